This design comes from an exercise in tuning for small area on the open sky130 flow, not from production work. At most, simulation tests tie the RTL to the original design; equivalence was not proved. Order is by start time. A run may have started before the one above it ended, and the first run may already hold edits. Some runs may be left out. An edit can pass the tests and still lose a function that they never use. Only the layout flow was run in runs 3 to 5, 9 to 15 and 17 to 21; the RTL was not checked for function there. The clock cells of runs 8 to 27 come from the design's own scripts or RTL, not from TritonCTS. No driver is modelled on the clock port, so clock power and skew are understated where the tree is cut down; a real chip needs a root buffer or a tree.

$ cat design.v
`timescale 1ns / 1ps
module Zad_1_1(
        input logic[11:0] input0,
        input logic[11:0] input1,
        output logic[23:0] output0
    );
always_comb begin
    output0 = input0*input1;
end
endmodule
`timescale 1ns / 1ps
module Zad_6_2(
    input logic clk,
    input logic rst,
    input logic start,
    output logic ready,
    input logic [23:0] input0,
    input logic [23:0] input1,
    output logic [47:0] output0
    );
    logic [11:0] mtp_input0, mtp_input1;
    logic [23:0] mtp_output0;
    Zad_1_1 Zad_1_1(.input0(mtp_input0),
                       .input1(mtp_input1),
                       .output0(mtp_output0));
    logic[11:0] a0, a1, b0, b1;
    assign a0 = input0[11:0];
    assign a1 = input0[23:12];
    assign b0 = input1[11:0];
    assign b1 = input1[23:12];
    logic [23:0] tmp;
    logic [47:0] result;
    assign output0 = result;
    localparam logic [2:0] IDLE = 3'd0, P0 = 3'd1, P1 = 3'd2, P2 = 3'd3, DONE = 3'd4;
    logic [2:0] state;
    always_ff @ (posedge clk) begin: fsm
        if(rst) begin
            state <= IDLE;
            ready <= 1'b0;
        end
        else begin
        case(state)
            IDLE: begin
                ready <=1'b0;
                if(start==1'b0) begin
                    state<=IDLE;
                 end
                 else begin
                    result<=48'h0;
                    tmp<=mtp_output0;
                    state<=P0;
                end
            end
            P0: begin
                result[23:0]<=tmp;
                tmp <= mtp_output0;
                state <=P1;
            end
            P1: begin
                result[35:12]<=result[35:12]+tmp;
                tmp<=mtp_output0;
                state<=P2;
            end
            P2: begin
                result[36:12] <= result[35:12] + tmp;
                tmp <= mtp_output0;
                state<=DONE;
            end
            DONE: begin
                result[47:24]<=result[47:24] + tmp;
                ready<=1'b1;
                state<=IDLE;
            end
            default: begin
                state<=IDLE;
            end
       endcase
       end
   end: fsm
   always_comb begin
   case(state)
        IDLE:begin
            mtp_input0 =a0;
            mtp_input1 =b0;
        end
        P0:begin
            mtp_input0 =a1;
            mtp_input1 =b0;
        end
        P1:begin
            mtp_input0 =a0;
            mtp_input1 =b1;
        end
        P2:begin
            mtp_input0 =a1;
            mtp_input1 =b1;
        end
        default:begin
            mtp_input0 =12'h0;
            mtp_input1 =12'h0;
        end
   endcase
   end
endmodule
`timescale 1ns / 1ps
module Zad_8_1(
       input logic [15:0] input0,
       output logic [23:0] output0,
       input logic clk,
       input logic rst,
       input logic start,
       output logic ready
    );
localparam logic [23:0] A = 24'h0F0F0D;  
localparam logic [23:0] B = 24'h169696;  
localparam logic [23:0] HALF = 24'h040000;  
localparam logic [23:0] TWO = 24'h100000;  
logic [4:0] scaling;  
logic [47:0] mtpResult;  
logic [23:0] scaledVal;
logic [23:0] approxedVal;
logic [23:0] newVal;
logic mtp_start;
logic mtp_ready;
logic[23:0] mtp_input0;
logic[23:0] mtp_input1;
logic[47:0] mtp_output0;
Zad_6_2 mtp_inst(
        .clk(clk),
        .rst(rst),
        .start(mtp_start),
        .ready(mtp_ready),
        .input0(mtp_input0),
        .input1(mtp_input1),
        .output0(mtp_output0));
localparam logic [3:0] IDLE = 4'd0, COMP_AND_SCALE = 4'd1, MUL_A = 4'd2, SUB_B = 4'd3,
                       MUL_SCALED = 4'd4, SUB_2 = 4'd5, MUL_NEW = 4'd6, CHECK_EQ = 4'd7,
                       ASSIGN_NEW = 4'd8, MUL_SCALING = 4'd9, DONE = 4'd10;
logic [3:0] state;
    always_ff@(posedge clk) begin: fsm
        if(rst) begin
            state<=IDLE;
            ready<=1'b0;
        end
        else begin
        case(state)
        IDLE: begin
            ready<=1'b0;
            if(start==1'b0) begin
                state<=IDLE;
            end
            else begin
                scaledVal<=input0;
                scaling <= 5'd19;
                state<=COMP_AND_SCALE;
                end
         end
         COMP_AND_SCALE: begin
                if(scaledVal == 24'h0) begin
                    approxedVal<=24'hFFFFFF;
                    scaling<=5'd0;
                    state<=DONE;
                end
                else if(scaledVal<HALF) begin
                    scaledVal<=scaledVal << 1;
                    scaling <= scaling - 5'd1;
                    state<=COMP_AND_SCALE;
                end
                else begin
                    state<=MUL_A;
                end
         end
         MUL_A: begin
                if(mtp_ready==1'b1) begin
                    mtpResult<=mtp_output0;
                    state<=SUB_B;
                 end
                 else begin
                    state<=MUL_A;
                 end
         end
         SUB_B: begin
                approxedVal <= B - mtpResult[42:19];
                state<=MUL_SCALED;
         end
         MUL_SCALED: begin
                if(mtp_ready ==1'b1) begin
                    mtpResult<=mtp_output0;
                    state<=SUB_2;
                 end
                 else begin
                    state<=MUL_SCALED;
                 end
         end
         SUB_2: begin
            newVal <= TWO-mtpResult[42:19];
            state <= MUL_NEW;
         end
         MUL_NEW: begin
                if(mtp_ready == 1'b1) begin
                    mtpResult <= mtp_output0;
                    state<=CHECK_EQ;
                 end
                 else begin
                    state <= MUL_NEW;
                 end
          end
          CHECK_EQ: begin
                if(approxedVal == mtpResult[42:19]) begin
                    state <= DONE;
                end
                else begin
                    state<=ASSIGN_NEW;
                    newVal<=mtpResult[42:19];
                end    
          end
          ASSIGN_NEW: begin
                approxedVal<=newVal;
                state<=MUL_SCALED;
          end
          DONE: begin
                output0<=(approxedVal >>scaling);
                ready<=1'b1;
                state<=IDLE;
          end
          default: begin
                state<=IDLE;
          end
         endcase
         end
    end: fsm
    always_comb begin
        case(state)
            MUL_A: begin
                mtp_start = ~mtp_ready;
                mtp_input0 = A;
                mtp_input1 = scaledVal;
            end
            MUL_SCALING: begin
                mtp_start = ~mtp_ready;
                mtp_input0 = {19'h0, scaling};
                mtp_input1 = approxedVal;   
            end    
            MUL_SCALED: begin
                mtp_start = ~mtp_ready;
                mtp_input0 = approxedVal;
                mtp_input1 = scaledVal;
            end
            MUL_NEW: begin
                mtp_start = ~mtp_ready;
                mtp_input0 = approxedVal;
                mtp_input1 = newVal; 
             end
            default: begin
                mtp_start = 1'b0;
                mtp_input0 = 24'h0;
                mtp_input1 = 24'h0;
            end                       
        endcase
   end             
endmodule
$ cat run.sh
#!/bin/bash
# synth_recipe.tcl (not shown) runs the flow's synth.tcl, then flattens the netlist and writes it again
# the make line also repeats each setting of config.mk as NAME=value (left out here)
make -C /OpenROAD-flow-scripts/flow DESIGN_CONFIG=/design/flow/config.mk WORK_HOME=/design/flow/orfs CLKGATE_MAP_FILE= SYNTH_SCRIPT=/design/flow/synth_recipe.tcl finish
$ cat config.mk
export PLATFORM = sky130hd
export DESIGN_NAME = Zad_8_1
export DESIGN_NICKNAME = Zad_8_1
export VERILOG_FILES = /design/flow/design.v
export SDC_FILE = /design/flow/constraint.sdc
export NUM_CORES = 4
export LEC_CHECK = 0
export CAP_MARGIN = 20
export CORE_MARGIN = 2
export CORE_UTILIZATION = 40
export SLEW_MARGIN = 20
$ cat constraint.sdc
create_clock -name core_clock -period 7.0 [get_ports {clk}]
set_input_delay 1.4000 -clock core_clock [delete_from_list [all_inputs] [get_ports {clk}]]
set_output_delay 1.4000 -clock core_clock [all_outputs]
set_load 0.01 [all_outputs]
==> results of run 1 <==
-- layer usage --
layer  global-route usage [%]  up-vias  wire [um]
li1                         -     6364          -
met1                     30.7     6632      21700
met2                     37.5      496      23200
met3                     3.50       98       2900
met4                     10.1        0       2120
met5                        0        -          0
-- worst reg2reg max path: stages (launching register included) --
cell,delay (ps)
dfxtp_4,400
buf_4,190
inv_1,90
nand2_1,110
a21oi_4,100
buf_6,160
a22oi_1,310
a21oi_2,110
nor2_2,180
buf_4,200
nor2_1,80
fa_1,510
fa_1,560
fa_1,550
fa_1,560
inv_1,60
fa_1,550
inv_1,50
ha_1,380
o211ai_1,140
a211oi_2,290
a21oi_1,150
o31ai_1,350
a21oi_2,120
o21ai_1,160
xnor2_1,80
-- Yosys cell counts (18+ instances only) --
| cell | instances | area, um^2 |
|---|---|---|
| edfxtp_1 | 180 | 5410 |
| nand2_1 | 175 | 657 |
| inv_1 | 151 | 567 |
| nor2_1 | 137 | 514 |
| a21oi_1 | 131 | 656 |
| ha_1 | 107 | 1340 |
| fa_1 | 102 | 2040 |
| o21ai_0 | 98 | 490 |
| clkbuf_1 | 64 | 240 |
| xor2_1 | 61 | 534 |
| xnor2_1 | 52 | 455 |
| nor2b_1 | 33 | 206 |
| a21o_1 | 30 | 225 |
| and2_1 | 28 | 175 |
| nor3_1 | 28 | 140 |
| a211oi_1 | 27 | 203 |
| nand2b_1 | 24 | 150 |
| o22ai_1 | 24 | 150 |
| mux2_2 | 23 | 259 |
| mux2i_1 | 23 | 230 |
| nand3_1 | 21 | 105 |
| buf_2 | 18 | 90.1 |
-- per-stage QoR --
stage | hold slack (ps) | setup TNS (ps)
after CTS | 483 | 0
after global routing | 492 | -15.1
after global placement | 459 | 0
after floorplan | 431 | 0
final | 479 | 0
after detailed placement | 469 | 0
-- logic make-up (layout without fill, tap and decap cells) --
logic type                 Yosys count  after routing  synth area share (%)
AOI/OAI and AO/OA                  449            449                  16.7
xor gates and xnor gates           113            113                  5.84
adders and majority gates          209            209                  19.9
buffers and inverters              246            296                  5.76
DFF                                189            189                  32.9
muxes                               57             57                  4.35
and+or+nand+nor                    517            517                  14.4
-- worst paths after layout --
kind / from / end / slack (ps) / cells past startpoint
worst min-delay path: mtp_inst.result[36]$_SDFFCE_PN0P_ / mtpResult[36]$_DFFE_PP_ / 480 / 0
worst max register to register: state[1]$_SDFF_PP0_ / mtp_inst.tmp[23]$_DFFE_PP_ / 330 / 25
worst max-delay path: state[1]$_SDFF_PP0_ / mtp_inst.tmp[23]$_DFFE_PP_ / 330 / 25
worst min register to register: mtp_inst.result[36]$_SDFFCE_PN0P_ / mtpResult[36]$_DFFE_PP_ / 480 / 0
-- layout make-up --
type                       count  share of cell area (%)
tap                          539                    3.56
timing repair buffer         113                    5.35
clock buffer                  20                    2.31
inverter                     151                    2.99
clock inverter                12                   0.806
multi-input combinational   1345                    55.4
sequential                   189                    29.5
-- flip-flops by register name, summed over array words and instances, names as in the netlist --
signal / count
approxedVal: 24
mtpResult: 24
mtp_inst.ready: 1
mtp_inst.result: 31
mtp_inst.state: 3
mtp_inst.tmp: 24
newVal: 24
output0: 24
ready: 1
scaledVal: 24
scaling: 5
state: 4
-- timing repair --
item,CTS,global route
setup buffers,0,4
hold endpoints to repair,0,0
setup endpoints to repair,0,7
hold buffers,0,0
resized for setup,0,28
==> run notes, run 1 <==
Async S/R FF share, synth 0%; total core area 41900 um^2; CTS root buffer clkbuf_16; critical path peak fanout 11; Finished Layout Cells 2369; register area 5590 um^2; hpwl dp 39.5 mm; Synth cell types 77; register area share after synthesis 32.9%; fin crit period 6670 ps; Max-Cap Viols 0; Mapped Cells 1780; GPL Wtd Cong 0.960; total routed wirelength 49.9 mm; most frequent cells in the layout 180 x edfxtp_1, 173 x nand2_1, 150 x inv_1; CTS buffer count 17; initial antenna violation count 0; Slew Limit Fails 0; Fin. Hold Viols 0; initial core utilization 40.5%; grt ovf 0; Rows 75; Worst path slowest cell fa_1; CTS tree yes; CTS H-Tree Depth 4; mean post-synth cell area 9.52 um^2; Critical path buffers and inverters 6; Largest delay share family, worst path adder cells; Die H 210 um; synthesized area 17000 um^2; die area 44000 um^2; ANT nets after route 0; Tcrit/Tclk final 95.3%; Critical Path AT 6880 ps; clock tree buffer depth 2; Synth warnings 3; crit path capture type flop; cell mode on critical path fa_1; number of port buffers 43; DR WL/cell 21.0 um; area of placed instances 18200 um^2; die width 210 um; Layout Nets 2045; Main synth FF type edfxtp_1; via count 13.6k; Initial DRC Count 1078; Worst-Skew Late Latency 470 ps; Ports 44; number of synthesized flops with an enable pin 180; Post-Layout Inst Area 18900 um^2; Placed Instances 2332; endpoints failing setup 0; final core occ 45.2%; Fillers 3932; crit start category flop; slew of the pin with the lowest slew margin 1030 ps; Slew HR 31.1%; Setup WS pre-CTS 151 ps; multi-input logic area 10500 um^2; most common cell after layout, fill and taps aside edfxtp_1; Seq cells post-synth 189; Vias/cell 5.74; first-pass GRT wire length 77.8 mm; CP Class reg2reg; data required time at the worst endpoint 7210 ps; DRT Pass-1 Iters 7; outcome complete, no violations; clk sinks 189; Worst Hold Class reg2reg; number of global-route vias before repair 13.3k; synth-to-layout area growth 11.7%; slowest stage delay, CP 560 ps; clk_skew 17.2 ps; drt drc 0; ANT cells 0; FMAX 0.150 GHz; post-route setup slack 328 ps; largest net degree at the start of global routing 36; layout cells sized above 1 9.34%; clock-pin slew on the worst setup and hold paths 80 ps; GR Util All Layers 23.1%
Power of run 1 is not shown: the default activity estimate is doubtful for this run.
==> run 2: changes to the inputs <==
==> design.v (replaced) <==
`timescale 1ns / 1ps
module Zad_8_1(
       input logic [15:0] input0,
       output logic [23:0] output0,
       input logic clk,
       input logic rst,
       input logic start,
       output logic ready
    );
logic [15:0] d;     
logic [16:0] r;     
logic [19:0] q;     
logic [4:0] cnt;    
logic first, s, z;
assign z = (d == 16'd0);
logic [16:0] t, op, sum;
logic [17:0] c;
assign first = (cnt == 5'd0);
assign s = r[16] & ~first;                   
assign t = {r[15:0] & {16{~first}}, first};   
assign op = s ? {1'b0, d} : {1'b1, ~d};
assign c[0] = ~s;
genvar i;
generate for (i = 0; i < 17; i++) begin : g_add
    assign sum[i] = t[i] ^ op[i] ^ c[i];
    assign c[i+1] = (t[i] & op[i]) | (t[i] & c[i]) | (op[i] & c[i]);
end endgenerate
always_ff @(posedge clk) begin
    if (start) d <= input0;
    r <= sum;
    q <= {q[18:0], ~sum[16] | z};
    if (rst)                cnt <= 5'd21;
    else if (start)         cnt <= 5'd0;
    else if (cnt != 5'd21)  cnt <= cnt + 5'd1;
end
assign ready = (cnt == 5'd20);
assign output0 = {{4{z}}, q};
endmodule
==> run notes, run 2 <==
outcome complete, no violations; number of global-route vias before repair 1403 (-89%); Slew Limit Fails 0 (unchanged); Worst Hold Class reg2reg; met3 WL 157 um (-95%); unrepaired setup endpoints after global routing yes; data required time at the worst endpoint 7220 ps (about the same); critical path peak fanout 4 (-7); CP Class reg2reg; Placed Instances 279 (-88%); Crit Reg-Reg Startpoint cnt[1]$_SDFFE_PP0N_; first-pass GRT wire length 6.46 mm (-92%); total core area 5440 um^2 (-87%); most frequent cells in the layout 43 x clkdlybuf4s50_1, 42 x dfxtp_1, 17 x xnor2_1; register area share after synthesis 59.7% (+27 points); setup TNS 0 ps (unchanged); Rows 27 (-64%); Synth area leaders dfxtp_1 38%, edfxtp_1 22%, fa_1 14%; Worst-Skew Late Latency 330 ps (-140 ps); Vias/cell 4.44 (-23%); Main synth FF type dfxtp_1; Ports 44 (unchanged); initial core utilization 40.7% (+0.19 points); clock-pin slew on the worst setup and hold paths 70 ps (about the same); M1 WL 1.58 mm (-93%); crit path capture type flop; register area 1320 um^2 (-76%); leading area contributor after synthesis dfxtp_1; Max-Cap Viols 0 (unchanged); Seq cells post-synth 58 (-69%); synthesized area 2210 um^2 (-87%); Fillers 448 (-89%); Synth cell types 30 (-61%); clock tree buffer depth 2 (unchanged); Commonest cells post-synth 42 x dfxtp_1, 17 x xnor2_1, 16 x edfxtp_1, 16 x inv_1, 15 x fa_1; die width 78.4 um (-63%); Tcrit/Tclk final 97.1% (+1.8 points); total routed wirelength 3.87 mm (-92%); Synth warnings 1 (-2); fin crit period 6800 ps (+123 ps); CTS Hold Buffers Added 0 (unchanged); mean post-synth cell area 13.7 um^2 (+44%); DR WL/cell 13.1 um (-38%); clk sinks 58 (-69%); post-synth top area share 38.0% (+6.1 points); Layout Nets 256 (-87%); initial antenna violation count 0 (unchanged); FMAX 0.147 GHz (-1.8%); most common cell after layout, fill and taps aside clkdlybuf4s50_1; Top Registers q (20), r (17), d (16); Fin. Hold Viols 0 (unchanged); hpwl dp 2.86 mm (-93%); Critical Path AT 7010 ps (+130 ps); crit start category flop; Async S/R FF share, synth 0% (unchanged); CTS root buffer clkbuf_8; multi-input logic area 827 um^2 (-92%); DRT Pass-1 Iters 4 (-3); GPL Wtd Cong 0.737 (-23%); CTS H-Tree Depth 3 (-1); most common cell in the netlist dfxtp_1; number of synthesized flops with an enable pin 16 (-91%); worst setup path startpoint cnt[1]$_SDFFE_PP0N_; endpoints failing setup 0 (unchanged); Largest register FFs 20 (-35%); Slew HR 37.2% (+6.1 points); clk_skew 9.46 ps (-7.73 ps); Worst path slowest cell or4b_4; Min Hold Slack 349 ps (-130 ps); hold_sp q[14]$_DFF_P_; cell mode on critical path fa_2; number of port buffers 43 (unchanged); synth-to-layout area growth 34.7%; met2 WL 2.07 mm (-91%); CTS buffer count 9 (-8); die area 6140 um^2 (-86%); Largest Register q; Top Metal Used met4; Critical Path, Cell by Cell inv_2 > ha_2 > or4b_4 > nand2_8 > xor2_4 > fa_2 > fa_1 > inv_1 > fa_2 > fa_2 > fa_2 > fa_2 > fa_2 > fa_2 > fa_2 > fa_2 > fa_2 > fa_2 > fa_2 > fa_2 > fa_2 > o21a_1 > or2_2; via count 1313 (-90%); Initial DRC Count 30 (-97%); GR Util All Layers 14.5% (-8.6 points); CTS tree yes; Die H 78.4 um (-63%); Mapped Cells 161 (-91%); drt drc 0 (unchanged); slew of the pin with the lowest slew margin 940 ps (-88.5 ps); grt ovf 0 (unchanged); slowest stage delay, CP 530 ps (-30 ps); Finished Layout Cells 296 (-88%); layout cells sized above 1 20.5% (+11 points); largest net degree at the start of global routing 22 (-39%); ANT cells 0 (unchanged); ANT nets after route 0 (unchanged)
run 2: area by class of cell:
class / count / share of cell area [%]
Inverter: 16 / 2.01
Tap cell: 72 / 3.02
Sequential cell: 58 / 44.3
Clock inverter: 5 / 0.965
Clock buffer: 11 / 4.74
Multi-Input combinational cell: 80 / 27.7
Timing Repair Buffer: 54 / 17.2
run 2: logic make-up after synthesis:
kind of cell    after synthesis  synth area share (%)
fa+ha+maj                    18                  15.3
flops                        58                  59.7
simple gates                 35                  9.10
buf+inv                      23                  5.65
xor+xnor                     20                  7.91
mux                           1                 0.452
compound gates                6                  1.92
run 2: worst paths after layout:
kind / slack [ps] / cells after the start / end
worst max-delay path: 200 / 23 / r[16]$_DFF_P_
worst min-delay path: 350 / 0 / q[15]$_DFF_P_
worst max register to register: 200 / 23 / r[16]$_DFF_P_
worst min register to register: 350 / 0 / q[15]$_DFF_P_
run 2: what timing repair did:
action	4_1_cts	5_1_grt
endpoints found under the hold margin	0	0
resized for setup	5	5
pin swaps	2	3
buffers inserted	0	1
endpoints found under the setup margin	3	2
run 2: stage by stage:
step / instance area (um^2) / util (%) / worst slack, ps
finish: 2980 / 54.8 / 205
global placement: 2770 / 51.0 / -52.3
detailed placement: 2770 / 51.0 / -220
CTS: 2960 / 54.3 / 12.9
global route: 2980 / 54.8 / -12.7
floorplan: 2240 / - / 38.1
run 2: layer usage:
layer	vias to the layer above	GRT usage [%]
met5	-	0
met4	0	8.07
met1	648	15.7
met2	25	24.2
li1	632	-
met3	8	5.52
run 2: worst max-delay path: cells and delay by family (launching register included):
kind | cells | cell delay [ps]
adder cells (fa/ha/maj) | 16 | 5050
AO/OA/AOI/OAI | 1 | 120
XOR/XNOR | 1 | 160
flip-flops | 1 | 320
AND/OR/NAND/NOR | 3 | 930
buffers and inverters | 2 | 110
Power of run 2 is not shown: the default activity estimate is doubtful for this run.
==> run 3: changes to the inputs <==
==> design.v (replaced) <==
`timescale 1ns / 1ps
module Zad_8_1(
       input logic [15:0] input0,
       output logic [23:0] output0,
       input logic clk,
       input logic rst,
       input logic start,
       output logic ready
    );
logic [15:0] dn;    
logic [15:0] r;     
logic [19:0] q;     
logic [4:0] cnt;    
logic first, clr, qb;
logic [16:0] t, op, sum;
logic [17:0] c;
assign first = (cnt == 5'd0);
assign clr = (cnt >= 5'd20);             
assign t = {r, first};                   
assign op = {1'b1, dn};
assign c[0] = 1'b1;
genvar i;
generate for (i = 0; i < 17; i++) begin : g_sub
    assign sum[i] = t[i] ^ op[i] ^ c[i];
    assign c[i+1] = (t[i] & op[i]) | (t[i] & c[i]) | (op[i] & c[i]);
end endgenerate
assign qb = c[17];    
always_ff @(posedge clk) begin
    if (start) dn <= ~input0;
    if (clr)     r <= 16'd0;
    else if (qb) r <= sum[15:0];
    else         r <= t[15:0];
    q <= {q[18:0], qb};
    if (rst)                cnt <= 5'd21;
    else if (start)         cnt <= 5'd0;
    else if (cnt != 5'd21)  cnt <= cnt + 5'd1;
end
assign ready = (cnt == 5'd20);
assign output0 = {{4{dn == 16'hFFFF}}, q};
endmodule
==> flow/run.sh (new file) <==
#!/bin/bash
cp standard.sh standard_sh_copy.txt
cp config.mk config_mk_copy.txt
export BUFFER_PORTS_ARGS="-buffer_cell sky130_fd_sc_hd__buf_1"
export CTS_ARGS="-sink_clustering_enable -repair_clock_nets -dont_use_dummy_load"
bash standard.sh > standard.log 2>&1
==> standard.sh (new file) <==
#!/bin/bash
# synth_recipe.tcl (not shown) runs the flow's synth.tcl, then flattens the netlist and writes it again
# the make line also repeats each setting of config.mk as NAME=value (left out here)
make -C /OpenROAD-flow-scripts/flow DESIGN_CONFIG=/design/flow/config.mk WORK_HOME=/design/flow/orfs CLKGATE_MAP_FILE= SYNTH_SCRIPT=/design/flow/synth_recipe.tcl "${@:-finish}"
removed: run.sh
==> run notes, run 3 <==
outcome complete, no violations; Seq cells post-synth 57 (-1.7%); die area 6100 um^2 (-0.75%); Worst-Skew Late Latency 330 ps (about the same); crit path capture type flop; Synth cell types 31 (+3.3%); slowest stage delay, CP 380 ps (-150 ps); FF-to-FF path depth 27 (+17%); Crit Reg-Reg Startpoint cnt[1]$_SDFFE_PP0N_; CTS H-Tree Depth 3 (unchanged); Synth area leaders dfxtp_1 37%, edfxtp_1 22%, fa_1 14%; Async S/R FF share, synth 0% (unchanged); R2R Setup Slk 290 ps (+80 ps); Largest Register q; R2R Path End r[7]$_SDFF_PP0_; GPL Wtd Cong 0.733 (-0.54%); number of port buffers 43 (unchanged); Largest register FFs 20 (unchanged); endpoints failing setup 0 (unchanged); cell mode on critical path fa_2; Critical Path AT 6890 ps (-120 ps); CP Class reg2reg; ANT cells 0 (unchanged); Mapped Cells 180 (+12%); Layout Nets 273 (+6.6%); mean post-synth cell area 12.2 um^2 (-11%); total routed wirelength 3.50 mm (-9.6%); CTS buffer count 9 (unchanged); unrepaired setup endpoints after global routing no; initial antenna violation count 0 (unchanged); Hold Path Stages 0 (unchanged); hold_sp q[5]$_DFF_P_; layout cells sized above 1 17.2% (-3.4 points); clk sinks 57 (-1.7%); Vias/cell 4.51 (+1.6%); CTS root buffer clkbuf_8; Worst path slowest cell fa_1; Setup WS pre-CTS -220 ps (-0.827 ps); grt ovf 0 (unchanged); Slew HR 53.2% (+16 points); first-pass GRT wire length 6.25 mm (-3.2%); crit start category flop; Max-Cap Viols 0 (unchanged); total core area 5200 um^2 (-4.3%); critical path depth in cells 27 (+17%); ANT nets after route 0 (unchanged); clock-pin slew on the worst setup and hold paths 50 ps (-20 ps); Commonest cells post-synth 41 x dfxtp_1, 29 x nand2_1, 23 x inv_1, 16 x edfxtp_1; via count 1366 (+4.0%); number of synthesized flops with an enable pin 16 (unchanged); Main synth FF type dfxtp_1; Post-CTS Setup Bufs 0 (unchanged); most common cell after layout, fill and taps aside buf_1; number of global-route vias before repair 1377 (-1.9%); Initial DRC Count 74 (+150%); critical path peak fanout 15 (+11); slew of the pin with the lowest slew margin 696 ps (-244 ps); Largest delay share family, worst path adder cells; synthesized area 2200 um^2 (-0.79%); Post-Layout Inst Area 2630 um^2 (-12%); DR WL/cell 11.6 um (-12%); Die H 78.1 um (-0.38%); post-route setup slack 287 ps (+82.1 ps); area of placed instances 2470 um^2 (-11%); initial core utilization 42.2% (+1.5 points); post-synth top area share 37.4% (-0.61 points); Top Registers q (20), dn (16), r (16); synth-to-layout area growth 19.7%; data required time at the worst endpoint 7170 ps (-50 ps); most frequent cells in the layout 42 x buf_1, 40 x dfxtp_1, 29 x nand2_1; largest net degree at the start of global routing 22 (unchanged); most common cell in the netlist dfxtp_1; Synth warnings 1 (unchanged); Fin. Hold Viols 0 (unchanged); CTS Hold Buffers Added 0 (unchanged); CTS tree yes; final core occ 50.5% (-4.3 points); die width 78.1 um (-0.38%); Ports 44 (unchanged); DRT Pass-1 Iters 6 (+2); FMAX 0.149 GHz (+1.2%); clk_skew 10.1 ps (+0.587 ps); GR Util All Layers 13.8% (-0.64 points); setup TNS 0 ps (unchanged); Worst Hold Class reg2reg; fin crit period 6710 ps (-82.0 ps); Hold Path End q[6]$_DFF_P_; leading area contributor after synthesis dfxtp_1; Rows 26 (-3.7%); Slew Limit Fails 0 (unchanged); clock tree buffer depth 2 (unchanged); register area share after synthesis 59.3% (-0.44 points); hpwl dp 2.52 mm (-12%); Tcrit/Tclk final 95.9% (-1.2 points); Critical path buffers and inverters 5 (+3); drt drc 0 (unchanged)
[run 3: how the worst max path moves through the flow]
stage	startpoint	end	slack, ps
CTS	cnt[1]$_SDFFE_PP0N_	r[7]$_SDFF_PP0_	30
finish	cnt[1]$_SDFFE_PP0N_	r[7]$_SDFF_PP0_	290
global placement	cnt[0]$_SDFFE_PP1P_	r[12]$_SDFF_PP0_	-140
global route	cnt[1]$_SDFFE_PP0N_	r[5]$_SDFF_PP0_	20
detailed placement	cnt[1]$_SDFFE_PP0N_	r[10]$_SDFF_PP0_	-220
floorplan	cnt[1]$_SDFFE_PP0N_	r[15]$_SDFF_PP0_	0.8
[run 3: cells by family after synthesis]
logic type      after synthesis  share of synthesized area, %
xor+xnor                      4                          1.60
mux                           1                         0.456
fa+ha+maj                    19                          16.0
flops                        57                          59.3
simple gates                 47                          10.3
buf+inv                      32                          7.12
compound gates               20                          5.36
[run 3: metrics by stage]
| step | hold slack [ps] | cells |
|---|---|---|
| detailed placement | 334 | 294 |
| floorplan | 382 | 180 |
| global route | 354 | 303 |
| CTS | 346 | 303 |
| finish | 343 | 303 |
| global placement | 331 | 294 |
[run 3: metal layers]
layer	vias to the layer above	wire (um)	global-route usage (%)
met5	-	0	0
met2	37	1660	20.9
li1	682	-	-
met4	0	70	7.54
met1	640	1550	15.8
met3	7	222	7.24
[run 3: final cells by class]
class | count | area, um^2
Fill cell | 488 | 2580
Sequential cell | 57 | 1300
Multi-Input combinational cell | 91 | 778
Timing Repair Buffer | 52 | 246
Clock buffer | 9 | 124
Inverter | 24 | 90.1
Tap cell | 70 | 87.6
[run 3: repair_timing]
item                       in CTS  in global routing
gates resized for setup         7                  6
setup endpoints to repair      17                 17
cloned                          0                  0
Power of run 3 is not shown: the default activity estimate is doubtful for this run.
==> run 4: changes to the inputs <==
==> flow/run.sh (replaced) <==
#!/bin/bash
export BUFFER_PORTS_ARGS="-buffer_cell sky130_fd_sc_hd__buf_1"
export CTS_ARGS="-sink_clustering_enable -repair_clock_nets -dont_use_dummy_load -sink_clustering_size 64 -sink_clustering_max_diameter 300 -buf_list sky130_fd_sc_hd__clkbuf_16"
bash standard.sh > standard.log 2>&1
==> run notes, run 4 <==
Fin. Hold Viols 0 (unchanged); unrepaired setup endpoints after global routing no; fin crit period 6740 ps (+24.3 ps); Largest delay share family, worst path adder cells; slew of the pin with the lowest slew margin 698 ps (+2.48 ps); Adder-Cell Fraction of Synth Area 16.0% (unchanged); Async S/R FF share, synth 0% (unchanged); DRT Pass-1 Iters 4 (-2); outcome complete, no violations; hpwl dp 2.52 mm (unchanged); clk_skew 6.84 ps (-3.21 ps); cell mode on critical path fa_2; Compound-Gate Fraction of Synth Area 5.36% (unchanged); CTS root buffer clkbuf_16; CP Class reg2reg; clk sinks 57 (unchanged); post-synthesis xor/xnor area fraction 1.60% (unchanged); number of synthesized flops with an enable pin 16 (unchanged); Die H 78.1 um (unchanged); CTS buffer count 9 (unchanged); Tcrit/Tclk final 96.2% (+0.35 points); Synth warnings 1 (unchanged); Slew Limit Fails 0 (unchanged); Critical Path AT 6900 ps (about the same); die width 78.1 um (unchanged); ANT cells 0 (unchanged); layout cells sized above 1 17.6% (+0.43 points); first-pass GRT wire length 6.32 mm (+1.1%); Largest Register q; post-synthesis simple-gate area fraction 10.3% (unchanged); Mapped Cells 180 (unchanged); initial core utilization 42.2% (unchanged); multiplexer share of the synthesized area 0.456% (unchanged); synth-to-layout area growth 24.4%; most common cell after layout, fill and taps aside buf_1; via count 1346 (-1.5%); Top Registers q (20), dn (16), r (16); FMAX 0.148 GHz (-0.36%); clock tree buffer depth 2 (unchanged); Worst path slowest cell fa_1; leading area contributor after synthesis dfxtp_1; Synth cell types 31 (unchanged); critical path peak fanout 15 (unchanged); total core area 5200 um^2 (unchanged); Critical path buffers and inverters 5 (unchanged); endpoints failing setup 0 (unchanged); crit path capture type flop; Synth area leaders dfxtp_1 37%, edfxtp_1 22%, fa_1 14%; GR Util All Layers 13.9% (+0.071 points); crit start category flop; number of global-route vias before repair 1398 (+1.5%); Main synth FF type dfxtp_1; Rows 26 (unchanged); largest net degree at the start of global routing 22 (unchanged); largest family of logic cells by synthesized area adder cells; most common cell in the netlist dfxtp_1; CTS tree yes; Min Hold Slack 343 ps (-0.108 ps); total routed wirelength 3.54 mm (+0.97%); drt drc 0 (unchanged); die area 6100 um^2 (unchanged); post-synth top area share 37.4% (unchanged); data required time at the worst endpoint 7160 ps (about the same); register area share after synthesis 59.3% (unchanged); Vias/cell 4.44 (-1.5%); Seq cells post-synth 57 (unchanged); initial antenna violation count 0 (unchanged); CTS H-Tree Depth 3 (unchanged); Ports 44 (unchanged); grt ovf 0 (unchanged); GPL Wtd Cong 0.733 (unchanged); Slew HR 53.0% (-0.17 points); slowest stage delay, CP 380 ps (about the same); Fillers 477 (-2.3%); ANT nets after route 0 (unchanged); Max-Cap Viols 0 (unchanged); Worst Hold Class reg2reg; Commonest cells post-synth 41 x dfxtp_1, 29 x nand2_1, 23 x inv_1, 16 x edfxtp_1; clock-pin slew on the worst setup and hold paths 40 ps (about the same); most frequent cells in the layout 42 x buf_1, 40 x dfxtp_1, 29 x nand2_1; mean post-synth cell area 12.2 um^2 (unchanged); synthesized area 2200 um^2 (unchanged); Largest register FFs 20 (unchanged); Initial DRC Count 69 (-6.8%); Layout Nets 273 (unchanged); number of port buffers 43 (unchanged); DR WL/cell 11.7 um (+0.97%); Worst-Skew Late Latency 310 ps (-20 ps)
-- run 4: cell counts after synthesis --
No cell type changed its count.
-- run 4: worst paths after layout --
kind	from	end	slack, ps	depth (start not counted)
setup / recovery	cnt[1]$_SDFFE_PP0N_	r[7]$_SDFF_PP0_	260	27
hold / removal	q[4]$_DFF_P_	q[5]$_DFF_P_	340	0
setup reg to reg	cnt[1]$_SDFFE_PP0N_	r[7]$_SDFF_PP0_	260	27
hold reg to reg	q[4]$_DFF_P_	q[5]$_DFF_P_	340	0
-- run 4: stage by stage --
step	setup slack, ps	instance area, um^2	cells	setup TNS (ps)	utilization (%)
2_1_floorplan	0.782	2210	180	0	-
3_3_place_gp	-142	2470	294	-1780	47.5
3_5_place_dp	-220	2470	294	-3140	47.5
4_1_cts	29.6	2720	303	0	52.2
5_1_grt	15.4	2730	303	0	52.5
6_report	263	2730	303	0	52.5
-- run 4: worst register-to-register path, cell delays in order, from the launching register on --
cell and delay [ps]:
dfxtp_1 320, inv_1 50, ha_1 200, nand2b_4 70, or3_4 110, ha_1 130, inv_1 50, fa_2 340
fa_2 350, fa_2 350, fa_2 340, fa_2 340, fa_2 340, fa_2 350, fa_2 360, fa_2 350
fa_2 340, fa_1 380, fa_2 360, fa_2 360, fa_2 340, inv_2 70, fa_2 170, nor2b_4 160
inv_2 70, buf_12 150, nand2_1 70, a21oi_1 60
-- run 4: cell families (layout without fill, tap and decap cells) --
kind of cell | Yosys count | in the layout
flip-flops | 57 | 57
AO/OA/AOI/OAI | 20 | 20
AND/OR/NAND/NOR | 47 | 47
XOR/XNOR | 4 | 4
multiplexers | 1 | 1
adder cells (fa/ha/maj) | 19 | 19
buffers and inverters | 32 | 85
-- run 4: repair_timing --
action	4_1_cts	5_1_grt
endpoints found under the setup margin	17	17
hold buffers	0	0
pin swaps	0	0
gates resized for setup	7	7
buffers inserted	0	0
-- run 4: final cells by class --
class	count	area, um^2	area share (%)
repair buffers	52	246	9.02
flip-flops and latches	57	1300	47.7
inverters	24	90.1	3.30
well taps	70	87.6	3.21
multi-input cells	91	781	28.6
clock buffers	9	225	8.24
-- run 4: per-layer routing --
| layer | vias up | share of wire (%) | GRT usage (%) |
|---|---|---|---|
| met1 | 635 | 44 | 15.8 |
| met4 | 0 | 0.37 | 7.02 |
| li1 | 676 | - | - |
| met2 | 33 | 50 | 21.4 |
| met5 | - | 0 | 0 |
| met3 | 2 | 5.7 | 7.24 |
Power of run 4 is not shown: the default activity estimate is doubtful for this run.
==> run 5: changes to the inputs <==
==> flow/run.sh (replaced) <==
#!/bin/bash
export BUFFER_PORTS_ARGS="-buffer_cell sky130_fd_sc_hd__buf_1"
export CTS_ARGS="-sink_clustering_enable -repair_clock_nets -dont_use_dummy_load -buf_list sky130_fd_sc_hd__clkbuf_4"
bash standard.sh > standard.log 2>&1
==> run notes, run 5 <==
Max-Cap Viols 0 (unchanged); leading area contributor after synthesis dfxtp_1; Async S/R FF share, synth 0% (unchanged); via count 1369 (+1.7%); Worst Hold Class reg2reg; post-route setup slack 290 ps (+26.9 ps); Slew HR 53.2% (+0.19 points); Worst path slowest cell fa_1; Main synth FF type dfxtp_1; synth-to-layout area growth 17.2%; Synth cell types 31 (unchanged); Worst-Skew Late Latency 380 ps (+70 ps); Fin. Hold Viols 0 (unchanged); number of port buffers 43 (unchanged); initial antenna violation count 0 (unchanged); crit path capture type flop; Synth warnings 1 (unchanged); Top Registers q (20), dn (16), r (16); Rows 26 (unchanged); DR WL/cell 11.5 um (-1.9%); most frequent cells in the layout 42 x buf_1, 39 x dfxtp_1, 29 x nand2_1; Critical path buffers and inverters 5 (unchanged); synthesized area 2200 um^2 (unchanged); Synth area leaders dfxtp_1 37%, edfxtp_1 22%, fa_1 14%; largest net degree at the start of global routing 22 (unchanged); register area share after synthesis 59.3% (unchanged); first-pass GRT wire length 6.22 mm (-1.5%); hpwl dp 2.52 mm (unchanged); Seq cells post-synth 57 (unchanged); initial core utilization 42.2% (unchanged); setup TNS 0 ps (unchanged); most common cell after layout, fill and taps aside buf_1; Vias/cell 4.52 (+1.7%); post-synth top area share 37.4% (unchanged); grt ovf 0 (unchanged); CTS buffer count 9 (unchanged); cell mode on critical path fa_2; most common cell in the netlist dfxtp_1; Ports 44 (unchanged); total routed wirelength 3.47 mm (-1.9%); CP Class reg2reg; ANT nets after route 0 (unchanged); outcome complete, no violations; slowest stage delay, CP 380 ps (about the same); data required time at the worst endpoint 7220 ps (+60 ps); clk sinks 57 (unchanged); CTS root buffer clkbuf_4; DRT Pass-1 Iters 4 (unchanged); CTS H-Tree Depth 3 (unchanged); Commonest cells post-synth 41 x dfxtp_1, 29 x nand2_1, 23 x inv_1, 16 x edfxtp_1; mean post-synth cell area 12.2 um^2 (unchanged); total core area 5200 um^2 (unchanged); Largest delay share family, worst path adder cells; Fillers 498 (+4.4%); fin crit period 6710 ps (-26.9 ps); final core occ 49.4% (-3.1 points); clock-pin slew on the worst setup and hold paths 80 ps (+40 ps); CTS tree yes; FMAX 0.149 GHz (+0.40%); Mapped Cells 180 (unchanged); Die H 78.1 um (unchanged); GR Util All Layers 13.7% (-0.20 points); number of global-route vias before repair 1367 (-2.2%); crit start category flop; Critical Path AT 6930 ps (+30 ps); clock tree buffer depth 2 (unchanged); GPL Wtd Cong 0.733 (unchanged); endpoints failing setup 0 (unchanged); drt drc 0 (unchanged); ANT cells 0 (unchanged); layout cells sized above 1 17.6% (unchanged); Largest Register q; Tcrit/Tclk final 95.9% (-0.38 points); die width 78.1 um (unchanged); critical path peak fanout 15 (unchanged); Slew Limit Fails 0 (unchanged); Initial DRC Count 58 (-16%); die area 6100 um^2 (unchanged); number of synthesized flops with an enable pin 16 (unchanged); Largest register FFs 20 (unchanged); slew of the pin with the lowest slew margin 695 ps (-2.86 ps); Layout Nets 273 (unchanged); Setup WS pre-CTS -220 ps (unchanged); clk_skew 14.6 ps (+7.80 ps); unrepaired setup endpoints after global routing no
-- run 5: changes by cell type in the layout (fill, tap and decap cells not counted) --
cell       delta
dfxtp_1       -1
fa_2          -1
clkbuf_4      +9
fa_1          +1
dfxtp_2       +1
clkbuf_16     -9
-- run 5: path summary, 6_finish.rpt --
| path | from | endpoint | slack, ps | cells after the start |
|---|---|---|---|---|
| max | cnt[0]$_SDFFE_PP1P_ | r[5]$_SDFF_PP0_ | 290 | 27 |
| min reg2reg | q[5]$_DFF_P_ | q[6]$_DFF_P_ | 350 | 0 |
| min | q[5]$_DFF_P_ | q[6]$_DFF_P_ | 350 | 0 |
| max reg2reg | cnt[0]$_SDFFE_PP1P_ | r[5]$_SDFF_PP0_ | 290 | 27 |
-- run 5: routing by layer --
metal / GRT usage [%] / routed length (um)
met3: 5.86 / 204
met1: 15.6 / 1520
met5: 0 / 0
met4: 9.12 / 105
met2: 20.9 / 1640
-- run 5: timing repair --
action                                  in CTS  in global routing
endpoints found under the hold margin        0                  0
resized for setup                            7                  7
buffers inserted                             0                  0
hold buffers                                 0                  0
endpoints found under the setup margin      17                 17
-- run 5: metrics by stage --
stage | instance area [um^2] | std cells | hold slack (ps)
5_1_grt | 2570 | 303 | 354
3_5_place_dp | 2470 | 294 | 334
2_1_floorplan | 2210 | 180 | 382
3_3_place_gp | 2470 | 294 | 331
6_report | 2570 | 303 | 351
4_1_cts | 2560 | 303 | 348
-- run 5: kinds of logic (layout without fill, tap and decap cells) --
family / Yosys count / in the layout / share of synthesized area [%]
DFF: 57 / 57 / 59.3
buffers and inverters: 32 / 85 / 7.12
adders and majority gates: 19 / 19 / 16.0
AOI/OAI and AO/OA: 20 / 20 / 5.36
xor gates and xnor gates: 4 / 4 / 1.60
muxes: 1 / 1 / 0.456
and+or+nand+nor: 47 / 47 / 10.3
-- run 5: layout make-up --
type / instances / area [um^2] / area share, %
Multi-Input combinational cell: 91 / 778 / 30.2
Inverter: 24 / 90.1 / 3.50
Tap cell: 70 / 87.6 / 3.40
Clock buffer: 9 / 67.6 / 2.63
Timing Repair Buffer: 52 / 246 / 9.58
Sequential cell: 57 / 1300 / 50.7
Power of run 5 is not shown: the default activity estimate is doubtful for this run.
==> run 6: changes to the inputs <==
==> design.v (replaced) <==
`timescale 1ns / 1ps
module Zad_8_1(
       input logic [15:0] input0,
       output logic [23:0] output0,
       input logic clk,
       input logic rst,
       input logic start,
       output logic ready
    );
logic [15:0] d;     
logic [15:0] rn;    
logic [18:0] q;     
logic [4:0] cnt;    
logic done, clr, qb, hi;
logic [16:0] tn, dx, sn;    
logic [17:0] k;             
assign done = (cnt == 5'b00110);         
assign clr = done | (cnt == 5'b00000);   
assign tn = {rn, 1'b1};
assign dx = {1'b0, d};
assign k[0] = 1'b0;
genvar i;
generate for (i = 0; i < 17; i++) begin : g_sub
    assign sn[i] = tn[i] ^ dx[i] ^ k[i];
    assign k[i+1] = (tn[i] & dx[i]) | (tn[i] & k[i]) | (dx[i] & k[i]);
end endgenerate
assign qb = ~k[17];    
always_ff @(posedge clk) begin
    if (start) d <= input0;
    if (clr)     rn <= {15'h7FFF, input0 == 16'd1};
    else if (qb) rn <= sn[15:0];
    else         rn <= tn[15:0];
    q <= {q[17:0], qb};
    if (rst)                cnt <= 5'b00000;
    else if (start)         cnt <= 5'b00001;
    else if (done)          cnt <= 5'b00000;
    else                    cnt <= {cnt[3:0], cnt[4] ^ cnt[2]};
end
assign hi = (d[15:1] == 15'd0);          
assign ready = done;
assign output0 = {{4{hi & ~d[0]}}, hi, q};
endmodule
==> flow/run.sh (replaced) <==
#!/bin/bash
# The standard layout (standard.sh), with buf_1 cells as the port buffers
# and the clock tree built from the buffers listed below, without dummy loads.
export BUFFER_PORTS_ARGS="-buffer_cell sky130_fd_sc_hd__buf_1"
export CTS_ARGS="-repair_clock_nets -dont_use_dummy_load -buf_list sky130_fd_sc_hd__clkbuf_1 sky130_fd_sc_hd__clkbuf_2"
bash standard.sh > standard.log 2>&1
==> run notes, run 6 <==
Mapped Cells 156 (-13%); Commonest cells post-synth 40 x dfxtp_1, 28 x nand2_1, 16 x edfxtp_1, 15 x fa_1, 15 x nand3_1; mean post-synth cell area 13.1 um^2 (+7.2%); initial core utilization 42.3% (+0.15 points); Synth warnings 1 (unchanged); register area share after synthesis 62.8% (+3.6 points); Die H 75.4 um (-3.4%); most common cell in the netlist dfxtp_1; Main synth FF type dfxtp_1; Seq cells post-synth 56 (-1.8%); GPL Wtd Cong 0.820 (+12%); Synth area leaders dfxtp_1 39%, edfxtp_1 24%, fa_1 15%; outcome stopped before the end; Tool Error [ERROR STA-0564] clock_tree_synthesis positional arguments not supported.; synthesized area 2040 um^2 (-7.1%); die width 75.4 um (-3.4%); Async S/R FF share, synth 0% (unchanged); Rows 25 (-3.8%); post-synth top area share 39.3% (+1.9 points); hpwl dp 2.41 mm (-4.4%); leading area contributor after synthesis dfxtp_1; Stop stage 4_1_cts; Synth cell types 26 (-16%); number of port buffers 43 (unchanged); Ports 44 (unchanged); area of placed instances 2260 um^2 (-8.6%); number of synthesized flops with an enable pin 16 (unchanged)
-- run 6: cell count changes after synthesis, moves of 2 or more --
cell      before  now
a21oi_1       15    0
a31oi_1        0    2
o21bai_1       2    0
nand3_1        2   15
inv_1         23    5
nand4_1        4    1
nor4_1         1    6
ha_1           4    0
and2_1         1    5
-- run 6: how the worst min path moves through the flow --
stage / from / endpoint / depth (start not counted)
floorplan: q[9]$_DFF_P_ / q[10]$_DFF_P_ / 0
global placement: q[9]$_DFF_P_ / q[10]$_DFF_P_ / 0
detailed placement: q[14]$_DFF_P_ / q[15]$_DFF_P_ / 0
-- run 6: kinds of logic after synthesis --
kind of cell               after synthesis  synth area share, %
and+or+nand+nor                         64                 15.7
DFF                                     56                 62.8
adders and majority gates               15                 14.7
buffers and inverters                   14                 4.17
AOI/OAI and AO/OA                        5                 1.72
xor gates and xnor gates                 2                0.859
-- run 6: through the flow --
stage / util, % / worst slack (ps) / std cells
floorplan: - / 397 / 156
global placement: 46.9 / 185 / 261
detailed placement: 46.9 / 133 / 261
==> run 7: changes to the inputs <==
==> flow/run.sh (replaced) <==
#!/bin/bash
# The standard layout (standard.sh), with buf_1 cells as the port buffers
# and the clock tree built from the buffers listed below, without dummy loads.
export BUFFER_PORTS_ARGS="-buffer_cell sky130_fd_sc_hd__buf_1"
export CTS_ARGS="-sink_clustering_enable -repair_clock_nets -dont_use_dummy_load -sink_clustering_size 30 -sink_clustering_max_diameter 200 -buf_list sky130_fd_sc_hd__clkbuf_8"
bash standard.sh > standard.log 2>&1
==> run notes, run 7 <==
largest net degree at the start of global routing 19; drt drc 0; ANT nets after route 0; Crit Reg-Reg Startpoint d[0]$_DFFE_PP_; CTS Hold Buffers Added 0; Fin. Hold Viols 0; register area share after synthesis 62.8% (unchanged); synthesized area 2040 um^2 (unchanged); Critical Path AT 6870 ps; Ports 44 (unchanged); Commonest cells post-synth 40 x dfxtp_1, 28 x nand2_1, 16 x edfxtp_1, 15 x fa_1, 15 x nand3_1; leading area contributor after synthesis dfxtp_1; synth-to-layout area growth 14.4%; Die H 75.4 um (unchanged); number of port buffers 43 (unchanged); FF-to-FF path depth 22; Slew HR 42.8%; hold_sp q[9]$_DFF_P_; Worst path slowest cell fa_1; setup TNS 0 ps; Synth warnings 1 (unchanged); CTS root buffer clkbuf_8; GPL Wtd Cong 0.820 (unchanged); Synth area leaders dfxtp_1 39%, edfxtp_1 24%, fa_1 15%; Rows 25 (unchanged); crit path capture type flop; FMAX 0.150 GHz; CTS H-Tree Depth 2; unrepaired setup endpoints after global routing no; worst setup path startpoint d[0]$_DFFE_PP_; total core area 4820 um^2; Largest delay share family, worst path adder cells; fin crit period 6650 ps; Top Registers q (19), d (16), rn (16); Worst-Skew Late Latency 310 ps; DRT Pass-1 Iters 4; Max-Cap Viols 0; data required time at the worst endpoint 7230 ps; Critical path buffers and inverters 4; Worst Hold Class reg2reg; Seq cells post-synth 56 (unchanged); Finished Layout Cells 266; Initial DRC Count 43; mean post-synth cell area 13.1 um^2 (unchanged); ANT cells 0; grt ovf 0; slew of the pin with the lowest slew margin 858 ps; clk_skew 23.7 ps; clock-pin slew on the worst setup and hold paths 100 ps; Placed Instances 261 (unchanged); Layout Nets 235; hpwl dp 2.41 mm (unchanged); CP Class reg2reg; clk sinks 56; initial core utilization 42.3% (unchanged); critical path depth in cells 22; Hold Path Stages 0; via count 1203; initial antenna violation count 0; endpoints failing setup 0; slowest stage delay, CP 400 ps; Fillers 435; Main synth FF type dfxtp_1; Slew Limit Fails 0; total routed wirelength 3.13 mm; die width 75.4 um (unchanged); CTS buffer count 5; number of synthesized flops with an enable pin 16 (unchanged); number of global-route vias before repair 1153; GR Util All Layers 13.4%; Vias/cell 4.52; CTS tree yes; Tcrit/Tclk final 94.9%; clock tree buffer depth 2; post-synth top area share 39.3% (unchanged); die area 5690 um^2; DR WL/cell 11.8 um; most common cell in the netlist dfxtp_1; Mapped Cells 156 (unchanged); Largest Register q; cell mode on critical path fa_1; most common cell after layout, fill and taps aside buf_1; critical path peak fanout 14; Synth cell types 26 (unchanged); layout cells sized above 1 8.04%; Async S/R FF share, synth 0% (unchanged); Largest register FFs 19; first-pass GRT wire length 5.53 mm; outcome complete, no violations; Critical Path, Cell by Cell inv_2 > fa_1 > inv_1 > fa_1 > fa_1 > fa_1 > fa_1 > fa_1 > fa_2 > fa_2 > fa_1 > fa_1 > fa_1 > fa_1 > fa_1 > fa_1 > fa_1 > and2_4 > inv_2 > buf_12 > nand2_1 > nand3_1; most frequent cells in the layout 43 x buf_1, 40 x dfxtp_1, 28 x nand2_1; crit start category flop
-- run 7: cell counts after synthesis --
No cell type changed its count.
-- run 7: through the flow --
stage / worst slack (ps) / hold WS (ps) / area, um^2 / utilization, %
after floorplan: 397 / 382 / 2040 / -
after global placement: 185 / 334 / 2260 / 46.9
after detailed placement: 133 / 335 / 2260 / 46.9
after CTS: 92.8 / 336 / 2330 / 48.3
after global routing: 35.1 / 347 / 2330 / 48.4
final: 355 / 331 / 2330 / 48.4
-- run 7: worst paths after layout --
path,endpoint,slack (ps)
worst min-delay path,q[10]$_DFF_P_,330
worst min register to register,q[10]$_DFF_P_,330
worst max register to register,rn[6]$_SDFF_PN1_,350
worst max-delay path,rn[6]$_SDFF_PN1_,350
-- run 7: cell families after synthesis --
logic type                 count (synthesis)  share of synthesized area [%]
AOI/OAI and AO/OA                          5                           1.72
xor gates and xnor gates                   2                          0.859
adders and majority gates                 15                           14.7
buffers and inverters                     14                           4.17
DFF                                       56                           62.8
and+or+nand+nor                           64                           15.7
-- run 7: final cells by class --
type | instances | area [um^2] | area share, %
clock buffers | 5 | 68.8 | 2.95
flip-flops and latches | 56 | 1280 | 54.9
well taps | 67 | 83.8 | 3.59
repair buffers | 46 | 196 | 8.42
multi-input cells | 86 | 681 | 29.2
inverters | 6 | 22.5 | 0.965
-- run 7: routing by layer --
layer	vias up	wire, um	global-route usage [%]
li1	605	-	-
met1	562	1520	19.9
met2	31	1410	18.3
met3	5	136	4.37
met4	0	53	5.26
met5	-	0	0
-- run 7: repair_timing --
| item | in CTS | in global routing |
|---|---|---|
| resized for setup | 0 | 5 |
| setup buffers | 0 | 0 |
| setup endpoints to repair | 0 | 17 |
Power of run 7 is not shown: the default activity estimate is doubtful for this run.
==> run 8: changes to the inputs <==
==> flow/run.sh (replaced) <==
#!/bin/bash
# The standard layout (standard.sh), with buf_1 cells as the port buffers and
# a one-level clock distribution (flow/clkn.tcl) in place of TritonCTS.
export OWN_FLOW_DIR=$(pwd)/flow
export BUFFER_PORTS_ARGS="-buffer_cell sky130_fd_sc_hd__buf_1"
export PRE_CTS_TCL=$OWN_FLOW_DIR/cts_pre.tcl
export CLK_NBUF=2
export CLK_BUF=sky130_fd_sc_hd__clkbuf_16
bash standard.sh > standard.log 2>&1
==> flow/clkn.tcl (new file) <==
# Clock distribution without CTS: the clock port drives CLK_NBUF buffers of type
# CLK_BUF directly, each driving one cluster of registers (k-means on the register
# locations), placed at its cluster's centroid.
set nbuf $::env(CLK_NBUF)
set bcell $::env(CLK_BUF)
set block [ord::get_db_block]
set dbu [$block getDbUnitsPerMicron]
set pts {}
foreach it [[$block findNet clk] getITerms] {
  set b [[$it getInst] getBBox]
  lappend pts [list [expr {([$b xMin] + [$b xMax]) / 2.0 / $dbu}] [expr {([$b yMin] + [$b yMax]) / 2.0 / $dbu}] [$it getInst]]
}
set pts [lsort -real -index 0 $pts]
set n [llength $pts]
# initial centres: spread along x
set cen {}
for {set k 0} {$k < $nbuf} {incr k} {
  set p [lindex $pts [expr {int(($k + 0.5) * $n / $nbuf)}]]
  lappend cen [list [lindex $p 0] [lindex $p 1]]
}
for {set iter 0} {$iter < 50} {incr iter} {
  set asg {}
  foreach p $pts {
    set best 0; set bd 1e18
    for {set k 0} {$k < $nbuf} {incr k} {
      set c [lindex $cen $k]
      set dd [expr {abs([lindex $p 0] - [lindex $c 0]) + abs([lindex $p 1] - [lindex $c 1])}]
      if {$dd < $bd} { set bd $dd; set best $k }
    }
    lappend asg $best
  }
  set new {}
  for {set k 0} {$k < $nbuf} {incr k} {
    set sx 0; set sy 0; set m 0
    foreach p $pts a $asg { if {$a == $k} { set sx [expr {$sx + [lindex $p 0]}]; set sy [expr {$sy + [lindex $p 1]}]; incr m } }
    if {$m > 0} { lappend new [list [expr {$sx / $m}] [expr {$sy / $m}]] } else { lappend new [lindex $cen $k] }
  }
  set cen $new
}
for {set k 0} {$k < $nbuf} {incr k} {
  set pins {}
  foreach p $pts a $asg { if {$a == $k} { lappend pins [get_pins -of_objects [get_cells [[lindex $p 2] getName]] -filter "direction == input && is_clock"] } }
  set c [lindex $cen $k]
  puts "clock buffer $k: [llength $pins] registers at $c"
  insert_buffer -buffer_cell $bcell -net clk -load_pins $pins -location $c -buffer_name clkbuf_$k -net_name clknet_$k
}
==> flow/cts_pre.tcl (new file) <==
# Sourced by ORFS's cts.tcl before clock_tree_synthesis (PRE_CTS_TCL): build the
# clock distribution with clkn.tcl and turn the following clock_tree_synthesis
# call into a no-op.
source $::env(OWN_FLOW_DIR)/clkn.tcl
rename clock_tree_synthesis {}
proc clock_tree_synthesis {args} { puts "clock_tree_synthesis skipped: clock buffers placed by clkn.tcl" }
==> run notes, run 8 <==
outcome complete, no violations; via count 1173 (-2.5%); Main synth FF type dfxtp_1; Seq cells post-synth 56 (unchanged); synth-to-layout area growth 13.5%; die width 75.4 um (unchanged); Synth warnings 1 (unchanged); Slew Limit Fails 0 (unchanged); crit start category flop; DRT Pass-1 Iters 4 (unchanged); Rows 25 (unchanged); Critical Path AT 6760 ps (-110 ps); total routed wirelength 3.07 mm (-2.0%); synthesized area 2040 um^2 (unchanged); initial antenna violation count 0 (unchanged); Commonest cells post-synth 40 x dfxtp_1, 28 x nand2_1, 16 x edfxtp_1, 15 x fa_1, 15 x nand3_1; Tcrit/Tclk final 95.1% (+0.13 points); Largest Register q; drt drc 0 (unchanged); post-synth top area share 39.3% (unchanged); GR Util All Layers 11.9% (-1.5 points); number of port buffers 43 (unchanged); R2R Setup Slk 350 ps (about the same); final core occ 48.1% (-0.39 points); Largest register FFs 19 (unchanged); total core area 4820 um^2 (unchanged); FMAX 0.150 GHz (-0.14%); CTS Hold Buffers Added 0 (unchanged); Vias/cell 4.46 (-1.4%); Min Hold Slack 355 ps (+23.4 ps); grt ovf 0 (unchanged); most common cell in the netlist dfxtp_1; Slew HR 42.5% (-0.31 points); number of global-route vias before repair 1127 (-2.3%); Top Registers q (19), d (16), rn (16); Initial DRC Count 38 (-12%); ANT nets after route 0 (unchanged); Worst Hold Class reg2reg; Synth area leaders dfxtp_1 39%, edfxtp_1 24%, fa_1 15%; ANT cells 0 (unchanged); Mapped Cells 156 (unchanged); data required time at the worst endpoint 7110 ps (-120 ps); Ports 44 (unchanged); hpwl dp 2.41 mm (unchanged); Fin. Hold Viols 0 (unchanged); register area share after synthesis 62.8% (unchanged); fin crit period 6650 ps (+9.12 ps); number of synthesized flops with an enable pin 16 (unchanged); largest net degree at the start of global routing 30 (+11); mean post-synth cell area 13.1 um^2 (unchanged); crit path capture type flop; Async S/R FF share, synth 0% (unchanged); slew of the pin with the lowest slew margin 862 ps (+4.70 ps); Fillers 442 (+1.6%); endpoints failing setup 0 (unchanged); CP Class reg2reg; Worst-Skew Late Latency 160 ps (-150 ps); most common cell after layout, fill and taps aside buf_1; layout cells sized above 1 6.63% (-1.4 points); first-pass GRT wire length 5.37 mm (-2.9%); Max-Cap Viols 0 (unchanged); critical path peak fanout 14 (unchanged); most frequent cells in the layout 43 x buf_1, 40 x dfxtp_1, 28 x nand2_1; clk_skew 7.75 ps (-15.9 ps); Synth cell types 26 (unchanged); setup TNS 0 ps (unchanged); die area 5690 um^2 (unchanged); GPL Wtd Cong 0.820 (unchanged); leading area contributor after synthesis dfxtp_1; Layout Nets 232 (-1.3%); DR WL/cell 11.7 um (-0.83%); initial core utilization 42.3% (unchanged); clock-pin slew on the worst setup and hold paths 100 ps (about the same); unrepaired setup endpoints after global routing no; Die H 75.4 um (unchanged)
run 8: cell counts after synthesis:
Identical to the previous run, type by type.
run 8: final timing paths:
check	to	cells past startpoint	startpoint
max	rn[12]$_SDFF_PN1_	22	d[0]$_DFFE_PP_
min	q[15]$_DFF_P_	0	q[14]$_DFF_P_
max reg2reg	rn[12]$_SDFF_PN1_	22	d[0]$_DFFE_PP_
min reg2reg	q[15]$_DFF_P_	0	q[14]$_DFF_P_
run 8: critical path, stage by stage, from the launching register on:
cell	delay (ps)
edfxtp_1	390
inv_2	90
fa_1	180
inv_1	50
fa_1	370
fa_1	390
fa_1	380
fa_1	380
fa_1	400
fa_2	350
fa_2	340
fa_1	380
fa_1	390
fa_1	400
fa_1	390
fa_1	390
fa_1	390
fa_1	370
and2_4	180
inv_2	100
buf_12	140
nand2_1	50
nand3_1	70
run 8: final cells by class, clock buffers not listed:
type	count	area, um^2	area share (%)
Timing Repair Buffer	46	196	8.49
Sequential cell	56	1280	55.4
Tap cell	67	83.8	3.62
Multi-Input combinational cell	86	681	29.4
Inverter	6	22.5	0.973
run 8: timing repair:
item                                    in CTS  in global routing
setup buffers                                0                  0
endpoints found under the setup margin       0                 17
resized for setup                            0                  5
hold endpoints to repair                     0                  0
run 8: kinds of logic after synthesis:
family                   Yosys count  synth area share [%]
AND/OR/NAND/NOR                   64                  15.7
adder cells (fa/ha/maj)           15                  14.7
buffers and inverters             14                  4.17
flip-flops                        56                  62.8
AO/OA/AOI/OAI                      5                  1.72
XOR/XNOR                           2                 0.859
run 8: routing by layer:
layer / track usage (%) / vias up / wire length (um)
li1: - / 598 / -
met1: 19.8 / 554 / 1560
met2: 18.2 / 19 / 1400
met3: 0.529 / 2 / 84
met4: 0.780 / 0 / 27
met5: 0 / - / 0
run 8: stage by stage:
stage | std cells | area [um^2] | setup slack (ps)
after global placement | 261 | 2260 | 185
final | 263 | 2310 | 345
after global routing | 263 | 2310 | 25.9
after detailed placement | 261 | 2260 | 133
after CTS | 263 | 2310 | 118
after floorplan | 156 | 2040 | 397
Power of run 8 is not shown: the default activity estimate is doubtful for this run.
==> run 9: changes to the inputs <==
--- a/design.v
+++ b/design.v
@@ -9,12 +9,13 @@
     );
 logic [15:0] d;     
 logic [15:0] rn;    
-logic [18:0] q;     
+logic [17:0] q;     
 logic [4:0] cnt;    
 logic done, clr, qb, hi;
+logic [15:0] r0n;           
 logic [16:0] tn, dx, sn;    
 logic [17:0] k;             
-assign done = (cnt == 5'b00110);         
+assign done = (cnt == 5'b00011);         
 assign clr = done | (cnt == 5'b00000);   
 assign tn = {rn, 1'b1};
 assign dx = {1'b0, d};
@@ -27,16 +28,17 @@
 assign qb = ~k[17];    
 always_ff @(posedge clk) begin
     if (start) d <= input0;
-    if (clr)     rn <= {15'h7FFF, input0 == 16'd1};
+    if (clr)     rn <= r0n;
     else if (qb) rn <= sn[15:0];
     else         rn <= tn[15:0];
-    q <= {q[17:0], qb};
+    q <= {q[16:0], qb};
     if (rst)                cnt <= 5'b00000;
     else if (start)         cnt <= 5'b00001;
     else if (done)          cnt <= 5'b00000;
     else                    cnt <= {cnt[3:0], cnt[4] ^ cnt[2]};
 end
-assign hi = (d[15:1] == 15'd0);          
+assign r0n = {14'h3FFF, (input0[15:2] == 14'd0) & (input0[1] ^ input0[0]), 1'b1};
+assign hi = (d[15:2] == 14'd0);          
 assign ready = done;
-assign output0 = {{4{hi & ~d[0]}}, hi, q};
+assign output0 = {{4{hi & ~d[1] & ~d[0]}}, hi & ~d[1], hi & ~d[0], q};
 endmodule
==> run notes, run 9 <==
outcome complete, no violations; Critical path buffers and inverters 2 (-2); layout cells sized above 1 7.54% (+0.91 points); Critical Path AT 6810 ps (+50 ps); GPL Wtd Cong 0.777 (-5.2%); cell mode on critical path fa_1; Mapped Cells 157 (+0.64%); Vias/cell 4.63 (+3.8%); number of port buffers 43 (unchanged); data required time at the worst endpoint 7090 ps (-20 ps); grt ovf 0 (unchanged); synth-to-layout area growth 14.0%; fin crit period 6720 ps (+64.2 ps); largest net degree at the start of global routing 33 (+10%); Ports 44 (unchanged); critical path peak fanout 7 (-7); Layout Nets 235 (+1.3%); Slew HR 34.4% (-8.1 points); DR WL/cell 12.7 um (+9.2%); most common cell in the netlist dfxtp_1; register area share after synthesis 61.9% (-0.91 points); Slew Limit Fails 0 (unchanged); leading area contributor after synthesis dfxtp_1; Synth cell types 24 (-7.7%); Worst path slowest cell edfxtp_1; DRT Pass-1 Iters 4 (unchanged); initial antenna violation count 0 (unchanged); Initial DRC Count 72 (+89%); endpoints failing setup 0 (unchanged); unrepaired setup endpoints after global routing no; Main synth FF type dfxtp_1; number of synthesized flops with an enable pin 16 (unchanged); Critical Path, Cell by Cell inv_1 > fa_1 > inv_1 > fa_2 > fa_2 > fa_1 > fa_1 > fa_1 > fa_1 > fa_1 > fa_1 > fa_1 > fa_1 > fa_1 > fa_1 > fa_1 > fa_2 > and2_4 > a221oi_2 > o21bai_1; M1 WL 1.47 mm (-5.8%); Top Metal Used met4; most frequent cells in the layout 43 x buf_1, 39 x dfxtp_1, 28 x nand2_1; FMAX 0.149 GHz (-0.95%); CP Class reg2reg; Largest Register q; setup TNS 0 ps (unchanged); ANT nets after route 0 (unchanged); drt drc 0 (unchanged); hpwl dp 2.60 mm (+7.7%); Largest register FFs 18 (-1); die width 75.4 um (about the same); Worst Hold Class reg2reg; die area 5680 um^2 (-0.12%); clock-pin slew on the worst setup and hold paths 110 ps (about the same); post-synth top area share 38.3% (-0.93 points); total routed wirelength 3.39 mm (+10%); crit start category flop; Die H 75.4 um (about the same); Largest delay share family, worst path adder cells; Synth warnings 1 (unchanged); first-pass GRT wire length 5.60 mm (+4.2%); crit path capture type flop; slew of the pin with the lowest slew margin 983 ps (+121 ps); clk_skew 18.8 ps (+11.0 ps); Commonest cells post-synth 39 x dfxtp_1, 28 x nand2_1, 17 x nand3_1, 16 x edfxtp_1, 15 x fa_1; GR Util All Layers 12.6% (+0.66 points); Worst-Skew Late Latency 170 ps (about the same); ANT cells 0 (unchanged); number of global-route vias before repair 1199 (+6.4%); met2 WL 1.71 mm (+23%); via count 1232 (+5.0%); met3 WL 147 um (+75%); Rows 25 (unchanged); Tcrit/Tclk final 96.0% (+0.92 points); Async S/R FF share, synth 0% (unchanged); total core area 4820 um^2 (unchanged); Max-Cap Viols 0 (unchanged); Fin. Hold Viols 0 (unchanged); Synth area leaders dfxtp_1 38%, edfxtp_1 24%, fa_1 15%; mean post-synth cell area 13.0 um^2 (-0.76%); most common cell after layout, fill and taps aside buf_1; slowest stage delay, CP 420 ps (+20 ps); initial core utilization 42.3% (-0.052 points); synthesized area 2040 um^2 (-0.12%); Seq cells post-synth 55 (-1.8%); Top Registers q (18), d (16), rn (16)
-- run 9: changes by cell type after synthesis, moves of 2 or more --
cell and change:
nor2_1 +5, and2_1 -3, a31oi_1 -2, nand3_1 +2
xnor2_1 -2, xor2_1 +2
-- run 9: through the flow --
step	std cells	worst slack [ps]	utilization [%]	cell area (um^2)	hold WS, ps
finish	266	281	48.2	2320	357
global route	266	41.2	48.2	2320	366
CTS	262	42.3	47.1	2270	338
detailed placement	260	68.9	46.1	2220	337
global placement	260	163	46.1	2220	332
floorplan	157	308	-	2040	382
-- run 9: worst register-to-register path, stage by stage (launching register included) --
cell	delay [ps]
edfxtp_1	420
inv_1	90
fa_1	170
inv_1	50
fa_2	350
fa_2	360
fa_1	390
fa_1	400
fa_1	400
fa_1	390
fa_1	400
fa_1	390
fa_1	380
fa_1	390
fa_1	380
fa_1	390
fa_1	390
fa_2	340
and2_4	180
a221oi_2	250
o21bai_1	130
-- run 9: layout make-up, clock buffers not listed --
| type | instances | area, um^2 |
|---|---|---|
| tap | 67 | 83.8 |
| sequential | 55 | 1260 |
| multi-input combinational | 89 | 699 |
| inverter | 6 | 23.8 |
| fill | 468 | 2490 |
| timing repair buffer | 47 | 204 |
-- run 9: timing repair --
action	CTS	global route
hold buffers	0	0
resized for setup	0	4
setup endpoints to repair	0	17
buffers inserted	0	4
-- run 9: path summary, 6_finish.rpt --
path	startpoint	end	slack, ps	cells after the start
min reg2reg	q[4]$_DFF_P_	q[5]$_DFF_P_	360	0
min	q[4]$_DFF_P_	q[5]$_DFF_P_	360	0
max	d[1]$_DFFE_PP_	rn[1]$_DFF_P_	280	20
max reg2reg	d[1]$_DFFE_PP_	rn[1]$_DFF_P_	280	20
-- run 9: per-layer routing --
| layer | vias up | track usage [%] |
|---|---|---|
| met4 | 0 | 1.95 |
| met3 | 5 | 0.529 |
| li1 | 608 | - |
| met1 | 589 | 18.3 |
| met2 | 30 | 21.5 |
| met5 | - | 0 |
-- run 9: kinds of logic (layout without fill, tap and decap cells) --
group / after synthesis / count (layout) / share of synthesized area (%)
buf+inv: 13 / 55 / 4.11
fa+ha+maj: 15 / 15 / 14.7
simple gates: 68 / 68 / 16.1
compound gates: 3 / 3 / 1.47
xor+xnor: 3 / 3 / 1.66
flops: 55 / 55 / 61.9
Power of run 9 is not shown: the default activity estimate is doubtful for this run.
==> run 10: changes to the inputs <==
==> design.v (replaced) <==
`timescale 1ns / 1ps
module Zad_8_1(
       input logic [15:0] input0,
       output logic [23:0] output0,
       input logic clk,
       input logic rst,
       input logic start,
       output logic ready
    );
logic [35:0] w;      
logic [17:0] dr;     
logic [2:0] ph;      
logic busy;          
logic init;          
logic sg;            
logic sh;            
logic c;             
logic p0, p3, p5, rph, sub, shin, hi, ge3, cin;
logic [5:0] din, op, sum;
logic [6:0] k;
assign p0  = ~ph[2] & ~ph[0];
assign p3  = ph[2] & ph[0];
assign p5  = ph[2] & ~ph[1];
assign rph = ph[2];                      
assign hi  = (dr[15:2] == 14'd0);        
assign ge3 = ~hi | (dr[1] & dr[0]);      
assign sub  = ~sg;                       
assign shin = p0 ? ~sg : sh;             
assign din = init ? {3'b000, p3 & ge3, 1'b0, p0} : {w[4:0], shin};
assign op  = rph ? (dr[5:0] ^ {6{sub}}) : 6'd0;
assign cin = rph & (p3 ? sub : c);
assign k[0] = cin;
genvar i;
generate for (i = 0; i < 6; i++) begin : g_add
    assign sum[i] = din[i] ^ op[i] ^ k[i];
    assign k[i+1] = (din[i] & op[i]) | (din[i] & k[i]) | (op[i] & k[i]);
end endgenerate
assign ready = busy & ~init & p0 & w[17];
always_ff @(posedge clk) begin
    w  <= {sum, w[35:6]};
    dr <= start ? {2'b00, input0} : {dr[5:0], dr[17:6]};
    sh <= w[5];
    c  <= k[6];
    if (start)   ph <= 3'b000;
    else         ph <= {ph[1:0], ~ph[2]};
    if (start)   init <= 1'b1;
    else if (p5) init <= 1'b0;
    if (start)   sg <= 1'b0;
    else if (p5) sg <= sum[5];
    if (rst)        busy <= 1'b0;
    else if (start) busy <= 1'b1;
    else if (ready) busy <= 1'b0;
end
assign output0 = {{4{hi & ~dr[1] & ~dr[0]}}, hi & ~dr[1], hi & ~dr[0], w[16:0], ~sg};
endmodule
==> run notes, run 10 <==
Ports 44 (unchanged); ANT nets after route 0 (unchanged); hpwl dp 2.27 mm (-13%); FMAX 0.312 GHz (+110%); Mapped Cells 166 (+5.7%); Layout Nets 214 (-8.9%); register area 1240 um^2 (-1.6%); DRT Pass-1 Iters 4 (unchanged); Die H 75.8 um (+0.52%); most common cell after layout, fill and taps aside dfxtp_1; Synth area leaders dfxtp_1 60%, buf_4 7.7%, mux2_1 7.1%; largest net degree at the start of global routing 33 (unchanged); Placed Instances 255 (-1.9%); Min Hold Slack 337 ps (-20.2 ps); mean post-synth cell area 12.4 um^2 (-4.4%); Slew HR 67.1% (+33 points); initial antenna violation count 0 (unchanged); Commonest cells post-synth 62 x dfxtp_1, 21 x buf_4, 13 x mux2_1, 13 x nand2_1, 9 x inv_1; synthesized area 2060 um^2 (+1.1%); Vias/cell 4.18 (-9.7%); critical path peak fanout 12 (+5); Main synth FF type dfxtp_1; layout cells sized above 1 6.42% (-1.1 points); ANT cells 0 (unchanged); number of port buffers 43 (unchanged); leading area contributor after synthesis dfxtp_1; most frequent cells in the layout 62 x dfxtp_1, 43 x buf_1, 13 x nand2_1, 13 x mux2_1, 9 x inv_1; data required time at the worst endpoint 7090 ps (about the same); unrepaired setup endpoints after global routing no; Async S/R FF share, synth 0% (unchanged); fin crit period 3200 ps (-3510 ps); CTS Hold Buffers Added 0 (unchanged); setup TNS 0 ps (unchanged); via count 1075 (-13%); synth-to-layout area growth 6.50%; Finished Layout Cells 257 (-3.4%); Worst-Skew Late Latency 170 ps (about the same); register area share after synthesis 60.3% (-1.6 points); crit start category flop; Synth warnings 1 (unchanged); Fin. Hold Viols 0 (unchanged); CTS resizes 0 (unchanged); Critical Path AT 3300 ps (-3510 ps); Setup WS pre-CTS 3770 ps (+3700 ps); Initial DRC Count 10 (-86%); number of synthesized flops with an enable pin 0 (-16); total routed wirelength 2.91 mm (-14%); outcome complete, no violations; drt drc 0 (unchanged); Max-Cap Viols 0 (unchanged); Post-CTS Setup Bufs 0 (unchanged); Fillers 481 (+2.8%); GR Util All Layers 10.7% (-1.9 points); number of global-route vias before repair 991 (-17%); post-synth top area share 60.3% (+22 points); endpoints failing setup 0 (unchanged); Seq cells post-synth 62 (+13%); Largest Register w; Synth cell types 26 (+8.3%); DR WL/cell 11.3 um (-11%); total core area 5040 um^2 (+4.7%); Rows 26 (+4.0%); Top Registers w (36), dr (18), ph (3); first-pass GRT wire length 4.78 mm (-15%); most common cell in the netlist dfxtp_1; Worst Hold Class reg2reg; slew of the pin with the lowest slew margin 493 ps (-490 ps); CP Class reg2reg; Slew Limit Fails 0 (unchanged); GPL Wtd Cong 0.794 (+2.2%); die width 75.8 um (+0.52%); crit path capture type flop; die area 5740 um^2 (+1.1%); multi-input logic area 604 um^2 (-14%); Largest register FFs 36 (+18); grt ovf 0 (unchanged); clk_skew 2.77 ps (-16.0 ps); initial core utilization 40.8% (-1.4 points); clock-pin slew on the worst setup and hold paths 110 ps (about the same); post-route setup slack 3800 ps (+3510 ps); Tcrit/Tclk final 45.8% (-50 points)
## run 10: metal layers
layer | vias up | share of wire [%] | track usage, %
li1 | 550 | - | -
met1 | 484 | 50 | 16.0
met2 | 39 | 43 | 17.4
met3 | 2 | 6.9 | 1.06
met4 | 0 | 0.65 | 0.780
met5 | - | 0 | 0
## run 10: area by class of cell, clock buffers not listed
cell class | instances | area share, %
Inverter | 10 | 1.71
Multi-Input combinational cell | 69 | 27.6
Sequential cell | 62 | 56.6
Tap cell | 70 | 3.99
Timing Repair Buffer | 44 | 7.87
## run 10: cells by family after synthesis
kind of cell,synth area share (%)
simple gates,9.48
compound gates,2.19
flops,60.3
fa+ha+maj,5.83
buf+inv,10.4
xor+xnor,2.55
mux,9.30
## run 10: critical path: stages (launching register included)
cell      delay (ps)
dfxtp_1          540
nor3_1           140
nand2_1           90
nand2_1           80
fa_1             430
fa_1             390
fa_1             370
inv_1             70
fa_1             170
fa_1             160
inv_1             50
fa_1             440
a211oi_1         200
## run 10: path summary, 6_finish.rpt
check / from / endpoint / slack, ps / cells after the start
worst max-delay path: ph[2]$_SDFF_PP0_ / sg$_SDFFE_PP0P_ / 3800 / 12
worst min-delay path: w[23]$_DFF_P_ / w[17]$_DFF_P_ / 340 / 0
worst min register to register: w[23]$_DFF_P_ / w[17]$_DFF_P_ / 340 / 0
worst max register to register: ph[2]$_SDFF_PP0_ / sg$_SDFFE_PP0P_ / 3800 / 12
## run 10: metrics by stage
stage | util [%] | area [um^2]
final | 43.5 | 2190
after global routing | 43.5 | 2190
after CTS | 43.5 | 2190
after detailed placement | 42.5 | 2140
after global placement | 42.3 | 2130
after floorplan | - | 2060
Power of run 10 is not shown: the default activity estimate is doubtful for this run.
==> run 11: changes to the inputs <==
--- a/flow/run.sh
+++ b/flow/run.sh
@@ -6,4 +6,5 @@
 export PRE_CTS_TCL=$OWN_FLOW_DIR/cts_pre.tcl
 export CLK_NBUF=2
 export CLK_BUF=sky130_fd_sc_hd__clkbuf_16
+export RECOVER_POWER=100
 bash standard.sh > standard.log 2>&1
==> run notes, run 11 <==
setup TNS 0 ps (unchanged); Largest Register w; unrepaired setup endpoints after global routing no; Async S/R FF share, synth 0% (unchanged); outcome complete, no violations; Synth area leaders dfxtp_1 60%, buf_4 7.7%, mux2_1 7.1%; Adder-Cell Fraction of Synth Area 5.83% (unchanged); grt ovf 0 (unchanged); DR WL/cell 11.4 um (+0.86%); Layout Nets 214 (unchanged); Worst-Skew Late Latency 170 ps (about the same); synth-to-layout area growth 5.41%; clock-pin slew on the worst setup and hold paths 110 ps (about the same); crit path capture type flop; DRT Pass-1 Iters 4 (unchanged); first-pass GRT wire length 4.78 mm (unchanged); most common cell after layout, fill and taps aside dfxtp_1; post-synthesis simple-gate area fraction 9.48% (unchanged); Tcrit/Tclk final 45.9% (+0.12 points); largest net degree at the start of global routing 33 (unchanged); Ports 44 (unchanged); synthesized area 2060 um^2 (unchanged); Seq cells post-synth 62 (unchanged); Initial DRC Count 17 (+7); leading area contributor after synthesis dfxtp_1; critical path peak fanout 12 (unchanged); final core occ 43.1% (-0.45 points); Crit Reg-Reg Startpoint ph[2]$_SDFF_PP0_; via count 1074 (-0.093%); hold_sp w[23]$_DFF_P_; Top Registers w (36), dr (18), ph (3); post-synthesis xor/xnor area fraction 2.55% (unchanged); die width 75.8 um (unchanged); GPL Wtd Cong 0.794 (unchanged); Worst Hold Class reg2reg; Commonest cells post-synth 62 x dfxtp_1, 21 x buf_4, 13 x mux2_1, 13 x nand2_1, 9 x inv_1; number of port buffers 43 (unchanged); number of global-route vias before repair 991 (unchanged); Post-CTS Setup Bufs 0 (unchanged); initial antenna violation count 0 (unchanged); multiplexer share of the synthesized area 9.30% (unchanged); slew of the pin with the lowest slew margin 753 ps (+259 ps); Vias/cell 4.18 (about the same); crit start category flop; drt drc 0 (unchanged); total core area 5040 um^2 (unchanged); GR Util All Layers 10.7% (unchanged); hpwl dp 2.27 mm (unchanged); ANT cells 0 (unchanged); most common cell in the netlist dfxtp_1; Slew Limit Fails 0 (unchanged); fin crit period 3210 ps (+8.39 ps); Mapped Cells 166 (unchanged); CTS resizes 0 (unchanged); Fin. Hold Viols 0 (unchanged); Critical Path AT 3300 ps (about the same); Compound-Gate Fraction of Synth Area 2.19% (unchanged); FMAX 0.311 GHz (-0.26%); die area 5740 um^2 (unchanged); largest family of logic cells by synthesized area buffers and inverters; Synth warnings 1 (unchanged); most frequent cells in the layout 62 x dfxtp_1, 42 x buf_1, 13 x nand2_1, 13 x mux2_1, 10 x inv_1; Die H 75.8 um (unchanged); endpoints failing setup 0 (unchanged); Slew HR 49.8% (-17 points); CTS Hold Buffers Added 0 (unchanged); post-synth top area share 60.3% (unchanged); data required time at the worst endpoint 7090 ps (about the same); Synth cell types 26 (unchanged); Largest register FFs 36 (unchanged); initial core utilization 40.8% (unchanged); Main synth FF type dfxtp_1; mean post-synth cell area 12.4 um^2 (unchanged); total routed wirelength 2.94 mm (+0.86%); register area share after synthesis 60.3% (unchanged); clk_skew 3.03 ps (+0.265 ps); Max-Cap Viols 0 (unchanged); Rows 26 (unchanged); worst setup path startpoint ph[2]$_SDFF_PP0_; layout cells sized above 1 4.81% (-1.6 points); CP Class reg2reg; Fillers 485 (+0.83%); ANT nets after route 0 (unchanged); number of synthesized flops with an enable pin 0 (unchanged)
[run 11: cell counts after synthesis]
Identical to the previous run, type by type.
[run 11: cell type report, clock buffers not listed]
| class | instances | area, um^2 | area share, % |
|---|---|---|---|
| flip-flops and latches | 62 | 1240 | 57.2 |
| inverters | 10 | 37.5 | 1.73 |
| repair buffers | 44 | 165 | 7.61 |
| multi-input cells | 69 | 589 | 27.1 |
| well taps | 70 | 87.6 | 4.03 |
[run 11: routing by layer]
layer  track usage [%]  vias up  share of wire, %
met3              1.06        2               6.4
li1                  -      550                 -
met4             0.780        0              0.65
met2              17.4       35                43
met1              16.0      487                50
met5                 0        -                 0
[run 11: worst paths after layout]
| check | endpoint | slack [ps] | cells after the start |
|---|---|---|---|
| hold reg to reg | w[17]$_DFF_P_ | 340 | 0 |
| setup / recovery | sg$_SDFFE_PP0P_ | 3790 | 12 |
| setup reg to reg | sg$_SDFFE_PP0P_ | 3790 | 12 |
| hold / removal | w[17]$_DFF_P_ | 340 | 0 |
[run 11: metrics by stage]
stage	setup WS (ps)	hold slack, ps	instance area, um^2	instances
2_1_floorplan	4010	310	2060	166
3_3_place_gp	3850	311	2130	254
3_5_place_dp	3770	312	2140	255
4_1_cts	3800	312	2190	257
5_1_grt	3600	343	2170	257
6_report	3790	337	2170	257
[run 11: kinds of logic (layout without fill, tap and decap cells)]
group | count (synthesis) | count (layout)
AO/OA/AOI/OAI | 6 | 6
XOR/XNOR | 6 | 6
adder cells (fa/ha/maj) | 6 | 6
buffers and inverters | 35 | 56
flip-flops | 62 | 62
multiplexers | 17 | 17
AND/OR/NAND/NOR | 34 | 34
[run 11: critical path, cell delays in order, from the launching register on]
cell and delay, ps:
dfxtp_1 550, nor3_1 140, nand2_1 90, nand2_1 70, fa_1 430, fa_1 390, fa_1 370, inv_1 70
fa_1 170, fa_1 160, inv_1 50, fa_1 440, a211oi_1 200
Power of run 11 is not shown: the default activity estimate is doubtful for this run.
==> run 12: changes to the inputs <==
--- a/flow/run.sh
+++ b/flow/run.sh
@@ -7,4 +7,5 @@
 export CLK_NBUF=2
 export CLK_BUF=sky130_fd_sc_hd__clkbuf_16
 export RECOVER_POWER=100
+export REMOVE_ABC_BUFFERS=1
 bash standard.sh > standard.log 2>&1
==> run notes, run 12 <==
number of synthesized flops with an enable pin 0 (unchanged); register area share after synthesis 60.3% (unchanged); ANT nets after route 0 (unchanged); synth-to-layout area growth 5.83%; die width 75.8 um (unchanged); CTS resizes 0 (unchanged); Top Registers w (36), dr (18), ph (3); critical path peak fanout 12 (unchanged); FMAX 0.311 GHz (about the same); grt ovf 0 (unchanged); mean post-synth cell area 12.4 um^2 (unchanged); setup TNS 0 ps (unchanged); Placed Instances 255 (unchanged); largest net degree at the start of global routing 33 (unchanged); GPL Wtd Cong 0.781 (-1.6%); drt drc 0 (unchanged); most frequent cells in the layout 62 x dfxtp_1, 42 x buf_1, 13 x nand2_1, 13 x mux2_1, 10 x inv_1; clk_skew 3.31 ps (+0.276 ps); Worst path slowest cell dfxtp_1; slowest stage delay, CP 540 ps (about the same); leading area contributor after synthesis dfxtp_1; Critical Path AT 3290 ps (about the same); GR Util All Layers 10.5% (-0.16 points); ANT cells 0 (unchanged); Worst-Skew Late Latency 160 ps (about the same); total routed wirelength 2.92 mm (-0.72%); layout cells sized above 1 4.81% (unchanged); Max-Cap Viols 0 (unchanged); Layout Nets 214 (unchanged); endpoints failing setup 0 (unchanged); Synth area leaders dfxtp_1 60%, buf_4 7.7%, mux2_1 7.1%; unrepaired setup endpoints after global routing no; final core occ 43.2% (+0.17 points); DR WL/cell 11.3 um (-0.72%); Critical path buffers and inverters 2 (unchanged); Worst Hold Class reg2reg; Main synth FF type dfxtp_1; Initial DRC Count 42 (+25); clock-pin slew on the worst setup and hold paths 100 ps (about the same); Largest register FFs 36 (unchanged); data required time at the worst endpoint 7080 ps (about the same); hpwl dp 2.29 mm (+1.0%); Vias/cell 4.19 (+0.37%); Slew HR 57.7% (+7.9 points); most common cell in the netlist dfxtp_1; Largest delay share family, worst path adder cells; Ports 44 (unchanged); Largest Register w; Synth cell types 26 (unchanged); fin crit period 3210 ps (-2.22 ps); Die H 75.8 um (unchanged); Tcrit/Tclk final 45.9% (about the same); die area 5740 um^2 (unchanged); DRT Pass-1 Iters 4 (unchanged); Synth warnings 1 (unchanged); CP Class reg2reg; Commonest cells post-synth 62 x dfxtp_1, 21 x buf_4, 13 x mux2_1, 13 x nand2_1, 9 x inv_1; most common cell after layout, fill and taps aside dfxtp_1; Async S/R FF share, synth 0% (unchanged); first-pass GRT wire length 4.74 mm (-0.86%); crit start category flop; Post-CTS Setup Bufs 0 (unchanged); initial core utilization 40.8% (unchanged); slew of the pin with the lowest slew margin 634 ps (-118 ps); cell mode on critical path fa_1; crit path capture type flop; Seq cells post-synth 62 (unchanged); total core area 5040 um^2 (unchanged); outcome complete, no violations; Finished Layout Cells 257 (unchanged); post-synth top area share 60.3% (unchanged); Mapped Cells 166 (unchanged); Fin. Hold Viols 0 (unchanged); CTS Hold Buffers Added 0 (unchanged); Critical Path, Cell by Cell nor3_1 > nand2_1 > nand2_1 > fa_1 > fa_1 > fa_1 > inv_1 > fa_1 > fa_1 > inv_1 > fa_1 > a211oi_1; Rows 26 (unchanged); Slew Limit Fails 0 (unchanged); synthesized area 2060 um^2 (unchanged); via count 1078 (+0.37%); number of global-route vias before repair 1029 (+3.8%); number of port buffers 43 (unchanged); initial antenna violation count 0 (unchanged)
==> run 12: logic make-up after synthesis <==
| kind of cell | synth area share [%] |
|---|---|
| AOI/OAI and AO/OA | 2.19 |
| buffers and inverters | 10.4 |
| xor gates and xnor gates | 2.55 |
| muxes | 9.30 |
| and+or+nand+nor | 9.48 |
| DFF | 60.3 |
| adders and majority gates | 5.83 |
==> run 12: per-stage QoR <==
| step | hold WS [ps] | cell area, um^2 | setup slack [ps] |
|---|---|---|---|
| floorplan | 310 | 1880 | 3970 |
| global placement | 310 | 2130 | 3840 |
| detailed placement | 312 | 2140 | 3790 |
| CTS | 312 | 2190 | 3790 |
| global route | 342 | 2180 | 3530 |
| finish | 336 | 2180 | 3790 |
==> run 12: cell type report, clock buffers not listed <==
cell class	instances	area, um^2
inverters	10	37.5
repair buffers	44	165
well taps	70	87.6
multi-input cells	69	598
fillers	499	2860
flip-flops and latches	62	1240
==> run 12: worst paths after layout <==
check | startpoint | to | slack, ps | cells after the start
min reg2reg | w[28]$_DFF_P_ | w[22]$_DFF_P_ | 340 | 0
max reg2reg | ph[2]$_SDFF_PP0_ | sg$_SDFFE_PP0P_ | 3790 | 12
max | ph[2]$_SDFF_PP0_ | sg$_SDFFE_PP0P_ | 3790 | 12
min | w[28]$_DFF_P_ | w[22]$_DFF_P_ | 340 | 0
==> run 12: worst register-to-register path, stage by stage (launching register included) <==
cell,delay [ps]
dfxtp_1,540
nor3_1,140
nand2_1,90
nand2_1,80
fa_1,430
fa_1,390
fa_1,370
inv_1,70
fa_1,170
fa_1,160
inv_1,50
fa_1,450
a211oi_1,200
==> run 12: per-layer routing <==
layer | vias to the layer above | part of all wire (%) | global-route usage, % | wire length (um)
li1 | 553 | - | - | -
met1 | 482 | 48 | 15.4 | 1400
met2 | 39 | 42 | 17.2 | 1240
met3 | 4 | 8.3 | 1.32 | 241
met4 | 0 | 1.1 | 0.975 | 32
met5 | - | 0 | 0 | 0
Power of run 12 is not shown: the default activity estimate is doubtful for this run.
==> run 13: changes to the inputs <==
==> flow/run.sh (replaced) <==
#!/bin/bash
# The standard layout (standard.sh) with these changes:
# - buf_1 cells as the port buffers;
# - synthesis's upsized logic cells set back to drive 1 after floorplan (downsize.tcl);
# - a one-level clock distribution (clkn.tcl) in place of TritonCTS;
# - power recovery (downsizing off the critical paths) after global routing.
# make's output goes to standard.log; each ORFS step keeps its own log under orfs/logs.
export OWN_FLOW_DIR=$(pwd)/flow
export BUFFER_PORTS_ARGS="-buffer_cell sky130_fd_sc_hd__buf_1"
export POST_FLOORPLAN_TCL=$OWN_FLOW_DIR/downsize.tcl
export PRE_CTS_TCL=$OWN_FLOW_DIR/cts_pre.tcl
export CLK_NBUF=2
export CLK_BUF=sky130_fd_sc_hd__clkbuf_16
export RECOVER_POWER=100
bash standard.sh > standard.log 2>&1
==> flow/downsize.tcl (new file) <==
# Sourced after floorplan (POST_FLOORPLAN_TCL): give every logic cell that
# synthesis upsized the drive-1 version of its cell (the same function and
# pins); later timing repair upsizes again where a path needs it.
set n 0
foreach inst [[ord::get_db_block] getInsts] {
  set m [[$inst getMaster] getName]
  if {![regexp {^(sky130_fd_sc_hd__[a-z0-9]+)_([0-9]+)$} $m -> base drive]} { continue }
  if {$drive <= 1} { continue }
  if {[string match *clkbuf* $base] || [string match *tap* $base]} { continue }
  set small [get_lib_cells -quiet ${base}_1]
  if {$small eq ""} { continue }
  replace_cell [get_cells [$inst getName]] $small
  incr n
}
puts "downsize.tcl: $n cells set to drive 1"
==> run notes, run 13 <==
outcome complete, no violations; hpwl dp 2.14 mm (-6.4%); initial antenna violation count 0 (unchanged); Mapped Cells 166 (unchanged); Hold Path End w[12]$_DFF_P_; via count 1096 (+1.7%); Synth warnings 1 (unchanged); Vias/cell 4.26 (+1.7%); Slew HR 23.0% (-35 points); most frequent cells in the layout 62 x dfxtp_1, 43 x buf_1, 17 x mux2_1; Crit Reg-Reg Startpoint ph[2]$_SDFF_PP0_; Worst Hold Class reg2reg; GR Util All Layers 10.2% (-0.29 points); Top Registers w (36), dr (18), ph (3); slew of the pin with the lowest slew margin 1150 ps (+520 ps); Hold Path Stages 0 (unchanged); die width 75.8 um (unchanged); Largest delay share family, worst path adder cells; FF-to-FF path depth 12 (unchanged); ANT nets after route 0 (unchanged); CTS resizes 0 (unchanged); Critical path buffers and inverters 2 (unchanged); largest net degree at the start of global routing 32 (-3.0%); Fin. Hold Viols 0 (unchanged); synthesized area 2060 um^2 (unchanged); Synth area leaders dfxtp_1 60%, buf_4 7.7%, mux2_1 7.1%; total core area 5040 um^2 (unchanged); number of global-route vias before repair 1025 (-0.39%); DR WL/cell 10.9 um (-3.8%); Worst-Skew Late Latency 170 ps (about the same); Critical Path, Cell by Cell nor3_1 > nand2_1 > nand2_1 > fa_1 > fa_1 > fa_1 > inv_1 > fa_1 > fa_1 > inv_1 > fa_1 > a211oi_1; Layout Nets 214 (unchanged); FMAX 0.311 GHz (about the same); crit start category flop; drt drc 0 (unchanged); number of port buffers 43 (unchanged); register area share after synthesis 60.3% (unchanged); CP Class reg2reg; initial core utilization 40.8% (unchanged); most common cell after layout, fill and taps aside dfxtp_1; CTS Hold Buffers Added 0 (unchanged); layout cells sized above 1 1.07% (-3.7 points); unrepaired setup endpoints after global routing no; R2R Path End sg$_SDFFE_PP0P_; clk_skew 7.53 ps (+4.22 ps); synth-to-layout area growth 4.68%; number of synthesized flops with an enable pin 0 (unchanged); total routed wirelength 2.81 mm (-3.8%); endpoints failing setup 0 (unchanged); Die H 75.8 um (unchanged); Max-Cap Viols 0 (unchanged); crit path capture type flop; ANT cells 0 (unchanged); clock-pin slew on the worst setup and hold paths 110 ps (about the same); hold_sp w[18]$_DFF_P_; grt ovf 0 (unchanged); data required time at the worst endpoint 7080 ps (about the same); Main synth FF type dfxtp_1; Worst path slowest cell dfxtp_1; mean post-synth cell area 12.4 um^2 (unchanged); Largest Register w; Rows 26 (unchanged); Synth cell types 26 (unchanged); Initial DRC Count 26 (-38%); slowest stage delay, CP 540 ps (about the same); most common cell in the netlist dfxtp_1; GPL Wtd Cong 0.749 (-4.0%); Seq cells post-synth 62 (unchanged); first-pass GRT wire length 4.67 mm (-1.5%); fin crit period 3210 ps (+0.0300 ps); die area 5740 um^2 (unchanged); critical path peak fanout 12 (unchanged); Async S/R FF share, synth 0% (unchanged); Commonest cells post-synth 62 x dfxtp_1, 21 x buf_4, 13 x mux2_1, 13 x nand2_1, 9 x inv_1; setup TNS 0 ps (unchanged); Critical Path AT 3290 ps (about the same); Fillers 512 (+2.6%); post-synth top area share 60.3% (unchanged); Post-CTS Setup Bufs 0 (unchanged); cell mode on critical path fa_1; Largest register FFs 36 (unchanged); leading area contributor after synthesis dfxtp_1; Slew Limit Fails 0 (unchanged); DRT Pass-1 Iters 2 (-2); Tcrit/Tclk final 45.9% (about the same); R2R Setup Slk 3790 ps (about the same); Ports 44 (unchanged)
[run 13: cell types whose count changed in the layout (fill, tap and decap cells not counted)]
cell and delta:
buf_1 +1, clkbuf_1 -1, mux2_1 +4, mux2_2 -4, nor2b_1 +1, nor2b_2 -1, nor4_1 +2, nor4_2 -1
nor4_4 -1
[run 13: how the worst max path moves through the flow]
stage | start | endpoint | slack, ps | cells past startpoint
floorplan | sg$_SDFFE_PP0P_ | sg$_SDFFE_PP0P_ | 4010 | 12
CTS | sg$_SDFFE_PP0P_ | sg$_SDFFE_PP0P_ | 3820 | 11
global placement | sg$_SDFFE_PP0P_ | sg$_SDFFE_PP0P_ | 3890 | 11
finish | ph[2]$_SDFF_PP0_ | sg$_SDFFE_PP0P_ | 3790 | 12
detailed placement | sg$_SDFFE_PP0P_ | sg$_SDFFE_PP0P_ | 3820 | 11
global route | ph[2]$_SDFF_PP0_ | sg$_SDFFE_PP0P_ | 3540 | 12
[run 13: final cells by class, clock buffers not listed]
class / instances / area, um^2 / share of cell area (%)
repair buffers: 44 / 165 / 7.66
inverters: 10 / 37.5 / 1.74
multi-input cells: 69 / 574 / 26.6
flip-flops and latches: 62 / 1240 / 57.6
well taps: 70 / 87.6 / 4.06
[run 13: metrics by stage]
step	cells	setup slack, ps	instance area [um^2]	utilization, %	hold slack [ps]
after floorplan	166	4010	2060	-	310
after global placement	255	3890	2110	41.8	310
after detailed placement	255	3820	2110	41.8	312
after CTS	257	3820	2160	42.8	312
after global routing	257	3540	2160	42.8	342
final	257	3790	2160	42.8	337
[run 13: routing by layer]
layer  global-route usage [%]  vias up  share of wire, %  routed length, um
met5                        0        -                 0                  0
met4                    0.780        0              0.86                 24
met3                     1.85        4               7.9                222
met2                     16.1       37                39               1100
met1                     15.3      506                52               1460
li1                         -      549                 -                  -
[run 13: cells by family (layout without fill, tap and decap cells)]
group                    Yosys count  count (layout)  share of synthesized area (%)
AND/OR/NAND/NOR                   34              34                           9.48
flip-flops                        62              62                           60.3
adder cells (fa/ha/maj)            6               6                           5.83
AO/OA/AOI/OAI                      6               6                           2.19
buffers and inverters             35              56                           10.4
multiplexers                      17              17                           9.30
XOR/XNOR                           6               6                           2.55
Power of run 13 is not shown: the default activity estimate is doubtful for this run.
==> run 14: changes to the inputs <==
--- a/design.v
+++ b/design.v
@@ -12,20 +12,20 @@
 logic [2:0] ph;      
 logic busy;          
 logic init;          
-logic sg;            
 logic sh;            
 logic c;             
-logic p0, p3, p5, rph, sub, shin, hi, ge3, cin;
+logic p0, p3, p4, p5, rph, sub, shin, hi, ge3, cin;
 logic [5:0] din, op, sum;
 logic [6:0] k;
 assign p0  = ~ph[2] & ~ph[0];
 assign p3  = ph[2] & ph[0];
+assign p4  = ph[2] & ph[1] & ~ph[0];
 assign p5  = ph[2] & ~ph[1];
 assign rph = ph[2];                      
 assign hi  = (dr[15:2] == 14'd0);        
 assign ge3 = ~hi | (dr[1] & dr[0]);      
-assign sub  = ~sg;                       
-assign shin = p0 ? ~sg : sh;             
+assign sub  = init | ~(p3 ? w[17] : p4 ? w[11] : w[5]);    
+assign shin = p0 ? ~w[35] : sh;          
 assign din = init ? {3'b000, p3 & ge3, 1'b0, p0} : {w[4:0], shin};
 assign op  = rph ? (dr[5:0] ^ {6{sub}}) : 6'd0;
 assign cin = rph & (p3 ? sub : c);
@@ -45,11 +45,9 @@
     else         ph <= {ph[1:0], ~ph[2]};
     if (start)   init <= 1'b1;
     else if (p5) init <= 1'b0;
-    if (start)   sg <= 1'b0;
-    else if (p5) sg <= sum[5];
     if (rst)        busy <= 1'b0;
     else if (start) busy <= 1'b1;
     else if (ready) busy <= 1'b0;
 end
-assign output0 = {{4{hi & ~dr[1] & ~dr[0]}}, hi & ~dr[1], hi & ~dr[0], w[16:0], ~sg};
+assign output0 = {{4{hi & ~dr[1] & ~dr[0]}}, hi & ~dr[1], hi & ~dr[0], w[16:0], ~w[35]};
 endmodule
==> run notes, run 14 <==
crit start category flop; Fillers 512 (unchanged); total routed wirelength 2.93 mm (+4.6%); register area share after synthesis 58.1% (-2.2 points); synth-to-layout area growth 3.99%; fin crit period 4080 ps (+867 ps); CP Class reg2reg; number of global-route vias before repair 1060 (+3.4%); Vias/cell 4.24 (-0.54%); CTS Hold Buffers Added 0 (unchanged); Largest delay share family, worst path adder cells; Crit Reg-Reg Startpoint ph[2]$_SDFF_PP0_; slowest stage delay, CP 690 ps (+150 ps); drt drc 0 (unchanged); die area 5850 um^2 (+2.0%); most frequent cells in the layout 61 x dfxtp_1, 42 x buf_1, 18 x mux2_1; GR Util All Layers 10.3% (+0.13 points); register area 1220 um^2 (-1.6%); critical path peak fanout 19 (+7); outcome complete, no violations; largest net degree at the start of global routing 37 (+16%); Slew HR 26.5% (+3.5 points); endpoints failing setup 0 (unchanged); first-pass GRT wire length 5.18 mm (+11%); GPL Wtd Cong 0.721 (-3.8%); Ports 44 (unchanged); hold_sp w[34]$_DFF_P_; Worst Hold Class reg2reg; Tcrit/Tclk final 58.2% (+12 points); Async S/R FF share, synth 0% (unchanged); mean post-synth cell area 12.3 um^2 (-0.86%); setup TNS 0 ps (unchanged); post-synth top area share 58.1% (-2.2 points); data required time at the worst endpoint 7130 ps (+50 ps); Commonest cells post-synth 61 x dfxtp_1, 20 x buf_4, 16 x mux2_2, 13 x nand2_1; multi-input logic area 641 um^2 (+12%); worst setup path startpoint ph[2]$_SDFF_PP0_; number of port buffers 43 (unchanged); FMAX 0.245 GHz (-21%); grt ovf 0 (unchanged); most common cell after layout, fill and taps aside dfxtp_1; Seq cells post-synth 61 (-1.6%); most common cell in the netlist dfxtp_1; ANT cells 0 (unchanged); Main synth FF type dfxtp_1; Post-CTS Setup Bufs 0 (unchanged); Synth warnings 1 (unchanged); Worst path slowest cell nor3_1; Die H 76.5 um (+1.0%); Fin. Hold Viols 0 (unchanged); hpwl dp 2.23 mm (+3.9%); Top Registers w (36), dr (18), ph (3); slew of the pin with the lowest slew margin 1100 ps (-52.4 ps); synthesized area 2100 um^2 (+2.1%); Max-Cap Viols 0 (unchanged); DRT Pass-1 Iters 4 (+2); Critical Path AT 4200 ps (+910 ps); Largest register FFs 36 (unchanged); R2R Setup Slk 2920 ps (-870 ps); Slew Limit Fails 0 (unchanged); Worst-Skew Late Latency 170 ps (about the same); Synth area leaders dfxtp_1 58%, mux2_2 8.6%, buf_4 7.1%; Initial DRC Count 38 (+46%); CTS resizes 0 (unchanged); initial antenna violation count 0 (unchanged); Rows 26 (unchanged); clk_skew 17.7 ps (+10.2 ps); number of synthesized flops with an enable pin 0 (unchanged); crit path capture type flop; Largest Register w; initial core utilization 41.4% (+0.60 points); die width 76.5 um (+1.0%); Synth cell types 28 (+7.7%); layout cells sized above 1 1.05% (-0.022 points); total core area 5070 um^2 (+0.65%); clock-pin slew on the worst setup and hold paths 110 ps (about the same); via count 1107 (+1.0%); DR WL/cell 11.2 um (+3.0%); cell mode on critical path fa_1; Critical path buffers and inverters 3 (+1); Layout Nets 218 (+1.9%); ANT nets after route 0 (unchanged); Critical Path, Cell by Cell o32ai_1 > nor3_1 > mux2_1 > fa_1 > inv_1 > fa_1 > fa_1 > fa_1 > fa_1 > inv_1 > fa_1 > inv_1; Mapped Cells 171 (+3.0%); leading area contributor after synthesis dfxtp_1; unrepaired setup endpoints after global routing no
[run 14: changes by cell type after synthesis, sizes merged, moves of 3 or more]
| cell | change |
|---|---|
| mux2i | +4 |
| nand2b | +6 |
| inv | -3 |
| xnor2 | -6 |
[run 14: stage by stage]
step	hold WS (ps)	instance area (um^2)	setup WS [ps]	instances	util, %
after floorplan	310	2100	3620	171	-
after global placement	310	2140	2970	259	42.1
after detailed placement	312	2140	2890	259	42.1
after CTS	314	2190	2890	261	43.1
after global routing	346	2190	2630	261	43.1
final	338	2190	2920	261	43.1
[run 14: area by class of cell, clock buffers not listed]
type / count / share of cell area, %
inverter: 7 / 1.20
multi-input combinational: 78 / 29.3
sequential: 61 / 55.8
tap: 70 / 4.00
timing repair buffer: 43 / 7.38
[run 14: kinds of logic after synthesis]
family | after synthesis | share of synthesized area [%]
AO/OA/AOI/OAI | 8 | 3.69
adder cells (fa/ha/maj) | 6 | 5.71
buffers and inverters | 32 | 9.76
flip-flops | 61 | 58.1
multiplexers | 22 | 11.9
AND/OR/NAND/NOR | 42 | 10.9
[run 14: final timing paths]
check / end / depth (start not counted)
setup / recovery: w[35]$_DFF_P_ / 12
setup reg to reg: w[35]$_DFF_P_ / 12
hold / removal: w[28]$_DFF_P_ / 0
hold reg to reg: w[28]$_DFF_P_ / 0
[run 14: metal layers]
layer | global-route usage, % | part of all wire, % | wire (um) | vias up
met5 | 0 | 0 | 0 | -
met4 | 0.727 | 0.92 | 27 | 0
met3 | 1.54 | 5.5 | 161 | 3
met2 | 16.5 | 44 | 1300 | 30
met1 | 15.5 | 49 | 1440 | 500
li1 | - | - | - | 574
Power of run 14 is not shown: the default activity estimate is doubtful for this run.
==> run 15: changes to the inputs <==
--- a/design.v
+++ b/design.v
@@ -10,17 +10,16 @@
 logic [35:0] w;      
 logic [17:0] dr;     
 logic [2:0] ph;      
-logic busy;          
 logic init;          
 logic sh;            
 logic c;             
 logic p0, p3, p4, p5, rph, sub, shin, hi, ge3, cin;
 logic [5:0] din, op, sum;
 logic [6:0] k;
-assign p0  = ~ph[2] & ~ph[0];
-assign p3  = ph[2] & ph[0];
+assign p0  = ~ph[2] & ~ph[1] & ~ph[0];
+assign p3  = ph[2] & ph[1] & ph[0];
 assign p4  = ph[2] & ph[1] & ~ph[0];
-assign p5  = ph[2] & ~ph[1];
+assign p5  = ph[2] & ~ph[1] & ~ph[0];
 assign rph = ph[2];                      
 assign hi  = (dr[15:2] == 14'd0);        
 assign ge3 = ~hi | (dr[1] & dr[0]);      
@@ -35,19 +34,18 @@
     assign sum[i] = din[i] ^ op[i] ^ k[i];
     assign k[i+1] = (din[i] & op[i]) | (din[i] & k[i]) | (op[i] & k[i]);
 end endgenerate
-assign ready = busy & ~init & p0 & w[17];
+assign ready = ~init & p0 & w[17];
 always_ff @(posedge clk) begin
     w  <= {sum, w[35:6]};
     dr <= start ? {2'b00, input0} : {dr[5:0], dr[17:6]};
     sh <= w[5];
     c  <= k[6];
-    if (start)   ph <= 3'b000;
-    else         ph <= {ph[1:0], ~ph[2]};
+    if (rst)        ph <= 3'b010;
+    else if (start) ph <= 3'b000;
+    else if (ready) ph <= 3'b010;
+    else            ph <= {ph[1:0], ~ph[2]};
     if (start)   init <= 1'b1;
     else if (p5) init <= 1'b0;
-    if (rst)        busy <= 1'b0;
-    else if (start) busy <= 1'b1;
-    else if (ready) busy <= 1'b0;
 end
 assign output0 = {{4{hi & ~dr[1] & ~dr[0]}}, hi & ~dr[1], hi & ~dr[0], w[16:0], ~w[35]};
 endmodule
==> run notes, run 15 <==
Tcrit/Tclk final 63.8% (+5.5 points); hpwl dp 2.26 mm (+1.6%); first-pass GRT wire length 4.98 mm (-3.7%); most common cell in the netlist dfxtp_1; Async S/R FF share, synth 0% (unchanged); CTS resizes 0 (unchanged); die width 76.0 um (-0.74%); number of port buffers 43 (unchanged); Hold Path Stages 0 (unchanged); FF-to-FF path depth 12 (unchanged); Vias/cell 4.32 (+1.7%); Ports 44 (unchanged); Post-Layout Inst Area 2160 um^2 (-1.1%); M2 GR Usage 17.9% (+1.4 points); Crit Reg-Reg Startpoint ph[2]$_SDFF_PP0_; Finished Layout Cells 257 (-1.5%); drt drc 0 (unchanged); clock-pin slew on the worst setup and hold paths 110 ps (about the same); Max-Cap Viols 0 (unchanged); initial core utilization 41.1% (-0.38 points); CTS Hold Buffers Added 0 (unchanged); Slew HR 17.2% (-9.3 points); mean post-synth cell area 12.3 um^2 (-0.38%); gr busiest metal met2; fin crit period 4460 ps (+387 ps); slew of the pin with the lowest slew margin 1230 ps (+132 ps); synth-to-layout area growth 4.41%; total core area 5040 um^2 (-0.64%); Largest register FFs 36 (unchanged); Fin. Hold Viols 0 (unchanged); post-synth top area share 58.0% (about the same); via count 1109 (+0.18%); Worst-Skew Late Latency 170 ps (about the same); endpoints failing setup 0 (unchanged); largest net degree at the start of global routing 32 (-14%); Placed Instances 255 (-1.5%); initial antenna violation count 0 (unchanged); area of placed instances 2120 um^2 (-0.88%); die area 5770 um^2 (-1.5%); synthesized area 2070 um^2 (-1.5%); CP Class reg2reg; Main synth FF type dfxtp_1; critical path peak fanout 18 (-1); Commonest cells post-synth 60 x dfxtp_1, 21 x buf_4, 16 x mux2_2, 10 x nand2_1, 8 x inv_1; setup TNS 0 ps (unchanged); ANT nets after route 0 (unchanged); DRT Pass-1 Iters 4 (unchanged); leading area contributor after synthesis dfxtp_1; register area share after synthesis 58.0% (about the same); Post-CTS Setup Bufs 0 (unchanged); Top Registers w (36), dr (18), ph (3); layout cells sized above 1 1.07% (+0.022 points); Synth cell types 29 (+3.6%); Largest Register w; Die H 76.0 um (-0.74%); Hold Path End w[14]$_DFF_P_; GPL Wtd Cong 0.769 (+6.6%); DR WL/cell 11.8 um (+5.3%); GR Util All Layers 10.2% (-0.12 points); ANT cells 0 (unchanged); met3 Track Usage GR 1.67% (+0.13 points); hold_sp w[20]$_DFF_P_; R2R Path End w[35]$_DFF_P_; total routed wirelength 3.04 mm (+3.6%); Worst Hold Class reg2reg; most common cell after layout, fill and taps aside dfxtp_1; number of global-route vias before repair 1065 (+0.47%); most frequent cells in the layout 60 x dfxtp_1, 42 x buf_1, 18 x mux2_1; Rows 26 (unchanged); number of synthesized flops with an enable pin 0 (unchanged); clk_skew 9.42 ps (-8.26 ps); unrepaired setup endpoints after global routing no; Slew Limit Fails 0 (unchanged); crit path capture type flop; Mapped Cells 169 (-1.2%); crit start category flop; grt ovf 0 (unchanged); data required time at the worst endpoint 7120 ps (about the same); Initial DRC Count 29 (-24%); Seq cells post-synth 60 (-1.6%); met1 GRT Util 13.9% (-1.6 points); outcome complete, no violations; Synth area leaders dfxtp_1 58%, mux2_2 8.7%, buf_4 7.6%; Layout Nets 214 (-1.8%); Synth warnings 1 (unchanged); R2R Setup Slk 2540 ps (-390 ps); Critical Path AT 4590 ps (+390 ps); FMAX 0.224 GHz (-8.7%)
[run 15: cell count changes in the layout (fill, tap and decap cells not counted), moves of 2 or more]
cell and delta:
nand2_1 -3, a21oi_1 +2, or2b_1 -2, nor2_1 -3, nor2b_1 -3, o32ai_1 -2
[run 15: worst max-delay path, cell delays in order (launching register included)]
cell	delay, ps
dfxtp_1	690
a21oi_1	140
a311oi_1	990
a311o_1	330
fa_1	170
inv_1	50
fa_1	370
fa_1	390
fa_1	400
fa_1	360
inv_1	70
fa_1	410
inv_1	60
[run 15: metal layers]
metal	up-vias	wire [um]
li1	569	-
met4	0	24
met2	36	1340
met5	-	0
met3	3	200
met1	501	1480
[run 15: worst max path at each step]
stage,startpoint,to,cells past startpoint
floorplan,ph[0]$_SDFF_PP0_,w[35]$_DFF_P_,13
global placement,ph[2]$_SDFF_PP0_,w[35]$_DFF_P_,12
detailed placement,ph[2]$_SDFF_PP0_,w[35]$_DFF_P_,12
CTS,ph[2]$_SDFF_PP0_,w[35]$_DFF_P_,12
global route,ph[2]$_SDFF_PP0_,w[35]$_DFF_P_,12
finish,ph[2]$_SDFF_PP0_,w[35]$_DFF_P_,12
[run 15: final cells by class, clock buffers not listed]
cell class | instances | area, um^2
multi-input cells | 74 | 632
inverters | 8 | 30.0
flip-flops and latches | 60 | 1200
well taps | 70 | 87.6
fillers | 497 | 2880
repair buffers | 43 | 161
[run 15: logic make-up (layout without fill, tap and decap cells)]
kind of cell	Yosys count	in the layout	synth area share, %
fa+ha+maj	6	6	5.80
buf+inv	35	53	10.3
flops	60	60	58.0
mux	23	23	12.6
simple gates	35	35	8.88
compound gates	10	10	4.47
[run 15: per-stage QoR]
step           util [%]  setup slack (ps)  hold WS, ps
3_5_place_dp       42.0              2890          312
3_3_place_gp       41.9              2630          311
4_1_cts            43.0              2890          312
5_1_grt            42.9              2230          342
2_1_floorplan         -              3440          310
6_report           42.9              2540          336
Power of run 15 is not shown: the default activity estimate is doubtful for this run.
==> run 16: changes to the inputs <==
--- a/design.v
+++ b/design.v
@@ -11,20 +11,20 @@
 logic [17:0] dr;     
 logic [2:0] ph;      
 logic init;          
+logic sg;            
 logic sh;            
 logic c;             
-logic p0, p3, p4, p5, rph, sub, shin, hi, ge3, cin;
+logic p0, p3, p5, rph, sub, shin, hi, ge3, cin;
 logic [5:0] din, op, sum;
 logic [6:0] k;
 assign p0  = ~ph[2] & ~ph[1] & ~ph[0];
 assign p3  = ph[2] & ph[1] & ph[0];
-assign p4  = ph[2] & ph[1] & ~ph[0];
 assign p5  = ph[2] & ~ph[1] & ~ph[0];
 assign rph = ph[2];                      
 assign hi  = (dr[15:2] == 14'd0);        
 assign ge3 = ~hi | (dr[1] & dr[0]);      
-assign sub  = init | ~(p3 ? w[17] : p4 ? w[11] : w[5]);    
-assign shin = p0 ? ~w[35] : sh;          
+assign sub  = ~sg;                       
+assign shin = p0 ? ~sg : sh;             
 assign din = init ? {3'b000, p3 & ge3, 1'b0, p0} : {w[4:0], shin};
 assign op  = rph ? (dr[5:0] ^ {6{sub}}) : 6'd0;
 assign cin = rph & (p3 ? sub : c);
@@ -46,6 +46,8 @@
     else            ph <= {ph[1:0], ~ph[2]};
     if (start)   init <= 1'b1;
     else if (p5) init <= 1'b0;
+    if (start)   sg <= 1'b0;
+    else if (p5) sg <= sum[5];
 end
-assign output0 = {{4{hi & ~dr[1] & ~dr[0]}}, hi & ~dr[1], hi & ~dr[0], w[16:0], ~w[35]};
+assign output0 = {{4{hi & ~dr[1] & ~dr[0]}}, hi & ~dr[1], hi & ~dr[0], w[16:0], ~sg};
 endmodule
==> run notes, run 16 <==
Seq cells post-synth 61 (+1.7%); R2R Setup Slk 3450 ps (+920 ps); Initial DRC Count 30 (+3.4%); Tcrit/Tclk final 50.7% (-13 points); Post-CTS Setup Bufs 0 (unchanged); GR Util All Layers 9.79% (-0.41 points); Hold Path End w[17]$_DFF_P_; Largest register FFs 36 (unchanged); outcome complete, no violations; Synth warnings 1 (unchanged); ANT cells 0 (unchanged); number of port buffers 43 (unchanged); mean post-synth cell area 12.7 um^2 (+3.3%); FF-to-FF path depth 14 (+2); hold_sp w[23]$_DFF_P_; first-pass GRT wire length 4.80 mm (-3.7%); GPL Wtd Cong 0.742 (-3.5%); Mapped Cells 164 (-3.0%); fin crit period 3550 ps (-917 ps); Vias/cell 4.22 (-2.1%); post-synth top area share 58.8% (+0.82 points); Slew HR 58.4% (+41 points); endpoints failing setup 0 (unchanged); Largest Register w; Worst Hold Class reg2reg; clk_skew 13.8 ps (+4.42 ps); Top Registers w (36), dr (18), ph (3); Hold Path Stages 0 (unchanged); setup TNS 0 ps (unchanged); Synth area leaders dfxtp_1 59%, buf_4 7.6%, mux2_1 7.1%; Commonest cells post-synth 61 x dfxtp_1, 21 x buf_4, 13 x mux2_1, 10 x inv_1; critical path peak fanout 12 (-6); leading area contributor after synthesis dfxtp_1; synthesized area 2080 um^2 (+0.24%); data required time at the worst endpoint 7080 ps (-40 ps); cell mode on critical path fa_1; via count 1077 (-2.9%); DR WL/cell 11.5 um (-2.9%); CP Class reg2reg; register area share after synthesis 58.8% (+0.82 points); CTS resizes 0 (unchanged); Async S/R FF share, synth 0% (unchanged); Slew Limit Fails 0 (unchanged); most common cell in the netlist dfxtp_1; largest net degree at the start of global routing 36 (+13%); DRT Pass-1 Iters 4 (unchanged); R2R Path End sg$_SDFFE_PP0P_; slowest stage delay, CP 430 ps (-560 ps); crit path capture type flop; number of global-route vias before repair 1016 (-4.6%); synth-to-layout area growth 3.32%; ANT nets after route 0 (unchanged); die area 5780 um^2 (+0.22%); layout cells sized above 1 1.08% (+0.012 points); slew of the pin with the lowest slew margin 624 ps (-609 ps); CTS Hold Buffers Added 0 (unchanged); Ports 44 (unchanged); hpwl dp 2.24 mm (-0.74%); number of synthesized flops with an enable pin 0 (unchanged); Fin. Hold Viols 0 (unchanged); total routed wirelength 2.93 mm (-3.7%); drt drc 0 (unchanged); die width 76.0 um (+0.11%); total core area 5040 um^2 (unchanged); Max-Cap Viols 0 (unchanged); most common cell after layout, fill and taps aside dfxtp_1; grt ovf 0 (unchanged); Min Hold Slack 334 ps (-1.33 ps); Die H 76.0 um (+0.11%); FMAX 0.282 GHz (+26%); clock-pin slew on the worst setup and hold paths 100 ps (about the same); Worst path slowest cell dfxtp_1; Layout Nets 212 (-0.93%); initial core utilization 41.2% (+0.099 points); crit start category flop; unrepaired setup endpoints after global routing no; Synth cell types 31 (+6.9%); Critical Path, Cell by Cell nor3_1 > a31o_1 > fa_1 > inv_1 > fa_1 > inv_1 > fa_1 > inv_1 > fa_1 > fa_1 > inv_1 > fa_1 > and3_1 > a211oi_1; most frequent cells in the layout 61 x dfxtp_1, 42 x buf_1, 16 x mux2_1; Rows 26 (unchanged); Crit Reg-Reg Startpoint ph[2]$_SDFF_PP0_; Main synth FF type dfxtp_1; Critical Path AT 3630 ps (-960 ps); initial antenna violation count 0 (unchanged); Worst-Skew Late Latency 170 ps (about the same)
[run 16: how the worst max path moves through the flow]
stage / endpoint / slack (ps) / cells after the start / from
2_1_floorplan: sg$_SDFFE_PP0P_ / 3840 / 15 / init$_SDFFE_PP1P_
4_1_cts: sg$_SDFFE_PP0P_ / 3470 / 14 / ph[2]$_SDFF_PP0_
3_5_place_dp: sg$_SDFFE_PP0P_ / 3480 / 14 / ph[2]$_SDFF_PP0_
6_report: sg$_SDFFE_PP0P_ / 3450 / 14 / ph[2]$_SDFF_PP0_
5_1_grt: sg$_SDFFE_PP0P_ / 3200 / 14 / ph[2]$_SDFF_PP0_
3_3_place_gp: sg$_SDFFE_PP0P_ / 3520 / 14 / ph[2]$_SDFF_PP0_
[run 16: worst max-delay path: cells and delay by family (launching register included)]
family / cells / cell delay [ps]
adder cells (fa/ha/maj): 6 / 1820
AND/OR/NAND/NOR: 2 / 570
flip-flops: 1 / 430
AO/OA/AOI/OAI: 2 / 420
buffers and inverters: 4 / 240
[run 16: through the flow]
stage / std cells / cell area (um^2) / utilization, % / setup slack, ps
CTS: 255 / 2160 / 42.8 / 3470
detailed placement: 253 / 2110 / 41.8 / 3480
global route: 255 / 2140 / 42.5 / 3200
global placement: 252 / 2090 / 41.5 / 3520
floorplan: 164 / 2080 / - / 3840
finish: 255 / 2140 / 42.5 / 3450
[run 16: routing by layer]
metal,part of all wire [%],up-vias,global-route usage [%]
met4,1.2,0,1.09
met1,48,497,13.3
met2,46,29,17.3
li1,-,549,-
met3,4.9,2,1.30
met5,0,-,0
[run 16: final cells by class, clock buffers not listed]
type | count | area [um^2]
Sequential cell | 61 | 1220
Multi-Input combinational cell | 68 | 583
Inverter | 10 | 37.5
Fill cell | 487 | 2900
Timing Repair Buffer | 44 | 165
Tap cell | 70 | 87.6
[run 16: cells by family (layout without fill, tap and decap cells)]
family / after synthesis / in the layout / share of synthesized area, %
AND/OR/NAND/NOR: 32 / 32 / 10.8
flip-flops: 61 / 61 / 58.8
adder cells (fa/ha/maj): 6 / 6 / 5.79
multiplexers: 16 / 16 / 8.68
XOR/XNOR: 6 / 6 / 2.53
buffers and inverters: 35 / 56 / 10.4
AO/OA/AOI/OAI: 8 / 8 / 3.01
Power of run 16 is not shown: the default activity estimate is doubtful for this run.
==> run 17: changes to the inputs <==
==> design.v (replaced) <==
`timescale 1ns / 1ps
module Zad_8_1(
       input logic [15:0] input0,
       output logic [23:0] output0,
       input logic clk,
       input logic rst,
       input logic start,
       output logic ready
    );
logic [35:0] w;      
logic [17:0] dr;     
logic [2:0] ph;      
logic init;          
logic sub;           
logic sh;            
logic c;             
logic p0, p2, p3, p5, rph, shin, hi, ge3;
logic [5:0] din, op, sum;
logic [6:0] k;
assign p0  = ~ph[2] & ~ph[1] & ~ph[0];
assign p3  = ph[2] & ph[1] & ph[0];
assign p2  = ~ph[2] & ph[1] & ph[0];
assign p5  = ph[2] & ~ph[1] & ~ph[0];
assign rph = ph[2];                      
assign hi  = (dr[15:2] == 14'd0);        
assign ge3 = ~hi | (dr[1] & dr[0]);      
assign shin = p0 ? sub : sh;              
assign din = {w[4:2] & {3{~init}}, (w[1] & ~init) | (p3 & ge3 & init), w[0] & ~init, shin};
assign op  = {6{rph}} & (dr[5:0] ^ {6{sub}});
assign k[0] = c;
genvar i;
generate for (i = 0; i < 6; i++) begin : g_add
    assign sum[i] = din[i] ^ op[i] ^ k[i];
    assign k[i+1] = (din[i] & op[i]) | (din[i] & k[i]) | (op[i] & k[i]);
end endgenerate
assign ready = ~init & p0 & w[17];
always_ff @(posedge clk) begin
    w  <= {sum, w[35:6]};
    dr <= start ? {2'b00, input0} : {dr[5:0], dr[17:6]};
    sh <= w[5] & ~init;                  
    c  <= p2 ? sub : (k[6] & ~p5);
    if (rst)        ph <= 3'b010;
    else if (start) ph <= 3'b000;
    else if (ready) ph <= 3'b010;
    else            ph <= {ph[1:0], ~ph[2]};
    if (start)   init <= 1'b1;
    else if (p5) init <= 1'b0;
    if (start)   sub <= 1'b1;
    else if (p5) sub <= ~sum[5];
end
assign output0 = {{4{hi & ~dr[1] & ~dr[0]}}, hi & ~dr[1], hi & ~dr[0], w[16:0], sub};
endmodule
==> run notes, run 17 <==
outcome complete, no violations; data required time at the worst endpoint 7080 ps (about the same); met3 Track Usage GR 2.41% (+1.1 points); Ports 44 (unchanged); Seq cells post-synth 61 (unchanged); Main synth FF type dfxtp_1; met1 GRT Util 16.2% (+2.9 points); initial core utilization 42.2% (+1.0 points); synthesized area 2020 um^2 (-2.7%); DRT Pass-1 Iters 4 (unchanged); register area share after synthesis 60.5% (+1.6 points); Post-Layout Inst Area 2130 um^2 (-0.58%); CTS Hold Buffers Added 0 (unchanged); Mapped Cells 160 (-2.4%); initial antenna violation count 0 (unchanged); first-pass GRT wire length 5.24 mm (+9.2%); hpwl dp 2.41 mm (+7.3%); register area 1220 um^2 (unchanged); CP Class reg2reg; ANT nets after route 0 (unchanged); Synth area leaders dfxtp_1 60%, mux2_2 8.9%, buf_4 8.2%; total core area 4790 um^2 (-5.1%); Fillers 478 (-1.8%); total routed wirelength 3.12 mm (+6.5%); multi-input logic area 593 um^2 (+1.7%); Top Registers w (36), dr (18), ph (3); Crit Reg-Reg Startpoint ph[2]$_SDFF_PP0_; worst setup path startpoint ph[2]$_SDFF_PP0_; largest net degree at the start of global routing 39 (+8.3%); most common cell after layout, fill and taps aside dfxtp_1; R2R Setup Slk 3570 ps (+120 ps); Critical Path AT 3510 ps (-120 ps); setup TNS 0 ps (unchanged); crit start category flop; die area 5630 um^2 (-2.6%); layout cells sized above 1 1.11% (+0.030 points); Max-Cap Viols 0 (unchanged); clk_skew 29.4 ps (+15.5 ps); Die H 75.1 um (-1.3%); unrepaired setup endpoints after global routing no; endpoints failing setup 0 (unchanged); DR WL/cell 12.6 um (+9.9%); area of placed instances 2080 um^2 (-1.1%); CTS resizes 0 (unchanged); critical path peak fanout 12 (unchanged); ANT cells 0 (unchanged); crit path capture type flop; GR Util All Layers 11.8% (+2.0 points); FF-to-FF path depth 11 (-3); gr busiest metal met2; Slew HR 22.3% (-36 points); Placed Instances 245 (-3.2%); number of synthesized flops with an enable pin 0 (unchanged); Worst Hold Class reg2reg; crit path to sub$_SDFFE_PP1P_; die width 75.1 um (-1.3%); number of global-route vias before repair 1098 (+8.1%); most common cell in the netlist dfxtp_1; Vias/cell 4.50 (+6.5%); Largest register FFs 36 (unchanged); drt drc 0 (unchanged); Initial DRC Count 113 (+280%); synth-to-layout area growth 5.58%; Tcrit/Tclk final 48.9% (-1.7 points); Fin. Hold Viols 0 (unchanged); Largest Register w; most frequent cells in the layout 61 x dfxtp_1, 42 x buf_1, 16 x mux2_1; GPL Wtd Cong 0.867 (+17%); slew of the pin with the lowest slew margin 1170 ps (+541 ps); FMAX 0.292 GHz (+3.5%); via count 1111 (+3.2%); grt ovf 0 (unchanged); Worst-Skew Late Latency 180 ps (about the same); mean post-synth cell area 12.6 um^2 (-0.28%); fin crit period 3430 ps (-121 ps); Post-CTS Setup Bufs 0 (unchanged); Finished Layout Cells 247 (-3.1%); leading area contributor after synthesis dfxtp_1; Async S/R FF share, synth 0% (unchanged); Synth cell types 27 (-13%); Commonest cells post-synth 61 x dfxtp_1, 22 x buf_4, 16 x mux2_2; clock-pin slew on the worst setup and hold paths 120 ps (+20 ps); Rows 25 (-3.8%); M2 GR Usage 19.8% (+2.5 points); Synth warnings 1 (unchanged); number of port buffers 43 (unchanged); Layout Nets 207 (-2.4%); post-synth top area share 60.5% (+1.6 points); Slew Limit Fails 0 (unchanged); R2R Path End sub$_SDFFE_PP1P_; final core occ 44.5% (+2.0 points)
## run 17: cell count changes after synthesis, moves of 2 or more
cell / delta
inv_1: -4
nor2b_1: +2
xnor2_1: -6
xor2_1: +6
nor3_1: +2
nor4_1: +3
mux2_2: +13
mux2_1: -13
nor4_4: -2
## run 17: worst min path at each step
stage	from	to	slack, ps	cells past startpoint
after floorplan	w[18]$_DFF_P_	w[12]$_DFF_P_	310	0
after global placement	w[32]$_DFF_P_	w[26]$_DFF_P_	310	0
after detailed placement	w[20]$_DFF_P_	w[14]$_DFF_P_	310	0
after CTS	w[20]$_DFF_P_	w[14]$_DFF_P_	310	0
after global routing	w[7]$_DFF_P_	w[1]$_DFF_P_	340	0
final	w[7]$_DFF_P_	w[1]$_DFF_P_	320	0
## run 17: worst max-delay path, stage by stage (launching register included)
cell	delay [ps]
dfxtp_1	420
nor3_1	390
mux2i_1	310
fa_1	230
fa_1	180
fa_1	160
inv_1	50
fa_1	370
fa_1	390
fa_1	510
nor2_1	50
a211o_1	260
## run 17: layout make-up, clock buffers not listed
cell class	instances	area share [%]
multi-input cells	68	27.8
flip-flops and latches	61	57.3
well taps	67	3.93
repair buffers	43	7.57
inverters	6	1.06
## run 17: kinds of logic (layout without fill, tap and decap cells)
| kind of cell | after synthesis | in the layout | share of synthesized area [%] |
|---|---|---|---|
| flip-flops | 61 | 61 | 60.5 |
| AND/OR/NAND/NOR | 31 | 31 | 8.74 |
| buffers and inverters | 31 | 51 | 10.0 |
| multiplexers | 17 | 17 | 9.42 |
| AO/OA/AOI/OAI | 8 | 8 | 2.79 |
| adder cells (fa/ha/maj) | 6 | 6 | 5.95 |
| XOR/XNOR | 6 | 6 | 2.60 |
## run 17: metrics by stage
stage               setup WS, ps  hold WS [ps]
floorplan                   3770           310
global placement            3740           311
detailed placement          3590           312
CTS                         3590           312
global route                3350           337
finish                      3570           322
## run 17: layer usage
layer	wire [um]	vias up
met5	0	-
met4	23	0
met3	287	2
met2	1400	55
met1	1410	510
li1	-	544
Power of run 17 is not shown: the default activity estimate is doubtful for this run.
==> run 18: changes to the inputs <==
==> flow/run.sh (replaced) <==
#!/bin/bash
# The standard layout (standard.sh) with these changes:
# - buf_1 cells as the port buffers;
# - synthesis's upsized logic cells set back to drive 1 after floorplan (downsize.tcl);
# - a one-level clock distribution (clkb.tcl) in place of TritonCTS;
# - power recovery (downsizing off the critical paths) after global routing.
# make's output goes to standard.log; each ORFS step keeps its own log under orfs/logs.
export OWN_FLOW_DIR=$(pwd)/flow
export BUFFER_PORTS_ARGS="-buffer_cell sky130_fd_sc_hd__buf_1"
export POST_FLOORPLAN_TCL=$OWN_FLOW_DIR/downsize.tcl
export PRE_CTS_TCL=$OWN_FLOW_DIR/cts_pre.tcl
export CLK_NBUF=3
export CLK_BUF=sky130_fd_sc_hd__clkbuf_8
export RECOVER_POWER=100
bash standard.sh > standard.log 2>&1
==> flow/clkb.tcl (new file) <==
# Clock distribution without CTS: the clock port drives CLK_NBUF buffers of type
# CLK_BUF directly. The registers are split into CLK_NBUF groups of equal size by
# recursive bisection along the longer side of each group's bounding box; each
# buffer sits at its group's centroid and drives that group's clock pins.
set nbuf $::env(CLK_NBUF)
set bcell $::env(CLK_BUF)
set block [ord::get_db_block]
set dbu [$block getDbUnitsPerMicron]
set pts {}
foreach it [[$block findNet clk] getITerms] {
  set b [[$it getInst] getBBox]
  lappend pts [list [expr {([$b xMin] + [$b xMax]) / 2.0 / $dbu}] [expr {([$b yMin] + [$b yMax]) / 2.0 / $dbu}] [[$it getInst] getName]]
}
proc clk_split {pts k} {
  if {$k <= 1} { return [list $pts] }
  set xs [lmap p $pts {lindex $p 0}]
  set ys [lmap p $pts {lindex $p 1}]
  set dx [expr {[tcl::mathfunc::max {*}$xs] - [tcl::mathfunc::min {*}$xs]}]
  set dy [expr {[tcl::mathfunc::max {*}$ys] - [tcl::mathfunc::min {*}$ys]}]
  set ax [expr {$dx >= $dy ? 0 : 1}]
  set s [lsort -real -index $ax $pts]
  set k1 [expr {$k / 2}]
  set cut [expr {int(round(double([llength $s]) * $k1 / $k))}]
  return [concat [clk_split [lrange $s 0 [expr {$cut - 1}]] $k1] [clk_split [lrange $s $cut end] [expr {$k - $k1}]]]
}
set i 0
foreach g [clk_split $pts $nbuf] {
  set sx 0.0; set sy 0.0; set pins {}
  foreach p $g {
    set sx [expr {$sx + [lindex $p 0]}]; set sy [expr {$sy + [lindex $p 1]}]
    lappend pins [get_pins -of_objects [get_cells [lindex $p 2]] -filter "direction == input && is_clock"]
  }
  set c [list [expr {$sx / [llength $g]}] [expr {$sy / [llength $g]}]]
  puts "clock buffer $i: [llength $g] registers at $c"
  insert_buffer -buffer_cell $bcell -net clk -load_pins $pins -location $c -buffer_name clkbuf_$i -net_name clknet_$i
  incr i
}
==> flow/cts_pre.tcl (replaced) <==
# Sourced by ORFS's cts.tcl before clock_tree_synthesis (PRE_CTS_TCL): build the
# clock distribution with clkb.tcl and turn the following clock_tree_synthesis
# call into a no-op.
source $::env(OWN_FLOW_DIR)/clkb.tcl
rename clock_tree_synthesis {}
proc clock_tree_synthesis {args} { puts "clock_tree_synthesis skipped: clock buffers placed by clkb.tcl" }
--- a/config.mk
+++ b/config.mk
@@ -7,5 +7,6 @@
 export LEC_CHECK = 0
 export CAP_MARGIN = 20
 export CORE_MARGIN = 2
-export CORE_UTILIZATION = 40
+export CORE_UTILIZATION = 55
+export PLACE_DENSITY = 0.75
 export SLEW_MARGIN = 20
removed: flow/clkn.tcl
==> run notes, run 18 <==
outcome complete, no violations; Top Registers w (36), dr (18), ph (3); CTS Hold Buffers Added 0 (unchanged); crit path capture type flop; largest net degree at the start of global routing 24 (-38%); most frequent cells in the layout 61 x dfxtp_1, 42 x buf_1, 16 x mux2_1; Slew Limit Fails 0 (unchanged); layout cells sized above 1 1.66% (+0.55 points); total routed wirelength 3.06 mm (-1.7%); cell mode on critical path fa_1; leading area contributor after synthesis dfxtp_1; Fin. Hold Viols 0 (unchanged); mean post-synth cell area 12.6 um^2 (unchanged); Critical Path AT 3580 ps (+70 ps); via count 1102 (-0.81%); most common cell after layout, fill and taps aside dfxtp_1; FMAX 0.284 GHz (-2.6%); critical path peak fanout 12 (unchanged); Rows 22 (-12%); GR Util All Layers 14.8% (+3.0 points); DRT Pass-1 Iters 4 (unchanged); Main synth FF type dfxtp_1; endpoints failing setup 0 (unchanged); Async S/R FF share, synth 0% (unchanged); synth-to-layout area growth 3.97%; number of port buffers 43 (unchanged); unrepaired setup endpoints after global routing no; slew of the pin with the lowest slew margin 1120 ps (-47.2 ps); initial core utilization 56.0% (+14 points); Vias/cell 4.81 (+7.0%); first-pass GRT wire length 4.96 mm (-5.3%); post-route setup slack 3480 ps (-92.7 ps); grt ovf 0 (unchanged); Largest register FFs 36 (unchanged); Seq cells post-synth 61 (unchanged); met1 GRT Util 20.3% (+4.0 points); most common cell in the netlist dfxtp_1; Slew HR 25.5% (+3.1 points); CTS resizes 0 (unchanged); data required time at the worst endpoint 7060 ps (-20 ps); total core area 3610 um^2 (-25%); FF-to-FF path depth 11 (unchanged); gr busiest metal met2; Mapped Cells 160 (unchanged); drt drc 0 (unchanged); R2R Setup Slk 3480 ps (-90 ps); Synth cell types 27 (unchanged); hpwl dp 2.32 mm (-3.8%); final core occ 58.2% (+14 points); Synth area leaders dfxtp_1 60%, mux2_2 8.9%, buf_4 8.2%; Tcrit/Tclk final 50.3% (+1.3 points); setup TNS 0 ps (unchanged); Crit Reg-Reg Startpoint ph[2]$_SDFF_PP0_; ANT cells 0 (unchanged); Post-Layout Inst Area 2100 um^2 (-1.5%); Largest Register w; post-synth top area share 60.5% (unchanged); Ports 44 (unchanged); die width 64.6 um (-14%); die area 4170 um^2 (-26%); crit start category flop; area of placed instances 2060 um^2 (-1.1%); Worst-Skew Late Latency 170 ps (about the same); R2R Path End sub$_SDFFE_PP1P_; clk_skew 15.8 ps (-13.5 ps); register area share after synthesis 60.5% (unchanged); ANT nets after route 0 (unchanged); Setup WS pre-CTS 3540 ps (-51.1 ps); GPL Wtd Cong 0.746 (-14%); synthesized area 2020 um^2 (unchanged); Critical Path, Cell by Cell nor3_1 > mux2i_1 > fa_1 > fa_1 > fa_1 > inv_1 > fa_1 > fa_1 > fa_1 > nor2_1 > a211o_1; Commonest cells post-synth 61 x dfxtp_1, 22 x buf_4, 16 x mux2_2; met3 Track Usage GR 1.56% (-0.85 points); Hold Path End w[18]$_DFF_P_; Synth warnings 1 (unchanged); Max-Cap Viols 0 (unchanged); fin crit period 3520 ps (+92.7 ps); clock-pin slew on the worst setup and hold paths 120 ps (about the same); Hold Path Stages 0 (unchanged); Worst Hold Class reg2reg; Post-CTS Setup Bufs 0 (unchanged); M2 GR Usage 26.0% (+6.3 points); Worst path slowest cell fa_1; Initial DRC Count 44 (-61%); Fillers 333 (-30%); CP Class reg2reg; slowest stage delay, CP 520 ps (about the same); initial antenna violation count 0 (unchanged); number of global-route vias before repair 1044 (-4.9%); Layout Nets 208 (+0.48%); number of synthesized flops with an enable pin 0 (unchanged); DR WL/cell 13.4 um (+6.0%); hold_sp w[24]$_DFF_P_; Die H 64.6 um (-14%)
-- run 18: worst max-delay path by stage --
stage	slack, ps	startpoint	to	cells past startpoint
after global routing	3330	ph[2]$_SDFF_PP0_	sub$_SDFFE_PP1P_	11
after global placement	3730	ph[2]$_SDFF_PP0_	sub$_SDFFE_PP1P_	11
after CTS	3560	ph[2]$_SDFF_PP0_	sub$_SDFFE_PP1P_	11
after detailed placement	3540	ph[2]$_SDFF_PP0_	sub$_SDFFE_PP1P_	11
final	3480	ph[2]$_SDFF_PP0_	sub$_SDFFE_PP1P_	11
after floorplan	3770	ph[2]$_SDFF_PP0_	sub$_SDFFE_PP1P_	12
-- run 18: per-stage QoR --
stage          instances  hold WS [ps]
2_1_floorplan        160           310
6_report             229           337
3_3_place_gp         226           311
5_1_grt              229           341
3_5_place_dp         226           312
4_1_cts              229           312
-- run 18: critical path, delay by kind of cell (launching register included) --
family | cells | cell delay (ps)
fa+ha+maj | 6 | 1860
simple gates | 2 | 500
flops | 1 | 440
mux | 1 | 310
compound gates | 1 | 250
buf+inv | 1 | 50
-- run 18: kinds of logic after synthesis --
kind of cell / Yosys count / synth area share, %
xor+xnor: 6 / 2.60
mux: 17 / 9.42
flops: 61 / 60.5
fa+ha+maj: 6 / 5.95
simple gates: 31 / 8.74
compound gates: 8 / 2.79
buf+inv: 31 / 10.0
-- run 18: final cells by class, clock buffers not listed --
class	instances	area (um^2)	area share, %
well taps	48	60.1	2.86
repair buffers	43	161	7.69
flip-flops and latches	61	1220	58.2
multi-input cells	68	593	28.2
inverters	6	22.5	1.07
-- run 18: per-layer routing --
| metal | wire [um] | share of wire [%] | vias to the layer above |
|---|---|---|---|
| met1 | 1420 | 46 | 518 |
| met5 | 0 | 0 | - |
| met3 | 174 | 5.7 | 3 |
| li1 | - | - | 544 |
| met4 | 43 | 1.4 | 0 |
| met2 | 1430 | 47 | 37 |
Power of run 18 is not shown: the default activity estimate is doubtful for this run.
==> run 19: changes to the inputs <==
--- a/flow/run.sh
+++ b/flow/run.sh
@@ -9,7 +9,7 @@
 export BUFFER_PORTS_ARGS="-buffer_cell sky130_fd_sc_hd__buf_1"
 export POST_FLOORPLAN_TCL=$OWN_FLOW_DIR/downsize.tcl
 export PRE_CTS_TCL=$OWN_FLOW_DIR/cts_pre.tcl
-export CLK_NBUF=3
-export CLK_BUF=sky130_fd_sc_hd__clkbuf_8
+export CLK_NBUF=2
+export CLK_BUF=sky130_fd_sc_hd__clkbuf_16
 export RECOVER_POWER=100
 bash standard.sh > standard.log 2>&1
--- a/config.mk
+++ b/config.mk
@@ -7,6 +7,5 @@
 export LEC_CHECK = 0
 export CAP_MARGIN = 20
 export CORE_MARGIN = 2
-export CORE_UTILIZATION = 55
-export PLACE_DENSITY = 0.75
+export CORE_UTILIZATION = 40
 export SLEW_MARGIN = 20
==> run notes, run 19 <==
via count 1085 (-1.5%); Synth warnings 1 (unchanged); ANT cells 0 (unchanged); Critical Path, Cell by Cell nor3_1 > mux2i_1 > fa_1 > fa_1 > fa_1 > inv_1 > fa_1 > fa_1 > fa_1 > nor2_1 > a211o_1; Tcrit/Tclk final 49.9% (-0.39 points); Slew Limit Fails 0 (unchanged); data required time at the worst endpoint 7060 ps (about the same); Initial DRC Count 97 (+120%); Vias/cell 4.39 (-8.7%); Layout Nets 207 (-0.48%); met3 WL 243 um (+40%); Synth area leaders dfxtp_1 60%, mux2_2 8.9%, buf_4 8.2%; met2 WL 1.39 mm (-2.9%); number of port buffers 43 (unchanged); fin crit period 3490 ps (-27.5 ps); largest net degree at the start of global routing 32 (+33%); clock-pin slew on the worst setup and hold paths 110 ps (about the same); total core area 4790 um^2 (+33%); Post-CTS Setup Bufs 0 (unchanged); setup TNS 0 ps (unchanged); Largest register FFs 36 (unchanged); layout cells sized above 1 1.11% (-0.55 points); total routed wirelength 3.14 mm (+2.6%); initial core utilization 42.2% (-14 points); most common cell in the netlist dfxtp_1; slowest stage delay, CP 510 ps (about the same); cell mode on critical path fa_1; critical path peak fanout 12 (unchanged); unrepaired setup endpoints after global routing no; Top Registers w (36), dr (18), ph (3); DRT Pass-1 Iters 4 (unchanged); FMAX 0.286 GHz (+0.79%); Worst-Skew Late Latency 170 ps (about the same); Top Metal Used met4; die area 5630 um^2 (+35%); Worst path slowest cell fa_1; Commonest cells post-synth 61 x dfxtp_1, 22 x buf_4, 16 x mux2_2; most common cell after layout, fill and taps aside dfxtp_1; initial antenna violation count 0 (unchanged); Worst Hold Class reg2reg; CTS Hold Buffers Added 0 (unchanged); number of global-route vias before repair 1096 (+5.0%); Slew HR 22.2% (-3.2 points); Ports 44 (unchanged); Critical Path AT 3550 ps (-30 ps); drt drc 0 (unchanged); GR Util All Layers 11.9% (-2.9 points); crit start category flop; endpoints failing setup 0 (unchanged); leading area contributor after synthesis dfxtp_1; CP Class reg2reg; most frequent cells in the layout 61 x dfxtp_1, 42 x buf_1, 16 x mux2_1; CTS resizes 0 (unchanged); mean post-synth cell area 12.6 um^2 (unchanged); post-synth top area share 60.5% (unchanged); crit path capture type flop; register area share after synthesis 60.5% (unchanged); Fin. Hold Viols 0 (unchanged); Die H 75.1 um (+16%); Critical path buffers and inverters 1 (unchanged); Seq cells post-synth 61 (unchanged); clk_skew 12.2 ps (-3.63 ps); Rows 25 (+14%); Synth cell types 27 (unchanged); Mapped Cells 160 (unchanged); Largest delay share family, worst path adder cells; Largest Register w; Main synth FF type dfxtp_1; outcome complete, no violations; die width 75.1 um (+16%); ANT nets after route 0 (unchanged); grt ovf 0 (unchanged); Max-Cap Viols 0 (unchanged); synthesized area 2020 um^2 (unchanged); first-pass GRT wire length 5.27 mm (+6.2%); slew of the pin with the lowest slew margin 1170 ps (+48.7 ps); number of synthesized flops with an enable pin 0 (unchanged); DR WL/cell 12.7 um (-4.8%); Fillers 478 (+44%); hpwl dp 2.41 mm (+4.0%); GPL Wtd Cong 0.867 (+16%); Async S/R FF share, synth 0% (unchanged); synth-to-layout area growth 5.58%; M1 WL 1.49 mm (+4.9%)
-- run 19: cell counts after synthesis --
Identical to the previous run, type by type.
-- run 19: cell families after synthesis --
kind of cell    count (synthesis)  share of synthesized area, %
mux                            17                          9.42
fa+ha+maj                       6                          5.95
buf+inv                        31                          10.0
flops                          61                          60.5
simple gates                   31                          8.74
xor+xnor                        6                          2.60
compound gates                  8                          2.79
-- run 19: through the flow --
stage | setup WS [ps] | std cells | hold slack [ps] | utilization (%) | instance area [um^2]
after detailed placement | 3590 | 245 | 312 | 43.5 | 2080
after global placement | 3740 | 245 | 311 | 43.5 | 2080
after global routing | 3340 | 247 | 344 | 44.5 | 2130
final | 3510 | 247 | 336 | 44.5 | 2130
after CTS | 3590 | 247 | 312 | 44.5 | 2130
after floorplan | 3770 | 160 | 310 | - | 2020
-- run 19: routing by layer --
layer | vias to the layer above | track usage (%)
met5 | - | 0
met4 | 0 | 1.39
met3 | 2 | 2.41
met2 | 44 | 19.5
met1 | 496 | 16.9
li1 | 543 | -
-- run 19: cell type report, clock buffers not listed --
class / instances / area, um^2 / area share, %
Sequential cell: 61 / 1220 / 57.3
Multi-Input combinational cell: 68 / 593 / 27.8
Timing Repair Buffer: 43 / 161 / 7.57
Tap cell: 67 / 83.8 / 3.93
Inverter: 6 / 22.5 / 1.06
-- run 19: worst paths after layout --
check                                 startpoint               end  slack, ps  cells past startpoint
worst max-delay path            ph[2]$_SDFF_PP0_  sub$_SDFFE_PP1P_       3510                     11
worst min register to register     w[20]$_DFF_P_     w[14]$_DFF_P_        340                      0
worst max register to register  ph[2]$_SDFF_PP0_  sub$_SDFFE_PP1P_       3510                     11
worst min-delay path               w[20]$_DFF_P_     w[14]$_DFF_P_        340                      0
Power of run 19 is not shown: the default activity estimate is doubtful for this run.
==> run 20: changes to the inputs <==
--- a/flow/run.sh
+++ b/flow/run.sh
@@ -9,7 +9,7 @@
 export BUFFER_PORTS_ARGS="-buffer_cell sky130_fd_sc_hd__buf_1"
 export POST_FLOORPLAN_TCL=$OWN_FLOW_DIR/downsize.tcl
 export PRE_CTS_TCL=$OWN_FLOW_DIR/cts_pre.tcl
-export CLK_NBUF=2
-export CLK_BUF=sky130_fd_sc_hd__clkbuf_16
+export CLK_NBUF=3
+export CLK_BUF=sky130_fd_sc_hd__clkbuf_8
 export RECOVER_POWER=100
 bash standard.sh > standard.log 2>&1
--- a/config.mk
+++ b/config.mk
@@ -7,5 +7,6 @@
 export LEC_CHECK = 0
 export CAP_MARGIN = 20
 export CORE_MARGIN = 2
-export CORE_UTILIZATION = 40
+export CORE_UTILIZATION = 70
+export PLACE_DENSITY = 0.9
 export SLEW_MARGIN = 20
==> run notes, run 20 <==
outcome complete, no violations; total routed wirelength 3.04 mm (-3.2%); Setup WS pre-CTS 3560 ps (-28.5 ps); crit path capture type flop; Fin. Hold Viols 0 (unchanged); Slew Limit Fails 0 (unchanged); Largest Register w; Worst path slowest cell fa_1; die area 3330 um^2 (-41%); unrepaired setup endpoints after global routing no; Tcrit/Tclk final 49.4% (-0.46 points); number of global-route vias before repair 1086 (-0.91%); Vias/cell 5.17 (+18%); ANT cells 0 (unchanged); met3 WL 152 um (-37%); clock-pin slew on the worst setup and hold paths 120 ps (about the same); clk_skew 10.9 ps (-1.30 ps); Rows 19 (-24%); GPL Wtd Cong 0.733 (-15%); Max-Cap Viols 0 (unchanged); CTS Hold Buffers Added 0 (unchanged); mean post-synth cell area 12.6 um^2 (unchanged); most common cell after layout, fill and taps aside dfxtp_1; hpwl dp 2.38 mm (-1.2%); Top Registers w (36), dr (18), ph (3); Worst-Skew Late Latency 170 ps (about the same); synthesized area 2020 um^2 (unchanged); DR WL/cell 14.4 um (+13%); Critical Path AT 3530 ps (-20 ps); crit start category flop; grt ovf 0 (unchanged); GR Util All Layers 18.8% (+6.9 points); Critical Path, Cell by Cell nor3_1 > mux2i_1 > fa_1 > fa_1 > fa_1 > inv_1 > fa_1 > fa_1 > fa_1 > nor2_1 > a211o_1; register area share after synthesis 60.5% (unchanged); first-pass GRT wire length 4.91 mm (-6.8%); post-route setup slack 3540 ps (+32.4 ps); drt drc 0 (unchanged); Critical path buffers and inverters 1 (unchanged); Synth cell types 27 (unchanged); Mapped Cells 160 (unchanged); endpoints failing setup 0 (unchanged); cell mode on critical path fa_1; post-synth top area share 60.5% (unchanged); layout cells sized above 1 1.66% (+0.55 points); critical path peak fanout 12 (unchanged); Worst Hold Class reg2reg; number of port buffers 43 (unchanged); Synth warnings 1 (unchanged); M1 WL 1.32 mm (-11%); CP Class reg2reg; Async S/R FF share, synth 0% (unchanged); Synth area leaders dfxtp_1 60%, mux2_2 8.9%, buf_4 8.2%; Post-CTS Setup Bufs 0 (unchanged); fin crit period 3460 ps (-32.4 ps); leading area contributor after synthesis dfxtp_1; CTS resizes 0 (unchanged); Top Metal Used met4; Initial DRC Count 18 (-81%); data required time at the worst endpoint 7070 ps (about the same); ANT nets after route 0 (unchanged); most common cell in the netlist dfxtp_1; met2 WL 1.54 mm (+11%); number of synthesized flops with an enable pin 0 (unchanged); largest net degree at the start of global routing 24 (-25%); Die H 57.7 um (-23%); Layout Nets 208 (+0.48%); most frequent cells in the layout 61 x dfxtp_1, 42 x buf_1, 16 x mux2_1; FMAX 0.289 GHz (+0.94%); synth-to-layout area growth 2.91%; setup TNS 0 ps (unchanged); initial antenna violation count 0 (unchanged); DRT Pass-1 Iters 4 (unchanged); initial core utilization 73.2% (+31 points); Seq cells post-synth 61 (unchanged); Commonest cells post-synth 61 x dfxtp_1, 22 x buf_4, 16 x mux2_2; total core area 2760 um^2 (-42%); Largest register FFs 36 (unchanged); Slew HR 23.8% (+1.6 points); Largest delay share family, worst path adder cells; via count 1097 (+1.1%); slew of the pin with the lowest slew margin 1140 ps (-24.0 ps); die width 57.7 um (-23%); slowest stage delay, CP 510 ps (about the same); Ports 44 (unchanged); Main synth FF type dfxtp_1
==> run 20: changes by cell type in the layout (fill, tap and decap cells not counted) <==
cell / previous run / this run
clkbuf_16: 2 / 0
clkbuf_8: 0 / 3
==> run 20: cell type report, clock buffers not listed <==
class	count	area [um^2]
Timing Repair Buffer	43	161
Inverter	6	22.5
Fill cell	182	679
Multi-Input combinational cell	68	593
Tap cell	31	38.8
Sequential cell	61	1220
==> run 20: path summary, 6_finish.rpt <==
check / start / to / slack, ps / cells past startpoint
worst max-delay path: ph[2]$_SDFF_PP0_ / sub$_SDFFE_PP1P_ / 3540 / 11
worst min-delay path: w[26]$_DFF_P_ / w[20]$_DFF_P_ / 340 / 0
worst max register to register: ph[2]$_SDFF_PP0_ / sub$_SDFFE_PP1P_ / 3540 / 11
worst min register to register: w[26]$_DFF_P_ / w[20]$_DFF_P_ / 340 / 0
==> run 20: metal layers <==
| metal | track usage [%] | vias up |
|---|---|---|
| li1 | - | 543 |
| met5 | 0 | - |
| met1 | 25.3 | 518 |
| met4 | 1.99 | 0 |
| met3 | 2.23 | 4 |
| met2 | 33.8 | 32 |
==> run 20: worst reg2reg max path: stages (launching register included) <==
cell     delay, ps
dfxtp_1        430
nor3_1         360
mux2i_1        280
fa_1           230
fa_1           200
fa_1           160
inv_1           50
fa_1           400
fa_1           420
fa_1           510
nor2_1          50
a211o_1        250
==> run 20: logic make-up after synthesis <==
kind of cell,share of synthesized area (%)
AOI/OAI and AO/OA,2.79
buffers and inverters,10.0
xor gates and xnor gates,2.60
adders and majority gates,5.95
DFF,60.5
muxes,9.42
and+or+nand+nor,8.74
==> run 20: metrics by stage <==
stage	hold slack (ps)	utilization, %	cell area [um^2]	std cells
final	338	75.4	2080	212
after global routing	343	75.4	2080	212
after CTS	312	75.4	2080	212
after detailed placement	312	73.9	2040	209
after global placement	311	73.9	2040	209
after floorplan	310	-	2020	160
Power of run 20 is not shown: the default activity estimate is doubtful for this run.
==> run 21: changes to the inputs <==
--- a/flow/run.sh
+++ b/flow/run.sh
@@ -9,7 +9,7 @@
 export BUFFER_PORTS_ARGS="-buffer_cell sky130_fd_sc_hd__buf_1"
 export POST_FLOORPLAN_TCL=$OWN_FLOW_DIR/downsize.tcl
 export PRE_CTS_TCL=$OWN_FLOW_DIR/cts_pre.tcl
-export CLK_NBUF=3
-export CLK_BUF=sky130_fd_sc_hd__clkbuf_8
+export CLK_NBUF=2
+export CLK_BUF=sky130_fd_sc_hd__clkbuf_16
 export RECOVER_POWER=100
 bash standard.sh > standard.log 2>&1
==> run notes, run 21 <==
post-synth top area share 60.5% (unchanged); number of global-route vias before repair 1069 (-1.6%); Worst path slowest cell fa_1; clk_skew 3.84 ps (-7.07 ps); Slew HR 23.4% (-0.45 points); die area 3330 um^2 (unchanged); register area share after synthesis 60.5% (unchanged); initial core utilization 73.2% (unchanged); outcome complete, no violations; Initial DRC Count 21 (+3); Largest register FFs 36 (unchanged); Commonest cells post-synth 61 x dfxtp_1, 22 x buf_4, 16 x mux2_2; Die H 57.7 um (unchanged); most common cell in the netlist dfxtp_1; endpoints failing setup 0 (unchanged); GPL Wtd Cong 0.733 (unchanged); slew of the pin with the lowest slew margin 1150 ps (+6.75 ps); Compound-Gate Fraction of Synth Area 2.79% (unchanged); Adder-Cell Fraction of Synth Area 5.95% (unchanged); Mapped Cells 160 (unchanged); Seq cells post-synth 61 (unchanged); number of synthesized flops with an enable pin 0 (unchanged); Synth warnings 1 (unchanged); FMAX 0.288 GHz (-0.34%); hpwl dp 2.38 mm (unchanged); Critical Path AT 3530 ps (about the same); data required time at the worst endpoint 7060 ps (about the same); layout cells sized above 1 1.11% (-0.55 points); most frequent cells in the layout 61 x dfxtp_1, 42 x buf_1, 16 x mux2_1; Async S/R FF share, synth 0% (unchanged); crit path capture type flop; synth-to-layout area growth 3.35%; CTS Hold Buffers Added 0 (unchanged); GR Util All Layers 18.5% (-0.25 points); clock-pin slew on the worst setup and hold paths 100 ps (-20 ps); Tcrit/Tclk final 49.6% (+0.17 points); Fin. Hold Viols 0 (unchanged); unrepaired setup endpoints after global routing no; Vias/cell 5.30 (+2.5%); largest family of logic cells by synthesized area buffers and inverters; Largest Register w; Crit Reg-Reg Startpoint ph[2]$_SDFF_PP0_; multiplexer share of the synthesized area 9.42% (unchanged); Top Registers w (36), dr (18), ph (3); synthesized area 2020 um^2 (unchanged); via count 1119 (+2.0%); Post-Layout Inst Area 2090 um^2 (+0.42%); worst setup path startpoint ph[2]$_SDFF_PP0_; CP Class reg2reg; Rows 19 (unchanged); total core area 2760 um^2 (unchanged); Worst Hold Class reg2reg; Critical path buffers and inverters 1 (unchanged); leading area contributor after synthesis dfxtp_1; Post-CTS Setup Bufs 0 (unchanged); fin crit period 3470 ps (+11.9 ps); R2R Path End sub$_SDFFE_PP1P_; cell mode on critical path fa_1; hold_sp w[26]$_DFF_P_; Max-Cap Viols 0 (unchanged); slowest stage delay, CP 520 ps (about the same); Main synth FF type dfxtp_1; CTS resizes 0 (unchanged); ANT cells 0 (unchanged); Critical Path, Cell by Cell nor3_1 > mux2i_1 > fa_1 > fa_1 > fa_1 > inv_1 > fa_1 > fa_1 > fa_1 > nor2_1 > a211o_1; number of port buffers 43 (unchanged); Largest delay share family, worst path adder cells; ANT nets after route 0 (unchanged); Ports 44 (unchanged); Layout Nets 207 (-0.48%); area of placed instances 2040 um^2 (unchanged); setup TNS 0 ps (unchanged); initial antenna violation count 0 (unchanged); post-synthesis simple-gate area fraction 8.74% (unchanged); most common cell after layout, fill and taps aside dfxtp_1; DR WL/cell 14.5 um (+1.2%); Slew Limit Fails 0 (unchanged); register area 1220 um^2 (unchanged); multi-input logic area 593 um^2 (unchanged); Hold Path End w[20]$_DFF_P_; critical path peak fanout 12 (unchanged); total routed wirelength 3.07 mm (+0.76%); DRT Pass-1 Iters 4 (unchanged); largest net degree at the start of global routing 32 (+33%); post-synthesis xor/xnor area fraction 2.60% (unchanged); Fillers 184 (+1.1%); first-pass GRT wire length 4.86 mm (-1.1%); R2R Setup Slk 3530 ps (about the same); FF-to-FF path depth 11 (unchanged); die width 57.7 um (unchanged); grt ovf 0 (unchanged); Worst-Skew Late Latency 160 ps (about the same); mean post-synth cell area 12.6 um^2 (unchanged); crit start category flop; Synth area leaders dfxtp_1 60%, mux2_2 8.9%, buf_4 8.2%; Synth cell types 27 (unchanged); Hold Path Stages 0 (unchanged); drt drc 0 (unchanged)
-- run 21: changes by cell type in the layout (fill, tap and decap cells not counted) --
cell / previous run / this run
clkbuf_8: 3 / 0
clkbuf_16: 0 / 2
-- run 21: layout make-up, clock buffers not listed --
cell class / instances / area share [%]
sequential: 61 / 58.5
multi-input combinational: 68 / 28.4
timing repair buffer: 43 / 7.73
tap: 31 / 1.86
inverter: 6 / 1.08
-- run 21: worst max-delay path by stage --
stage / end / slack, ps / cells past startpoint
after floorplan: sub$_SDFFE_PP1P_ / 3770 / 12
after global placement: sub$_SDFFE_PP1P_ / 3740 / 11
after detailed placement: sub$_SDFFE_PP1P_ / 3560 / 11
after CTS: sub$_SDFFE_PP1P_ / 3570 / 11
after global routing: sub$_SDFFE_PP1P_ / 3370 / 11
final: sub$_SDFFE_PP1P_ / 3530 / 11
-- run 21: per-stage QoR --
| stage | hold slack (ps) | setup slack [ps] | util [%] | std cells |
|---|---|---|---|---|
| 2_1_floorplan | 310 | 3770 | - | 160 |
| 3_3_place_gp | 311 | 3740 | 73.9 | 209 |
| 3_5_place_dp | 312 | 3560 | 73.9 | 209 |
| 4_1_cts | 312 | 3570 | 75.7 | 211 |
| 5_1_grt | 342 | 3370 | 75.7 | 211 |
| 6_report | 337 | 3530 | 75.7 | 211 |
-- run 21: kinds of logic after synthesis --
group	Yosys count
compound gates	8
xor+xnor	6
fa+ha+maj	6
buf+inv	31
flops	61
mux	17
simple gates	31
-- run 21: layer usage --
metal / global-route usage, % / part of all wire, % / vias up
met4: 1.99 / 1.2 / 0
met3: 1.79 / 4.8 / 2
met2: 33.9 / 49 / 38
li1: - / - / 546
met5: 0 / 0 / -
met1: 24.7 / 45 / 533
Power of run 21 is not shown: the default activity estimate is doubtful for this run.
==> run 22: changes to the inputs <==
--- a/design.v
+++ b/design.v
@@ -38,7 +38,7 @@
     w  <= {sum, w[35:6]};
     dr <= start ? {2'b00, input0} : {dr[5:0], dr[17:6]};
     sh <= w[5] & ~init;                  
-    c  <= p2 ? sub : (k[6] & ~p5);
+    c  <= start ? 1'b0 : p2 ? sub : (k[6] & ~p5);
     if (rst)        ph <= 3'b010;
     else if (start) ph <= 3'b000;
     else if (ready) ph <= 3'b010;
--- a/config.mk
+++ b/config.mk
@@ -6,7 +6,7 @@
 export NUM_CORES = 4
 export LEC_CHECK = 0
 export CAP_MARGIN = 20
-export CORE_MARGIN = 2
-export CORE_UTILIZATION = 70
+export CORE_AREA = 2 2 60 60
+export DIE_AREA = 0 0 62 62
 export PLACE_DENSITY = 0.9
 export SLEW_MARGIN = 20
==> run notes, run 22 <==
Largest Register w; unrepaired setup endpoints after global routing no; ANT cells 0 (unchanged); Synth cell types 30 (+11%); Main synth FF type dfxtp_1; first-pass GRT wire length 4.67 mm (-3.8%); Worst-Skew Late Latency 160 ps (about the same); Layout Nets 207 (unchanged); Ports 44 (unchanged); Commonest cells post-synth 61 x dfxtp_1, 23 x buf_4, 16 x mux2_1; Initial DRC Count 51 (+140%); post-synth top area share 59.7% (-0.78 points); slew of the pin with the lowest slew margin 1140 ps (-8.09 ps); Async S/R FF share, synth 0% (unchanged); CTS Hold Buffers Added 0 (unchanged); Setup WS pre-CTS 3530 ps (-33.1 ps); die width 62 um (+7.4%); Fillers 266 (+45%); number of synthesized flops with an enable pin 0 (unchanged); Worst Hold Class reg2reg; data required time at the worst endpoint 7070 ps (about the same); grt ovf 0 (unchanged); fin crit period 3500 ps (+31.0 ps); initial core utilization 62.3% (-11 points); GPL Wtd Cong 0.826 (+13%); leading area contributor after synthesis dfxtp_1; DRT Pass-1 Iters 4 (unchanged); setup TNS 0 ps (unchanged); ANT nets after route 0 (unchanged); crit start category flop; register area share after synthesis 59.7% (-0.78 points); number of global-route vias before repair 1023 (-4.3%); Largest register FFs 36 (unchanged); Max-Cap Viols 0 (unchanged); initial antenna violation count 0 (unchanged); most common cell after layout, fill and taps aside dfxtp_1; Critical Path, Cell by Cell nor3_1 > mux2i_1 > fa_1 > fa_1 > fa_1 > inv_1 > fa_1 > fa_1 > fa_1 > nor2_1 > a211o_1; Fin. Hold Viols 0 (unchanged); Mapped Cells 161 (+0.63%); Slew Limit Fails 0 (unchanged); mean post-synth cell area 12.7 um^2 (+0.67%); via count 1074 (-4.0%); critical path peak fanout 12 (unchanged); Top Registers w (36), dr (18), ph (3); drt drc 0 (unchanged); most frequent cells in the layout 61 x dfxtp_1, 42 x buf_1, 16 x mux2_1; total routed wirelength 2.91 mm (-5.1%); largest net degree at the start of global routing 32 (unchanged); Synth warnings 1 (unchanged); Post-CTS Setup Bufs 0 (unchanged); Slew HR 23.9% (+0.54 points); number of port buffers 43 (unchanged); outcome complete, no violations; Tcrit/Tclk final 50.0% (+0.44 points); Vias/cell 4.75 (-10%); Synth area leaders dfxtp_1 60%, mux2_1 8.8%, buf_4 8.4%; clock-pin slew on the worst setup and hold paths 100 ps (about the same); post-route setup slack 3500 ps (-31.0 ps); most common cell in the netlist dfxtp_1; Worst path slowest cell fa_1; Die H 62 um (+7.4%); CTS resizes 0 (unchanged); Critical Path AT 3570 ps (+40 ps); slowest stage delay, CP 520 ps (about the same); FMAX 0.286 GHz (-0.89%); CP Class reg2reg; GR Util All Layers 16.3% (-2.3 points); endpoints failing setup 0 (unchanged); hpwl dp 2.23 mm (-6.3%); synth-to-layout area growth 3.06%; Seq cells post-synth 61 (unchanged); DR WL/cell 12.9 um (-11%); total core area 3280 um^2 (+19%); Rows 21 (+2); synthesized area 2050 um^2 (+1.3%); cell mode on critical path fa_1; layout cells sized above 1 1.11% (unchanged); die area 3840 um^2 (+15%); crit path capture type flop; clk_skew 7.76 ps (+3.92 ps)
==> run 22: final cells by class, clock buffers not listed <==
type / instances / area, um^2 / area share [%]
timing repair buffer: 43 / 161 / 7.66
sequential: 61 / 1220 / 57.9
inverter: 6 / 22.5 / 1.07
multi-input combinational: 68 / 596 / 28.2
tap: 46 / 57.6 / 2.73
==> run 22: routing by layer <==
layer / routed length, um / vias up / track usage [%]
met3: 128 / 5 / 1.04
li1: - / 544 / -
met2: 1360 / 36 / 28.0
met4: 56 / 0 / 2.74
met1: 1370 / 489 / 23.0
met5: 0 / - / 0
==> run 22: cells by family after synthesis <==
group / count (synthesis) / synth area share (%)
flip-flops: 61 / 59.7
buffers and inverters: 32 / 10.6
AND/OR/NAND/NOR: 30 / 8.87
multiplexers: 17 / 9.30
AO/OA/AOI/OAI: 9 / 3.12
XOR/XNOR: 6 / 2.57
adder cells (fa/ha/maj): 6 / 5.87
==> run 22: stage by stage <==
step / hold WS, ps / instances / area [um^2] / utilization [%]
after floorplan: 310 / 161 / 2050 / -
final: 334 / 226 / 2110 / 64.2
after detailed placement: 313 / 224 / 2060 / 62.7
after global routing: 342 / 226 / 2110 / 64.2
after CTS: 313 / 226 / 2110 / 64.2
after global placement: 312 / 224 / 2060 / 62.7
==> run 22: final timing paths <==
check / from / to / slack, ps / cells after the start
setup / recovery: ph[2]$_SDFF_PP0_ / sub$_SDFFE_PP1P_ / 3500 / 11
hold / removal: w[21]$_DFF_P_ / w[15]$_DFF_P_ / 330 / 0
hold reg to reg: w[21]$_DFF_P_ / w[15]$_DFF_P_ / 330 / 0
setup reg to reg: ph[2]$_SDFF_PP0_ / sub$_SDFFE_PP1P_ / 3500 / 11
==> run 22: worst max-delay path, delay by kind of cell, from the launching register on <==
kind / cells / cell delay, ps
fa+ha+maj: 6 / 1920
simple gates: 2 / 470
compound gates: 1 / 250
mux: 1 / 290
flops: 1 / 420
buf+inv: 1 / 50
Power of run 22 is not shown: the default activity estimate is doubtful for this run.
==> run 23: changes to the inputs <==
--- a/flow/run.sh
+++ b/flow/run.sh
@@ -9,7 +9,7 @@
 export BUFFER_PORTS_ARGS="-buffer_cell sky130_fd_sc_hd__buf_1"
 export POST_FLOORPLAN_TCL=$OWN_FLOW_DIR/downsize.tcl
 export PRE_CTS_TCL=$OWN_FLOW_DIR/cts_pre.tcl
-export CLK_NBUF=2
-export CLK_BUF=sky130_fd_sc_hd__clkbuf_16
+export CLK_NBUF=3
+export CLK_BUF=sky130_fd_sc_hd__clkbuf_8
 export RECOVER_POWER=100
 bash standard.sh > standard.log 2>&1
==> run notes, run 23 <==
data required time at the worst endpoint 7060 ps (about the same); most common cell after layout, fill and taps aside dfxtp_1; GR Util All Layers 16.3% (+0.087 points); initial core utilization 62.3% (unchanged); ANT cells 0 (unchanged); Slew Limit Fails 0 (unchanged); register area share after synthesis 59.7% (unchanged); slew of the pin with the lowest slew margin 1130 ps (-7.46 ps); Die H 62 um (unchanged); ANT nets after route 0 (unchanged); largest net degree at the start of global routing 25 (-22%); Mapped Cells 161 (unchanged); Worst-Skew Late Latency 170 ps (about the same); total routed wirelength 2.91 mm (about the same); Commonest cells post-synth 61 x dfxtp_1, 23 x buf_4, 16 x mux2_1; mean post-synth cell area 12.7 um^2 (unchanged); Critical path buffers and inverters 1 (unchanged); fin crit period 3510 ps (+11.2 ps); Worst path slowest cell fa_1; DRT Pass-1 Iters 4 (unchanged); final core occ 63.9% (-0.27 points); via count 1081 (+0.65%); initial antenna violation count 0 (unchanged); Critical Path AT 3580 ps (about the same); total core area 3280 um^2 (unchanged); Finished Layout Cells 227 (+0.44%); Layout Nets 208 (+0.48%); outcome complete, no violations; endpoints failing setup 0 (unchanged); Seq cells post-synth 61 (unchanged); Vias/cell 4.76 (+0.21%); number of port buffers 43 (unchanged); drt drc 0 (unchanged); clk_skew 9.90 ps (+2.14 ps); register area 1220 um^2 (unchanged); critical path peak fanout 12 (unchanged); Largest delay share family, worst path adder cells; unrepaired setup endpoints after global routing no; first-pass GRT wire length 4.68 mm (+0.15%); Synth area leaders dfxtp_1 60%, mux2_1 8.8%, buf_4 8.4%; Largest Register w; Initial DRC Count 48 (-5.9%); die width 62 um (unchanged); Synth cell types 30 (unchanged); Critical Path, Cell by Cell nor3_1 > mux2i_1 > fa_1 > fa_1 > fa_1 > inv_1 > fa_1 > fa_1 > fa_1 > nor2_1 > a211o_1; hpwl dp 2.23 mm (unchanged); die area 3840 um^2 (unchanged); multi-input logic area 596 um^2 (unchanged); Synth warnings 1 (unchanged); number of global-route vias before repair 1035 (+1.2%); most frequent cells in the layout 61 x dfxtp_1, 42 x buf_1, 16 x mux2_1; Fillers 277 (+4.1%); Fin. Hold Viols 0 (unchanged); number of synthesized flops with an enable pin 0 (unchanged); FMAX 0.285 GHz (-0.32%); Tcrit/Tclk final 50.2% (+0.16 points); most common cell in the netlist dfxtp_1; CTS Hold Buffers Added 0 (unchanged); CTS resizes 0 (unchanged); synthesized area 2050 um^2 (unchanged); post-synth top area share 59.7% (unchanged); CP Class reg2reg; Post-CTS Setup Bufs 0 (unchanged); cell mode on critical path fa_1; synth-to-layout area growth 2.63%; Top Registers w (36), dr (18), ph (3); layout cells sized above 1 1.66% (+0.55 points); Rows 21 (unchanged); Slew HR 24.4% (+0.50 points); DR WL/cell 12.8 um (-0.41%); Ports 44 (unchanged); leading area contributor after synthesis dfxtp_1; crit start category flop; Max-Cap Viols 0 (unchanged); Async S/R FF share, synth 0% (unchanged); setup TNS 0 ps (unchanged); slowest stage delay, CP 520 ps (about the same); grt ovf 0 (unchanged); Placed Instances 224 (unchanged); Main synth FF type dfxtp_1; Largest register FFs 36 (unchanged); clock-pin slew on the worst setup and hold paths 120 ps (+20 ps); Worst Hold Class reg2reg; crit path capture type flop; GPL Wtd Cong 0.826 (unchanged)
## run 23: cell counts after synthesis
Identical to the previous run, type by type.
## run 23: final cells by class, clock buffers not listed
cell class,count,area share (%)
Inverter,6,1.07
Multi-Input combinational cell,68,28.4
Sequential cell,61,58.2
Tap cell,46,2.74
Timing Repair Buffer,43,7.69
## run 23: path summary, 6_finish.rpt
path	startpoint	to	slack (ps)	cells past startpoint
setup / recovery	ph[2]$_SDFF_PP0_	sub$_SDFFE_PP1P_	3490	11
hold reg to reg	w[24]$_DFF_P_	w[18]$_DFF_P_	340	0
hold / removal	w[24]$_DFF_P_	w[18]$_DFF_P_	340	0
setup reg to reg	ph[2]$_SDFF_PP0_	sub$_SDFFE_PP1P_	3490	11
## run 23: cell families (layout without fill, tap and decap cells)
group	Yosys count	in the layout	synth area share, %
compound gates	9	9	3.12
fa+ha+maj	6	6	5.87
flops	61	61	59.7
buf+inv	32	52	10.6
mux	17	17	9.30
xor+xnor	6	6	2.57
simple gates	30	30	8.87
## run 23: per-stage QoR
stage / instance area [um^2] / hold WS, ps / worst slack [ps]
CTS: 2100 / 313 / 3500
floorplan: 2050 / 310 / 3850
finish: 2100 / 338 / 3490
global placement: 2060 / 312 / 3700
global route: 2100 / 345 / 3340
detailed placement: 2060 / 313 / 3530
## run 23: metal layers
| metal | track usage, % | vias up | wire [um] |
|---|---|---|---|
| met3 | 1.86 | 7 | 161 |
| li1 | - | 547 | - |
| met5 | 0 | - | 0 |
| met2 | 27.5 | 39 | 1320 |
| met1 | 23.4 | 488 | 1380 |
| met4 | 2.13 | 0 | 44 |
Power of run 23 is not shown: the default activity estimate is doubtful for this run.
==> run 24: changes to the inputs <==
--- a/flow/run.sh
+++ b/flow/run.sh
@@ -9,7 +9,7 @@
 export BUFFER_PORTS_ARGS="-buffer_cell sky130_fd_sc_hd__buf_1"
 export POST_FLOORPLAN_TCL=$OWN_FLOW_DIR/downsize.tcl
 export PRE_CTS_TCL=$OWN_FLOW_DIR/cts_pre.tcl
-export CLK_NBUF=3
-export CLK_BUF=sky130_fd_sc_hd__clkbuf_8
+export CLK_NBUF=2
+export CLK_BUF=sky130_fd_sc_hd__buf_12
 export RECOVER_POWER=100
 bash standard.sh > standard.log 2>&1
==> run notes, run 24 <==
slew of the pin with the lowest slew margin 1140 ps (+9.20 ps); Post-CTS Setup Bufs 0 (unchanged); leading area contributor after synthesis dfxtp_1; hold_sp w[21]$_DFF_P_; Slew HR 23.8% (-0.61 points); most common cell in the netlist dfxtp_1; crit start category flop; Die H 62 um (unchanged); Fin. Hold Viols 0 (unchanged); total core area 3280 um^2 (unchanged); Mapped Cells 161 (unchanged); Ports 44 (unchanged); critical path peak fanout 12 (unchanged); Hold Path Stages 0 (unchanged); clk_skew 7.67 ps (-2.23 ps); Worst-Skew Late Latency 140 ps (-30 ps); unrepaired setup endpoints after global routing no; grt ovf 0 (unchanged); die area 3840 um^2 (unchanged); synthesized area 2050 um^2 (unchanged); DR WL/cell 12.8 um (-0.25%); crit path capture type flop; Top Registers w (36), dr (18), ph (3); initial core utilization 62.3% (unchanged); Tcrit/Tclk final 50.2% (about the same); worst setup path startpoint ph[2]$_SDFF_PP0_; Initial DRC Count 49 (+2.1%); Layout Nets 207 (-0.48%); Crit Reg-Reg Startpoint ph[2]$_SDFF_PP0_; GPL Wtd Cong 0.826 (unchanged); register area share after synthesis 59.7% (unchanged); FMAX 0.285 GHz (about the same); Synth cell types 30 (unchanged); Seq cells post-synth 61 (unchanged); mean post-synth cell area 12.7 um^2 (unchanged); GR Util All Layers 16.1% (-0.22 points); Rows 21 (unchanged); Commonest cells post-synth 61 x dfxtp_1, 23 x buf_4, 16 x mux2_1; Max-Cap Viols 0 (unchanged); Largest Register w; clock-pin slew on the worst setup and hold paths 110 ps (about the same); number of synthesized flops with an enable pin 0 (unchanged); Main synth FF type dfxtp_1; Synth area leaders dfxtp_1 60%, mux2_1 8.8%, buf_4 8.4%; Hold Path End w[15]$_DFF_P_; Vias/cell 4.74 (-0.39%); register area 1220 um^2 (unchanged); data required time at the worst endpoint 7040 ps (-20 ps); Slew Limit Fails 0 (unchanged); initial antenna violation count 0 (unchanged); most common cell after layout, fill and taps aside dfxtp_1; number of global-route vias before repair 1022 (-1.3%); post-synth top area share 59.7% (unchanged); Worst Hold Class reg2reg; total routed wirelength 2.89 mm (-0.69%); Synth warnings 1 (unchanged); most frequent cells in the layout 61 x dfxtp_1, 42 x buf_1, 16 x mux2_1; Async S/R FF share, synth 0% (unchanged); setup TNS 0 ps (unchanged); number of port buffers 43 (unchanged); multi-input logic area 596 um^2 (unchanged); FF-to-FF path depth 11 (unchanged); drt drc 0 (unchanged); hpwl dp 2.23 mm (unchanged); largest net degree at the start of global routing 32 (+28%); DRT Pass-1 Iters 4 (unchanged); ANT cells 0 (unchanged); Largest register FFs 36 (unchanged); fin crit period 3510 ps (-0.670 ps); ANT nets after route 0 (unchanged); CTS resizes 0 (unchanged); first-pass GRT wire length 4.64 mm (-0.75%); synth-to-layout area growth 2.57% (about the same); layout cells sized above 1 1.11% (-0.55 points); Fillers 268 (-3.2%); endpoints failing setup 0 (unchanged); CP Class reg2reg; die width 62 um (unchanged); Critical Path AT 3550 ps (-30 ps); CTS Hold Buffers Added 0 (unchanged); R2R Path End sub$_SDFFE_PP1P_; via count 1072 (-0.83%); outcome complete, no violations; R2R Setup Slk 3490 ps (about the same)
[run 24: per-layer routing]
layer | up-vias | wire (um) | part of all wire, % | GRT usage (%)
li1 | 545 | - | - | -
met1 | 487 | 1380 | 48 | 23.0
met2 | 35 | 1350 | 47 | 27.8
met3 | 5 | 117 | 4.0 | 1.04
met4 | 0 | 46 | 1.6 | 2.13
met5 | - | 0 | 0 | 0
[run 24: how the worst max path moves through the flow]
stage,slack (ps),depth (start not counted),to
floorplan,3850,12,sub$_SDFFE_PP1P_
global placement,3700,11,sub$_SDFFE_PP1P_
detailed placement,3530,11,sub$_SDFFE_PP1P_
CTS,3500,11,sub$_SDFFE_PP1P_
global route,3350,11,sub$_SDFFE_PP1P_
finish,3490,11,sub$_SDFFE_PP1P_
[run 24: cells by family (layout without fill, tap and decap cells)]
family | after synthesis | in the layout | synth area share [%]
adder cells (fa/ha/maj) | 6 | 6 | 5.87
flip-flops | 61 | 61 | 59.7
multiplexers | 17 | 17 | 9.30
AO/OA/AOI/OAI | 9 | 9 | 3.12
buffers and inverters | 32 | 51 | 10.6
XOR/XNOR | 6 | 6 | 2.57
AND/OR/NAND/NOR | 30 | 30 | 8.87
[run 24: final cells by class, clock buffers not listed]
class,count,area share [%]
inverter,6,1.07
multi-input combinational,68,28.4
sequential,61,58.2
timing repair buffer,43,7.69
tap,46,2.74
[run 24: critical path, stage by stage (launching register included)]
cell	delay [ps]
dfxtp_1	420
nor3_1	420
mux2i_1	290
fa_1	230
fa_1	200
fa_1	190
inv_1	50
fa_1	380
fa_1	400
fa_1	520
nor2_1	60
a211o_1	250
[run 24: through the flow]
step	hold WS (ps)	instances	utilization, %	cell area, um^2	setup WS, ps
floorplan	310	161	-	2050	3850
global placement	312	224	62.7	2060	3700
detailed placement	313	224	62.7	2060	3530
CTS	313	226	63.9	2100	3500
global route	344	226	63.9	2100	3350
finish	335	226	63.9	2100	3490
Power of run 24 is not shown: the default activity estimate is doubtful for this run.
==> run 25: changes to the inputs <==
==> design.v (replaced) <==
`timescale 1ns / 1ps
module Zad_8_1(
       input logic [15:0] input0,
       output logic [23:0] output0,
       input logic clk,
       input logic rst,
       input logic start,
       output logic ready
    );
logic [17:0] r;      
logic [17:0] g;      
logic [17:0] dr;     
logic [2:0] ph;      
logic init;          
logic sub;           
logic shr, shg;      
logic c;             
logic p0, p5, hi, ge3;
logic [2:0] din, op, sum, gin;
logic [3:0] k;
assign p0 = ~ph[2] & ~ph[1] & ~ph[0];
assign p5 = ph[2] & ~ph[1] & ~ph[0];
assign hi  = (dr[15:2] == 14'd0);        
assign ge3 = ~hi | (dr[1] & dr[0]);      
assign din = init ? {p0 & ge3, 2'b00} : {r[1:0], shr};
assign gin = init ? {2'b00, p0}       : {g[1:0], p0 ? sub : shg};
assign op  = dr[2:0] ^ {3{sub}};
assign k[0] = c;
genvar i;
generate for (i = 0; i < 3; i++) begin : g_add
    assign sum[i] = din[i] ^ op[i] ^ k[i];
    assign k[i+1] = (din[i] & op[i]) | (din[i] & k[i]) | (op[i] & k[i]);
end endgenerate
assign ready = ~init & p0 & g[17];
always_ff @(posedge clk) begin
    r   <= {sum, r[17:3]};
    g   <= {gin, g[17:3]};
    dr  <= start ? {2'b00, input0} : {dr[2:0], dr[17:3]};
    shr <= r[2] & ~p5;                   
    shg <= g[2];
    if (start)   c <= 1'b1;
    else if (p5) c <= ~sum[2];
    else         c <= k[3];
    if (start)   sub <= 1'b1;
    else if (p5) sub <= ~sum[2];
    if (rst)        ph <= 3'b010;
    else if (start) ph <= 3'b000;
    else if (ready) ph <= 3'b010;
    else            ph <= {ph[1:0], ~ph[2]};
    if (start)   init <= 1'b1;
    else if (p5) init <= 1'b0;
end
assign output0 = {{4{hi & ~dr[1] & ~dr[0]}}, hi & ~dr[1], hi & ~dr[0], g[16:0], sub};
endmodule
==> run notes, run 25 <==
number of global-route vias before repair 990 (-3.1%); GPL Wtd Cong 0.721 (-13%); Max-Cap Viols 0 (unchanged); Post-Layout Inst Area 1990 um^2 (-5.0%); Layout Nets 194 (-6.3%); register area share after synthesis 64.7% (+5.0 points); Fin. Hold Viols 0 (unchanged); ANT cells 0 (unchanged); DRT Pass-1 Iters 3 (-1); crit path capture type output port; met3 WL 155 um (+32%); die area 3840 um^2 (unchanged); slowest stage delay, CP 330 ps (-190 ps); post-synthesis simple-gate area fraction 8.28% (-0.59 points); fin crit period 2960 ps (-554 ps); Ports 44 (unchanged); die width 62 um (unchanged); Commonest cells post-synth 62 x dfxtp_1, 21 x buf_4, 16 x mux2_2, 6 x inv_1; Async S/R FF share, synth 0% (unchanged); area of placed instances 1950 um^2 (-5.1%); Worst-Skew Late Latency 150 ps (about the same); Tcrit/Tclk final 42.3% (-7.9 points); final core occ 60.7% (-3.2 points); M1 WL 1.30 mm (-5.2%); Adder-Cell Fraction of Synth Area 3.13% (-2.7 points); Mapped Cells 149 (-7.5%); Critical Path, Cell by Cell nor4_1 > nand4_1 > nor3_1 > buf_1; post-route setup slack 4040 ps (+554 ps); Rows 21 (unchanged); Slew Limit Fails 0 (unchanged); Synth area leaders dfxtp_1 65%, mux2_2 9.4%, buf_4 8.2%; CTS Hold Buffers Added 0 (unchanged); crit start category flop; synthesized area 1920 um^2 (-6.2%); critical path peak fanout 4 (-8); layout cells sized above 1 1.18% (+0.065 points); Seq cells post-synth 62 (+1.6%); GR Util All Layers 14.7% (-1.4 points); largest net degree at the start of global routing 32 (unchanged); initial core utilization 58.4% (-3.8 points); Critical Path AT 1560 ps (-1990 ps); Vias/cell 4.74 (about the same); leading area contributor after synthesis dfxtp_1; total core area 3280 um^2 (unchanged); first-pass GRT wire length 4.27 mm (-8.0%); Top Registers dr (18), g (18), r (18); multiplexer share of the synthesized area 9.39% (+0.091 points); initial antenna violation count 0 (unchanged); Post-CTS Setup Bufs 0 (unchanged); Die H 62 um (unchanged); Synth warnings 1 (unchanged); grt ovf 0 (unchanged); unrepaired setup endpoints after global routing no; Worst path slowest cell dfxtp_1; CP Class reg2out; most common cell in the netlist dfxtp_1; synth-to-layout area growth 3.85%; hpwl dp 2.12 mm (-4.9%); largest family of logic cells by synthesized area buffers and inverters; clk_skew 10.4 ps (+2.77 ps); drt drc 0 (unchanged); Slew HR 22.1% (-1.7 points); Compound-Gate Fraction of Synth Area 3.00% (-0.12 points); CTS resizes 0 (unchanged); clock-pin slew on the worst setup and hold paths 120 ps (about the same); Main synth FF type dfxtp_1; via count 1024 (-4.5%); number of port buffers 43 (unchanged); endpoints failing setup 0 (unchanged); setup TNS 0 ps (unchanged); DR WL/cell 13.1 um (+2.2%); FMAX 0.338 GHz (+19%); met2 WL 1.35 mm (unchanged); mean post-synth cell area 12.9 um^2 (+1.4%); data required time at the worst endpoint 5600 ps (-1440 ps); Top Metal Used met4; Synth cell types 27 (-10%); post-synth top area share 64.7% (+5.0 points); number of synthesized flops with an enable pin 0 (unchanged); outcome complete, no violations; most common cell after layout, fill and taps aside dfxtp_1; Worst Hold Class reg2reg; Setup WS pre-CTS 4210 ps (+681 ps); ANT nets after route 0 (unchanged); total routed wirelength 2.82 mm (-2.4%); slew of the pin with the lowest slew margin 1170 ps (+24.9 ps); most frequent cells in the layout 62 x dfxtp_1, 42 x buf_1, 16 x mux2_1; Initial DRC Count 30 (-39%); post-synthesis xor/xnor area fraction 1.37% (-1.2 points)
[run 25: path summary, 6_finish.rpt]
check / endpoint / slack (ps) / startpoint / depth (start not counted)
worst max-delay path: output0[22] / 4040 / dr[7]$_DFF_P_ / 4
worst min-delay path: r[12]$_DFF_P_ / 340 / r[15]$_DFF_P_ / 0
worst max register to register: sub$_SDFFE_PP1P_ / 4660 / init$_SDFFE_PP1P_ / 10
worst min register to register: r[12]$_DFF_P_ / 340 / r[15]$_DFF_P_ / 0
[run 25: kinds of logic (layout without fill, tap and decap cells)]
group	count (synthesis)	after routing
muxes	16	16
AOI/OAI and AO/OA	8	8
adders and majority gates	3	3
DFF	62	62
buffers and inverters	30	51
xor gates and xnor gates	3	3
and+or+nand+nor	27	27
[run 25: layout make-up, clock buffers not listed]
class,count,area (um^2)
Inverter,6,22.5
Multi-Input combinational cell,57,470
Timing Repair Buffer,43,161
Fill cell,266,1290
Tap cell,46,57.6
Sequential cell,62,1240
[run 25: metrics by stage]
step | cells | hold slack (ps)
floorplan | 149 | 310
global placement | 214 | 312
detailed placement | 214 | 314
CTS | 216 | 314
global route | 216 | 350
finish | 216 | 337
[run 25: critical path, delay by kind of cell (launching register included)]
kind | cells | cell delay, ps
and+or+nand+nor | 3 | 900
DFF | 1 | 330
buffers and inverters | 1 | 190
[run 25: metal layers]
layer  up-vias  track usage [%]
li1        506                -
met1       481             19.7
met2        35             26.5
met3         2             1.86
met4         0             1.22
met5         -                0
Power of run 25 is not shown: the default activity estimate is doubtful for this run.
==> run 26: changes to the inputs <==
--- a/design.v
+++ b/design.v
@@ -14,7 +14,7 @@
 logic init;          
 logic sub;           
 logic shr, shg;      
-logic c;             
+logic cn;            
 logic p0, p5, hi, ge3;
 logic [2:0] din, op, sum, gin;
 logic [3:0] k;
@@ -25,7 +25,7 @@
 assign din = init ? {p0 & ge3, 2'b00} : {r[1:0], shr};
 assign gin = init ? {2'b00, p0}       : {g[1:0], p0 ? sub : shg};
 assign op  = dr[2:0] ^ {3{sub}};
-assign k[0] = c;
+assign k[0] = ~cn;
 genvar i;
 generate for (i = 0; i < 3; i++) begin : g_add
     assign sum[i] = din[i] ^ op[i] ^ k[i];
@@ -38,9 +38,9 @@
     dr  <= start ? {2'b00, input0} : {dr[2:0], dr[17:3]};
     shr <= r[2] & ~p5;                   
     shg <= g[2];
-    if (start)   c <= 1'b1;
-    else if (p5) c <= ~sum[2];
-    else         c <= k[3];
+    if (start)   cn <= 1'b0;
+    else if (p5) cn <= sum[2];
+    else         cn <= ~k[3];
     if (start)   sub <= 1'b1;
     else if (p5) sub <= ~sum[2];
     if (rst)        ph <= 3'b010;
==> run notes, run 26 <==
area of placed instances 1930 um^2 (-1.0%); number of synthesized flops with an enable pin 0 (unchanged); Adder-Cell Fraction of Synth Area 3.17% (+0.046 points); Seq cells post-synth 62 (unchanged); Fillers 262 (-1.5%); grt ovf 0 (unchanged); multi-input logic area 465 um^2 (-1.1%); die area 3840 um^2 (unchanged); CP Class reg2out; most common cell after layout, fill and taps aside dfxtp_1; setup TNS 0 ps (unchanged); total core area 3280 um^2 (unchanged); ANT nets after route 0 (unchanged); leading area contributor after synthesis dfxtp_1; unrepaired setup endpoints after global routing no; CTS resizes 0 (unchanged); Slew HR 21.4% (-0.69 points); die width 62 um (unchanged); largest net degree at the start of global routing 32 (unchanged); Ports 44 (unchanged); register area 1240 um^2 (unchanged); final core occ 60.1% (-0.61 points); post-route setup slack 4020 ps (-25.1 ps); crit start category flop; most frequent cells in the layout 62 x dfxtp_1, 42 x buf_1, 16 x mux2_1; critical path peak fanout 4 (unchanged); Setup WS pre-CTS 4220 ps (+13.2 ps); drt drc 0 (unchanged); multiplexer share of the synthesized area 9.52% (+0.14 points); layout cells sized above 1 1.22% (+0.043 points); initial core utilization 57.6% (-0.84 points); post-synthesis simple-gate area fraction 7.61% (-0.67 points); first-pass GRT wire length 4.10 mm (-4.1%); synthesized area 1890 um^2 (-1.4%); Die H 62 um (unchanged); slew of the pin with the lowest slew margin 1180 ps (+10.4 ps); Commonest cells post-synth 62 x dfxtp_1, 21 x buf_4, 16 x mux2_2, 6 x nor2b_1; endpoints failing setup 0 (unchanged); synth-to-layout area growth 4.30%; register area share after synthesis 65.6% (+0.94 points); number of port buffers 43 (unchanged); largest family of logic cells by synthesized area buffers and inverters; FMAX 0.335 GHz (-0.84%); crit path capture type output port; CTS Hold Buffers Added 0 (unchanged); Synth warnings 1 (unchanged); Vias/cell 4.71 (-0.66%); Layout Nets 188 (-3.1%); Max-Cap Viols 0 (unchanged); data required time at the worst endpoint 5600 ps (about the same); clock-pin slew on the worst setup and hold paths 110 ps (about the same); Synth area leaders dfxtp_1 66%, mux2_2 9.5%, buf_4 8.3%; post-synthesis xor/xnor area fraction 1.39% (+0.020 points); outcome complete, no violations; Tcrit/Tclk final 42.6% (+0.36 points); GPL Wtd Cong 0.772 (+7.1%); Synth cell types 25 (-7.4%); Main synth FF type dfxtp_1; Top Registers dr (18), g (18), r (18); DR WL/cell 13.1 um (+0.53%); Mapped Cells 143 (-4.0%); post-synth top area share 65.6% (+0.94 points); number of global-route vias before repair 930 (-6.1%); Worst Hold Class reg2reg; GR Util All Layers 14.1% (-0.57 points); Slew Limit Fails 0 (unchanged); clk_skew 3.47 ps (-6.97 ps); Fin. Hold Viols 0 (unchanged); Rows 21 (unchanged); Worst-Skew Late Latency 140 ps (about the same); Post-CTS Setup Bufs 0 (unchanged); Critical Path AT 1580 ps (+20 ps); Async S/R FF share, synth 0% (unchanged); ANT cells 0 (unchanged); mean post-synth cell area 13.2 um^2 (+2.7%); fin crit period 2980 ps (+25.1 ps); Initial DRC Count 18 (-40%); most common cell in the netlist dfxtp_1; Post-Layout Inst Area 1970 um^2 (-1.0%); total routed wirelength 2.76 mm (-2.3%); initial antenna violation count 0 (unchanged); hpwl dp 1.97 mm (-7.2%); via count 989 (-3.4%); DRT Pass-1 Iters 4 (+1); Compound-Gate Fraction of Synth Area 3.17% (+0.18 points)
==> run 26: kinds of logic (layout without fill, tap and decap cells) <==
logic type,after synthesis,in the layout
mux,16,16
buf+inv,26,47
compound gates,8,8
fa+ha+maj,3,3
xor+xnor,3,3
simple gates,25,25
flops,62,62
==> run 26: through the flow <==
stage                     hold WS [ps]  cells
after detailed placement           313    208
after floorplan                    310    143
final                              338    210
after global routing               344    210
after global placement             311    208
after CTS                          313    210
==> run 26: final timing paths <==
path / startpoint / slack, ps / depth (start not counted) / endpoint
max: dr[7]$_DFF_P_ / 4020 / 4 / output0[23]
min: r[10]$_DFF_P_ / 340 / 0 / r[7]$_DFF_P_
max reg2reg: init$_SDFFE_PP1P_ / 4620 / 6 / sub$_SDFFE_PP1P_
min reg2reg: r[10]$_DFF_P_ / 340 / 0 / r[7]$_DFF_P_
==> run 26: final cells by class, clock buffers not listed <==
cell class	count	area share, %
inverter	2	0.380
multi-input combinational	55	23.6
sequential	62	62.9
tap	46	2.92
timing repair buffer	43	8.18
==> run 26: layer usage <==
metal / vias up / track usage, % / wire length (um)
li1: 494 / - / -
met1: 463 / 19.6 / 1250
met2: 30 / 25.3 / 1340
met3: 2 / 1.24 / 149
met4: 0 / 0.912 / 21
met5: - / 0 / 0
==> run 26: worst max-delay path, stage by stage (launching register included) <==
cell and delay (ps):
dfxtp_1 330, nor4_1 320, nand4_1 240, nor3_1 360, buf_1 200
Power of run 26 is not shown: the default activity estimate is doubtful for this run.
==> run 27: changes to the inputs <==
--- a/design.v
+++ b/design.v
@@ -11,7 +11,7 @@
 logic [17:0] g;      
 logic [17:0] dr;     
 logic [2:0] ph;      
-logic init;          
+logic initn;         
 logic sub;           
 logic shr, shg;      
 logic cn;            
@@ -22,8 +22,8 @@
 assign p5 = ph[2] & ~ph[1] & ~ph[0];
 assign hi  = (dr[15:2] == 14'd0);        
 assign ge3 = ~hi | (dr[1] & dr[0]);      
-assign din = init ? {p0 & ge3, 2'b00} : {r[1:0], shr};
-assign gin = init ? {2'b00, p0}       : {g[1:0], p0 ? sub : shg};
+assign din = ~initn ? {p0 & ge3, 2'b00} : {r[1:0], shr};
+assign gin = ~initn ? {2'b00, p0}       : {g[1:0], p0 ? sub : shg};
 assign op  = dr[2:0] ^ {3{sub}};
 assign k[0] = ~cn;
 genvar i;
@@ -31,7 +31,7 @@
     assign sum[i] = din[i] ^ op[i] ^ k[i];
     assign k[i+1] = (din[i] & op[i]) | (din[i] & k[i]) | (op[i] & k[i]);
 end endgenerate
-assign ready = ~init & p0 & g[17];
+assign ready = initn & p0 & g[17];
 always_ff @(posedge clk) begin
     r   <= {sum, r[17:3]};
     g   <= {gin, g[17:3]};
@@ -47,8 +47,8 @@
     else if (start) ph <= 3'b000;
     else if (ready) ph <= 3'b010;
     else            ph <= {ph[1:0], ~ph[2]};
-    if (start)   init <= 1'b1;
-    else if (p5) init <= 1'b0;
+    if (start)   initn <= 1'b0;
+    else if (p5) initn <= 1'b1;
 end
 assign output0 = {{4{hi & ~dr[1] & ~dr[0]}}, hi & ~dr[1], hi & ~dr[0], g[16:0], sub};
 endmodule
==> run notes, run 27 <==
die area 3840 um^2 (unchanged); register area share after synthesis 65.7% (+0.13 points); most frequent cells in the layout 62 x dfxtp_1, 42 x buf_1, 16 x mux2_1; number of port buffers 43 (unchanged); leading area contributor after synthesis dfxtp_1; synthesized area 1890 um^2 (-0.20%); most common cell after layout, fill and taps aside dfxtp_1; post-synth top area share 65.7% (+0.13 points); clock-pin slew on the worst setup and hold paths 110 ps (about the same); Critical Path, Cell by Cell nor4_1 > nand4_1 > nor3_1 > buf_1; Die H 62 um (unchanged); GR Util All Layers 15.3% (+1.1 points); post-synthesis simple-gate area fraction 7.62% (+0.015 points); Synth area leaders dfxtp_1 66%, mux2_2 9.5%, buf_4 8.3%; Fin. Hold Viols 0 (unchanged); most common cell in the netlist dfxtp_1; Adder-Cell Fraction of Synth Area 3.18% (+0.0063 points); ANT cells 0 (unchanged); Setup WS pre-CTS 4250 ps (+26.0 ps); Worst Hold Class reg2reg; DR WL/cell 13.5 um (+2.9%); ANT nets after route 0 (unchanged); Critical Path AT 1510 ps (-70 ps); Mapped Cells 143 (unchanged); Async S/R FF share, synth 0% (unchanged); Tcrit/Tclk final 41.6% (-1.1 points); slew of the pin with the lowest slew margin 1150 ps (-31.2 ps); initial core utilization 57.5% (-0.11 points); GPL Wtd Cong 0.779 (+0.95%); Critical path buffers and inverters 1 (unchanged); Synth warnings 1 (unchanged); largest net degree at the start of global routing 32 (unchanged); Worst path slowest cell dfxtp_1; FMAX 0.344 GHz (+2.5%); Slew HR 23.5% (+2.1 points); multiplexer share of the synthesized area 9.54% (+0.019 points); Rows 21 (unchanged); number of synthesized flops with an enable pin 0 (unchanged); critical path peak fanout 4 (unchanged); Commonest cells post-synth 62 x dfxtp_1, 21 x buf_4, 16 x mux2_2; synth-to-layout area growth 4.37% (about the same); Max-Cap Viols 0 (unchanged); layout cells sized above 1 1.22% (unchanged); CP Class reg2out; data required time at the worst endpoint 5600 ps (about the same); post-synthesis xor/xnor area fraction 1.39% (+0.0028 points); die width 62 um (unchanged); post-route setup slack 4090 ps (+73.8 ps); endpoints failing setup 0 (unchanged); Post-CTS Setup Bufs 0 (unchanged); critical path depth in cells 4 (unchanged); Hold Path Stages 0 (unchanged); total core area 3280 um^2 (unchanged); Top Registers dr (18), g (18), r (18); crit path capture type output port; Post-Layout Inst Area 1970 um^2 (-0.13%); number of global-route vias before repair 986 (+6.0%); first-pass GRT wire length 4.42 mm (+7.8%); CTS Hold Buffers Added 0 (unchanged); clk_skew 3.05 ps (-0.420 ps); largest family of logic cells by synthesized area buffers and inverters; FF-to-FF path depth 6 (unchanged); Min Hold Slack 337 ps (-0.611 ps); mean post-synth cell area 13.2 um^2 (-0.20%); Synth cell types 26 (+4.0%); Worst-Skew Late Latency 140 ps (about the same); drt drc 0 (unchanged); Vias/cell 4.83 (+2.6%); outcome complete, no violations; grt ovf 0 (unchanged); unrepaired setup endpoints after global routing no; Seq cells post-synth 62 (unchanged); initial antenna violation count 0 (unchanged); via count 1015 (+2.6%); fin crit period 2910 ps (-73.8 ps); Layout Nets 188 (unchanged); total routed wirelength 2.84 mm (+2.9%); Slew Limit Fails 0 (unchanged); Largest delay share family, worst path simple AND/OR/NAND/NOR gates; Initial DRC Count 17 (-1); Compound-Gate Fraction of Synth Area 2.98% (-0.19 points); hpwl dp 2.13 mm (+8.4%); DRT Pass-1 Iters 3 (-1); CTS resizes 0 (unchanged); crit start category flop; setup TNS 0 ps (unchanged); area of placed instances 1930 um^2 (-0.13%); Main synth FF type dfxtp_1; Ports 44 (unchanged); slowest stage delay, CP 350 ps (about the same)
run 27: cell count changes after synthesis:
| cell | change |
|---|---|
| nor2b_1 | -4 |
| a21o_2 | -1 |
| a21oi_1 | +1 |
| and2_1 | +4 |
run 27: cell type report, clock buffers not listed:
class,instances,area (um^2)
inverters,2,7.51
multi-input cells,55,463
flip-flops and latches,62,1240
repair buffers,43,161
well taps,46,57.6
fillers,288,1310
run 27: kinds of logic (layout without fill, tap and decap cells):
group                      count (synthesis)  count (layout)
AOI/OAI and AO/OA                          8               8
xor gates and xnor gates                   3               3
muxes                                     16              16
DFF                                       62              62
adders and majority gates                  3               3
buffers and inverters                     26              47
and+or+nand+nor                           25              25
run 27: through the flow:
| step | utilization [%] | cells |
|---|---|---|
| floorplan | - | 143 |
| global placement | 58.8 | 208 |
| detailed placement | 58.8 | 208 |
| CTS | 60.0 | 210 |
| global route | 60.0 | 210 |
| finish | 60.0 | 210 |
run 27: final timing paths:
check	startpoint	slack, ps	to
min reg2reg	r[7]$_DFF_P_	340	r[4]$_DFF_P_
min	r[7]$_DFF_P_	340	r[4]$_DFF_P_
max	dr[2]$_DFF_P_	4090	output0[21]
max reg2reg	initn$_SDFFE_PP0P_	4680	sub$_SDFFE_PP1P_
run 27: routing by layer:
layer  wire length, um  track usage, %
met5                 0               0
met2              1490            29.3
met3               117            1.45
met4                25            1.22
met1              1210            19.2
run 27: worst register-to-register path, cell delays in order (launching register included):
cell and delay (ps):
dfxtp_1 390, and2_0 190, fa_1 410, fa_1 390, fa_1 520, nor2_1 60
a211o_1 260
Power of run 27 is not shown: the default activity estimate is doubtful for this run.

==> re-timing with driven ports <==
Ports are ideal in the flow. The routed layouts listed here were re-timed in OpenROAD.
Step 1, drivers: a clkbuf_16 drives clk and a buf_2 each remaining input, both assumed.
Step 2 moves the port delays by t, midway between the first and last clock arrival at a register: inputs arrive t later, outputs are due t later. That takes back most of the time a late clock gives input paths.
Three values: no drivers, after step 1, after step 2; two values: the first two.
run	t (ns)	slack for setup (ns)	worst setup path at the end	slew at the worst register clock pin (ns)	worst slew at a driven data input, ns
run 1	0.514	0.328 / 0.328 / 0.328	register to register	0.09 / 0.09	0.05
run 2	0.352	0.205 / 0.205 / 0.205	register to register	0.07 / 0.07	0.04
run 3	0.349	0.287 / 0.287 / 0.287	register to register	0.06 / 0.06	0.03
run 4	0.339	0.263 / 0.263 / 0.263	register to register	0.05 / 0.05	0.03
run 5	0.395	0.290 / 0.290 / 0.290	register to register	0.08 / 0.08	0.03
run 7	0.324	0.355 / 0.355 / 0.355	register to register	0.10 / 0.10	0.03
run 8	0.203	0.345 / 0.345 / 0.345	register to register	0.10 / 0.10	0.03
run 9	0.202	0.281 / 0.281 / 0.281	register to register	0.11 / 0.11	0.03
run 10	0.212	3.796 / 3.796 / 3.796	register to register	0.11 / 0.11	0.03
run 11	0.210	3.787 / 3.787 / 3.787	register to register	0.11 / 0.11	0.03
run 12	0.210	3.790 / 3.789 / 3.789	register to register	0.10 / 0.10	0.04
run 13	0.212	3.789 / 3.789 / 3.789	register to register	0.11 / 0.11	0.04
run 14	0.207	2.923 / 2.923 / 2.923	register to register	0.11 / 0.11	0.04
run 15	0.211	2.536 / 2.536 / 2.536	register to register	0.11 / 0.11	0.04
run 16	0.210	3.453 / 3.453 / 3.453	register to register	0.11 / 0.11	0.04
run 17	0.209	3.574 / 3.574 / 3.574	register to register	0.12 / 0.12	0.04
run 18	0.210	3.481 / 3.481 / 3.481	register to register	0.12 / 0.12	0.04
run 19	0.210	3.509 / 3.509 / 3.509	register to register	0.11 / 0.11	0.03
run 20	0.209	3.541 / 3.541 / 3.541	register to register	0.12 / 0.12	0.03
run 21	0.206	3.529 / 3.529 / 3.529	register to register	0.10 / 0.10	0.03
run 22	0.208	3.498 / 3.498 / 3.498	register to register	0.10 / 0.10	0.03
run 23	0.209	3.487 / 3.487 / 3.487	register to register	0.12 / 0.12	0.03
run 24	0.185	3.488 / 3.488 / 3.488	register to register	0.11 / 0.11	0.03
run 25	0.186	4.041 / 3.994 / 4.180	register to output	0.12 / 0.12	0.03
run 26	0.183	4.016 / 3.970 / 4.153	register to output	0.11 / 0.11	0.04
run 27	0.184	4.090 / 4.043 / 4.227	register to output	0.11 / 0.11	0.04
After both steps setup and hold are still met in every run listed. For run 12, which loses most, drivers alone change the setup slack by -0.001 ns; drivers and shift together by -0.001 ns.
